What follows belongs to an exercise in optimizing a design on an open flow for small area; a production flow would make more cautious choices.
Where RTL was checked, it was by simulation tests only, not by an equivalence proof against the original.
Runs are listed by start time; runs that overlapped did not see each other's results, and the first one shown may already differ from the original design.
Not every run is shown, and edits may drop behaviour that the tests do not exercise.
No functional check of the RTL was part of runs 3 and 4.
Power figures rest on the tool's default switching activity, not on a simulated workload.

<file path="design/flow/design.v">
module module_alu (
    input [15:0] register_A,
    input [15:0] register_B,
	 input sendButton,
    input [2:0] opcode,
    output reg [15:0] result
);
    reg signed [15:0] operand_A;
    reg signed [15:0] operand_B;
    reg signed [31:0] result_c2;   
    parameter LOAD = 0, ADD = 1, ADDI = 2, SUB = 3, SUBI = 4, MUL = 5, CLEAR = 6, DISPLAY = 7;
    always @(*) begin
        result = 16'd0;
        operand_A = 16'd0;
        operand_B = 16'd0;
        result_c2 = 32'd0;
        if (opcode != LOAD && opcode != CLEAR && opcode != DISPLAY) begin
            operand_A = $signed(register_A);
            operand_B = $signed(register_B);
            case (opcode)
					 3'b001: result_c2 = operand_A + operand_B;   
					 3'b010: result_c2 = operand_A + operand_B;   
					 3'b011: result_c2 = operand_A - operand_B;   
					 3'b100: result_c2 = operand_A - operand_B;   
					 3'b101: result_c2 = operand_A * operand_B;   
					 default: result_c2 = result_c2;
				endcase
            if (result_c2 > 32767) begin
                result = 16'h7FFF;
            end else if (result_c2 < -32768) begin
                result = 16'h8000;
            end else begin
                result = result_c2[15:0];   
            end
        end
    end
endmodule
module memory (
    input wire clk,                 
    input wire reset,               
    input wire [3:0] read_reg1,     
    input wire [3:0] read_reg2,     
    input wire [3:0] write_reg,     
    input wire [15:0] write_data,   
    input wire reg_write_en,        
    output [15:0] read_data1,   
    output [15:0] read_data2    
);
    reg [15:0] registers [0:15];
    integer i;
	 assign read_data1 = registers[read_reg1];
	 assign read_data2 = registers[read_reg2];
    always @(posedge clk) begin
        if (reset) begin
            for (i = 0; i < 16; i = i + 1) begin
                registers[i] <= 16'b0;
            end
        end else if (reg_write_en) begin
            registers[write_reg] <= write_data;
        end
    end
endmodule
module lcd (
    input clk_50MHz,
    input reset_n,            
    input system_on,
    input display_enable,
    input [2:0] opcode_last,
    input [3:0] reg_number,
    input [15:0] reg_value,
    output reg [7:0] LCD_DATA,
    output reg LCD_RS,
    output reg LCD_EN,
    output LCD_RW,
    output wire LCD_ON
);
    assign LCD_RW = 1'b0;  
    assign LCD_ON = 1'b1;  
    localparam DELAY_15MS  = 750_000;     
    localparam DELAY_4_1MS = 205_000;     
    localparam DELAY_100US = 5_000;       
    localparam DELAY_40US  = 2_000;       
    localparam DELAY_2MS   = 100_000;     
    localparam [5:0]
        OFF = 0,
        POWER_ON = 1,
        WAIT_15MS = 2,
        FUNC_SET1 = 3,
        PULSE_EN = 4,
        WAIT_4_1MS = 5,
        FUNC_SET2 = 6,
        WAIT_100US1 = 7,
        FUNC_SET3 = 8,
        WAIT_100US2 = 9,
        FUNC_SET_FINAL = 10,
        WAIT_100US3 = 11,
        DISP_OFF = 12,
        WAIT_100US4 = 13,
        DISP_CLEAR = 14,
        WAIT_2MS = 15,
        ENTRY_MODE = 16,
        WAIT_100US5 = 17,
        DISP_ON = 18,
        IDLE = 20,
        SET_ADDR1 = 21,
        WAIT_ADDR1 = 22,
        WRITE_CHAR1 = 23,
        CHECK_LOOP1 = 24,
        SET_ADDR2 = 25,
        WAIT_ADDR2 = 26,
        WRITE_CHAR2 = 27,
        CHECK_LOOP2 = 28,
        CLEAR_SCREEN = 29;
    reg [5:0] state;
    reg [5:0] next_state_after_pulse;
    reg [19:0] delay_cnt;
    reg [4:0] char_index;
    reg [7:0] line1 [0:15];
    reg [7:0] line2 [0:15];
    reg write_pending;
    reg clear_pending;
    reg init_mode;
    reg lcd_ready;  
    wire signed [15:0] signed_value = reg_value;
    reg [15:0] abs_value;
    reg negative;
    reg [19:0] bcd;
    integer i, j;
    always @(*) begin
        negative = (signed_value < 0);
        if (signed_value == 16'sh8000)
            abs_value = 32768;
        else
            abs_value = negative ? -signed_value : signed_value;
        bcd = 0;
        for (i = 15; i >= 0; i = i - 1) begin
            if (bcd[3:0] >= 5) bcd[3:0] = bcd[3:0] + 3;
            if (bcd[7:4] >= 5) bcd[7:4] = bcd[7:4] + 3;
            if (bcd[11:8] >= 5) bcd[11:8] = bcd[11:8] + 3;
            if (bcd[15:12] >= 5) bcd[15:12] = bcd[15:12] + 3;
            if (bcd[19:16] >= 5) bcd[19:16] = bcd[19:16] + 3;
            bcd = {bcd[18:0], abs_value[i]};
        end
    end
    always @(posedge clk_50MHz) begin
        if (!reset_n) begin
            state <= OFF;
            LCD_EN <= 0;
            LCD_RS <= 0;
            LCD_DATA <= 0;
            write_pending <= 0;
            clear_pending <= 0;
            init_mode <= 0;
            lcd_ready <= 0;
            delay_cnt <= 0;
            char_index <= 0;
            for (j = 0; j < 16; j = j + 1) begin
                line1[j] <= " ";
                line2[j] <= " ";
            end
        end else begin
            if (!system_on) begin
                state <= OFF;
                LCD_EN <= 0;
                LCD_RS <= 0;
                LCD_DATA <= 0;
                lcd_ready <= 0;
                for (j = 0; j < 16; j = j + 1) begin
                    line1[j] <= " ";
                    line2[j] <= " ";
                end
            end else begin
                case (state)
                    OFF: begin
                        LCD_DATA <= 8'h00;
                        LCD_EN <= 0;
                        LCD_RS <= 0;
                        lcd_ready <= 0;
                        state <= POWER_ON;
                    end
                    POWER_ON: begin
                        init_mode <= 1;
                        delay_cnt <= 0;
                        state <= WAIT_15MS;
                    end
                    WAIT_15MS: begin
                        delay_cnt <= delay_cnt + 1;
                        if (delay_cnt >= DELAY_15MS) begin
                            delay_cnt <= 0;
                            state <= FUNC_SET1;
                        end
                    end
                    FUNC_SET1: begin
                        LCD_RS <= 0;
                        LCD_DATA <= 8'h30;
                        next_state_after_pulse <= WAIT_4_1MS;
                        state <= PULSE_EN;
                    end
                    WAIT_4_1MS: begin
                        delay_cnt <= delay_cnt + 1;
                        if (delay_cnt >= DELAY_4_1MS) begin
                            delay_cnt <= 0;
                            state <= FUNC_SET2;
                        end
                    end
                    FUNC_SET2: begin
                        LCD_RS <= 0;
                        LCD_DATA <= 8'h30;
                        next_state_after_pulse <= WAIT_100US1;
                        state <= PULSE_EN;
                    end
                    WAIT_100US1: begin
                        delay_cnt <= delay_cnt + 1;
                        if (delay_cnt >= DELAY_100US) begin
                            delay_cnt <= 0;
                            state <= FUNC_SET3;
                        end
                    end
                    FUNC_SET3: begin
                        LCD_RS <= 0;
                        LCD_DATA <= 8'h30;
                        next_state_after_pulse <= WAIT_100US2;
                        state <= PULSE_EN;
                    end
                    WAIT_100US2: begin
                        delay_cnt <= delay_cnt + 1;
                        if (delay_cnt >= DELAY_100US) begin
                            delay_cnt <= 0;
                            state <= FUNC_SET_FINAL;
                        end
                    end
                    FUNC_SET_FINAL: begin
                        LCD_RS <= 0;
                        LCD_DATA <= 8'h38;  
                        next_state_after_pulse <= WAIT_100US3;
                        state <= PULSE_EN;
                    end
                    WAIT_100US3: begin
                        delay_cnt <= delay_cnt + 1;
                        if (delay_cnt >= DELAY_100US) begin
                            delay_cnt <= 0;
                            state <= DISP_OFF;
                        end
                    end
                    DISP_OFF: begin
                        LCD_RS <= 0;
                        LCD_DATA <= 8'h08;
                        next_state_after_pulse <= WAIT_100US4;
                        state <= PULSE_EN;
                    end
                    WAIT_100US4: begin
                        delay_cnt <= delay_cnt + 1;
                        if (delay_cnt >= DELAY_100US) begin
                            delay_cnt <= 0;
                            state <= DISP_CLEAR;
                        end
                    end
                    DISP_CLEAR: begin
                        LCD_RS <= 0;
                        LCD_DATA <= 8'h01;  
                        next_state_after_pulse <= WAIT_2MS;
                        state <= PULSE_EN;
                    end
                    WAIT_2MS: begin
                        delay_cnt <= delay_cnt + 1;
                        if (delay_cnt >= DELAY_2MS) begin
                            delay_cnt <= 0;
                            if (init_mode)
                                state <= ENTRY_MODE;
                            else begin
                                state <= IDLE;
                                clear_pending <= 0;
                            end
                        end
                    end
                    ENTRY_MODE: begin
                        LCD_RS <= 0;
                        LCD_DATA <= 8'h06;  
                        next_state_after_pulse <= WAIT_100US5;
                        state <= PULSE_EN;
                    end
                    WAIT_100US5: begin
                        delay_cnt <= delay_cnt + 1;
                        if (delay_cnt >= DELAY_100US) begin
                            delay_cnt <= 0;
                            state <= DISP_ON;
                        end
                    end
                    DISP_ON: begin
                        LCD_RS <= 0;
                        LCD_DATA <= 8'h0C;  
                        next_state_after_pulse <= IDLE;
                        state <= PULSE_EN;
                    end
                    IDLE: begin
                        init_mode <= 0;
                        lcd_ready <= 1;   
                        LCD_EN <= 0;
                        if (display_enable && lcd_ready) begin
                            for (j = 0; j < 16; j = j + 1) begin
                                line1[j] <= " ";
                                line2[j] <= " ";
                            end
                            case (opcode_last)
                                3'b000: begin 
                                    line1[0] <= "L"; line1[1] <= "O"; line1[2] <= "A"; line1[3] <= "D"; 
                                end
                                3'b001: begin 
                                    line1[0] <= "A"; line1[1] <= "D"; line1[2] <= "D"; 
                                end
                                3'b010: begin 
                                    line1[0] <= "A"; line1[1] <= "D"; line1[2] <= "D"; line1[3] <= "I"; 
                                end
                                3'b011: begin 
                                    line1[0] <= "S"; line1[1] <= "U"; line1[2] <= "B"; 
                                end
                                3'b100: begin 
                                    line1[0] <= "S"; line1[1] <= "U"; line1[2] <= "B"; line1[3] <= "I"; 
                                end
                                3'b101: begin 
                                    line1[0] <= "M"; line1[1] <= "U"; line1[2] <= "L"; 
                                end
                                3'b110: begin
                                    line1[0] <= "C"; line1[1] <= "L"; line1[2] <= "E";
                                    line1[3] <= "A"; line1[4] <= "R";
                                end
                                3'b111: begin 
                                    line1[0] <= "D"; line1[1] <= "P"; line1[2] <= "L"; 
                                end
                                default: begin 
                                end
                            endcase
                            if (opcode_last == 3'b110) begin
                                clear_pending <= 0;
                            end else begin
                                line2[0] <= "[";
										  line2[1] <= 8'h30 + reg_number[3];
                                line2[2] <= 8'h30 + reg_number[2];
                                line2[3] <= 8'h30 + reg_number[1];
                                line2[4] <= 8'h30 + reg_number[0];
                                line2[5] <= "]";
                                line2[10] <= negative ? "-" : "+";
                                line2[11] <= (bcd[19:16] == 0) ? " " : 8'h30 + bcd[19:16];
                                line2[12] <= (bcd[15:12] == 0 && bcd[19:16] == 0) ? " " : 8'h30 + bcd[15:12];
                                line2[13] <= 8'h30 + bcd[11:8];
                                line2[14] <= 8'h30 + bcd[7:4];
                                line2[15] <= 8'h30 + bcd[3:0];
                                clear_pending <= 0;
                            end
                            write_pending <= 1;
                            lcd_ready <= 0;   
                            state <= IDLE;    
                        end else if (write_pending) begin
                            if (clear_pending) begin
                                state <= CLEAR_SCREEN;
                                write_pending <= 0;
                            end else begin
                                char_index <= 0;
                                state <= SET_ADDR1;
                            end
                        end
                    end
                    SET_ADDR1: begin
                        LCD_RS <= 0;
                        LCD_DATA <= 8'h80;   
                        next_state_after_pulse <= WAIT_ADDR1;
                        state <= PULSE_EN;
                    end
                    WAIT_ADDR1: begin
                        delay_cnt <= delay_cnt + 1;
                        if (delay_cnt >= DELAY_40US) begin
                            delay_cnt <= 0;
                            state <= WRITE_CHAR1;
                        end
                    end
                    WRITE_CHAR1: begin
                        LCD_RS <= 1;
                        LCD_DATA <= line1[char_index];
                        next_state_after_pulse <= CHECK_LOOP1;
                        state <= PULSE_EN;
                    end
                    CHECK_LOOP1: begin
                        delay_cnt <= delay_cnt + 1;
                        if (delay_cnt >= DELAY_40US) begin
                            delay_cnt <= 0;
                            if (char_index == 15) begin
                                char_index <= 0;
                                state <= SET_ADDR2;
                            end else begin
                                char_index <= char_index + 1;
                                state <= WRITE_CHAR1;
                            end
                        end
                    end
                    SET_ADDR2: begin
                        LCD_RS <= 0;
                        LCD_DATA <= 8'hC0;  
                        next_state_after_pulse <= WAIT_ADDR2;
                        state <= PULSE_EN;
                    end
                    WAIT_ADDR2: begin
                        delay_cnt <= delay_cnt + 1;
                        if (delay_cnt >= DELAY_40US) begin
                            delay_cnt <= 0;
                            state <= WRITE_CHAR2;
                        end
                    end
                    WRITE_CHAR2: begin
                        LCD_RS <= 1;
                        LCD_DATA <= line2[char_index];
                        next_state_after_pulse <= CHECK_LOOP2;
                        state <= PULSE_EN;
                    end
                    CHECK_LOOP2: begin
                        delay_cnt <= delay_cnt + 1;
                        if (delay_cnt >= DELAY_40US) begin
                            delay_cnt <= 0;
                            if (char_index == 15) begin
                                char_index <= 0;
                                write_pending <= 0;
                                state <= IDLE;
                            end else begin
                                char_index <= char_index + 1;
                                state <= WRITE_CHAR2;
                            end
                        end
                    end
                    CLEAR_SCREEN: begin
                        LCD_RS <= 0;
                        LCD_DATA <= 8'h01;
                        next_state_after_pulse <= WAIT_2MS;
                        state <= PULSE_EN;
                    end
                    PULSE_EN: begin
                        if (delay_cnt == 0) begin
                            LCD_EN <= 1;
                        end
                        delay_cnt <= delay_cnt + 1;
                        if (delay_cnt >= DELAY_40US) begin
                            LCD_EN <= 0;
                            delay_cnt <= 0;
                            state <= next_state_after_pulse;
                        end
                    end
                    default: begin
                        state <= OFF;
                    end
                endcase
            end
        end
    end
endmodule
module module_mini_cpu(
    input clk,               
    input rst,               
    input power,             
    input send,              
    input [17:0] switches,   
    output wire [7:0] data,  
    output wire rs,          
    output wire rw,          
    output wire en,          
    output wire lcd_on,      
    output wire lcd_blon     
);
    localparam OFF        = 3'd0;
    localparam IDLE       = 3'd1;
    localparam FETCH      = 3'd2;
    localparam DECODE     = 3'd3;
    localparam EXECUTE    = 3'd4;
    localparam UPDATE_LCD = 3'd5;
    reg [2:0] state;
    reg system_on;
    reg prev_power;
    reg prev_send;
    reg [2:0] opcode;
    reg [3:0] dest_reg;
    reg [3:0] src1_reg;
    reg [3:0] src2_reg;
    reg [15:0] immediate;
    reg use_immediate;
    reg is_load;
    wire [15:0] mem_read_data1;
    wire [15:0] mem_read_data2;
    reg [3:0] mem_read_addr1;
    reg [3:0] mem_read_addr2;
    reg [3:0] mem_write_addr;
    reg [15:0] mem_write_data;
    reg mem_write_en;
    reg mem_reset;
    wire [15:0] alu_result;
    wire [15:0] alu_in_A;
    wire [15:0] alu_in_B;
    assign alu_in_A = mem_read_data1;
    assign alu_in_B = (use_immediate) ? immediate : mem_read_data2;
    reg lcd_update_en;
    wire [15:0] lcd_reg_value;
    memory mem_inst (
        .clk(clk),
        .reset(mem_reset),
        .read_reg1(mem_read_addr1),
        .read_reg2(mem_read_addr2),
        .write_reg(mem_write_addr),
        .write_data(mem_write_data),
        .reg_write_en(mem_write_en),
        .read_data1(mem_read_data1),
        .read_data2(mem_read_data2)
    );
    module_alu alu_inst (
        .register_A(alu_in_A),
        .register_B(alu_in_B),
		  .sendButton(send),
        .opcode(opcode),
        .result(alu_result)
    );
    lcd lcd_inst (
        .clk_50MHz(clk),
        .reset_n(system_on & ~rst),     
        .system_on(system_on),
        .display_enable(lcd_update_en),
        .opcode_last(opcode),
        .reg_number(src1_reg),  
        .reg_value(lcd_reg_value),
        .LCD_DATA(data),
        .LCD_RS(rs),
        .LCD_EN(en),
        .LCD_RW(rw),
        .LCD_ON(lcd_on) 
    );
    assign lcd_reg_value = (opcode == 3'b111) ? mem_read_data1 : mem_write_data;
    assign lcd_blon = 1'b0;
    always @(posedge clk) begin
      if (rst) begin
        state <= OFF;
        system_on <= 0;
        prev_power <= 1;
        prev_send <= 1;
        mem_read_addr1 <= 0;
        mem_read_addr2 <= 0;
        mem_write_addr <= 0;
        mem_write_data <= 0;
        mem_write_en <= 0;
        mem_reset <= 0;
        lcd_update_en <= 0;
      end else begin
        prev_power <= power;
        prev_send <= send;
        if (power && !prev_power) begin
            system_on <= ~system_on;
            if (system_on) begin
                state <= OFF;
                mem_reset <= 1;
            end else begin      
                state <= IDLE;
                mem_reset <= 1;  
            end
        end
        if (system_on) begin
            if (mem_reset) begin
                mem_reset <= 0;
            end
            case (state)
                OFF: begin
                    mem_write_en <= 0;
                    lcd_update_en <= 0;
                end
                IDLE: begin
                    mem_write_en <= 0;
                    lcd_update_en <= 0;
                    if (send && !prev_send) begin
                        state <= FETCH;
                    end
                end
                FETCH: begin
                    state <= DECODE;
                end
                DECODE: begin
                    if (switches[17:15] == 3'b010 || switches[17:15] == 3'b100 || switches[17:15] == 3'b101) begin 
                        opcode <= switches[17:15];
                        dest_reg <= switches[14:11];
                        src1_reg <= switches[10:7];
                        immediate <= switches[6] ? -{10'd0, switches[5:0]} : {10'd0, switches[5:0]};
                        use_immediate <= 1;
                        is_load <= 0;
                        mem_read_addr1 <= switches[10:7];
                        mem_read_addr2 <= 4'b0;  
                    end
                    else if (switches[17:15] == 3'b001 || switches[17:15] == 3'b011) begin 
                        opcode <= switches[17:15];
                        dest_reg <= switches[14:11];
                        src1_reg <= switches[10:7];
                        src2_reg <= switches[6:3];
                        use_immediate <= 0;
                        is_load <= 0;
                        mem_read_addr1 <= switches[10:7];
                        mem_read_addr2 <= switches[6:3];
                    end
                    else if (switches[17:15] == 3'b000) begin 
                        opcode <= 3'b000;
                        dest_reg <= switches[14:11];
                        immediate <= switches[10] ? -{10'd0, switches[9:4]} : {10'd0, switches[9:4]};
                        use_immediate <= 1;
                        is_load <= 1;
                    end
                    else begin 
                        if (switches[17:15] == 3'b111) begin  
                            opcode <= 3'b111;
                            src1_reg <= switches[14:11];  
                            mem_read_addr1 <= switches[14:11];  
                            use_immediate <= 0;
                            is_load <= 0;
                        end else begin  
                            opcode <= 3'b110;
                            mem_reset <= 1;
                            use_immediate <= 0;
                            is_load <= 0;
                        end
                    end
                    state <= EXECUTE;
                end
                EXECUTE: begin
                    if (opcode == 3'b110) begin
                        mem_reset <= 0;
                    end
                    if (opcode != 3'b111 && opcode != 3'b110) begin
                        mem_write_en <= 1;
                        mem_write_addr <= dest_reg;
                        if (is_load) mem_write_data <= immediate;
                        else mem_write_data <= alu_result;
                    end
                    state <= UPDATE_LCD;
                end
                UPDATE_LCD: begin
                    mem_write_en <= 0;
                    if (opcode != 3'b111) src1_reg <= dest_reg;
                    lcd_update_en <= 1;
                    state <= IDLE;
                end
                default: state <= IDLE;
            endcase
        end
      end
    end
endmodule
</file>
<file path="design/flow/run.sh">
#!/bin/bash
# synth_recipe.tcl (not shown) runs the flow's synth.tcl, then flattens the netlist and writes it again
# the make line also repeats each setting of config.mk as NAME=value (left out here)
make -C /OpenROAD-flow-scripts/flow DESIGN_CONFIG=/design/flow/config.mk WORK_HOME=/design/flow/orfs CLKGATE_MAP_FILE= SYNTH_SCRIPT=/design/flow/synth_recipe.tcl finish
</file>
<file path="design/flow/config.mk">
export PLATFORM = sky130hd
export DESIGN_NAME = module_mini_cpu
export DESIGN_NICKNAME = module_mini_cpu
export VERILOG_FILES = /design/flow/design.v
export SDC_FILE = /design/flow/constraint.sdc
export NUM_CORES = 4
export LEC_CHECK = 0
export CAP_MARGIN = 20
export CORE_MARGIN = 2
export CORE_UTILIZATION = 40
export PLACE_DENSITY = 0.6
export SLEW_MARGIN = 20
</file>
<file path="design/flow/constraint.sdc">
create_clock -name core_clock -period 20.0 [get_ports {clk}]
set_input_delay 4.0000 -clock core_clock [delete_from_list [all_inputs] [get_ports {clk}]]
set_output_delay 4.0000 -clock core_clock [all_outputs]
set_load 0.01 [all_outputs]
</file>
==> results.cfg, run 1 <==
[critical_path]
critPathTopFamily = compound AO/OA/AOI/OAI gates
cp-end-kind = flop
crit_type = reg2reg
path_common_cell = ha_1
slowest_delay_ns = 1.02
cp_num_cells = 65
worstReg2RegEnd = lcd_inst.line2[15][2]
critical_path_arrival_ns = 17.09
ff2ff_setup_slack_ns = 3.41
crit_slowest_cell = o41ai_2
crit_path_start_kind = flop
cp_max_fo = 36
reg2reg_depth = 65
endpoint = lcd_inst.line2[15][2]
cp_data_required_time_ns = 20.50
timing.critical_path.buf_inv = 7

[route]
drt-initial-drc-count = 3107
wirelength_microns = 118000
wire_per_inst_microns = 22.1
via_per_inst = 5.84
route.detailed.drc = 0
vias = 31100
dr.pass1.iters = 6
final_antenna_net_count = 0

[timing]
rsz0062_at_grt = false
maxSlewHeadroom_pct = 30.1
setup_violations = 0
period_share_pct = 83.0
min_period_ns = 16.59
clock_skew_ns = 0.0534
clock.fmax_mhz = 60.3
report.final.slew_viol_count = 0
tightest_slew_ns = 1.05
final_hold_viol_count = 0
tns_ns = 0

[finish]
postLayoutCoreUtil_pct = 43.5
finalNetCount = 4468
layout-drive-gt1-share_pct = 9.94
fillers = 9392
multi_input_area_sq_um = 25000
largest_register_ffs = 256
area_growth_pct = 7.95
reg_top3 = mem_inst.registers (256), lcd_inst.line2 (30), lcd_inst.line1 (23)
regArea_sq_um = 11400
max_flop_register = mem_inst.registers

[die]
fp.coreArea_sq_um = 96400
dieWidth_microns = 316
rows = 114
initial_core_util_pct = 40.3
dieArea_sq_um = 99500
io_pins = 35
dieHeight_microns = 316

[placed_design]
place.gp.congestion = 0.902
portBuffers = 31
dp_hpwl_microns = 84400

[clock_tree]
holdBufCountCts = 0
cts_made_buffers = 48
insertion_delay_ns = 0.62
tritoncts = yes
cts_resized = 0
cts-root-buf = clkbuf_16
clkTransAtPathRegs_ns = 0.06
cts_setup_buffers = 0
cts_htree_levels = 2
clockBufferDepth = 3
cts.sinks = 426

[global_routing]
grt_max_degree = 59
overflow = 0
first_global_vias = 30400
grt_pass1_wl_microns = 182000
grt.total_usage_pct = 23.7
antenna_found_initial = 5

[job]
cap_violations = 0

[power]
power.density_nw_per_um2 = 107
peakVddDrop_mv = 0.245
leakagePower_nw = 16.3

[outcome]
run_status = no timing/DRC/antenna violations

[synth]
ys.flop_type = edfxtp_1
yosysSeqAreaShare_pct = 29.3
ys_ff_latch = 426
synth.cell_area_sq_um = 38800
synth-edff-count = 285
ys_types = 119
async_flop_share_pct = 0
yosysTopAreaCell = edfxtp_1
synth_warnings = 6
syn_avg_cell_area_sq_um = 9.48
synth_area_leaders = edfxtp_1 22%, fa_1 14%, dfxtp_1 7.3%, mux4_2 6.6%, ha_1 5.4%
syn_inst = 4093
synth_top_area_share_pct = 22.0

[hold_path]
hold_path_class = reg2reg
## cells in the final DEF, fill, tap and decap left out, drive strengths merged, types with 100 or more instances in the layout
cell	instances
and2	293
mux2i	100
a21oi	222
nor2	355
fa	264
mux4	113
o21ai	161
edfxtp	285
inv	385
dfxtp	141
ha	166
nand2	410
## tightest hold or removal path, stage by stage, from the launching register on
cell	delay, ns
dfxtp_1	0.31
nand2_1	0.05
a41oi_1	0.04
## cells in the mapped netlist (40+ instances only)
master	count
a22oi_1	40
a21oi_1	214
clkbuf_1	171
fa_1	264
nor3_1	60
o21ai_0	141
and2_1	291
mux2i_1	97
nand2_1	409
nor2_1	350
mux4_2	113
ha_1	166
edfxtp_1	285
dfxtp_1	141
nand3_1	90
inv_1	377
xnor2_1	52
## layer usage
layer / vias to the layer above / part of all wire [%] / track usage, %
met3: 267 / 8.8 / 5.44
li1: 14300 / - / -
met5: - / 0.0085 / 0
met1: 15200 / 42 / 32.0
met2: 1283 / 44 / 36.8
met4: 2 / 4.4 / 9.32
## report_power, final
| part | switching [W] | internal [W] | total (W) |
|---|---|---|---|
| clock | 0.000382 | 0.000510 | 0.000892 |
| combinational | 0.00152 | 0.00110 | 0.00262 |
| sequential | 0.0000159 | 0.000966 | 0.000982 |
## final cells by class
class | count | share of cell area, %
clock buffer | 69 | 3.31
tap | 1276 | 3.81
clock inverter | 19 | 0.466
sequential | 426 | 27.2
antenna | 2 | 0.0119
inverter | 394 | 3.53
multi-input combinational | 3048 | 59.7
timing repair buffer | 98 | 1.94
## stage by stage
step	setup slack, ns	hold WS (ns)	instance area, sq um	instances	total power, W
6_report	3.41	0.443	41900	5332	0.00449
3_5_place_dp	3.68	0.437	40300	5242	0.00361
2_1_floorplan	6.71	0.411	38800	4094	0.00301
5_1_grt	2.15	0.463	41900	5331	0.00492
4_1_cts	3.59	0.447	41900	5330	0.00452
3_3_place_gp	4.16	0.421	40300	5242	0.00358
## logic make-up (layout without fill, tap and decap cells)
kind of cell	after synthesis	count (layout)	synth area share, %
flip-flops	426	426	29.3
AND/OR/NAND/NOR	1453	1453	18.3
multiplexers	243	243	10.1
buffers and inverters	620	580	6.37
other	2	5	0.0193
AO/OA/AOI/OAI	844	844	15.1
XOR/XNOR	73	73	1.74
adder cells (fa/ha/maj)	432	432	19.0
## worst min path at each step
stage	from	to	slack, ns	cells past startpoint
final	lcd_inst.char_index[4]	lcd_inst.char_index[4]	0.44	2
after global routing	lcd_inst.char_index[4]	lcd_inst.char_index[4]	0.46	2
after CTS	lcd_inst.char_index[4]	lcd_inst.char_index[4]	0.45	2
after detailed placement	lcd_inst.char_index[4]	lcd_inst.char_index[4]	0.44	2
after global placement	lcd_inst.char_index[4]	lcd_inst.char_index[4]	0.42	2
after floorplan	lcd_inst.char_index[4]	lcd_inst.char_index[4]	0.41	2
==> run 2, diff against run 1 <==
==> design/flow/design.v (replaced) <==
module module_alu (
    input  wire [21:0] x,
    input  wire [21:0] y,
    input  wire        sub,
    output wire [21:0] sum,
    output wire [15:0] sat
);
    assign sum = x + (y ^ {22{sub}}) + {21'd0, sub};
    wire pos_ovf = ~sum[21] & (|sum[20:15]);
    wire neg_ovf =  sum[21] & ~(&sum[20:15]);
    assign sat = pos_ovf ? 16'h7fff : neg_ovf ? 16'h8000 : sum[15:0];
endmodule
module memory (
    input wire clk,
    input wire clr,
    input wire we,
    input wire [3:0] waddr,
    input wire [15:0] wdata,
    input wire [3:0] raddr,
    output wire [15:0] rdata
);
    reg [255:0] regs;
    wire [15:0] d = clr ? 16'd0 : wdata;
    genvar i;
    generate
        for (i = 0; i < 16; i = i + 1) begin : row
            always @(posedge clk)
                if (clr | (we & (waddr == i)))
                    regs[16*i +: 16] <= d;
        end
    endgenerate
    assign rdata = regs[16*raddr +: 16];
endmodule
module lcd (
    input clk_50MHz,
    input reset_n,
    input display_enable,
    input [2:0] opcode_last,
    input [3:0] reg_number,
    input [15:0] reg_value,
    output reg [7:0] LCD_DATA,
    output reg LCD_RS,
    output reg LCD_EN,
    output LCD_RW,
    output wire LCD_ON
);
    assign LCD_RW = 1'b0;
    assign LCD_ON = 1'b1;
    localparam [4:0]
        S_OFF   = 5'd0,
        S_PWR   = 5'd1,
        S_W15   = 5'd2,
        S_FS1   = 5'd3,
        S_FS2   = 5'd4,
        S_FS3   = 5'd5,
        S_FSF   = 5'd6,
        S_DOFF  = 5'd7,
        S_DCLR  = 5'd8,
        S_EM    = 5'd9,
        S_DON   = 5'd10,
        S_IDLE0 = 5'd11,
        S_IDLE  = 5'd12,
        S_PRE   = 5'd13,
        S_SA1   = 5'd14,
        S_WC1   = 5'd15,
        S_SA2   = 5'd16,
        S_WC2   = 5'd17;
    reg [4:0] state;
    reg [19:0] cnt;
    reg [3:0] idx;
    reg [2:0] s_op;
    reg [3:0] s_rn;
    reg s_neg;
    reg [15:0] v;
    reg [3:0] dig;
    reg blank;
    reg [19:0] last;
    always @(*) begin
        case (state)
            S_W15:  last = 20'd750000;
            S_FS1:  last = 20'd207002;
            S_DCLR: last = 20'd102002;
            S_DON:  last = 20'd2001;
            S_SA1, S_WC1, S_SA2, S_WC2: last = 20'd4002;
            default: last = 20'd7002;
        endcase
    end
    wire at_end = (cnt == last);
    reg [7:0] c1;
    always @(*) begin
        c1 = " ";
        case (s_op)
            3'b000: case (idx) 0: c1 = "L"; 1: c1 = "O"; 2: c1 = "A"; 3: c1 = "D"; default: ; endcase
            3'b001: case (idx) 0: c1 = "A"; 1: c1 = "D"; 2: c1 = "D"; default: ; endcase
            3'b010: case (idx) 0: c1 = "A"; 1: c1 = "D"; 2: c1 = "D"; 3: c1 = "I"; default: ; endcase
            3'b011: case (idx) 0: c1 = "S"; 1: c1 = "U"; 2: c1 = "B"; default: ; endcase
            3'b100: case (idx) 0: c1 = "S"; 1: c1 = "U"; 2: c1 = "B"; 3: c1 = "I"; default: ; endcase
            3'b101: case (idx) 0: c1 = "M"; 1: c1 = "U"; 2: c1 = "L"; default: ; endcase
            3'b110: case (idx) 0: c1 = "C"; 1: c1 = "L"; 2: c1 = "E"; 3: c1 = "A"; 4: c1 = "R"; default: ; endcase
            3'b111: case (idx) 0: c1 = "D"; 1: c1 = "P"; 2: c1 = "L"; default: ; endcase
        endcase
    end
    wire dig0 = (dig == 4'd0);
    reg [7:0] c2;
    always @(*) begin
        c2 = " ";
        if (s_op != 3'b110) begin
            case (idx)
                0: c2 = "[";
                1: c2 = {7'h18, s_rn[3]};
                2: c2 = {7'h18, s_rn[2]};
                3: c2 = {7'h18, s_rn[1]};
                4: c2 = {7'h18, s_rn[0]};
                5: c2 = "]";
                10: c2 = s_neg ? "-" : "+";
                11, 12: c2 = (blank & dig0) ? " " : {4'h3, dig};
                13, 14, 15: c2 = {4'h3, dig};
                default: ;
            endcase
        end
    end
    reg [15:0] p;
    always @(*) begin
        case (idx)
            4'd10: p = 16'd10000;
            4'd11: p = 16'd1000;
            4'd12: p = 16'd100;
            4'd13: p = 16'd10;
            default: p = 16'd1;
        endcase
    end
    wire [15:0] t = s_neg ? v + p : v - p;
    wire fits = s_neg ? (t[15] | (t == 16'd0)) : ~t[15];
    wire run = (state == S_WC2) & (cnt != 20'd0) & (idx >= 4'd10) & (idx != 4'd15);
    wire latch = (state == S_IDLE) & display_enable;
    always @(posedge clk_50MHz) begin
        if (latch) begin
            s_op <= opcode_last;
            s_rn <= reg_number;
            s_neg <= reg_value[15];
            v <= reg_value;
            blank <= 1'b1;
            dig <= 4'd0;
        end else if (state == S_WC2 && cnt == 20'd0) begin
            dig <= 4'd0;
            if (idx == 4'd11) blank <= dig0;
        end else if (run & fits) begin
            v <= t;
            dig <= dig + 4'd1;
        end
    end
    always @(posedge clk_50MHz) begin
        if (!reset_n) begin
            state <= S_OFF;
            LCD_EN <= 0;
            LCD_RS <= 0;
            LCD_DATA <= 0;
            cnt <= 0;
            idx <= 0;
        end else begin
            case (state)
                S_OFF: begin
                    state <= S_PWR;
                end
                S_PWR: begin
                    state <= S_W15;
                end
                S_IDLE0: state <= S_IDLE;
                S_IDLE: if (display_enable) state <= S_PRE;
                S_PRE: state <= S_SA1;
                default: begin
                    cnt <= cnt + 20'd1;
                    if (state != S_W15) begin
                        if (cnt == 20'd0) begin
                            case (state)
                                S_FS1, S_FS2, S_FS3: LCD_DATA <= 8'h30;
                                S_FSF:  LCD_DATA <= 8'h38;
                                S_DOFF: LCD_DATA <= 8'h08;
                                S_DCLR: LCD_DATA <= 8'h01;
                                S_EM:   LCD_DATA <= 8'h06;
                                S_DON:  LCD_DATA <= 8'h0C;
                                S_SA1:  LCD_DATA <= 8'h80;
                                S_SA2:  LCD_DATA <= 8'hC0;
                                S_WC1:  LCD_DATA <= c1;
                                default: LCD_DATA <= c2;
                            endcase
                            LCD_RS <= (state == S_WC1) | (state == S_WC2);
                        end
                        if (cnt == 20'd1) LCD_EN <= 1;
                        if (cnt == 20'd2001) LCD_EN <= 0;
                    end
                    if (at_end) begin
                        cnt <= 0;
                        case (state)
                            S_WC1: begin
                                idx <= idx + 4'd1;
                                if (idx == 4'd15) state <= S_SA2;
                            end
                            S_WC2: begin
                                idx <= idx + 4'd1;
                                if (idx == 4'd15) state <= S_IDLE;
                            end
                            S_DON: state <= S_IDLE0;
                            default: state <= state + 5'd1;
                        endcase
                    end
                end
            endcase
        end
    end
endmodule
module module_mini_cpu(
    input clk,
    input rst,               
    input power,
    input send,
    input [17:0] switches,
    output wire [7:0] data,
    output wire rs,
    output wire rw,
    output wire en,
    output wire lcd_on,
    output wire lcd_blon
);
    localparam IDLE       = 3'd1;
    localparam FETCH      = 3'd2;
    localparam DECODE     = 3'd3;
    localparam EXECUTE    = 3'd4;
    localparam UPDATE_LCD = 3'd5;
    reg [2:0] state;
    reg system_on;
    reg prev_power;
    reg prev_send;
    reg mem_reset;
    reg lcd_update_en;
    reg [17:0] ir;
    reg [21:0] acc;
    wire [2:0] op  = ir[17:15];
    wire [2:0] op0 = switches[17:15];
    wire in_decode = (state == DECODE);
    wire in_exec   = (state == EXECUTE);
    wire in_upd    = (state == UPDATE_LCD);
    wire in_last   = (state == IDLE) & lcd_update_en;
    wire [3:0] raddr = in_decode ? ((op0 == 3'b111) ? switches[14:11] : switches[10:7])
                                 : ((op == 3'b001 || op == 3'b011) ? ir[6:3] : ir[10:7]);
    wire [15:0] rdata;
    wire [21:0] A = {{6{rdata[15]}}, rdata};
    reg [2:0] bt;
    always @(*) begin
        if (in_decode)    bt = {2'b00, switches[5]};
        else if (in_exec) bt = ir[5:3];
        else if (in_upd)  bt = ir[3:1];
        else              bt = {ir[1:0], 1'b0};
    end
    wire b_neg = bt[2] & ~(bt[1] & bt[0]);
    wire b_one = bt[1] ^ bt[0];
    wire b_two = (bt == 3'b011) | (bt == 3'b100);
    wire [21:0] booth = b_one ? A : b_two ? {A[20:0], 1'b0} : 22'd0;
    wire msign = in_decode ? switches[6] : ir[6];
    reg [21:0] ax, ay;
    reg asub;
    always @(*) begin
        ax = acc; ay = 22'd0; asub = 1'b0;
        if (in_decode) begin
            case (op0)
                3'b000: begin ax = 22'd0; ay = {16'd0, switches[9:4]}; asub = switches[10]; end
                3'b010: begin ax = A; ay = {16'd0, switches[5:0]}; asub = switches[6]; end
                3'b100: begin ax = A; ay = {16'd0, switches[5:0]}; asub = ~switches[6]; end
                3'b101: begin ax = 22'd0; ay = booth; asub = msign ^ b_neg; end
                default: begin ax = A; end
            endcase
        end else if (op == 3'b101) begin
            ax = {acc[19:0], 2'b00}; ay = booth; asub = msign ^ b_neg;
        end else if (in_exec && (op == 3'b001 || op == 3'b011)) begin
            ay = A; asub = op[1];
        end
    end
    wire [21:0] sum;
    wire [15:0] result;
    module_alu alu_inst (.x(ax), .y(ay), .sub(asub), .sum(sum), .sat(result));
    always @(posedge clk) begin
        acc <= sum;
        if (in_decode) ir <= switches;
    end
    wire mem_we = system_on & in_last & ~(op[2] & op[1]);
    memory mem_inst (
        .clk(clk),
        .clr(mem_reset),
        .we(mem_we),
        .waddr(ir[14:11]),
        .wdata(result),
        .raddr(raddr),
        .rdata(rdata)
    );
    lcd lcd_inst (
        .clk_50MHz(clk),
        .reset_n(system_on & ~rst),
        .display_enable(lcd_update_en),
        .opcode_last(op),
        .reg_number(ir[14:11]),
        .reg_value(result),
        .LCD_DATA(data),
        .LCD_RS(rs),
        .LCD_EN(en),
        .LCD_RW(rw),
        .LCD_ON(lcd_on)
    );
    assign lcd_blon = 1'b0;
    always @(posedge clk) begin
        if (rst) begin
            state <= IDLE;
            system_on <= 0;
            prev_power <= 1;
            prev_send <= 1;
            mem_reset <= 0;
            lcd_update_en <= 0;
        end else begin
            prev_power <= power;
            prev_send <= send;
            if (power && !prev_power) begin
                system_on <= ~system_on;
                if (!system_on) begin
                    state <= IDLE;
                    mem_reset <= 1;
                end
            end
            if (system_on) begin
                mem_reset <= 0;
                case (state)
                    IDLE: begin
                        lcd_update_en <= 0;
                        if (send && !prev_send) state <= FETCH;
                    end
                    FETCH: state <= DECODE;
                    DECODE: begin
                        if (op0 == 3'b110) mem_reset <= 1;
                        state <= EXECUTE;
                    end
                    EXECUTE: state <= UPDATE_LCD;
                    UPDATE_LCD: begin
                        lcd_update_en <= 1;
                        state <= IDLE;
                    end
                    default: state <= IDLE;
                endcase
            end
        end
    end
endmodule
==> run 2 against run 1 <==
Effect of this change: clock power down 14%; register-to-register slack better by 7.7 ns; worst setup slack improved by 4.2 ns; core utilization increased by 2.2 points; critical endpoint is now mem_inst.regs[129]; largest cell class is now sequential cells; highest routed layer unchanged.
==> results.cfg, run 2 <==
[outcome]
run_status = no timing/DRC/antenna violations

[synth]
ys_ff_latch = 387
synth_top_cells_by_count = 350 x nand2_1, 298 x edfxtp_1, 133 x a21oi_1
synth_top_area_share_pct = 45.0
yosysSeqAreaShare_pct = 53.9
syn_avg_cell_area_sq_um = 10.1
synth-edff-count = 298
synth_area_leaders = edfxtp_1 45%, dfxtp_1 9.0%, nand2_1 6.6%, a21oi_1 3.3%, ha_1 3.2%
synth.most_common_cell = nand2_1
async_flop_share_pct = 0
ys.flop_type = edfxtp_1
ys_types = 82
synth.cell_area_sq_um = 19900
yosysTopAreaCell = edfxtp_1
syn_inst = 1980
synth_warnings = 3

[die]
rows = 81
fp.coreArea_sq_um = 49100
initial_core_util_pct = 40.6
dieArea_sq_um = 51600
dieWidth_microns = 227
io_pins = 35
dieHeight_microns = 227

[route]
via_per_inst = 5.65
drt-initial-drc-count = 1575
vias = 15100
dr.pass1.iters = 5
final_antenna_net_count = 0
wire_per_inst_microns = 20.8
route.detailed.drc = 0
wirelength_microns = 55600

[critical_path]
critPathTopFamily = compound AO/OA/AOI/OAI gates
slowest_delay_ns = 0.89
crit_slowest_cell = clkdlybuf4s50_1
critical_path_arrival_ns = 12.59
path_common_cell = a21oi_1
cp_data_required_time_ns = 20.20
crit_path_start_kind = primary input
timing.critical_path.buf_inv = 4
cp_max_fo = 63
crit_type = in2reg
cp-end-kind = flop

[global_routing]
grt_max_degree = 93
first_global_vias = 14100
antenna_found_initial = 1
use_met2_pct = 36.5
grt.total_usage_pct = 21.6
use_met3_pct = 3.81
grt_use_met1_pct = 28.5
grt_pass1_wl_microns = 84600
overflow = 0
busiest_layer = met2

[timing]
clock_skew_ns = 0.0226
tightest_slew_ns = 1.06
report.final.slew_viol_count = 0
fin_ws_ns = 7.60
maxSlewHeadroom_pct = 29.4
min_period_ns = 12.40
final_hold_viol_count = 0
tns_ns = 0
period_share_pct = 62.0
setup_violations = 0
clock.fmax_mhz = 80.7
rsz0062_at_grt = false

[placed_design]
dp_slack_ns = 6.92
place.gp.congestion = 0.913
dp_hpwl_microns = 36200
placed_area_sq_um = 21000
portBuffers = 31

[clock_tree]
cts-root-buf = clkbuf_16
holdBufCountCts = 0
cts_htree_levels = 2
clkTransAtPathRegs_ns = 0.06
tritoncts = yes
cts_resized = 0
clockBufferDepth = 3
insertion_delay_ns = 0.59
cts.sinks = 387
cts_setup_buffers = 0
cts_made_buffers = 43

[power]
peakVddDrop_mv = 0.0727
power.density_nw_per_um2 = 105
leakagePower_nw = 8.24

[finish]
reg_top3 = mem_inst.regs (256), acc (22), lcd_inst.cnt (20)
max_flop_register = mem_inst.regs
diodes = 0
area_growth_pct = 12.6
final_cell_area_sq_um = 22400
finalNetCount = 2046
final_cell_mix = 350 x nand2_1, 298 x edfxtp_1, 128 x nor2_1
largest_register_ffs = 256
mostFrequentLayoutCell = nand2_1
layout-drive-gt1-share_pct = 7.58
postLayoutCoreUtil_pct = 45.7
fillers = 4650

[hold_path]
hold_path_class = reg2reg

[job]
cap_violations = 0
run 2: cell types whose count changed after synthesis, moves of 82 or more:
| cell | change |
|---|---|
| inv_1 | -321 |
| and2_1 | -283 |
| fa_1 | -262 |
| nor2_1 | -220 |
| ha_1 | -115 |
| mux4_2 | -112 |
| clkbuf_1 | -82 |
run 2: final cells by class:
type / count / area [sq um] / area share (%)
Sequential cell: 387 / 10700 / 47.9
Multi-Input combinational cell: 1422 / 8710 / 38.9
Clock buffer: 53 / 1120 / 5.01
Tap cell: 664 / 831 / 3.71
Timing Repair Buffer: 60 / 556 / 2.48
Clock inverter: 27 / 249 / 1.11
Inverter: 57 / 214 / 0.955
run 2: worst min-delay path: stages (launching register included):
cell	delay (ns)
dfxtp_1	0.31
nor2_1	0.09
a211oi_1	0.05
run 2: kinds of logic (layout without fill, tap and decap cells):
family / after synthesis / count (layout) / synth area share (%)
adder cells (fa/ha/maj): 53 / 53 / 3.41
other: 2 / 3 / 0.0377
AO/OA/AOI/OAI: 477 / 477 / 15.1
flip-flops: 387 / 387 / 53.9
multiplexers: 66 / 66 / 3.49
XOR/XNOR: 91 / 91 / 4.00
buffers and inverters: 172 / 197 / 3.46
AND/OR/NAND/NOR: 732 / 732 / 16.6
run 2: worst paths after layout:
path | from | to | slack [ns] | cells after the start
min | lcd_inst.LCD_RS | lcd_inst.LCD_RS | 0.50 | 2
max | switches[16] | mem_inst.regs[129] | 7.60 | 27
max reg2reg | state[0] | mem_inst.regs[129] | 11.07 | 27
min reg2reg | lcd_inst.LCD_RS | lcd_inst.LCD_RS | 0.50 | 2
run 2: power breakdown:
group          leakage (nW)  switching [W]  internal [W]  total (W)
clock network         0.671       0.000329      0.000442   0.000771
registers              3.46      0.0000331       0.00110    0.00113
logic                  4.11       0.000324      0.000125   0.000449
run 2: stage by stage:
step                hold slack (ns)  std cells  power [W]
floorplan                     0.464       1981    0.00142
global placement              0.480       2587    0.00157
detailed placement            0.496       2587    0.00158
CTS                           0.503       2667    0.00235
global route                  0.551       2670    0.00245
finish                        0.496       2670    0.00235
run 2: routing by layer:
layer  part of all wire, %  up-vias  routed length, microns
met1                    44     7366                   24300
met5                 0.029        -                      16
met4                   2.5        2                    1370
met3                   5.9      101                    3300
met2                    48      416                   26600
li1                      -     7196                       -
==> run 3, diff against run 2 <==
--- a/design/flow/design.v
+++ b/design/flow/design.v
@@ -12,6 +12,7 @@
 endmodule
 module memory (
     input wire clk,
+    input wire rst,
     input wire clr,
     input wire we,
     input wire [3:0] waddr,
@@ -19,17 +20,32 @@
     input wire [3:0] raddr,
     output wire [15:0] rdata
 );
-    reg [255:0] regs;
+    reg ph;
+    reg [127:0] s0;
+    reg [127:0] s1;
     wire [15:0] d = clr ? 16'd0 : wdata;
-    genvar i;
+    wire wr = we & (waddr[0] != ph);
+    always @(posedge clk) ph <= ~ph & ~rst;
+    genvar j;
     generate
-        for (i = 0; i < 16; i = i + 1) begin : row
-            always @(posedge clk)
-                if (clr | (we & (waddr == i)))
-                    regs[16*i +: 16] <= d;
+        for (j = 0; j < 8; j = j + 1) begin : ring
+            always @(posedge clk) begin
+                s1[16*j +: 16] <= s0[16*j +: 16];
+                s0[16*j +: 16] <= (clr | (wr & (waddr[3:1] == j))) ? d : s1[16*j +: 16];
+            end
         end
     endgenerate
-    assign rdata = regs[16*raddr +: 16];
+    wire [3:0] pos = {raddr[3:1], raddr[0] ^ ph};
+    reg [15:0] rd;
+    integer k;
+    always @(*) begin
+        rd = 16'd0;
+        for (k = 0; k < 8; k = k + 1) begin
+            rd = rd | (s0[16*k +: 16] & {16{pos == 2*k}});
+            rd = rd | (s1[16*k +: 16] & {16{pos == 2*k+1}});
+        end
+    end
+    assign rdata = rd;
 endmodule
 module lcd (
     input clk_50MHz,
@@ -74,18 +90,10 @@
     reg [15:0] v;
     reg [3:0] dig;
     reg blank;
-    reg [19:0] last;
-    always @(*) begin
-        case (state)
-            S_W15:  last = 20'd750000;
-            S_FS1:  last = 20'd207002;
-            S_DCLR: last = 20'd102002;
-            S_DON:  last = 20'd2001;
-            S_SA1, S_WC1, S_SA2, S_WC2: last = 20'd4002;
-            default: last = 20'd7002;
-        endcase
-    end
-    wire at_end = (cnt == last);
+    wire at_end = (state == S_W15 && cnt == 20'd750000) | (state == S_FS1 && cnt == 20'd207002) |
+                  (state == S_DCLR && cnt == 20'd102002) | (state == S_DON && cnt == 20'd2001) |
+                  ((state == S_SA1 || state == S_WC1 || state == S_SA2 || state == S_WC2) && cnt == 20'd4002) |
+                  ((state == S_FS2 || state == S_FS3 || state == S_FSF || state == S_DOFF || state == S_EM) && cnt == 20'd7002);
     reg [7:0] c1;
     always @(*) begin
         c1 = " ";
@@ -129,9 +137,19 @@
             default: p = 16'd1;
         endcase
     end
-    wire [15:0] t = s_neg ? v + p : v - p;
-    wire fits = s_neg ? (t[15] | (t == 16'd0)) : ~t[15];
-    wire run = (state == S_WC2) & (cnt != 20'd0) & (idx >= 4'd10) & (idx != 4'd15);
+    wire [3:0] bi = cnt[3:0] - 4'd1;
+    wire pb = p[bi];
+    reg cy;         
+    reg restore;    
+    reg done;       
+    wire negp = (idx == 4'd9);
+    wire xa = negp ? ~v[0] : v[0];
+    wire yb = negp ? 1'b0 : (pb ^ ~restore);
+    wire cin = (bi == 4'd0) ? ~restore : cy;
+    wire tb = xa ^ yb ^ cin;
+    wire co = negp ? (xa & cin) : ((xa & yb) | (xa & cin) | (yb & cin));
+    wire run = (state == S_WC2) & (cnt != 20'd0) & ~done & ((idx >= 4'd10 && idx != 4'd15) | (negp & s_neg));
+    wire pass_end = run & (bi == 4'd15);
     wire latch = (state == S_IDLE) & display_enable;
     always @(posedge clk_50MHz) begin
         if (latch) begin
@@ -141,12 +159,21 @@
             v <= reg_value;
             blank <= 1'b1;
             dig <= 4'd0;
+            restore <= 1'b0;
+            done <= 1'b0;
         end else if (state == S_WC2 && cnt == 20'd0) begin
             dig <= 4'd0;
+            restore <= 1'b0;
+            done <= 1'b0;
             if (idx == 4'd11) blank <= dig0;
-        end else if (run & fits) begin
-            v <= t;
-            dig <= dig + 4'd1;
+        end else if (run) begin
+            v <= {tb, v[15:1]};
+            cy <= co;
+            if (pass_end) begin
+                if (restore | negp) done <= 1'b1;
+                else if (co) dig <= dig + 4'd1;
+                else restore <= 1'b1;
+            end
         end
     end
     always @(posedge clk_50MHz) begin
@@ -269,7 +296,7 @@
                 3'b101: begin ax = 22'd0; ay = booth; asub = msign ^ b_neg; end
                 default: begin ax = A; end
             endcase
-        end else if (op == 3'b101) begin
+        end else if (op == 3'b101 && (in_exec | in_upd | in_last)) begin
             ax = {acc[19:0], 2'b00}; ay = booth; asub = msign ^ b_neg;
         end else if (in_exec && (op == 3'b001 || op == 3'b011)) begin
             ay = A; asub = op[1];
@@ -282,10 +309,15 @@
         acc <= sum;
         if (in_decode) ir <= switches;
     end
-    wire mem_we = system_on & in_last & ~(op[2] & op[1]);
+    reg last_d;
+    always @(posedge clk) last_d <= in_last;
+    wire mem_we = system_on & (in_last | last_d) & ~(op[2] & op[1]);
+    reg mem_reset_d;
+    always @(posedge clk) mem_reset_d <= mem_reset;
     memory mem_inst (
         .clk(clk),
-        .clr(mem_reset),
+        .rst(rst),
+        .clr(mem_reset | mem_reset_d),
         .we(mem_we),
         .waddr(ir[14:11]),
         .wdata(result),
--- a/design/flow/config.mk
+++ b/design/flow/config.mk
@@ -5,8 +5,10 @@
 export SDC_FILE = /design/flow/constraint.sdc
 export NUM_CORES = 4
 export LEC_CHECK = 0
+export ABC_AREA = 1
 export CAP_MARGIN = 20
 export CORE_MARGIN = 2
 export CORE_UTILIZATION = 40
+export CTS_BUF_LIST = sky130_fd_sc_hd__clkbuf_4
 export PLACE_DENSITY = 0.6
 export SLEW_MARGIN = 20
==> run 3 against run 2 <==
Effect of this change: synthesized area fell by 9.8%; hold slack lost 0.17 ns; global-route usage up 3.2 points; via count is 11% higher; total power rose by 8.5%; still clean; largest cell class is now multi-input combinational cells; design area is 10% lower; sequential share of layout area decreased by 8.2 points; clock-buffer cell count increased by 101; non-clock buffer count is 3 lower; register-to-register slack better by 0.68 ns; combinational power up 39%; final cell count grew 15%.
==> results.cfg, run 3 <==
[clock_tree]
tritoncts = yes
clockBufferDepth = 3
cts_htree_levels = 3
cts-root-buf = clkbuf_4
cts_made_buffers = 103
insertion_delay_ns = 0.88
cts_resized = 0
clkTransAtPathRegs_ns = 0.07
cts.sinks = 378
cts_setup_buffers = 0
holdBufCountCts = 0

[global_routing]
overflow = 0
grt_max_degree = 69
grt_pass1_wl_microns = 90500
grt.total_usage_pct = 24.8
antenna_found_initial = 1
first_global_vias = 15900

[synth]
ys_types = 68
synth_top_cells_by_count = 675 x nand2_1, 335 x dfxtp_1, 205 x inv_1
synth_top_area_share_pct = 37.4
yosysTopAreaCell = dfxtp_1
synth_warnings = 3
synth.most_common_cell = nand2_1
yosysSeqAreaShare_pct = 44.5
synth-edff-count = 43
syn_avg_cell_area_sq_um = 7.73
ys_ff_latch = 378
async_flop_share_pct = 0
synth_area_leaders = dfxtp_1 37%, nand2_1 14%, edfxtp_1 7.2%, nand3_1 4.8%, inv_1 4.3%
synth.cell_area_sq_um = 18000
syn_inst = 2324
ys.flop_type = dfxtp_1

[route]
dr_wl_met3_microns = 5000
wire_per_inst_microns = 18.9
vias = 16700
highest_layer = met4
route.detailed.drc = 0
via_per_inst = 5.44
final_antenna_net_count = 0
wl_met2_microns = 25100
drt-met1-wl_microns = 26100
wirelength_microns = 58100
drt-initial-drc-count = 1847
dr.pass1.iters = 6

[critical_path]
path_common_cell = nand2_1
crit_slowest_cell = clkdlybuf4s50_1
r2r_start = state[2]
worstReg2RegEnd = lcd_inst.v[3]
reg2reg_depth = 39
cp-end-kind = flop
crit_type = in2reg
crit_path_start_kind = primary input
cp_data_required_time_ns = 20.56
cp_max_fo = 23
slowest_delay_ns = 0.75
ff2ff_setup_slack_ns = 11.75
startpoint = switches[16]
critical_path_arrival_ns = 11.61

[hold_path]
hold_path_startpoint = mem_inst.s0[9]
hold_end = mem_inst.s1[9]
worstHoldPathCells = 0
hold_path_class = reg2reg

[power]
leakagePower_nw = 9.13
power.density_nw_per_um2 = 127
power_w = 0.00255
peakVddDrop_mv = 0.0708

[placed_design]
dp_slack_ns = 8.33
dp_hpwl_microns = 38500
place.gp.congestion = 0.913
portBuffers = 31

[outcome]
run_status = no timing/DRC/antenna violations

[timing]
tightest_slew_ns = 1.18
final_hold_viol_count = 0
maxSlewHeadroom_pct = 21.0
clock.fmax_mhz = 90.5
min_period_ns = 11.06
setup_violations = 0
tns_ns = 0
rsz0062_at_grt = false
report.final.slew_viol_count = 0
clock_skew_ns = 0.116
fin_ws_ns = 8.94
period_share_pct = 55.3
hold_slack_ns = 0.322

[die]
fp.coreArea_sq_um = 44200
dieWidth_microns = 216
dieHeight_microns = 216
io_pins = 35
initial_core_util_pct = 40.6
rows = 77
dieArea_sq_um = 46600

[finish]
fillers = 4415
final_cell_mix = 675 x nand2_1, 335 x dfxtp_1, 205 x inv_1
finalNetCount = 2465
area_growth_pct = 12.2
regArea_sq_um = 8000
layout-drive-gt1-share_pct = 11.6
mostFrequentLayoutCell = nand2_1
reg_top3 = mem_inst.s0 (128), mem_inst.s1 (128), acc (22)
multi_input_area_sq_um = 8700

[job]
cap_violations = 0
==> run 3: worst max path at each step <==
| stage | to | cells past startpoint |
|---|---|---|
| floorplan | lcd_inst.v[1] | 43 |
| global placement | lcd_inst.v[0] | 40 |
| detailed placement | lcd_inst.v[0] | 39 |
| CTS | lcd_inst.v[3] | 40 |
| global route | mem_inst.s0[115] | 39 |
| finish | lcd_inst.v[3] | 40 |
==> run 3: where the power goes <==
group          leakage (nW)  switching, W  internal (W)
logic                  5.16      0.000431      0.000192
registers              3.19      0.000149       0.00106
clock network         0.791      0.000341      0.000377
total                  9.13      0.000921       0.00163
==> run 3: kinds of logic after synthesis <==
family,after synthesis,share of synthesized area (%)
fa+ha+maj,41,2.94
compound gates,358,12.9
flops,378,44.5
other cells,2,0.0418
buf+inv,311,7.08
xor+xnor,43,2.10
simple gates,1191,30.4
==> run 3: critical path, delay by kind of cell <==
kind                       cells  cell delay, ns
AOI/OAI and AO/OA             10            2.50
buffers and inverters          3            1.16
adders and majority gates      1            0.48
xor gates and xnor gates       2            0.38
and+or+nand+nor               24            3.07
==> run 3: final cells by class <==
type                    instances  share of cell area (%)
flip-flops and latches        378                    39.7
repair buffers                 57                    2.51
multi-input cells            1636                    43.2
clock buffers                 154                    5.74
inverters                     226                    4.24
clock inverters                30                   0.926
well taps                     592                    3.68
diodes                          1                  0.0124
==> run 3: stage by stage <==
step | area, sq um | util, % | instances
2_1_floorplan | 18000 | - | 2325
3_3_place_gp | 18800 | 42.5 | 2889
3_5_place_dp | 18800 | 42.5 | 2889
4_1_cts | 20100 | 45.5 | 3073
5_1_grt | 20100 | 45.5 | 3074
6_report | 20100 | 45.5 | 3074
==> run 3: routing by layer <==
| layer | vias up | global-route usage [%] |
|---|---|---|
| met4 | 0 | 10.7 |
| met1 | 7826 | 34.0 |
| met3 | 125 | 5.54 |
| met5 | - | 0 |
| li1 | 8010 | - |
| met2 | 753 | 37.2 |
==> run 4, diff against run 3 <==
--- a/design/flow/config.mk
+++ b/design/flow/config.mk
@@ -9,6 +9,7 @@
 export CAP_MARGIN = 20
 export CORE_MARGIN = 2
 export CORE_UTILIZATION = 40
-export CTS_BUF_LIST = sky130_fd_sc_hd__clkbuf_4
+export CTS_BUF_LIST = sky130_fd_sc_hd__clkbuf_2
+export CTS_CLUSTER_SIZE = 20
 export PLACE_DENSITY = 0.6
 export SLEW_MARGIN = 20
==> run 4 against run 3 <==
Effect of this change: highest routed layer unchanged; non-clock buffer count stayed put; first-iteration DRC count down 8.7%; final cell count is 0.26% lower; sequential power about the same; wire length decreased by 0.19%; register-to-register slack got worse by 0.02 ns; hold slack got worse by 0.053 ns.
==> results.cfg, run 4 <==
[timing]
clock.fmax_mhz = 92.2
setup_violations = 0
clock_skew_ns = 0.179
hold_slack_ns = 0.269
period_share_pct = 54.2
final_hold_viol_count = 0
rsz0062_at_grt = false
tns_ns = 0
tightest_slew_ns = 1.08
report.final.slew_viol_count = 0
maxSlewHeadroom_pct = 27.8
min_period_ns = 10.84

[critical_path]
critical_path_arrival_ns = 11.67
r2r_start = state[0]
crit_type = in2reg
slowest_delay_ns = 0.74
ff2ff_setup_slack_ns = 11.73
cp_max_fo = 15
crit_slowest_cell = clkdlybuf4s50_1
cp-end-kind = flop
path_common_cell = nand2_1
crit_path_start_kind = primary input
cp_data_required_time_ns = 20.83
reg2reg_depth = 36
worstReg2RegEnd = lcd_inst.v[3]

[synth]
synth_warnings = 3
ys_ff_latch = 378
ys.flop_type = dfxtp_1
synth_area_leaders = dfxtp_1 37%, nand2_1 14%, edfxtp_1 7.2%, nand3_1 4.8%, inv_1 4.3%
async_flop_share_pct = 0
yosysTopAreaCell = dfxtp_1
syn_avg_cell_area_sq_um = 7.73
syn_inst = 2324
ys_types = 68
yosysSeqAreaShare_pct = 44.5
synth.most_common_cell = nand2_1
synth_top_cells_by_count = 675 x nand2_1, 335 x dfxtp_1, 205 x inv_1
synth-edff-count = 43
synth.cell_area_sq_um = 18000
synth_top_area_share_pct = 37.4

[route]
route.detailed.drc = 0
dr.pass1.iters = 7
drt-initial-drc-count = 1686
via_per_inst = 5.45
wirelength_microns = 58000
wire_per_inst_microns = 18.9
final_antenna_net_count = 0
vias = 16700

[die]
rows = 77
dieWidth_microns = 216
io_pins = 35
dieHeight_microns = 216
fp.coreArea_sq_um = 44200
dieArea_sq_um = 46600
initial_core_util_pct = 40.6

[clock_tree]
cts_resized = 0
tritoncts = yes
clockBufferDepth = 3
insertion_delay_ns = 1.14
cts.sinks = 378
cts_htree_levels = 3
clkTransAtPathRegs_ns = 0.11
cts_made_buffers = 100
holdBufCountCts = 0
cts_setup_buffers = 0
cts-root-buf = clkbuf_2

[finish]
final_cell_mix = 675 x nand2_1, 335 x dfxtp_1, 205 x inv_1
mostFrequentLayoutCell = nand2_1
layout-drive-gt1-share_pct = 11.3
reg_top3 = mem_inst.s0 (128), mem_inst.s1 (128), acc (22)
finalNetCount = 2462
instances_no_fill = 3066
fillers = 4451
postLayoutCoreUtil_pct = 44.6
area_growth_pct = 9.77

[global_routing]
overflow = 0
first_global_vias = 15900
antenna_found_initial = 1
grt_max_degree = 69
grt.total_usage_pct = 24.7
grt_pass1_wl_microns = 90300

[placed_design]
dp_hpwl_microns = 38500
portBuffers = 31
place_inst = 2889
place.gp.congestion = 0.913

[power]
power.density_nw_per_um2 = 121
power_w = 0.00238
leakagePower_nw = 9.03
peakVddDrop_mv = 0.0721

[outcome]
run_status = no timing/DRC/antenna violations

[hold_path]
worstHoldPathCells = 0
hold_path_startpoint = mem_inst.s0[44]
hold_end = mem_inst.s1[44]
hold_path_class = reg2reg

[job]
cap_violations = 0
-- run 4: worst max path at each step --
stage	slack [ns]	endpoint	cells after the start	startpoint
final	9.16	lcd_inst.v[3]	38	switches[16]
after detailed placement	8.33	lcd_inst.v[0]	39	switches[16]
after global placement	8.50	lcd_inst.v[0]	40	switches[16]
after global routing	8.48	mem_inst.s0[3]	39	switches[16]
after CTS	9.40	lcd_inst.v[3]	39	switches[16]
after floorplan	10.73	lcd_inst.v[1]	43	switches[17]
-- run 4: layout make-up --
| type | instances | area (sq um) | share of cell area, % |
|---|---|---|---|
| clock buffers | 146 | 731 | 3.71 |
| inverters | 226 | 853 | 4.33 |
| clock inverters | 30 | 179 | 0.908 |
| diodes | 1 | 2.50 | 0.0127 |
| well taps | 592 | 741 | 3.76 |
| repair buffers | 57 | 505 | 2.56 |
| multi-input cells | 1636 | 8700 | 44.1 |
| flip-flops and latches | 378 | 8000 | 40.6 |
-- run 4: through the flow --
step | setup slack (ns) | instance area, sq um
floorplan | 10.73 | 18000
global placement | 8.50 | 18800
detailed placement | 8.33 | 18800
CTS | 9.40 | 19700
global route | 8.48 | 19700
finish | 9.16 | 19700
-- run 4: critical path: cells and delay by family --
family / cells / cell delay, ns
AO/OA/AOI/OAI: 10 / 2.99
XOR/XNOR: 2 / 0.25
adder cells (fa/ha/maj): 1 / 0.35
buffers and inverters: 3 / 1.19
AND/OR/NAND/NOR: 22 / 2.87
-- run 4: routing by layer --
| metal | GRT usage, % | share of wire (%) | vias up |
|---|---|---|---|
| li1 | - | - | 8001 |
| met1 | 33.9 | 45 | 7818 |
| met2 | 37.3 | 43 | 759 |
| met3 | 5.53 | 8.8 | 126 |
| met4 | 10.3 | 3.5 | 0 |
| met5 | 0 | 0 | - |
-- run 4: cells by family after synthesis --
group,after synthesis,synth area share [%]
xor gates and xnor gates,43,2.10
adders and majority gates,41,2.94
and+or+nand+nor,1191,30.4
AOI/OAI and AO/OA,358,12.9
DFF,378,44.5
buffers and inverters,311,7.08
other,2,0.0418
-- run 4: report_power, final --
part           internal, W  leakage [nW]  switching (W)
clock             0.000213         0.686       0.000341
combinational     0.000192          5.16       0.000430
sequential         0.00106          3.19       0.000150
total              0.00146          9.03       0.000922
==> run 5, diff against run 4 <==
--- a/design/flow/design.v
+++ b/design/flow/design.v
@@ -272,36 +272,33 @@
                                  : ((op == 3'b001 || op == 3'b011) ? ir[6:3] : ir[10:7]);
     wire [15:0] rdata;
     wire [21:0] A = {{6{rdata[15]}}, rdata};
+    wire is_mul  = (op == 3'b101);
+    wire mul0    = (op0 == 3'b101);
+    wire load0   = (op0 == 3'b000);
+    wire mstep   = is_mul & (in_exec | in_upd | in_last);
+    wire addsub1 = in_exec & (op == 3'b001 || op == 3'b011);
+    wire imm1    = in_exec & (op == 3'b010 || op == 3'b100);
     reg [2:0] bt;
     always @(*) begin
-        if (in_decode)    bt = {2'b00, switches[5]};
-        else if (in_exec) bt = ir[5:3];
-        else if (in_upd)  bt = ir[3:1];
-        else              bt = {ir[1:0], 1'b0};
+        if (in_decode)     bt = mul0 ? {2'b00, switches[5]} : 3'b001;
+        else if (addsub1)  bt = 3'b001;
+        else if (!mstep)   bt = 3'b000;
+        else if (in_exec)  bt = ir[5:3];
+        else if (in_upd)   bt = ir[3:1];
+        else               bt = {ir[1:0], 1'b0};
     end
     wire b_neg = bt[2] & ~(bt[1] & bt[0]);
     wire b_one = bt[1] ^ bt[0];
     wire b_two = (bt == 3'b011) | (bt == 3'b100);
     wire [21:0] booth = b_one ? A : b_two ? {A[20:0], 1'b0} : 22'd0;
-    wire msign = in_decode ? switches[6] : ir[6];
-    reg [21:0] ax, ay;
-    reg asub;
-    always @(*) begin
-        ax = acc; ay = 22'd0; asub = 1'b0;
-        if (in_decode) begin
-            case (op0)
-                3'b000: begin ax = 22'd0; ay = {16'd0, switches[9:4]}; asub = switches[10]; end
-                3'b010: begin ax = A; ay = {16'd0, switches[5:0]}; asub = switches[6]; end
-                3'b100: begin ax = A; ay = {16'd0, switches[5:0]}; asub = ~switches[6]; end
-                3'b101: begin ax = 22'd0; ay = booth; asub = msign ^ b_neg; end
-                default: begin ax = A; end
-            endcase
-        end else if (op == 3'b101 && (in_exec | in_upd | in_last)) begin
-            ax = {acc[19:0], 2'b00}; ay = booth; asub = msign ^ b_neg;
-        end else if (in_exec && (op == 3'b001 || op == 3'b011)) begin
-            ay = A; asub = op[1];
-        end
-    end
+    wire use_imm = (in_decode & load0) | imm1;
+    wire [5:0] imm6 = in_decode ? switches[9:4] : ir[5:0];
+    wire [21:0] ax = in_decode ? 22'd0 : mstep ? {acc[19:0], 2'b00} : acc;
+    wire [21:0] ay = use_imm ? {16'd0, imm6} : booth;
+    wire asub = in_decode ? (load0 ? switches[10] : (mul0 & switches[6])) :
+                addsub1 ? op[1] :
+                imm1 ? (ir[6] ^ op[2]) :
+                mstep & (ir[6] ^ b_neg);
     wire [21:0] sum;
     wire [15:0] result;
     module_alu alu_inst (.x(ax), .y(ay), .sub(asub), .sum(sum), .sat(result));
==> design/flow/flow/run.sh (new file) <==
#!/bin/bash
# Standard ORFS layout (standard.sh) with two changes to how the
# netlist is mapped and buffered:
#  - ABC maps the logic with an area-oriented script (abc_area.script here)
#    instead of ORFS's delay-oriented one; registers are mapped before ABC,
#    so they are the standard synthesis's, with the same names and cells.
#  - port buffers use the smallest buffer cell.
# Every tool's output goes to the ORFS logs under orfs/logs and to
# standard.log in this folder.
set -euo pipefail
W=$PWD
rm -rf "$W/scripts_mod"
cp -r "$FLOW_HOME/scripts" "$W/scripts_mod"
cp "$W/flow/abc_area.script" "$W/scripts_mod/abc_area.script"
bash standard.sh SCRIPTS_DIR="$W/scripts_mod" ABC_AREA=1 \
  "BUFFER_PORTS_ARGS=-buffer_cell sky130_fd_sc_hd__buf_1" finish > "$W/standard.log" 2>&1
==> design/flow/flow/abc_area.script (new file) <==
strash
&get -n
&fraig -x
&put
scorr
dc2
dretime
strash
&get -n
&dch -f
&nf -R 1000
&put
strash
&get -n
&dch -f
&nf -R 1000
&put
==> design/flow/standard.sh (new file) <==
#!/bin/bash
# synth_recipe.tcl (not shown) runs the flow's synth.tcl, then flattens the netlist and writes it again
# the make line also repeats each setting of config.mk as NAME=value (left out here)
make -C /OpenROAD-flow-scripts/flow DESIGN_CONFIG=/design/flow/config.mk WORK_HOME=/design/flow/orfs CLKGATE_MAP_FILE= SYNTH_SCRIPT=/design/flow/synth_recipe.tcl "${@:-finish}"
==> design/flow/config.mk (replaced) <==
export PLATFORM = sky130hd
export DESIGN_NAME = module_mini_cpu
export DESIGN_NICKNAME = module_mini_cpu
export VERILOG_FILES = /design/flow/design.v
export SDC_FILE = /design/flow/constraint.sdc
export NUM_CORES = 4
export LEC_CHECK = 0
export CAP_MARGIN = 20
export CORE_MARGIN = 2
export CORE_UTILIZATION = 40
export CTS_BUF_LIST = sky130_fd_sc_hd__clkbuf_4
export PLACE_DENSITY = 0.6
export SLEW_MARGIN = 20
removed: design/flow/run.sh
==> run 5 against run 4 <==
Effect of this change: final cell count decreased by 26%; total power fell by 29%; worst setup slack got worse by 0.89 ns; maximum frequency down 7.5%; critical path type unchanged; critical endpoint is now mem_inst.s0[51]; largest power group unchanged.
==> results.cfg, run 5 <==
[outcome]
run_status = no timing/DRC/antenna violations

[job]
cap_violations = 0

[global_routing]
grt_max_degree = 40
first_global_vias = 13100
antenna_found_initial = 1
grt.total_usage_pct = 23.9
overflow = 0
grt_pass1_wl_microns = 73600

[clock_tree]
tritoncts = yes
cts_made_buffers = 96
clkTransAtPathRegs_ns = 0.07
cts_htree_levels = 3
cts_resized = 0
cts_setup_buffers = 0
cts.sinks = 378
insertion_delay_ns = 0.76
clockBufferDepth = 3
cts-root-buf = clkbuf_4
holdBufCountCts = 0

[finish]
mostFrequentLayoutCell = dfxtp_1
postLayoutCoreUtil_pct = 46.4
area_growth_pct = 14.7
instances_no_fill = 2273
layout-drive-gt1-share_pct = 10.7
finalNetCount = 1752
reg_top3 = mem_inst.s0 (128), mem_inst.s1 (128), acc (22)
final_cell_mix = 335 x dfxtp_1, 184 x nor2_1, 140 x clkbuf_4

[die]
dieArea_sq_um = 39600
dieHeight_microns = 199
initial_core_util_pct = 40.4
dieWidth_microns = 199
fp.coreArea_sq_um = 37600
io_pins = 35
rows = 71

[synth]
synth.most_common_cell = dfxtp_1
synth_top_area_share_pct = 44.1
synth-edff-count = 43
yosysSeqAreaShare_pct = 52.6
synth.cell_area_sq_um = 15200
syn_avg_cell_area_sq_um = 9.98
synth_warnings = 3
ys.flop_type = dfxtp_1
ys_ff_latch = 378
yosysTopAreaCell = dfxtp_1
ys_types = 56
async_flop_share_pct = 0
synth_area_leaders = dfxtp_1 44%, edfxtp_1 8.5%, a22o_1 7.6%, nor2_1 4.5%, a222oi_1 4.2%
synth_top_cells_by_count = 335 x dfxtp_1, 184 x nor2_1, 131 x a22o_1
syn_inst = 1523

[timing]
min_period_ns = 11.73
report.final.slew_viol_count = 0
tightest_slew_ns = 1.00
clock.fmax_mhz = 85.3
tns_ns = 0
period_share_pct = 58.6
maxSlewHeadroom_pct = 33.0
clock_skew_ns = 0.0383
rsz0062_at_grt = false
final_hold_viol_count = 0
setup_violations = 0

[critical_path]
crit_path_start_kind = primary input
path_common_cell = a21oi_1
crit_type = in2reg
cp_max_fo = 15
cp_data_required_time_ns = 20.68
cp-end-kind = flop
critical_path_arrival_ns = 12.41
crit_slowest_cell = nor2_1
slowest_delay_ns = 0.80

[power]
power_w = 0.00170
power.density_nw_per_um2 = 97.5
leakagePower_nw = 6.56
peakVddDrop_mv = 0.0511

[route]
drt-initial-drc-count = 1296
wirelength_microns = 46800
via_per_inst = 5.87
vias = 13400
final_antenna_net_count = 0
route.detailed.drc = 0
wire_per_inst_microns = 20.6
dr.pass1.iters = 6

[hold_path]
hold_path_class = reg2reg

[placed_design]
place.gp.congestion = 0.872
dp_hpwl_microns = 29800
portBuffers = 31
place_inst = 2102
==> run 5: cell count changes after synthesis, sizes merged, moves of 18 or more <==
cell,change
inv,-216
a22oi,+29
a221oi,-31
buf,-18
o22ai,-19
nand4,-45
a222oi,+63
nand2,-589
nor2,+19
nand3,-126
clkbuf,-64
a22o,+100
clkinv,+24
==> run 5: final cells by class <==
type                            instances  area [sq um]
Clock buffer                          140          1050
Fill cell                            3654         20200
Antenna cell                            1          2.50
Inverter                               34           128
Tap cell                              511           639
Sequential cell                       378          8000
Timing Repair Buffer                   70           409
Clock inverter                         30           136
Multi-Input combinational cell       1109          7060
==> run 5: stage by stage <==
step                hold slack (ns)  cell area (sq um)  setup slack, ns
global placement              0.334              16200             7.83
finish                        0.339              17400             8.27
detailed placement            0.337              16200             7.72
global route                  0.355              17400             7.60
CTS                           0.343              17400             8.44
floorplan                     0.330              15200             8.67
==> run 5: worst paths after layout <==
check / from / to / slack [ns] / depth (start not counted)
worst max-delay path: switches[16] / mem_inst.s0[51] / 8.27 / 40
worst min-delay path: mem_inst.s0[54] / mem_inst.s1[54] / 0.34 / 0
worst max register to register: state[0] / mem_inst.s0[51] / 10.68 / 42
worst min register to register: mem_inst.s0[54] / mem_inst.s1[54] / 0.34 / 0
==> run 5: worst max-delay path: cells and delay by family <==
family,cells,cell delay (ns)
adder cells (fa/ha/maj),1,0.51
buffers and inverters,3,0.80
AO/OA/AOI/OAI,25,4.25
XOR/XNOR,3,0.72
AND/OR/NAND/NOR,8,2.09
==> run 5: report_power, final <==
part / switching [W] / internal, W / total (W)
Combinational: 0.000185 / 0.0000685 / 0.000253
Clock: 0.000320 / 0.000322 / 0.000642
Sequential: 0.0000125 / 0.000792 / 0.000804
Total: 0.000517 / 0.00118 / 0.00170
==> run 5: cell families (layout without fill, tap and decap cells) <==
kind of cell / after synthesis / count (layout) / synth area share (%)
muxes: 9 / 9 / 0.601
buffers and inverters: 37 / 274 / 0.988
adders and majority gates: 41 / 41 / 3.47
xor gates and xnor gates: 57 / 57 / 3.29
and+or+nand+nor: 502 / 502 / 15.2
AOI/OAI and AO/OA: 497 / 497 / 23.8
DFF: 378 / 378 / 52.6
other: 2 / 4 / 0.0494
==> run 5: routing by layer <==
metal | wire length (microns) | global-route usage [%]
met1 | 20100 | 30.3
met2 | 21600 | 39.8
met3 | 3390 | 4.39
met4 | 1810 | 10.1
met5 | 0 | 0
==> run 6, diff against run 5 <==
==> design/flow/flow/run.sh (replaced) <==
#!/bin/bash
# Standard ORFS layout (standard.sh) with these changes to how the
# netlist is mapped and buffered:
#  - ABC maps the logic with an area-oriented script (abc_area.script here)
#    instead of ORFS's delay-oriented one; registers are mapped before ABC,
#    so they are the standard synthesis's, with the same names and cells.
#  - Yosys does not extract adders into full/half-adder cells (ADDER_MAP_FILE
#    empty); ABC maps that logic with the rest.
#  - port buffers use the smallest buffer cell.
# Every tool's output goes to the ORFS logs under orfs/logs and to
# standard.log in this folder.
set -euo pipefail
W=$PWD
rm -rf "$W/scripts_mod"
cp -r "$FLOW_HOME/scripts" "$W/scripts_mod"
cp "$W/flow/abc_area.script" "$W/scripts_mod/abc_area.script"
bash standard.sh SCRIPTS_DIR="$W/scripts_mod" ABC_AREA=1 ADDER_MAP_FILE= \
  "BUFFER_PORTS_ARGS=-buffer_cell sky130_fd_sc_hd__buf_1" finish > "$W/standard.log" 2>&1
==> run 6 against run 5 <==
Effect of this change: sequential power hardly changed; combinational power hardly changed; critical path type unchanged; global-route usage is 0.15 points lower; maximum frequency is 3.3% lower; synthesized area is 3.3% lower; core utilization hardly changed; wire length is 3.0% lower; clock skew is 0.031 ns higher.
==> results.cfg, run 6 <==
[timing]
period_share_pct = 60.6
tns_ns = 0
rsz0062_at_grt = false
clock.fmax_mhz = 82.5
final_hold_viol_count = 0
setup_violations = 0
maxSlewHeadroom_pct = 30.6
tightest_slew_ns = 1.03
min_period_ns = 12.13
clock_skew_ns = 0.0689
report.final.slew_viol_count = 0
hold_slack_ns = 0.339

[synth]
yosysTopAreaCell = dfxtp_1
syn_inst = 1466
async_flop_share_pct = 0
synth_top_area_share_pct = 45.7
ys_ff_latch = 378
yosysSeqAreaShare_pct = 54.5
synth.cell_area_sq_um = 14700
synth_area_leaders = dfxtp_1 46%, edfxtp_1 8.8%, a22o_1 7.6%, nor2_1 4.9%, a222oi_1 4.4%
syn_avg_cell_area_sq_um = 10.0
synth.most_common_cell = dfxtp_1
synth_top_cells_by_count = 335 x dfxtp_1, 190 x nor2_1, 128 x a22o_1
synth_warnings = 3
ys_types = 56
synth-edff-count = 43
ys.flop_type = dfxtp_1

[die]
io_pins = 35
dieWidth_microns = 196
rows = 70
dieArea_sq_um = 38300
dieHeight_microns = 196
fp.coreArea_sq_um = 36300
initial_core_util_pct = 40.4

[critical_path]
ff2ff_setup_slack_ns = 9.67
reg2reg_depth = 42
slowest_delay_ns = 0.53
cp_max_fo = 16
cp_data_required_time_ns = 20.67
crit_path_start_kind = primary input
r2r_start = state[0]
worstReg2RegEnd = mem_inst.s0[104]
cp-end-kind = flop
crit_slowest_cell = or4_1
startpoint = switches[16]
crit_type = in2reg
path_common_cell = nor2_1
critical_path_arrival_ns = 12.80

[clock_tree]
clockBufferDepth = 3
holdBufCountCts = 0
cts_htree_levels = 3
cts_resized = 0
insertion_delay_ns = 0.81
cts-root-buf = clkbuf_4
cts_made_buffers = 94
tritoncts = yes
cts_setup_buffers = 0
cts.sinks = 378
clkTransAtPathRegs_ns = 0.07

[route]
drt-initial-drc-count = 1129
wire_per_inst_microns = 20.9
vias = 12800
via_per_inst = 5.91
final_antenna_net_count = 0
wirelength_microns = 45400
dr.pass1.iters = 10
route.detailed.drc = 0

[outcome]
run_status = no timing/DRC/antenna violations

[finish]
mostFrequentLayoutCell = dfxtp_1
postLayoutCoreUtil_pct = 46.4
layout-drive-gt1-share_pct = 11.1
final_cell_area_sq_um = 16900
finalNetCount = 1652
fillers = 3518
final_cell_mix = 335 x dfxtp_1, 190 x nor2_1, 138 x clkbuf_4
area_growth_pct = 14.9
reg_top3 = mem_inst.s0 (128), mem_inst.s1 (128), acc (22)
instances_no_fill = 2170

[placed_design]
placed_area_sq_um = 15700
dp_hpwl_microns = 28600
place.gp.congestion = 0.843
portBuffers = 31
place_inst = 2002

[power]
switching_share_pct = 30.2
clockPowerShare_pct = 37.9
leakagePower_nw = 6.19
combPwrFrac_pct = 14.9
power.density_nw_per_um2 = 101
p_seq_share_pct = 47.2
intPower_w = 0.00119
switchingPower_w = 0.000516
peakVddDrop_mv = 0.0607

[job]
cap_violations = 0

[global_routing]
overflow = 0
grt_pass1_wl_microns = 71200
grt_max_degree = 36
grt.total_usage_pct = 23.7
antenna_found_initial = 2
first_global_vias = 12700

[hold_path]
hold_path_startpoint = mem_inst.s0[80]
hold_end = mem_inst.s1[80]
hold_path_class = reg2reg
worstHoldPathCells = 0
[run 6: cell types whose count changed in the layout (fill, tap and decap cells not counted), moves of 11 or more]
cell     before  now
nand3_1      57   37
ha_1         39    0
a21oi_1      89   70
nand2_1     128  111
nor3_1       27   44
xnor2_1      26   37
[run 6: metrics by stage]
stage          setup slack [ns]  total power [W]
6_report                   7.87          0.00171
5_1_grt                    6.94          0.00179
4_1_cts                    8.01          0.00172
3_5_place_dp               7.23          0.00107
3_3_place_gp               7.35          0.00107
2_1_floorplan              8.11         0.000980
[run 6: layer usage]
metal	vias to the layer above	global-route usage (%)	wire length, microns
met5	-	0	0
met4	0	10.4	1360
met3	108	5.25	3520
met2	535	38.1	21000
met1	6135	30.8	19600
li1	6036	-	-
[run 6: worst max-delay path by stage]
stage	endpoint	slack, ns	cells past startpoint
finish	mem_inst.s0[104]	7.87	44
CTS	mem_inst.s0[21]	8.01	45
detailed placement	mem_inst.s0[37]	7.23	45
global placement	mem_inst.s0[85]	7.35	45
global route	mem_inst.s0[117]	6.94	45
floorplan	mem_inst.s0[101]	8.11	41
[run 6: worst max-delay path: cells and delay by family]
kind	cells	cell delay (ns)
buf+inv	5	0.77
compound gates	16	3.43
xor+xnor	3	0.69
simple gates	17	2.84
fa+ha+maj	3	1.06
[run 6: cell families after synthesis]
kind of cell | count (synthesis) | share of synthesized area [%]
and+or+nand+nor | 507 | 16.2
AOI/OAI and AO/OA | 469 | 23.6
DFF | 378 | 54.5
xor gates and xnor gates | 58 | 3.46
buffers and inverters | 31 | 0.869
muxes | 17 | 1.17
adders and majority gates | 4 | 0.273
other | 2 | 0.0511
[run 6: layout make-up]
cell class,count,area [sq um],share of cell area (%)
sequential,378,8000,47.4
multi-input combinational,1058,6580,39.0
clock buffer,138,1040,6.14
tap,468,586,3.47
timing repair buffer,70,409,2.43
clock inverter,28,156,0.927
inverter,28,105,0.623
antenna,2,5.00,0.0297
[run 6: power by group through the flow]
stage	clock, W	sequential, W	combinational [W]
4_1_cts	0.000663	0.000806	0.000249
3_3_place_gp	0	0.000823	0.000250
5_1_grt	0.000701	0.000809	0.000275
6_report	0.000647	0.000806	0.000254
2_1_floorplan	0	0.000819	0.000162
3_5_place_dp	0	0.000823	0.000249
==> run 7, diff against run 6 <==
--- a/design/flow/config.mk
+++ b/design/flow/config.mk
@@ -8,6 +8,8 @@
 export CAP_MARGIN = 20
 export CORE_MARGIN = 2
 export CORE_UTILIZATION = 40
-export CTS_BUF_LIST = sky130_fd_sc_hd__clkbuf_4
+export CTS_BUF_LIST = sky130_fd_sc_hd__clkbuf_8
+export CTS_CLUSTER_DIAMETER = 80
+export CTS_CLUSTER_SIZE = 15
 export PLACE_DENSITY = 0.6
 export SLEW_MARGIN = 20
==> run 7 against run 6 <==
Effect of this change: still clean; non-clock buffer count unchanged; combinational power barely moved; register-to-register slack barely moved; critical path depth is the same; clock power is 37% lower; hold slack got worse by 0.0028 ns; total power fell by 14%; wire length fell by 1.9%; maximum frequency is 1.3% lower; sequential share of layout area grew 2.0 points; worst setup slack worse by 0.16 ns; die area unchanged; largest cell class unchanged; highest routed layer unchanged.
==> results.cfg, run 7 <==
[finish]
diodes = 0
final_cell_area_sq_um = 16200
instances_no_fill = 2042
final_cell_mix = 335 x dfxtp_1, 190 x nor2_1, 128 x a22o_1
layout-drive-gt1-share_pct = 4.70
mostFrequentLayoutCell = dfxtp_1
reg_top3 = mem_inst.s0 (128), mem_inst.s1 (128), acc (22)
finalNetCount = 1587
area_growth_pct = 10.1

[synth]
syn_avg_cell_area_sq_um = 10.0
ys.flop_type = dfxtp_1
synth_top_cells_by_count = 335 x dfxtp_1, 190 x nor2_1, 128 x a22o_1
syn_inst = 1466
yosys.area_share.xor_xnor_pct = 3.46
synth_top_area_share_pct = 45.7
ys_types = 56
async_flop_share_pct = 0
synth.most_common_cell = dfxtp_1
synth_top_family_by_area = compound AO/OA/AOI/OAI gates
yosysTopAreaCell = dfxtp_1
ys_ff_latch = 378
synth_area_leaders = dfxtp_1 46%, edfxtp_1 8.8%, a22o_1 7.6%, nor2_1 4.9%, a222oi_1 4.4%
yosysSeqAreaShare_pct = 54.5
synth_warnings = 3
synth.cell_area_sq_um = 14700
synth-edff-count = 43
synth_fa_ha_area_share_pct = 0.273
synth_mux_area_share_pct = 1.17
yosys.area_share.simple_pct = 16.2
synth-compound-area-share_pct = 23.6

[route]
final_antenna_net_count = 0
dr.pass1.iters = 7
wire_per_inst_microns = 21.8
wirelength_microns = 44600
vias = 12500
drt-initial-drc-count = 1205
via_per_inst = 6.10
route.detailed.drc = 0

[critical_path]
cp_data_required_time_ns = 20.54
worstReg2RegEnd = mem_inst.s0[24]
slowest_delay_ns = 0.53
crit_type = in2reg
r2r_start = state[0]
cp-end-kind = flop
ff2ff_setup_slack_ns = 9.67
crit_slowest_cell = or4_1
reg2reg_depth = 42
cp_max_fo = 16
critical_path_arrival_ns = 12.83
crit_path_start_kind = primary input
path_common_cell = nor2_1

[clock_tree]
cts-root-buf = clkbuf_8
cts.sinks = 378
clockBufferDepth = 3
cts_setup_buffers = 0
holdBufCountCts = 0
insertion_delay_ns = 0.66
clkTransAtPathRegs_ns = 0.09
cts_resized = 0
cts_made_buffers = 29
cts_htree_levels = 1
tritoncts = yes

[global_routing]
grt_max_degree = 36
overflow = 0
antenna_found_initial = 0
grt.total_usage_pct = 23.0
first_global_vias = 12100
grt_pass1_wl_microns = 69600

[power]
power.density_nw_per_um2 = 90.5
combPwrFrac_pct = 17.3
clockPowerShare_pct = 27.7
intPower_w = 0.00102
switchingPower_w = 0.000446
switching_share_pct = 30.4
peakVddDrop_mv = 0.0591
p_seq_share_pct = 55.0
leakagePower_nw = 5.76

[outcome]
run_status = no timing/DRC/antenna violations

[die]
fp.coreArea_sq_um = 36300
initial_core_util_pct = 40.4
dieArea_sq_um = 38300
dieWidth_microns = 196
io_pins = 35
dieHeight_microns = 196
rows = 70

[timing]
clock_skew_ns = 0.0486
final_hold_viol_count = 0
setup_violations = 0
report.final.slew_viol_count = 0
clock.fmax_mhz = 81.4
hold_slack_ns = 0.337
min_period_ns = 12.29
tns_ns = 0
maxSlewHeadroom_pct = 30.6
rsz0062_at_grt = false
period_share_pct = 61.4
tightest_slew_ns = 1.03

[hold_path]
hold_end = mem_inst.s1[32]
hold_path_startpoint = mem_inst.s0[32]
worstHoldPathCells = 0
hold_path_class = reg2reg

[placed_design]
portBuffers = 31
place_inst = 2002
dp_hpwl_microns = 28600
place.gp.congestion = 0.843
placed_area_sq_um = 15700

[job]
cap_violations = 0
## run 7: cell types whose count changed in the layout (fill, tap and decap cells not counted), sizes merged
cell	previous run	this run
clkbuf	138	29
clkinv	52	29
inv	3	8
bufinv	1	2
diode	2	0
## run 7: routing by layer
metal,wire length [microns],global-route usage [%],vias to the layer above
li1,-,-,5814
met1,19600,31.0,6035
met2,20500,37.9,515
met3,3210,3.58,102
met4,1260,7.10,0
met5,0,0,-
## run 7: cell families after synthesis
kind of cell,after synthesis
compound gates,469
mux,17
fa+ha+maj,4
flops,378
other cells,2
simple gates,507
buf+inv,31
xor+xnor,58
## run 7: how the worst max path moves through the flow
stage / depth (start not counted) / startpoint / to
2_1_floorplan: 41 / switches[15] / mem_inst.s0[101]
3_3_place_gp: 45 / switches[16] / mem_inst.s0[85]
3_5_place_dp: 45 / switches[16] / mem_inst.s0[37]
4_1_cts: 45 / switches[16] / mem_inst.s0[21]
5_1_grt: 45 / switches[16] / mem_inst.s0[117]
6_report: 44 / switches[16] / mem_inst.s0[24]
## run 7: power groups by stage
stage / combinational (W) / sequential (W) / clock, W
after floorplan: 0.000162 / 0.000819 / 0
after global placement: 0.000250 / 0.000823 / 0
after detailed placement: 0.000249 / 0.000823 / 0
after CTS: 0.000249 / 0.000805 / 0.000415
after global routing: 0.000275 / 0.000809 / 0.000443
final: 0.000253 / 0.000805 / 0.000406
## run 7: stage by stage
stage               setup WS (ns)  power, W  util, %
floorplan                    8.11  0.000980        -
global placement             7.35   0.00107     43.1
detailed placement           7.23   0.00107     43.1
CTS                          7.88   0.00147     44.5
global route                 6.81   0.00153     44.5
finish                       7.71   0.00146     44.5
## run 7: critical path: cells and delay by family
kind,cells,cell delay (ns)
buf+inv,5,0.76
compound gates,16,3.46
simple gates,17,2.86
fa+ha+maj,3,1.07
xor+xnor,3,0.66
## run 7: area by class of cell
cell class	instances	area, sq um
fill	3544	20200
sequential	378	8000
multi-input combinational	1058	6580
tap	468	586
timing repair buffer	70	409
clock buffer	29	399
inverter	28	105
clock inverter	11	103
==> run 8, diff against run 7 <==
--- a/design/flow/config.mk
+++ b/design/flow/config.mk
@@ -11,5 +11,6 @@
 export CTS_BUF_LIST = sky130_fd_sc_hd__clkbuf_8
 export CTS_CLUSTER_DIAMETER = 80
 export CTS_CLUSTER_SIZE = 15
+export GPL_TIMING_DRIVEN = 0
 export PLACE_DENSITY = 0.6
 export SLEW_MARGIN = 20
==> run 8 against run 7 <==
Effect of this change: still clean; critical path depth stayed put; clock skew is 0.0082 ns lower; clock power is 2% lower; synthesized area stayed put; combinational power is 2% higher; sequential cell count stayed put.
==> results.cfg, run 8 <==
[outcome]
run_status = no timing/DRC/antenna violations

[global_routing]
overflow = 0
antenna_found_initial = 0
grt_max_degree = 46
grt.total_usage_pct = 22.9
grt_pass1_wl_microns = 69400
first_global_vias = 12100

[timing]
tns_ns = 0
clock_skew_ns = 0.0403
hold_slack_ns = 0.333
report.final.slew_viol_count = 0
rsz0062_at_grt = false
clock.fmax_mhz = 74.0
min_period_ns = 13.51
tightest_slew_ns = 1.00
final_hold_viol_count = 0
setup_violations = 0
period_share_pct = 67.5
maxSlewHeadroom_pct = 32.8

[clock_tree]
cts_resized = 0
clockBufferDepth = 3
cts_made_buffers = 29
cts.sinks = 378
clkTransAtPathRegs_ns = 0.10
cts_htree_levels = 1
cts_setup_buffers = 0
insertion_delay_ns = 0.65
holdBufCountCts = 0
tritoncts = yes
cts-root-buf = clkbuf_8

[placed_design]
dp_hpwl_microns = 29600
place.gp.congestion = 0.874
portBuffers = 31

[power]
combPwrFrac_pct = 17.7
clockPowerShare_pct = 27.2
power_w = 0.00146
leakagePower_nw = 5.77
switchingPower_w = 0.000450
power.density_nw_per_um2 = 89.2
intPower_w = 0.00101
switching_share_pct = 30.8
p_seq_share_pct = 55.1
peakVddDrop_mv = 0.0586

[critical_path]
worstReg2RegEnd = mem_inst.s0[72]
critical_path_arrival_ns = 14.10
cp_max_fo = 15
ff2ff_setup_slack_ns = 8.32
crit_slowest_cell = nor2_2
crit_type = in2reg
reg2reg_depth = 46
cp-end-kind = flop
r2r_start = state[0]
slowest_delay_ns = 0.70
crit_path_start_kind = primary input
path_common_cell = nor2_1
cp_data_required_time_ns = 20.59

[route]
drt-met1-wl_microns = 19200
dr.pass1.iters = 6
vias = 12400
wl_met2_microns = 20500
wirelength_microns = 44200
highest_layer = met4
via_per_inst = 6.11
final_antenna_net_count = 0
drt-initial-drc-count = 1486
dr_wl_met3_microns = 3030
route.detailed.drc = 0
wire_per_inst_microns = 21.7

[synth]
synth.most_common_cell = dfxtp_1
synth_warnings = 3
synth.cell_area_sq_um = 14700
ys.flop_type = dfxtp_1
synth_top_cells_by_count = 335 x dfxtp_1, 190 x nor2_1, 128 x a22o_1
ys_ff_latch = 378
synth-edff-count = 43
yosysTopAreaCell = dfxtp_1
syn_avg_cell_area_sq_um = 10.0
async_flop_share_pct = 0
syn_inst = 1466
yosysSeqAreaShare_pct = 54.5
synth_top_area_share_pct = 45.7
synth_area_leaders = dfxtp_1 46%, edfxtp_1 8.8%, a22o_1 7.6%, nor2_1 4.9%, a222oi_1 4.4%
ys_types = 56

[die]
initial_core_util_pct = 40.4
rows = 70
io_pins = 35
dieWidth_microns = 196
dieArea_sq_um = 38300
fp.coreArea_sq_um = 36300
dieHeight_microns = 196

[finish]
diodes = 0
finalNetCount = 1576
final_cell_mix = 335 x dfxtp_1, 159 x nor2_1, 128 x a22o_1
area_growth_pct = 11.5
mostFrequentLayoutCell = dfxtp_1
postLayoutCoreUtil_pct = 45.1
reg_top3 = mem_inst.s0 (128), mem_inst.s1 (128), acc (22)
layout-drive-gt1-share_pct = 6.39

[job]
cap_violations = 0

[hold_path]
worstHoldPathCells = 0
hold_path_startpoint = mem_inst.s0[81]
hold_end = mem_inst.s1[81]
hold_path_class = reg2reg
## run 8: how the worst max path moves through the flow
stage,start,to,slack [ns],depth (start not counted)
after CTS,switches[16],mem_inst.s0[72],6.68,44
after detailed placement,switches[16],mem_inst.s0[24],6.05,44
after global placement,switches[16],mem_inst.s0[56],4.39,43
final,switches[16],mem_inst.s0[72],6.49,44
after global routing,switches[16],mem_inst.s0[38],5.65,44
after floorplan,switches[15],mem_inst.s0[101],8.11,41
## run 8: cells by family after synthesis
logic type / synth area share [%]
multiplexers: 1.17
XOR/XNOR: 3.46
buffers and inverters: 0.869
AND/OR/NAND/NOR: 16.2
AO/OA/AOI/OAI: 23.6
flip-flops: 54.5
adder cells (fa/ha/maj): 0.273
other: 0.0511
## run 8: final cells by class
cell class	count	area (sq um)
fill	3487	20000
inverter	28	106
sequential	378	8000
multi-input combinational	1058	6720
buffer	3	22.5
tap	468	586
clock buffer	30	413
timing repair buffer	56	459
clock inverter	11	77.6
## run 8: layer usage
layer,GRT usage (%),up-vias
li1,-,5785
met4,7.72,0
met3,2.63,103
met5,0,-
met1,31.0,6020
met2,38.0,515
## run 8: stage by stage
step | cells | area, sq um | setup slack, ns
4_1_cts | 2032 | 16400 | 6.68
6_report | 2032 | 16400 | 6.49
3_3_place_gp | 1966 | 15400 | 4.39
2_1_floorplan | 1467 | 14700 | 8.11
3_5_place_dp | 1991 | 15900 | 6.05
5_1_grt | 2032 | 16400 | 5.65
## run 8: worst max-delay path: cells and delay by family
family / cells / cell delay, ns
adders and majority gates: 3 / 1.09
xor gates and xnor gates: 3 / 0.82
and+or+nand+nor: 18 / 4.02
AOI/OAI and AO/OA: 15 / 3.28
buffers and inverters: 5 / 0.83
## run 8: power groups by stage
stage | Combinational [W] | Sequential [W] | Clock [W]
after floorplan | 0.000162 | 0.000819 | 0
after global placement | 0.000240 | 0.000822 | 0
after detailed placement | 0.000253 | 0.000823 | 0
after CTS | 0.000254 | 0.000806 | 0.000405
after global routing | 0.000279 | 0.000808 | 0.000431
final | 0.000258 | 0.000806 | 0.000397
==> run 9, diff against run 8 <==
--- a/design/flow/config.mk
+++ b/design/flow/config.mk
@@ -5,7 +5,7 @@
 export SDC_FILE = /design/flow/constraint.sdc
 export NUM_CORES = 4
 export LEC_CHECK = 0
-export CAP_MARGIN = 20
+export CAP_MARGIN = 0
 export CORE_MARGIN = 2
 export CORE_UTILIZATION = 40
 export CTS_BUF_LIST = sky130_fd_sc_hd__clkbuf_8
@@ -13,4 +13,4 @@
 export CTS_CLUSTER_SIZE = 15
 export GPL_TIMING_DRIVEN = 0
 export PLACE_DENSITY = 0.6
-export SLEW_MARGIN = 20
+export SLEW_MARGIN = 0
==> run 9 against run 8 <==
Effect of this change: wire length grew 0.17%; largest cell class unchanged; core utilization rose by 0.54 points; still clean on timing, DRC and antenna; maximum frequency is 0.27% lower; clock power fell by 3%.
==> results.cfg, run 9 <==
[clock_tree]
cts_setup_buffers = 0
cts_htree_levels = 1
cts_resized = 0
cts-root-buf = clkbuf_8
holdBufCountCts = 0
tritoncts = yes
insertion_delay_ns = 0.66
cts.sinks = 378
clkTransAtPathRegs_ns = 0.10
cts_made_buffers = 29
clockBufferDepth = 3

[timing]
maxSlewHeadroom_pct = 26.6
min_period_ns = 13.55
setup_violations = 0
final_hold_viol_count = 0
fin_ws_ns = 6.45
tns_ns = 0
report.final.slew_viol_count = 0
tightest_slew_ns = 1.10
clock_skew_ns = 0.0265
rsz0062_at_grt = false
hold_slack_ns = 0.343
clock.fmax_mhz = 73.8
period_share_pct = 67.7

[finish]
layout-drive-gt1-share_pct = 6.59
area_growth_pct = 12.8
final_cell_area_sq_um = 16600
diodes = 0
reg_top3 = mem_inst.s0 (128), mem_inst.s1 (128), acc (22)
instances_no_fill = 2045
final_cell_mix = 335 x dfxtp_1, 160 x nor2_1, 128 x a22o_1
mostFrequentLayoutCell = dfxtp_1
finalNetCount = 1587

[hold_path]
hold_path_startpoint = mem_inst.s0[35]
worstHoldPathCells = 0
hold_end = mem_inst.s1[35]
hold_path_class = reg2reg

[critical_path]
slowest_delay_ns = 0.88
cp_data_required_time_ns = 20.58
ff2ff_setup_slack_ns = 8.51
crit_slowest_cell = nor2_1
path_common_cell = nor2_1
reg2reg_depth = 47
worstReg2RegEnd = mem_inst.s0[19]
cp_max_fo = 15
cp-end-kind = flop
critical_path_arrival_ns = 14.12
r2r_start = state[0]
crit_type = in2reg
crit_path_start_kind = primary input

[route]
drt-initial-drc-count = 1266
vias = 12400
wirelength_microns = 44300
dr.pass1.iters = 9
wire_per_inst_microns = 21.6
final_antenna_net_count = 0
route.detailed.drc = 0
via_per_inst = 6.07

[power]
switchingPower_w = 0.000453
peakVddDrop_mv = 0.0663
combPwrFrac_pct = 17.9
leakagePower_nw = 5.87
switching_share_pct = 31.2
power.density_nw_per_um2 = 87.6
clockPowerShare_pct = 26.7
p_seq_share_pct = 55.5
intPower_w = 0.000999

[synth]
synth_top_area_share_pct = 45.7
syn_inst = 1466
synth.most_common_cell = dfxtp_1
synth_top_cells_by_count = 335 x dfxtp_1, 190 x nor2_1, 128 x a22o_1
yosysTopAreaCell = dfxtp_1
ys_types = 56
async_flop_share_pct = 0
yosysSeqAreaShare_pct = 54.5
syn_avg_cell_area_sq_um = 10.0
synth_warnings = 3
synth_area_leaders = dfxtp_1 46%, edfxtp_1 8.8%, a22o_1 7.6%, nor2_1 4.9%, a222oi_1 4.4%
synth.cell_area_sq_um = 14700
ys_ff_latch = 378
synth-edff-count = 43
ys.flop_type = dfxtp_1

[placed_design]
portBuffers = 31
place_inst = 2002
placed_area_sq_um = 16100
place.gp.congestion = 0.874
dp_hpwl_microns = 30600
dp_slack_ns = 5.85

[die]
dieHeight_microns = 196
dieArea_sq_um = 38300
dieWidth_microns = 196
rows = 70
initial_core_util_pct = 40.4
fp.coreArea_sq_um = 36300
io_pins = 35

[global_routing]
grt.total_usage_pct = 23.0
grt_max_degree = 35
grt_pass1_wl_microns = 69200
overflow = 0
antenna_found_initial = 0
first_global_vias = 12200

[outcome]
run_status = no timing/DRC/antenna violations

[job]
cap_violations = 0
## run 9: cell counts after synthesis
Identical to the previous run, type by type.
## run 9: power groups by stage
stage / registers [W] / clock network, W / logic [W]
finish: 0.000806 / 0.000387 / 0.000259
global route: 0.000808 / 0.000424 / 0.000281
CTS: 0.000806 / 0.000396 / 0.000256
detailed placement: 0.000823 / 0 / 0.000255
global placement: 0.000822 / 0 / 0.000240
floorplan: 0.000819 / 0 / 0.000162
## run 9: worst max-delay path, delay by kind of cell
kind                     cells  cell delay (ns)
AO/OA/AOI/OAI               15             3.30
adder cells (fa/ha/maj)      3             1.09
XOR/XNOR                     3             0.81
AND/OR/NAND/NOR             18             4.14
buffers and inverters        5             0.77
## run 9: worst max-delay path by stage
stage	startpoint	end	slack, ns	cells after the start
CTS	switches[16]	mem_inst.s0[72]	6.48	44
global placement	switches[16]	mem_inst.s0[56]	4.39	43
finish	switches[16]	mem_inst.s0[19]	6.45	44
floorplan	switches[15]	mem_inst.s0[101]	8.11	41
detailed placement	switches[16]	mem_inst.s0[72]	5.85	44
global route	switches[16]	mem_inst.s0[72]	5.57	44
## run 9: area by class of cell
cell class | count | area, sq um
clock buffers | 29 | 399
inverters | 28 | 105
flip-flops and latches | 378 | 8000
well taps | 468 | 586
multi-input cells | 1058 | 6650
fillers | 3508 | 19800
repair buffers | 67 | 743
clock inverters | 14 | 67.6
plain buffers | 3 | 22.5
## run 9: routing by layer
metal	vias up	wire length, microns	track usage (%)
met4	0	1530	8.51
li1	5821	-	-
met2	481	20200	37.2
met3	117	3200	4.35
met5	-	0	0
met1	5997	19300	30.6
## run 9: kinds of logic after synthesis
family	count (synthesis)	share of synthesized area, %
flip-flops	378	54.5
XOR/XNOR	58	3.46
AND/OR/NAND/NOR	507	16.2
other	2	0.0511
adder cells (fa/ha/maj)	4	0.273
buffers and inverters	31	0.869
AO/OA/AOI/OAI	469	23.6
multiplexers	17	1.17
## run 9: through the flow
stage | util [%] | power, W
finish | 45.6 | 0.00145
CTS | 45.6 | 0.00146
global route | 45.6 | 0.00151
floorplan | - | 0.000980
global placement | 42.4 | 0.00106
detailed placement | 44.3 | 0.00108
==> run 10, diff against run 9 <==
--- a/design/flow/design.v
+++ b/design/flow/design.v
@@ -82,18 +82,28 @@
         S_SA2   = 5'd16,
         S_WC2   = 5'd17;
     reg [4:0] state;
-    reg [19:0] cnt;
     reg [3:0] idx;
+    reg [3:0] cnt_lo;
+    reg [15:0] cnt_hi;
+    wire [15:0] hi_next = {cnt_hi[14:0], ~(cnt_hi[15] ^ cnt_hi[14] ^ cnt_hi[12] ^ cnt_hi[3])};
+    wire c0     = (cnt_lo == 4'd0)  & (cnt_hi == 16'h0000);   
+    wire c1_    = (cnt_lo == 4'd1)  & (cnt_hi == 16'h0000);   
+    wire c2001  = (cnt_lo == 4'd1)  & (cnt_hi == 16'h6b08);   
+    wire c4002  = (cnt_lo == 4'd2)  & (cnt_hi == 16'h53e5);   
+    wire c7002  = (cnt_lo == 4'd10) & (cnt_hi == 16'h32b2);   
+    wire c102k  = (cnt_lo == 4'd2)  & (cnt_hi == 16'h24b9);   
+    wire c207k  = (cnt_lo == 4'd10) & (cnt_hi == 16'h8464);   
+    wire c750k  = (cnt_lo == 4'd0)  & (cnt_hi == 16'h7b0b);   
     reg [2:0] s_op;
     reg [3:0] s_rn;
     reg s_neg;
     reg [15:0] v;
     reg [3:0] dig;
     reg blank;
-    wire at_end = (state == S_W15 && cnt == 20'd750000) | (state == S_FS1 && cnt == 20'd207002) |
-                  (state == S_DCLR && cnt == 20'd102002) | (state == S_DON && cnt == 20'd2001) |
-                  ((state == S_SA1 || state == S_WC1 || state == S_SA2 || state == S_WC2) && cnt == 20'd4002) |
-                  ((state == S_FS2 || state == S_FS3 || state == S_FSF || state == S_DOFF || state == S_EM) && cnt == 20'd7002);
+    wire at_end = (state == S_W15 && c750k) | (state == S_FS1 && c207k) |
+                  (state == S_DCLR && c102k) | (state == S_DON && c2001) |
+                  ((state == S_SA1 || state == S_WC1 || state == S_SA2 || state == S_WC2) && c4002) |
+                  ((state == S_FS2 || state == S_FS3 || state == S_FSF || state == S_DOFF || state == S_EM) && c7002);
     reg [7:0] c1;
     always @(*) begin
         c1 = " ";
@@ -128,46 +138,52 @@
         end
     end
     reg [15:0] p;
+    reg [3:0] k;
     always @(*) begin
         case (idx)
-            4'd10: p = 16'd10000;
-            4'd11: p = 16'd1000;
-            4'd12: p = 16'd100;
-            4'd13: p = 16'd10;
-            default: p = 16'd1;
+            4'd9:  begin p = 16'd1;     k = 4'd2;  end
+            4'd10: begin p = 16'd10000; k = 4'd5;  end
+            4'd11: begin p = 16'd1000;  k = 4'd8;  end
+            4'd12: begin p = 16'd100;   k = 4'd11; end
+            4'd13: begin p = 16'd10;    k = 4'd14; end
+            default: begin p = 16'd1;   k = 4'd1;  end
         endcase
     end
-    wire [3:0] bi = cnt[3:0] - 4'd1;
+    wire [3:0] bi = cnt_lo + k;
     wire pb = p[bi];
     reg cy;         
     reg restore;    
     reg done;       
+    reg hold;       
     wire negp = (idx == 4'd9);
     wire xa = negp ? ~v[0] : v[0];
     wire yb = negp ? 1'b0 : (pb ^ ~restore);
     wire cin = (bi == 4'd0) ? ~restore : cy;
     wire tb = xa ^ yb ^ cin;
     wire co = negp ? (xa & cin) : ((xa & yb) | (xa & cin) | (yb & cin));
-    wire run = (state == S_WC2) & (cnt != 20'd0) & ~done & ((idx >= 4'd10 && idx != 4'd15) | (negp & s_neg));
+    wire run = (state == S_WC2) & ~c0 & ~hold & ~done & ((idx >= 4'd10 && idx != 4'd15) | (negp & s_neg));
     wire pass_end = run & (bi == 4'd15);
     wire latch = (state == S_IDLE) & display_enable;
     always @(posedge clk_50MHz) begin
+        if (latch) v <= reg_value;
+        else v <= {run ? tb : v[0], v[15:1]};
+    end
+    always @(posedge clk_50MHz) begin
         if (latch) begin
             s_op <= opcode_last;
             s_rn <= reg_number;
             s_neg <= reg_value[15];
-            v <= reg_value;
             blank <= 1'b1;
             dig <= 4'd0;
-            restore <= 1'b0;
-            done <= 1'b0;
-        end else if (state == S_WC2 && cnt == 20'd0) begin
+        end else if (state == S_WC2 && c0) begin
             dig <= 4'd0;
             restore <= 1'b0;
             done <= 1'b0;
+            hold <= 1'b1;
             if (idx == 4'd11) blank <= dig0;
+        end else if (hold) begin
+            if (bi == 4'd15) hold <= 1'b0;
         end else if (run) begin
-            v <= {tb, v[15:1]};
             cy <= co;
             if (pass_end) begin
                 if (restore | negp) done <= 1'b1;
@@ -182,7 +198,8 @@
             LCD_EN <= 0;
             LCD_RS <= 0;
             LCD_DATA <= 0;
-            cnt <= 0;
+            cnt_lo <= 0;
+            cnt_hi <= 0;
             idx <= 0;
         end else begin
             case (state)
@@ -196,9 +213,10 @@
                 S_IDLE: if (display_enable) state <= S_PRE;
                 S_PRE: state <= S_SA1;
                 default: begin
-                    cnt <= cnt + 20'd1;
+                    cnt_lo <= cnt_lo + 4'd1;
+                    if (cnt_lo == 4'd15) cnt_hi <= hi_next;
                     if (state != S_W15) begin
-                        if (cnt == 20'd0) begin
+                        if (c0) begin
                             case (state)
                                 S_FS1, S_FS2, S_FS3: LCD_DATA <= 8'h30;
                                 S_FSF:  LCD_DATA <= 8'h38;
@@ -213,11 +231,12 @@
                             endcase
                             LCD_RS <= (state == S_WC1) | (state == S_WC2);
                         end
-                        if (cnt == 20'd1) LCD_EN <= 1;
-                        if (cnt == 20'd2001) LCD_EN <= 0;
+                        if (c1_) LCD_EN <= 1;
+                        if (c2001) LCD_EN <= 0;
                     end
                     if (at_end) begin
-                        cnt <= 0;
+                        cnt_lo <= 0;
+                        cnt_hi <= 0;
                         case (state)
                             S_WC1: begin
                                 idx <= idx + 4'd1;
==> design/flow/config.mk (replaced) <==
export PLATFORM = sky130hd
export DESIGN_NAME = module_mini_cpu
export DESIGN_NICKNAME = module_mini_cpu
export VERILOG_FILES = /design/flow/design.v
export SDC_FILE = /design/flow/constraint.sdc
export NUM_CORES = 4
export LEC_CHECK = 0
export CAP_MARGIN = 20
export CORE_MARGIN = 2
export CORE_UTILIZATION = 40
export CTS_BUF_LIST = sky130_fd_sc_hd__clkbuf_8
export CTS_CLUSTER_DIAMETER = 80
export CTS_CLUSTER_SIZE = 15
export PLACE_DENSITY = 0.6
export SLEW_MARGIN = 20
==> run 10 against run 9 <==
Effect of this change: synthesized area fell by 1.4%; wire length is 2.5% lower; clock-buffer cell count rose by 2; total power fell by 0.43%; sequential power is essentially flat; clock skew down 0.012 ns; die area shrank 1.4%; via count decreased by 2.2%; combinational power decreased by 3%; critical path type unchanged; largest cell class unchanged.
==> results.cfg, run 10 <==
[clock_tree]
cts_htree_levels = 1
cts_resized = 0
cts_setup_buffers = 0
clockBufferDepth = 3
cts-root-buf = clkbuf_8
cts_made_buffers = 29
tritoncts = yes
cts.sinks = 379
holdBufCountCts = 0
clkTransAtPathRegs_ns = 0.10
insertion_delay_ns = 0.65

[power]
power.density_nw_per_um2 = 90.7
clockPowerShare_pct = 27.1
peakVddDrop_mv = 0.0538
leakagePower_nw = 5.86
intPower_w = 0.000999
switchingPower_w = 0.000446
combPwrFrac_pct = 17.3
p_seq_share_pct = 55.6
switching_share_pct = 30.9

[finish]
mostFrequentLayoutCell = dfxtp_1
layout-drive-gt1-share_pct = 4.86
fillers = 3440
diodes = 0
postLayoutCoreUtil_pct = 44.7
reg_top3 = mem_inst.s0 (128), mem_inst.s1 (128), acc (22)
finalNetCount = 1557
area_growth_pct = 10.0
final_cell_mix = 349 x dfxtp_1, 171 x nor2_1, 150 x a22o_1
instances_no_fill = 2004

[timing]
maxSlewHeadroom_pct = 34.4
clock_skew_ns = 0.0146
final_hold_viol_count = 0
rsz0062_at_grt = false
setup_violations = 0
tightest_slew_ns = 0.981
clock.fmax_mhz = 77.4
tns_ns = 0
hold_slack_ns = 0.351
report.final.slew_viol_count = 0
min_period_ns = 12.93
period_share_pct = 64.6

[die]
dieHeight_microns = 194
dieWidth_microns = 194
io_pins = 35
rows = 69
fp.coreArea_sq_um = 35700
dieArea_sq_um = 37700
initial_core_util_pct = 40.6

[critical_path]
ff2ff_setup_slack_ns = 9.03
critPathTopFamily = compound AO/OA/AOI/OAI gates
critical_path_arrival_ns = 13.51
startpoint = switches[17]
cp-end-kind = flop
worstReg2RegEnd = mem_inst.s0[43]
reg2reg_depth = 41
timing.critical_path.buf_inv = 2
crit_slowest_cell = nor2b_1
crit_path_start_kind = primary input
path_common_cell = nand2_1
slowest_delay_ns = 0.63
cp_data_required_time_ns = 20.59
cp_max_fo = 16
cp_num_cells = 46
r2r_start = state[0]
crit_type = in2reg
endpoint = mem_inst.s0[43]

[global_routing]
antenna_found_initial = 0
use_met3_pct = 3.26
overflow = 0
first_global_vias = 11600
busiest_layer = met2
grt_use_met1_pct = 29.4
grt_pass1_wl_microns = 67000
grt_max_degree = 42
use_met2_pct = 37.1
grt.total_usage_pct = 22.3

[synth]
synth_warnings = 3
syn_inst = 1437
yosysSeqAreaShare_pct = 54.5
synth.cell_area_sq_um = 14500
synth_top_cells_by_count = 349 x dfxtp_1, 171 x nor2_1, 150 x a22o_1
syn_avg_cell_area_sq_um = 10.1
synth-edff-count = 30
synth_top_area_share_pct = 48.2
synth_area_leaders = dfxtp_1 48%, a22o_1 9.1%, edfxtp_1 6.2%, nor2_1 4.4%, a222oi_1 4.4%
ys.flop_type = dfxtp_1
yosysTopAreaCell = dfxtp_1
ys_ff_latch = 379
async_flop_share_pct = 0
ys_types = 57
synth.most_common_cell = dfxtp_1

[route]
drt-initial-drc-count = 1232
final_antenna_net_count = 0
via_per_inst = 6.06
wire_per_inst_microns = 21.5
route.detailed.drc = 0
wirelength_microns = 43200
vias = 12100
dr.pass1.iters = 22

[placed_design]
place_inst = 1964
place.gp.congestion = 0.890
dp_hpwl_microns = 27800
portBuffers = 31

[outcome]
run_status = no timing/DRC/antenna violations

[hold_path]
hold_path_class = reg2reg

[job]
cap_violations = 0
run 10: cell types whose count changed after synthesis, moves of 9 or more:
| cell | before | now |
|---|---|---|
| nor2_1 | 190 | 171 |
| o22ai_1 | 17 | 7 |
| nand2_1 | 111 | 129 |
| nor3_1 | 46 | 37 |
| dfxtp_1 | 335 | 349 |
| a21oi_1 | 70 | 60 |
| edfxtp_1 | 43 | 30 |
| a22o_1 | 128 | 150 |
run 10: worst reg2reg max path: cells and delay by family, from the launching register on:
| family | cells | cell delay, ns |
|---|---|---|
| AND/OR/NAND/NOR | 23 | 4.81 |
| buffers and inverters | 1 | 0.30 |
| adder cells (fa/ha/maj) | 2 | 0.81 |
| XOR/XNOR | 1 | 0.43 |
| flip-flops | 1 | 0.54 |
| AO/OA/AOI/OAI | 14 | 4.04 |
run 10: layout make-up:
cell class	instances	area (sq um)	area share (%)
repair buffers	69	402	2.52
well taps	461	577	3.62
inverters	21	78.8	0.495
flip-flops and latches	379	7890	49.5
clock buffers	31	427	2.68
clock inverters	8	40.0	0.251
multi-input cells	1035	6530	40.9
run 10: routing by layer:
| metal | vias up | wire length (microns) |
|---|---|---|
| met4 | 0 | 1620 |
| li1 | 5691 | - |
| met3 | 112 | 2970 |
| met5 | - | 0 |
| met2 | 477 | 19900 |
| met1 | 5863 | 18700 |
run 10: cell families after synthesis:
family / after synthesis / share of synthesized area (%)
AO/OA/AOI/OAI: 461 / 24.0
XOR/XNOR: 66 / 3.99
adder cells (fa/ha/maj): 3 / 0.207
buffers and inverters: 24 / 0.700
flip-flops: 379 / 54.5
multiplexers: 16 / 1.15
other: 2 / 0.0519
AND/OR/NAND/NOR: 486 / 15.4
run 10: power by group through the flow:
stage               combinational (W)  clock, W  sequential (W)
finish                       0.000250  0.000392        0.000804
global route                 0.000272  0.000427        0.000807
CTS                          0.000244  0.000401        0.000804
detailed placement           0.000243         0        0.000821
global placement             0.000243         0        0.000821
floorplan                    0.000162         0        0.000817
run 10: worst min path at each step:
stage | startpoint | to | slack, ns | depth (start not counted)
final | mem_inst.s0[79] | mem_inst.s1[79] | 0.35 | 0
after global routing | mem_inst.s0[79] | mem_inst.s1[79] | 0.35 | 0
after CTS | mem_inst.s0[79] | mem_inst.s1[79] | 0.35 | 0
after detailed placement | mem_inst.s0[85] | mem_inst.s1[85] | 0.34 | 0
after global placement | mem_inst.s0[21] | mem_inst.s1[21] | 0.33 | 0
after floorplan | mem_inst.s0[0] | mem_inst.s1[0] | 0.33 | 0
run 10: metrics by stage:
step	setup WS, ns	power (W)	area, sq um
2_1_floorplan	7.87	0.000979	14500
3_5_place_dp	6.47	0.00106	15500
5_1_grt	6.04	0.00151	15900
3_3_place_gp	6.71	0.00106	15500
6_report	7.07	0.00145	15900
4_1_cts	7.09	0.00145	15900
==> run 11, diff against run 10 <==
--- a/design/flow/flow/run.sh
+++ b/design/flow/flow/run.sh
@@ -14,5 +14,5 @@
 rm -rf "$W/scripts_mod"
 cp -r "$FLOW_HOME/scripts" "$W/scripts_mod"
 cp "$W/flow/abc_area.script" "$W/scripts_mod/abc_area.script"
-bash standard.sh SCRIPTS_DIR="$W/scripts_mod" ABC_AREA=1 ADDER_MAP_FILE= \
+bash standard.sh SCRIPTS_DIR="$W/scripts_mod" ABC_AREA=1 ADDER_MAP_FILE= MATCH_CELL_FOOTPRINT=0 \
   "BUFFER_PORTS_ARGS=-buffer_cell sky130_fd_sc_hd__buf_1" finish > "$W/standard.log" 2>&1
==> run 11 against run 10 <==
Effect of this change: still clean on timing, DRC and antenna; synthesized cell count unchanged; sequential share of layout area is the same; worst setup slack did not move; global-route usage did not move; core utilization is the same; critical path type unchanged; largest power group unchanged.
==> results.cfg, run 11 <==
[outcome]
run_status = no timing/DRC/antenna violations

[clock_tree]
clockBufferDepth = 3
cts_resized = 0
insertion_delay_ns = 0.65
cts_setup_buffers = 0
cts_made_buffers = 29
clkTransAtPathRegs_ns = 0.10
holdBufCountCts = 0
cts_htree_levels = 1
tritoncts = yes
cts-root-buf = clkbuf_8
cts.sinks = 379

[route]
dr.pass1.iters = 22
final_antenna_net_count = 0
drt-initial-drc-count = 1232
vias = 12100
wirelength_microns = 43200
route.detailed.drc = 0
via_per_inst = 6.06
wire_per_inst_microns = 21.5

[critical_path]
critical_path_arrival_ns = 13.51
cp_max_fo = 16
cp_data_required_time_ns = 20.59
slowest_delay_ns = 0.63
critPathTopFamily = compound AO/OA/AOI/OAI gates
crit_slowest_cell = nor2b_1
reg2reg_depth = 41
r2r_start = state[0]
path_common_cell = nand2_1
cp-end-kind = flop
timing.critical_path.buf_inv = 2
crit_type = in2reg
ff2ff_setup_slack_ns = 9.03
crit_path_start_kind = primary input
worstReg2RegEnd = mem_inst.s0[43]

[die]
dieArea_sq_um = 37700
rows = 69
io_pins = 35
initial_core_util_pct = 40.6
dieHeight_microns = 194
fp.coreArea_sq_um = 35700
dieWidth_microns = 194

[synth]
synth.most_common_cell = dfxtp_1
synth_top_area_share_pct = 48.2
ys.flop_type = dfxtp_1
ys_ff_latch = 379
syn_avg_cell_area_sq_um = 10.1
synth_warnings = 3
synth_top_cells_by_count = 349 x dfxtp_1, 171 x nor2_1, 150 x a22o_1
async_flop_share_pct = 0
yosysTopAreaCell = dfxtp_1
syn_inst = 1437
yosysSeqAreaShare_pct = 54.5
synth_area_leaders = dfxtp_1 48%, a22o_1 9.1%, edfxtp_1 6.2%, nor2_1 4.4%, a222oi_1 4.4%
synth.cell_area_sq_um = 14500
ys_types = 57
synth-edff-count = 30

[finish]
finalNetCount = 1557
mostFrequentLayoutCell = dfxtp_1
diodes = 0
final_cell_area_sq_um = 15900
fillers = 3440
layout-drive-gt1-share_pct = 4.86
final_cell_mix = 349 x dfxtp_1, 171 x nor2_1, 150 x a22o_1
area_growth_pct = 10.0
reg_top3 = mem_inst.s0 (128), mem_inst.s1 (128), acc (22)

[placed_design]
placed_area_sq_um = 15500
portBuffers = 31
dp_hpwl_microns = 27800
place.gp.congestion = 0.890

[timing]
tightest_slew_ns = 0.981
final_hold_viol_count = 0
rsz0062_at_grt = false
report.final.slew_viol_count = 0
clock_skew_ns = 0.0146
min_period_ns = 12.93
tns_ns = 0
maxSlewHeadroom_pct = 34.4
period_share_pct = 64.6
setup_violations = 0
clock.fmax_mhz = 77.4

[hold_path]
hold_path_class = reg2reg
hold_end = mem_inst.s1[79]
worstHoldPathCells = 0
hold_path_startpoint = mem_inst.s0[79]

[global_routing]
overflow = 0
first_global_vias = 11600
grt.total_usage_pct = 22.3
grt_max_degree = 42
grt_pass1_wl_microns = 67000
antenna_found_initial = 0

[power]
power.density_nw_per_um2 = 90.7
leakagePower_nw = 5.86
peakVddDrop_mv = 0.0538

[job]
cap_violations = 0
[run 11: how the worst max path moves through the flow]
stage / cells after the start / end / startpoint / slack, ns
after floorplan: 43 / mem_inst.s0[114] / switches[17] / 7.87
after global placement: 45 / mem_inst.s0[27] / switches[17] / 6.71
after detailed placement: 45 / mem_inst.s0[27] / switches[17] / 6.47
after CTS: 45 / mem_inst.s0[43] / switches[17] / 7.09
after global routing: 46 / mem_inst.s0[43] / switches[17] / 6.04
final: 46 / mem_inst.s0[43] / switches[17] / 7.07
[run 11: logic make-up after synthesis]
kind of cell	Yosys count	share of synthesized area, %
compound gates	461	24.0
flops	379	54.5
fa+ha+maj	3	0.207
other cells	2	0.0519
mux	16	1.15
buf+inv	24	0.700
simple gates	486	15.4
xor+xnor	66	3.99
[run 11: power breakdown]
part | switching, W | internal, W
combinational | 0.000182 | 0.0000678
sequential | 0.0000135 | 0.000790
clock | 0.000250 | 0.000141
[run 11: cell type report]
cell class	instances	area, sq um	area share (%)
clock inverters	8	40.0	0.251
well taps	461	577	3.62
repair buffers	69	402	2.52
multi-input cells	1035	6530	40.9
clock buffers	31	427	2.68
flip-flops and latches	379	7890	49.5
inverters	21	78.8	0.495
[run 11: per-stage QoR]
step | total power, W | worst slack, ns | utilization [%] | cells | hold WS (ns)
after floorplan | 0.000979 | 7.87 | - | 1438 | 0.330
after global placement | 0.00106 | 6.71 | 43.3 | 1964 | 0.333
after detailed placement | 0.00106 | 6.47 | 43.3 | 1964 | 0.335
after CTS | 0.00145 | 7.09 | 44.7 | 2003 | 0.352
after global routing | 0.00151 | 6.04 | 44.7 | 2004 | 0.351
final | 0.00145 | 7.07 | 44.7 | 2004 | 0.351
[run 11: routing by layer]
metal / track usage (%) / vias up / wire [microns]
met3: 3.26 / 112 / 2970
met1: 29.4 / 5863 / 18700
met2: 37.1 / 477 / 19900
met5: 0 / - / 0
li1: - / 5691 / -
met4: 8.38 / 0 / 1620
==> run 12, diff against run 11 <==
--- a/design/flow/flow/run.sh
+++ b/design/flow/flow/run.sh
@@ -14,5 +14,5 @@
 rm -rf "$W/scripts_mod"
 cp -r "$FLOW_HOME/scripts" "$W/scripts_mod"
 cp "$W/flow/abc_area.script" "$W/scripts_mod/abc_area.script"
-bash standard.sh SCRIPTS_DIR="$W/scripts_mod" ABC_AREA=1 ADDER_MAP_FILE= MATCH_CELL_FOOTPRINT=0 \
+bash standard.sh SCRIPTS_DIR="$W/scripts_mod" ABC_AREA=1 ADDER_MAP_FILE= \
   "BUFFER_PORTS_ARGS=-buffer_cell sky130_fd_sc_hd__buf_1" finish > "$W/standard.log" 2>&1
--- a/design/flow/config.mk
+++ b/design/flow/config.mk
@@ -7,9 +7,9 @@
 export LEC_CHECK = 0
 export CAP_MARGIN = 20
 export CORE_MARGIN = 2
-export CORE_UTILIZATION = 40
+export CORE_UTILIZATION = 65
 export CTS_BUF_LIST = sky130_fd_sc_hd__clkbuf_8
 export CTS_CLUSTER_DIAMETER = 80
 export CTS_CLUSTER_SIZE = 15
-export PLACE_DENSITY = 0.6
+export PLACE_DENSITY = 0.75
 export SLEW_MARGIN = 20
==> run 12 against run 11 <==
Effect of this change: clock skew rose by 0.0099 ns; total power fell by 0.77%; critical endpoint is now mem_inst.s0[121]; clock-buffer cell count fell by 1; clock power fell by 4%; still clean on timing, DRC and antenna; sequential power barely moved; first-iteration DRC count rose by 17%; combinational power barely moved; final cell count fell by 9.2%; die area fell by 38%; critical path type unchanged; non-clock buffer count fell by 1; sequential cell count did not move.
==> results.cfg, run 12 <==
[critical_path]
worstReg2RegEnd = mem_inst.s0[121]
path_common_cell = nand2_1
timing.critical_path.buf_inv = 2
critical_path_arrival_ns = 13.37
endpoint = mem_inst.s0[121]
cp_max_fo = 16
slowest_delay_ns = 0.54
ff2ff_setup_slack_ns = 9.30
startpoint = switches[15]
reg2reg_depth = 44
crit_slowest_cell = o31a_1
cp_data_required_time_ns = 20.55
cp_num_cells = 46
crit_path_start_kind = primary input
r2r_start = state[0]
critPathTopFamily = compound AO/OA/AOI/OAI gates
cp-end-kind = flop
crit_type = in2reg

[power]
switching_share_pct = 30.6
combPwrFrac_pct = 17.6
leakagePower_nw = 5.84
switchingPower_w = 0.000439
p_seq_share_pct = 56.1
intPower_w = 0.000996
power.density_nw_per_um2 = 91.5
peakVddDrop_mv = 0.0667
clockPowerShare_pct = 26.4

[route]
final_antenna_net_count = 0
vias = 12300
wire_per_inst_microns = 23.4
drt-initial-drc-count = 1446
via_per_inst = 6.75
dr.pass1.iters = 8
wirelength_microns = 42500
route.detailed.drc = 0

[finish]
final_cell_mix = 349 x dfxtp_1, 170 x nor2_1, 150 x a22o_1
reg_top3 = mem_inst.s0 (128), mem_inst.s1 (128), acc (22)
finalNetCount = 1556
area_growth_pct = 8.23
diodes = 0
postLayoutCoreUtil_pct = 71.8
mostFrequentLayoutCell = dfxtp_1
layout-drive-gt1-share_pct = 4.74

[timing]
report.final.slew_viol_count = 0
maxSlewHeadroom_pct = 20.0
rsz0062_at_grt = false
clock_skew_ns = 0.0245
clock.fmax_mhz = 78.0
tightest_slew_ns = 1.20
min_period_ns = 12.82
tns_ns = 0
final_hold_viol_count = 0
setup_violations = 0
period_share_pct = 64.1

[synth]
yosysSeqAreaShare_pct = 54.5
ys_types = 57
ys.flop_type = dfxtp_1
synth_top_cells_by_count = 349 x dfxtp_1, 171 x nor2_1, 150 x a22o_1
synth_warnings = 3
syn_inst = 1437
synth.cell_area_sq_um = 14500
ys_ff_latch = 379
syn_avg_cell_area_sq_um = 10.1
synth_top_area_share_pct = 48.2
synth.most_common_cell = dfxtp_1
async_flop_share_pct = 0
synth_area_leaders = dfxtp_1 48%, a22o_1 9.1%, edfxtp_1 6.2%, nor2_1 4.4%, a222oi_1 4.4%
synth-edff-count = 30
yosysTopAreaCell = dfxtp_1

[die]
fp.coreArea_sq_um = 21800
io_pins = 35
dieHeight_microns = 153
rows = 54
dieWidth_microns = 153
initial_core_util_pct = 66.4
dieArea_sq_um = 23500

[global_routing]
grt_pass1_wl_microns = 65900
grt_max_degree = 43
grt.total_usage_pct = 35.4
antenna_found_initial = 0
overflow = 0
first_global_vias = 11700

[clock_tree]
insertion_delay_ns = 0.62
tritoncts = yes
holdBufCountCts = 0
cts_made_buffers = 29
cts-root-buf = clkbuf_8
cts_htree_levels = 1
cts_resized = 0
cts.sinks = 379
clkTransAtPathRegs_ns = 0.10
clockBufferDepth = 3
cts_setup_buffers = 0

[job]
cap_violations = 0

[outcome]
run_status = no timing/DRC/antenna violations

[placed_design]
dp_hpwl_microns = 27600
portBuffers = 31
place.gp.congestion = 0.879

[hold_path]
hold_path_class = reg2reg
run 12: metal layers:
layer	global-route usage [%]	vias to the layer above	wire, microns
li1	-	5671	-
met1	47.7	5794	17100
met2	55.8	683	18700
met4	15.3	0	2180
met3	7.40	137	4520
met5	0	-	0
run 12: how the worst min path moves through the flow:
stage | start | to | cells past startpoint
after detailed placement | mem_inst.s0[86] | mem_inst.s1[86] | 0
after CTS | mem_inst.s0[123] | mem_inst.s1[123] | 0
final | mem_inst.s0[123] | mem_inst.s1[123] | 0
after global placement | mem_inst.s0[126] | mem_inst.s1[126] | 0
after floorplan | mem_inst.s0[0] | mem_inst.s1[0] | 0
after global routing | mem_inst.s0[123] | mem_inst.s1[123] | 0
run 12: final cells by class:
class | instances | area, sq um
Multi-Input combinational cell | 1035 | 6520
Clock buffer | 30 | 413
Fill cell | 1689 | 6150
Sequential cell | 379 | 7890
Clock inverter | 6 | 37.5
Inverter | 21 | 78.8
Timing Repair Buffer | 68 | 394
Tap cell | 280 | 350
run 12: cells by family (layout without fill, tap and decap cells):
family,count (synthesis),in the layout,synth area share [%]
compound gates,461,461,24.0
xor+xnor,66,66,3.99
buf+inv,24,125,0.700
flops,379,379,54.5
fa+ha+maj,3,3,0.207
other cells,2,3,0.0519
simple gates,486,486,15.4
mux,16,16,1.15
run 12: power groups by stage:
stage | logic [W] | registers (W) | clock network (W)
after floorplan | 0.000162 | 0.000817 | 0
after CTS | 0.000246 | 0.000804 | 0.000380
after global placement | 0.000243 | 0.000821 | 0
final | 0.000252 | 0.000804 | 0.000378
after global routing | 0.000273 | 0.000807 | 0.000407
after detailed placement | 0.000245 | 0.000821 | 0
run 12: metrics by stage:
| stage | power [W] | worst slack [ns] | instance area (sq um) | std cells | hold WS (ns) |
|---|---|---|---|---|---|
| detailed placement | 0.00107 | 6.76 | 15200 | 1783 | 0.336 |
| global placement | 0.00106 | 7.00 | 15200 | 1783 | 0.333 |
| finish | 0.00143 | 7.18 | 15700 | 1819 | 0.336 |
| CTS | 0.00143 | 7.35 | 15700 | 1819 | 0.338 |
| global route | 0.00149 | 6.24 | 15700 | 1819 | 0.341 |
| floorplan | 0.000979 | 7.87 | 14500 | 1438 | 0.330 |
==> run 13, diff against run 12 <==
--- a/design/flow/design.v
+++ b/design/flow/design.v
@@ -23,15 +23,14 @@
     reg ph;
     reg [127:0] s0;
     reg [127:0] s1;
-    wire [15:0] d = clr ? 16'd0 : wdata;
-    wire wr = we & (waddr[0] != ph);
+    wire wr = we & ~clr & (waddr[0] != ph);
     always @(posedge clk) ph <= ~ph & ~rst;
     genvar j;
     generate
         for (j = 0; j < 8; j = j + 1) begin : ring
             always @(posedge clk) begin
                 s1[16*j +: 16] <= s0[16*j +: 16];
-                s0[16*j +: 16] <= (clr | (wr & (waddr[3:1] == j))) ? d : s1[16*j +: 16];
+                s0[16*j +: 16] <= ({16{wr & (waddr[3:1] == j)}} & wdata) | ({16{~clr & ~(wr & (waddr[3:1] == j))}} & s1[16*j +: 16]);
             end
         end
     endgenerate
@@ -299,7 +298,7 @@
     wire imm1    = in_exec & (op == 3'b010 || op == 3'b100);
     reg [2:0] bt;
     always @(*) begin
-        if (in_decode)     bt = mul0 ? {2'b00, switches[5]} : 3'b001;
+        if (in_decode)     bt = mul0 ? {2'b00, switches[5]} : load0 ? 3'b000 : 3'b001;
         else if (addsub1)  bt = 3'b001;
         else if (!mstep)   bt = 3'b000;
         else if (in_exec)  bt = ir[5:3];
@@ -309,11 +308,11 @@
     wire b_neg = bt[2] & ~(bt[1] & bt[0]);
     wire b_one = bt[1] ^ bt[0];
     wire b_two = (bt == 3'b011) | (bt == 3'b100);
-    wire [21:0] booth = b_one ? A : b_two ? {A[20:0], 1'b0} : 22'd0;
+    wire [21:0] booth = ({22{b_one}} & A) | ({22{b_two}} & {A[20:0], 1'b0});
     wire use_imm = (in_decode & load0) | imm1;
     wire [5:0] imm6 = in_decode ? switches[9:4] : ir[5:0];
-    wire [21:0] ax = in_decode ? 22'd0 : mstep ? {acc[19:0], 2'b00} : acc;
-    wire [21:0] ay = use_imm ? {16'd0, imm6} : booth;
+    wire [21:0] ax = ({22{mstep}} & {acc[19:0], 2'b00}) | ({22{~in_decode & ~mstep}} & acc);
+    wire [21:0] ay = booth | {16'd0, imm6 & {6{use_imm}}};
     wire asub = in_decode ? (load0 ? switches[10] : (mul0 & switches[6])) :
                 addsub1 ? op[1] :
                 imm1 ? (ir[6] ^ op[2]) :
==> run 13 against run 12 <==
Effect of this change: still clean on timing, DRC and antenna; clock-buffer cell count fell by 1; non-clock buffer count fell by 4; design area fell by 1.5%; critical path depth fell by 4; synthesized area fell by 1.5%; first-iteration DRC count rose by 14%; total power rose by 4.9%; global-route usage rose by 1.1 points.
==> results.cfg, run 13 <==
[synth]
async_flop_share_pct = 0
synth_top_cells_by_count = 349 x dfxtp_1, 180 x nand2_1, 124 x o21ai_0
synth_warnings = 3
synth_top_area_share_pct = 49.0
synth.cell_area_sq_um = 14300
synth_top_family_by_area = compound AO/OA/AOI/OAI gates
synth_area_leaders = dfxtp_1 49%, edfxtp_1 6.3%, nand2_1 4.7%, a22o_1 4.6%, a222oi_1 4.6%
syn_avg_cell_area_sq_um = 9.97
ys_types = 52
ys_ff_latch = 379
yosysTopAreaCell = dfxtp_1
ys.flop_type = dfxtp_1
synth-compound-area-share_pct = 23.0
yosys.area_share.simple_pct = 15.5
yosysSeqAreaShare_pct = 55.3
synth-edff-count = 30
synth_fa_ha_area_share_pct = 0.562
synth_mux_area_share_pct = 0.755
yosys.area_share.xor_xnor_pct = 4.18
synth.most_common_cell = dfxtp_1
syn_inst = 1431

[clock_tree]
cts_resized = 0
clockBufferDepth = 3
insertion_delay_ns = 0.64
cts_htree_levels = 1
cts-root-buf = clkbuf_8
cts.sinks = 379
clkTransAtPathRegs_ns = 0.10
cts_made_buffers = 29
holdBufCountCts = 0
tritoncts = yes
cts_setup_buffers = 0

[finish]
diodes = 0
instances_no_fill = 1811
area_growth_pct = 8.31
reg_top3 = mem_inst.s0 (128), mem_inst.s1 (128), acc (22)
layout-drive-gt1-share_pct = 4.70
finalNetCount = 1546
mostFrequentLayoutCell = dfxtp_1
final_cell_mix = 349 x dfxtp_1, 180 x nand2_1, 124 x o21ai_0

[timing]
clock.fmax_mhz = 69.2
maxSlewHeadroom_pct = 16.0
final_hold_viol_count = 0
tightest_slew_ns = 1.26
setup_violations = 0
fin_ws_ns = 5.54
rsz0062_at_grt = false
period_share_pct = 72.3
min_period_ns = 14.46
hold_slack_ns = 0.330
report.final.slew_viol_count = 0
tns_ns = 0
clock_skew_ns = 0.0389

[die]
initial_core_util_pct = 65.8
dieHeight_microns = 152
dieArea_sq_um = 23100
fp.coreArea_sq_um = 21700
dieWidth_microns = 152
io_pins = 35
rows = 54

[route]
wire_per_inst_microns = 23.9
via_per_inst = 6.73
vias = 12200
final_antenna_net_count = 0
route.detailed.drc = 0
drt-initial-drc-count = 1650
wirelength_microns = 43400
dr.pass1.iters = 8

[power]
clockPowerShare_pct = 25.9
power.density_nw_per_um2 = 97.4
leakagePower_nw = 5.60
switchingPower_w = 0.000491
combPwrFrac_pct = 20.2
intPower_w = 0.00101
power_w = 0.00150
p_seq_share_pct = 53.9
peakVddDrop_mv = 0.0836
switching_share_pct = 32.6

[placed_design]
dp_hpwl_microns = 27900
place_inst = 1773
dp_slack_ns = 5.33
place.gp.congestion = 0.922
portBuffers = 31

[global_routing]
grt_max_degree = 27
overflow = 0
grt_pass1_wl_microns = 66900
antenna_found_initial = 0
grt.total_usage_pct = 36.5
first_global_vias = 11800

[critical_path]
slowest_delay_ns = 0.83
cp_max_fo = 15
cp_data_required_time_ns = 20.48
crit_slowest_cell = nor2_1
crit_path_start_kind = primary input
cp-end-kind = flop
crit_type = in2reg
ff2ff_setup_slack_ns = 7.74
critical_path_arrival_ns = 14.93

[hold_path]
hold_path_class = reg2reg

[job]
cap_violations = 0

[outcome]
run_status = no timing/DRC/antenna violations
## run 13: cell types whose count changed in the layout (fill, tap and decap cells not counted), moves of 26 or more
cell     previous run  this run
a22o_1            150        75
a22oi_1            29        55
nand2_1           129       180
nor2_1            170       107
o21ai_0            77       124
## run 13: cells by family after synthesis
group	count (synthesis)
muxes	10
and+or+nand+nor	479
xor gates and xnor gates	68
DFF	379
adders and majority gates	8
AOI/OAI and AO/OA	464
other	2
buffers and inverters	21
## run 13: area by class of cell
type / instances / area (sq um)
Sequential cell: 379 / 7890
Multi-Input combinational cell: 1032 / 6300
Clock buffer: 29 / 399
Clock inverter: 9 / 72.6
Timing Repair Buffer: 64 / 364
Fill cell: 1700 / 6240
Inverter: 18 / 67.6
Tap cell: 280 / 350
## run 13: layer usage
layer / part of all wire (%) / track usage, % / vias to the layer above
met5: 0 / 0 / -
met1: 38 / 48.2 / 5707
met3: 11 / 6.70 / 176
met2: 44 / 57.5 / 702
li1: - / - / 5598
met4: 6.3 / 19.6 / 0
## run 13: metrics by stage
step / area, sq um / util, %
final: 15400 / 71.2
after global placement: 15000 / 69.0
after detailed placement: 15000 / 69.0
after floorplan: 14300 / -
after CTS: 15400 / 71.2
after global routing: 15400 / 71.2
## run 13: worst paths after layout
| check | start | end | cells past startpoint |
|---|---|---|---|
| setup / recovery | switches[17] | mem_inst.s0[94] | 42 |
| hold / removal | mem_inst.s0[17] | mem_inst.s1[17] | 0 |
| setup reg to reg | state[0] | mem_inst.s0[94] | 43 |
| hold reg to reg | mem_inst.s0[17] | mem_inst.s1[17] | 0 |
## run 13: critical path, delay by kind of cell
kind / cells / cell delay, ns
adders and majority gates: 7 / 2.72
xor gates and xnor gates: 3 / 1.27
buffers and inverters: 4 / 0.97
and+or+nand+nor: 7 / 1.92
AOI/OAI and AO/OA: 21 / 4.03
## run 13: power groups by stage
| stage | Clock [W] | Sequential [W] | Combinational, W |
|---|---|---|---|
| after floorplan | 0 | 0.000821 | 0.000186 |
| after global placement | 0 | 0.000828 | 0.000290 |
| after detailed placement | 0 | 0.000828 | 0.000294 |
| after CTS | 0.000391 | 0.000811 | 0.000296 |
| after global routing | 0.000417 | 0.000815 | 0.000325 |
| final | 0.000389 | 0.000811 | 0.000304 |
==> run 14, diff against run 13 <==
--- a/design/flow/config.mk
+++ b/design/flow/config.mk
@@ -5,11 +5,11 @@
 export SDC_FILE = /design/flow/constraint.sdc
 export NUM_CORES = 4
 export LEC_CHECK = 0
-export CAP_MARGIN = 20
+export CAP_MARGIN = 0
 export CORE_MARGIN = 2
 export CORE_UTILIZATION = 65
 export CTS_BUF_LIST = sky130_fd_sc_hd__clkbuf_8
 export CTS_CLUSTER_DIAMETER = 80
 export CTS_CLUSTER_SIZE = 15
 export PLACE_DENSITY = 0.75
-export SLEW_MARGIN = 20
+export SLEW_MARGIN = 0
==> run 14 against run 13 <==
Effect of this change: hold slack about the same; core utilization about the same; global-route usage unchanged; die area unchanged; combinational power about the same; maximum frequency about the same; via count up 0.15%; critical endpoint unchanged; largest cell class unchanged; largest power group unchanged.
==> results.cfg, run 14 <==
[outcome]
run_status = no timing/DRC/antenna violations

[synth]
synth.cell_area_sq_um = 14300
yosysTopAreaCell = dfxtp_1
synth.most_common_cell = dfxtp_1
synth_top_area_share_pct = 49.0
synth_top_cells_by_count = 349 x dfxtp_1, 180 x nand2_1, 124 x o21ai_0
ys_types = 52
synth_warnings = 3
ys_ff_latch = 379
syn_inst = 1431
ys.flop_type = dfxtp_1
synth-edff-count = 30
async_flop_share_pct = 0
yosysSeqAreaShare_pct = 55.3
synth_area_leaders = dfxtp_1 49%, edfxtp_1 6.3%, nand2_1 4.7%, a22o_1 4.6%, a222oi_1 4.6%
syn_avg_cell_area_sq_um = 9.97

[finish]
reg_top3 = mem_inst.s0 (128), mem_inst.s1 (128), acc (22)
regArea_sq_um = 7890
diodes = 0
postLayoutCoreUtil_pct = 71.2
instances_no_fill = 1811
area_growth_pct = 8.29
final_cell_mix = 349 x dfxtp_1, 180 x nand2_1, 124 x o21ai_0
finalNetCount = 1546
layout-drive-gt1-share_pct = 4.64
multi_input_area_sq_um = 6300
mostFrequentLayoutCell = dfxtp_1
fillers = 1701

[clock_tree]
cts_resized = 0
cts-root-buf = clkbuf_8
holdBufCountCts = 0
clockBufferDepth = 3
cts_htree_levels = 1
cts_setup_buffers = 0
tritoncts = yes
insertion_delay_ns = 0.64
cts.sinks = 379
cts_made_buffers = 29
clkTransAtPathRegs_ns = 0.10

[power]
combPwrFrac_pct = 20.2
switching_share_pct = 32.6
intPower_w = 0.00101
peakVddDrop_mv = 0.0836
power.density_nw_per_um2 = 97.4
p_seq_share_pct = 53.9
clockPowerShare_pct = 25.9
leakagePower_nw = 5.60
switchingPower_w = 0.000491

[timing]
final_hold_viol_count = 0
tightest_slew_ns = 1.41
tns_ns = 0
report.final.slew_viol_count = 0
setup_violations = 0
clock_skew_ns = 0.0384
min_period_ns = 14.44
rsz0062_at_grt = false
maxSlewHeadroom_pct = 5.98
clock.fmax_mhz = 69.2
period_share_pct = 72.2

[global_routing]
busiest_layer = met2
use_met3_pct = 6.70
first_global_vias = 11800
grt_use_met1_pct = 48.2
grt.total_usage_pct = 36.5
antenna_found_initial = 0
overflow = 0
grt_max_degree = 27
grt_pass1_wl_microns = 66900
use_met2_pct = 57.5

[placed_design]
place_inst = 1773
place.gp.congestion = 0.922
dp_hpwl_microns = 27900
portBuffers = 31

[hold_path]
hold_path_startpoint = mem_inst.s0[17]
hold_path_class = reg2reg

[job]
cap_violations = 0

[die]
fp.coreArea_sq_um = 21700
dieArea_sq_um = 23100
rows = 54
io_pins = 35
dieWidth_microns = 152
dieHeight_microns = 152
initial_core_util_pct = 65.8

[critical_path]
r2r_start = state[0]
crit_slowest_cell = xnor2_1
crit_type = in2reg
startpoint = switches[17]
cp_max_fo = 15
timing.critical_path.buf_inv = 4
slowest_delay_ns = 0.83
crit_path_start_kind = primary input
critical_path_arrival_ns = 14.92
cp-end-kind = flop
cp_data_required_time_ns = 20.47
critPathTopFamily = compound AO/OA/AOI/OAI gates

[route]
final_antenna_net_count = 0
wire_per_inst_microns = 24.0
via_per_inst = 6.74
route.detailed.drc = 0
drt-initial-drc-count = 1651
dr.pass1.iters = 8
wirelength_microns = 43400
vias = 12200
-- run 14: worst register-to-register path: cells and delay by family, from the launching register on --
family	cells	cell delay (ns)
AO/OA/AOI/OAI	21	4.04
buffers and inverters	4	1.28
adder cells (fa/ha/maj)	7	2.72
XOR/XNOR	3	1.27
flip-flops	1	0.42
AND/OR/NAND/NOR	8	2.39
-- run 14: power by group through the flow --
stage	Combinational (W)	Clock, W	Sequential, W
detailed placement	0.000294	0	0.000828
global route	0.000325	0.000417	0.000815
floorplan	0.000186	0	0.000821
global placement	0.000290	0	0.000828
CTS	0.000296	0.000391	0.000811
finish	0.000304	0.000389	0.000811
-- run 14: metrics by stage --
| step | hold slack [ns] | power (W) | setup WS [ns] | area (sq um) |
|---|---|---|---|---|
| 6_report | 0.330 | 0.00150 | 5.56 | 15400 |
| 3_3_place_gp | 0.331 | 0.00112 | 5.74 | 15000 |
| 4_1_cts | 0.338 | 0.00150 | 5.92 | 15400 |
| 5_1_grt | 0.350 | 0.00156 | 4.89 | 15400 |
| 2_1_floorplan | 0.330 | 0.00101 | 7.00 | 14300 |
| 3_5_place_dp | 0.337 | 0.00112 | 5.33 | 15000 |
-- run 14: worst paths after layout --
| check | to | slack, ns | cells past startpoint |
|---|---|---|---|
| setup / recovery | mem_inst.s0[94] | 5.56 | 42 |
| setup reg to reg | mem_inst.s0[94] | 7.75 | 43 |
| hold reg to reg | mem_inst.s1[17] | 0.33 | 0 |
| hold / removal | mem_inst.s1[17] | 0.33 | 0 |
-- run 14: layout make-up --
cell class	count	share of cell area (%)
flip-flops and latches	379	51.1
well taps	280	2.27
multi-input cells	1032	40.8
clock buffers	29	2.58
clock inverters	9	0.470
repair buffers	64	2.36
inverters	18	0.437
-- run 14: cell families (layout without fill, tap and decap cells) --
group / Yosys count / after routing / synth area share, %
AOI/OAI and AO/OA: 464 / 464 / 23.0
xor gates and xnor gates: 68 / 68 / 4.18
and+or+nand+nor: 479 / 479 / 15.5
DFF: 379 / 379 / 55.3
other: 2 / 3 / 0.0527
buffers and inverters: 21 / 120 / 0.632
muxes: 10 / 10 / 0.754
adders and majority gates: 8 / 8 / 0.562
-- run 14: routing by layer --
metal / up-vias / part of all wire (%) / wire [microns]
met5: - / 0 / 0
met4: 0 / 6.1 / 2650
met3: 173 / 11 / 4700
met2: 723 / 44 / 19300
met1: 5705 / 39 / 16700
li1: 5600 / - / -

static timing again, ports no longer ideal:
How much do the figures lean on ideal ports? The routed layouts below were timed once more, with nothing changed but the port constraints. Step 1 (the two cells are an assumption about what drives the block):
set clk [get_ports {clk}]
set_driving_cell -lib_cell sky130_fd_sc_hd__clkbuf_16 $clk
set_driving_cell -lib_cell sky130_fd_sc_hd__buf_2 [delete_from_list [all_inputs] $clk]
Step 2 also shifts input and output timing later by t, the mid clock arrival at the registers, as if the neighbouring blocks saw the same clock. Three values: ideal ports, drivers, drivers and shift; two values: the first two.
run	t, ns	slack for setup (ns)	latest minus earliest clock arrival (ns)	worst register clock-pin slew, ns	cell pins on the clock port's net
run 1	0.664	3.406 / 3.406 / 3.406	0.053 / 0.053	0.07 / 0.07	1
run 2	0.633	7.605 / 7.636 / 7.002	0.023 / 0.023	0.06 / 0.06	1
run 3	0.871	8.944 / 8.971 / 8.100	0.115 / 0.116	0.08 / 0.08	1
run 4	1.101	9.157 / 9.183 / 8.082	0.178 / 0.178	0.12 / 0.12	1
run 5	0.782	8.271 / 8.293 / 7.511	0.039 / 0.038	0.07 / 0.07	1
run 6	0.829	7.872 / 7.900 / 7.071	0.069 / 0.068	0.08 / 0.08	1
run 7	0.684	7.714 / 7.742 / 7.057	0.049 / 0.049	0.11 / 0.11	1
run 8	0.679	6.491 / 6.516 / 5.836	0.041 / 0.041	0.11 / 0.11	1
run 9	0.689	6.454 / 6.475 / 5.787	0.027 / 0.027	0.11 / 0.11	1
run 10	0.684	7.073 / 7.093 / 6.409	0.015 / 0.014	0.11 / 0.11	1
run 11	0.684	7.073 / 7.093 / 6.409	0.015 / 0.014	0.11 / 0.11	1
run 12	0.653	7.177 / 7.197 / 6.545	0.025 / 0.025	0.11 / 0.11	1
run 13	0.669	5.545 / 5.566 / 4.897	0.039 / 0.039	0.11 / 0.11	1
run 14	0.667	5.557 / 5.579 / 4.912	0.038 / 0.039	0.11 / 0.11	1
After both steps setup and hold are still met in every run listed. For run 4, which loses most, drivers alone change the setup slack by +0.026 ns; drivers and shift together by -1.075 ns.
